From an optimization exercise on the open Yosys and OpenROAD flow, aimed at small area; shortcuts taken in it are not production practice. RTL that was checked went through simulation tests only; none was proved equivalent to the original. Runs are listed by start time; runs that overlapped did not see each other's results, and the first one shown may already differ from the original design. Some runs may be left out. An edit can pass the tests and still lose a function that they never use. Function not checked in runs 3 to 9: the RTL went through the layout flow alone.

==> flow/run.sh <==
#!/bin/bash
# synth_recipe.tcl (not shown) runs the flow's synth.tcl, then flattens the netlist and writes it again
# the make line also repeats each setting of config.mk as NAME=value (left out here)
make -C /OpenROAD-flow-scripts/flow DESIGN_CONFIG=/design/flow/config.mk WORK_HOME=/design/flow/orfs CLKGATE_MAP_FILE= SYNTH_SCRIPT=/design/flow/synth_recipe.tcl finish
==> flow/config.mk <==
export PLATFORM = sky130hd
export DESIGN_NAME = pianotiles
export DESIGN_NICKNAME = pianotiles
export VERILOG_FILES = /design/flow/design.v
export SDC_FILE = /design/flow/constraint.sdc
export NUM_CORES = 4
export LEC_CHECK = 0
export CAP_MARGIN = 20
export CORE_MARGIN = 2
export CORE_UTILIZATION = 40
export PLACE_DENSITY = 0.6
export SLEW_MARGIN = 20
==> flow/constraint.sdc <==
create_clock -name core_clock -period 10.0 [get_ports {CLOCK_50}]
set_input_delay 2.0000 -clock core_clock [delete_from_list [all_inputs] [get_ports {CLOCK_50}]]
set_output_delay 2.0000 -clock core_clock [all_outputs]
set_load 0.01 [all_outputs]
==> flow/design.v <==
module pianotiles(
		CLOCK_50,
		reset,
		KEY,
		plot,
		vga_x,
		vga_y,
		vga_colour,
		HEX0,
		HEX1,
		LEDR
		);
	input 			CLOCK_50;
	input			reset;
	input 	[3:0] KEY;
	output			plot;
	output	[8:0]	vga_x;
	output	[7:0]	vga_y;
	output	[2:0]	vga_colour;
	output [6:0] HEX0;
	output [6:0] HEX1;
	output [17:0] LEDR;
	reg [1:0] game_state;
	assign LEDR[1:0] = game_state;
	assign LEDR[3:2] = 2'b00;
	assign LEDR[5:4] = game_state;
	assign LEDR[13:6] = 8'd0;
	assign LEDR[17:14] = KEY;
	assign plot = (game_state == 2'd1);
	reg [3:0] rate;
	wire tick = (rate == 4'd7);
	always @(posedge CLOCK_50)
		if (reset) rate <= 4'd0;
		else rate <= rate + 4'd1;
	reg [8:0] n0;
	reg [5:0] n1;
	always @(posedge CLOCK_50)
		if (reset) begin
			n0 <= 9'h100;
			n1 <= 6'h20;
		end else begin
			n0 <= {n0[7:0], n0[3] ^ n0[8]};
			n1 <= {n1[4:0], n1[5] ^ n1[0]};
		end
	wire [1:0] rnd = {n0[0], n1[0]};
	reg [7:0] S;
	reg [5:0] f;
	reg [1:0] q0, q1, q2, q3, q4, q5;
	reg [50:0] B;
	reg [5:0] A;	 
	reg [1:0] ac;
	reg [7:0] score;
	function [2:0] tile_idx;
		input [7:0] r;
		input [5:0] ff;
		reg [8:0] d;
		begin
			d = {1'b0, r} - {3'b0, ff};
			if (d[8] || d == 9'd0) tile_idx = 3'd0;
			else if (d <= 9'd51) tile_idx = 3'd1;
			else if (d <= 9'd102) tile_idx = 3'd2;
			else if (d <= 9'd153) tile_idx = 3'd3;
			else if (d <= 9'd204) tile_idx = 3'd4;
			else tile_idx = 3'd5;
		end
	endfunction
	function [1:0] pick;
		input [2:0] i;
		input [1:0] c0, c1, c2, c3, c4, c5;
		case (i)
			3'd0: pick = c0;
			3'd1: pick = c1;
			3'd2: pick = c2;
			3'd3: pick = c3;
			3'd4: pick = c4;
			default: pick = c5;
		endcase
	endfunction
	wire new_tile = (f == 6'd51);
	wire [5:0] nf = new_tile ? 6'd1 : f + 6'd1;
	wire [1:0] nq0 = new_tile ? rnd : q0;
	wire [1:0] nq1 = new_tile ? q0 : q1;
	wire [1:0] nq2 = new_tile ? q1 : q2;
	wire [1:0] nq3 = new_tile ? q2 : q3;
	wire [1:0] nq4 = new_tile ? q3 : q4;
	wire [1:0] nq5 = new_tile ? q4 : q5;
	wire [7:0] nS = (S == 8'd240) ? S : S + 8'd1;
	wire [50:0] sB = {B[49:0], (S >= 8'd189)};
	wire lit239 = sB[49] & (nS >= 8'd239);
	wire [1:0] c239 = pick(tile_idx(8'd239, nf), nq0, nq1, nq2, nq3, nq4, nq5);
	wire hit = (A != 6'd63) && (A != 6'd0) && (KEY == ~(4'b1000 >> ac));
	wire [49:0] clr;
	genvar gi;
	generate
		for (gi = 0; gi < 50; gi = gi + 1) begin : g_clr
			assign clr[gi] = hit && (A >= 6'd50 - gi) &&
				(pick(tile_idx(8'd190 + gi, nf), nq0, nq1, nq2, nq3, nq4, nq5) == ac);
		end
	endgenerate
	wire start = tick && (game_state != 2'd1) && (KEY != 4'hf);
	wire step = tick && (game_state == 2'd1);
	always @(posedge CLOCK_50) begin
		if (reset) begin
			game_state <= 2'd0;
			S <= 8'd0;
			score <= 8'd0;
		end else if (start) begin
			game_state <= 2'd1;
			S <= 8'd0;
			f <= 6'd1;
			q0 <= rnd;
			A <= 6'd63;
			ac <= 2'd0;
			score <= 8'd0;
		end else if (step) begin
			S <= nS;
			f <= nf;
			q0 <= nq0; q1 <= nq1; q2 <= nq2; q3 <= nq3; q4 <= nq4; q5 <= nq5;
			B <= sB & ~{1'b0, clr};
			if (A == 6'd63) begin
				if (lit239) begin
					A <= 6'd50;
					ac <= c239;
				end
			end else if (A != 6'd0) begin
				if (hit) begin
					score <= score + 8'd1;
					if (lit239 && c239 != ac) begin
						A <= 6'd50;
						ac <= c239;
					end else
						A <= 6'd63;
				end else
					A <= A - 6'd1;
			end else
				game_state <= 2'd2;
		end
	end
	reg [8:0] x;
	reg [7:0] y;
	reg [2:0] colour;
	wire xwrap = (x == 9'd320);
	wire [8:0] nx = xwrap ? 9'd0 : x + 9'd1;
	wire [7:0] ny = xwrap ? ((y == 8'd240) ? 8'd0 : y + 8'd1) : y;
	wire [1:0] cx = (nx < 9'd80) ? 2'd0 : (nx < 9'd160) ? 2'd1 :
		(nx < 9'd240) ? 2'd2 : (nx < 9'd320) ? 2'd3 : 2'd0;
	wire [63:0] Bv = {B[1:0], 13'd0, B[50:2]};
	wire blit = Bv[ny[5:0]];
	wire lit = (ny != 8'd0) && (S >= ny) && ((ny < 8'd190) || blit);
	wire [1:0] rc = pick(tile_idx(ny, f), q0, q1, q2, q3, q4, q5);
	always @(posedge CLOCK_50)
		if (reset) begin
			x <= 9'd0;
			y <= 8'd0;
			colour <= 3'b111;
		end else begin
			x <= nx;
			y <= ny;
			colour <= (lit && rc == cx) ? {1'b0, cx} + 3'd1 : 3'b111;
		end
	assign vga_x = x;
	assign vga_y = y;
	assign vga_colour = colour;
	hex_decoder hd1(score[7:4], HEX1);
	hex_decoder hd0(score[3:0], HEX0);
endmodule
module hex_decoder(hex_digit, segments);
    input [3:0] hex_digit;
    output reg [6:0] segments;
    always @(*)
        case (hex_digit)
            4'h0: segments = 7'b100_0000;
            4'h1: segments = 7'b111_1001;
            4'h2: segments = 7'b010_0100;
            4'h3: segments = 7'b011_0000;
            4'h4: segments = 7'b001_1001;
            4'h5: segments = 7'b001_0010;
            4'h6: segments = 7'b000_0010;
            4'h7: segments = 7'b111_1000;
            4'h8: segments = 7'b000_0000;
            4'h9: segments = 7'b001_1000;
            4'hA: segments = 7'b000_1000;
            4'hB: segments = 7'b000_0011;
            4'hC: segments = 7'b100_0110;
            4'hD: segments = 7'b010_0001;
            4'hE: segments = 7'b000_0110;
            default: segments = 7'b000_1110;
        endcase
endmodule
==> results of run 1 <==
## metal layers
metal,vias to the layer above,routed length [um]
met2,714,24600
met1,7248,22490
li1,6934,-
met5,-,0
met4,0,2375
met3,109,4256
## registers in the layout (all words and copies together), names as in the netlist
register    count
A               6
B              51
HEX0            7
HEX1            7
S               8
ac              2
colour          3
f               6
game_state      2
n0              9
n1              6
q0              2
q1              2
q2              2
q3              2
q4              2
q5              2
rate            4
score           8
x               9
y               8
## how the worst max path moves through the flow
stage                      from     to
after floorplan           reset   B[0]
after global placement     f[0]  ac[0]
after detailed placement   f[0]  ac[0]
after CTS                  f[0]  ac[1]
after global routing       f[0]   B[0]
final                      f[0]  ac[1]
## critical path, stage by stage, from the launching register on
cell      delay, ns
edfxtp_1       0.74
ha_1           0.39
and4_1         0.23
buf_4          0.32
nor2_4         0.15
inv_2          0.29
ha_1           0.97
o21ai_0        0.71
a21boi_0       0.35
o21a_1         0.20
mux2i_1        0.09
mux2i_1        0.42
xor2_1         0.15
a21o_1         0.22
nand3_1        0.14
and2_1         0.19
## area by class of cell
cell class	instances	area (sq um)	area share
clock buffer	17	425.4	0.02567
clock inverter	15	177.7	0.01072
inverter	72	270.3	0.01631
multi-input combinational	1540	10640	0.6418
sequential	148	3734	0.2253
tap	511	639.4	0.03858
timing repair buffer	76	690.7	0.04167
## cell families (layout without fill, tap and decap cells)
kind of cell    Yosys count  in the layout  share of synthesized area
compound gates          594            594                     0.2739
xor+xnor                194            194                     0.1150
fa+ha+maj                84             84                    0.06964
buf+inv                 212            180                    0.05952
flops                   148            148                     0.2456
mux                      42             42                    0.03326
other cells               1             10                  0.0002467
simple gates            616            616                     0.2028
## through the flow
stage               instance area (sq um)  setup WS, ns  utilization  hold WS [ns]  instances
floorplan                           15230         4.536            -        0.3895       1900
global placement                    15970         4.431       0.4250        0.4067       2347
detailed placement                  15970         4.264       0.4250        0.3942       2347
CTS                                 16570         4.270       0.4410        0.4205       2379
global route                        16570         3.746       0.4410        0.4359       2379
finish                              16570         4.131       0.4410        0.4167       2379
## cell usage in the layout (no fill, tap or decap), types with 11 or more instances in the layout
cell             netlist  final
xnor2_1              132    132
xor2_1                57     57
o221ai_1              12     12
o22ai_1               36     36
nand3_1               66     66
nand4_1               18     18
nor2_1               146    144
and3_1                22     22
a22o_1                11     11
and2_1                18     18
a221oi_1              33     33
edfxtp_1              77     77
o31a_1                21     21
mux2i_1               28     28
o211ai_1              25     25
nand2_1              173    173
a21oi_1              130    126
inv_1                 60     60
buf_4                 19     28
nand2b_1              18     18
nor3_1                48     48
o41a_1                22     22
o21ai_0               80     80
or2_2                 11     11
a211oi_1              18     18
a21o_1                24     24
ha_1                  83     83
a31oi_1               56     56
nor2b_1               31     31
clkbuf_16              0     17
clkdlybuf4s50_1        0     48
dfxtp_1               71     71
==> flow_summary.yaml, run 1 <==
layout:
  diodes: 0
  drive_above_1_share: 0.07334
  nFillCells: 3741
  area_growth_pct: 9.039
  fin_nets: 1945
global_route:
  antenna_found_initial: 0
  track_usage: 0.2716
  gr-usage-met1: 0.3557
  grt_pass1_vias: 14016
  grt_use_met2: 0.4385
  grt_use_met3: 0.04663
  grt_max_degree: 62
  grt_remaining_overflow: 0
  busiest_layer: "met2"
  grt_pass1_wl_um: 82530
route:
  antenna_left: 0
  wl_per_cell_um: 22.58
  drt_first_pass_iters: 6
  drt_iter0_drc: 1693
  drcViolationCount: 0
  routed_wl_um: 53720
  viasPerCell: 6.307
  vias: 15005
yosys:
  ys_types: 105
  synth.top_cell.area_share: 0.1521
  ys_ff_latch: 148
  synth-async-reset-ratio: 0
  ys_top_cells_by_count: "173 x nand2_1, 146 x nor2_1, 132 x xnor2_1, 130 x a21oi_1, 88 x clkbuf_1"
  avgSynthCellArea_sq_um: 8.038
  synth-edff-count: 77
  synth.most_common_cell: "nand2_1"
  netlist_instances: 1891
  ys.warnings.count: 2
  yosys.area.top_type: "edfxtp_1"
  synth_area_sq_um: 15200
  synthTopCellsByArea: "edfxtp_1 15%, dfxtp_1 9.4%, xnor2_1 7.6%, ha_1 6.8%, a21oi_1 4.3%"
  ys.flop_type: "edfxtp_1"
  ys_seq_area_frac: 0.2456
timing:
  min_period_ns: 5.869
  max_slew.worst_pin.slew_ns: 1.121
  finalSetupViolations: 0
  max_freq_mhz: 170.4
  fin_tns_setup_ns: 0
  drv_slew: 0
  rsz0062_at_grt: "no"
  hold_viol: 0
  max_slew_margin: 0.2528
  finClkSkew_ns: 0.02197
  period_share: 0.5869
clock_tree:
  cts_tree: "done"
  htreeDepth: 4
  cts_setup_buffers: 0
  clock_sinks: 148
  path_clk_slew_ns: 0.07
  clkLatencyLatePin_ns: 0.46
  ctsRootBufferMaster: "clkbuf_16"
  clk_path_buf_depth: 2
  ctsResizeCount: 0
  cts_made_buffers: 17
  hold_buffers: 0
setup_path:
  reg2reg_depth: 15
  timing.rr.end: "ac[1]"
  reg2reg_from: "f[0]"
  crit_required_ns: 10.16
  critPathArrivalTime_ns: 6.03
  cp_max_fo: 27
  end_kind: "flip-flop"
  start_kind: "flip-flop"
  rrSetupSlack_ns: 4.13
  crit_type: "flip-flop to flip-flop"
floorplan:
  die_area_sq_um: 39580
  die_w_um: 198.9
  fp.dieH_um: 198.9
  io_pins: 59
  start_util: 0.4045
  rows: 71
  core-area_sq_um: 37580
place:
  port_buffers: 48
  gp_congestion: 0.9527
  dp_hpwl_um: 38950
flow_run:
  drv_cap: 0
worst_hold_path:
  hold_path_startpoint: "n1[4]"
  whs_path_depth: 1
  min_to: "n1[5]"
  hold_class: "flip-flop to flip-flop"
run_status:
  status: "timing/DRC/antenna clean"
Power of run 1 is not shown: the default activity estimate is doubtful for this run.
==> run 2: changes to the inputs <==
==> flow/design.v (replaced) <==
module pianotiles(
		CLOCK_50,
		reset,
		KEY,
		plot,
		vga_x,
		vga_y,
		vga_colour,
		HEX0,
		HEX1,
		LEDR
		);
	input 			CLOCK_50;
	input			reset;
	input 	[3:0] KEY;
	output			plot;
	output	[8:0]	vga_x;
	output	[7:0]	vga_y;
	output	[2:0]	vga_colour;
	output [6:0] HEX0;
	output [6:0] HEX1;
	output [17:0] LEDR;
	reg [1:0] game_state;
	assign LEDR[1:0] = game_state;
	assign LEDR[3:2] = 2'b00;
	assign LEDR[5:4] = game_state;
	assign LEDR[13:6] = 8'd0;
	assign LEDR[17:14] = KEY;
	assign plot = (game_state == 2'd1);
	reg [3:0] rate;
	wire tick = (rate == 4'd7);
	always @(posedge CLOCK_50)
		if (reset) rate <= 4'd0;
		else rate <= rate + 4'd1;
	reg [8:0] n0;
	reg [5:0] n1;
	always @(posedge CLOCK_50)
		if (reset) begin
			n0 <= 9'h100;
			n1 <= 6'h20;
		end else begin
			n0 <= {n0[7:0], n0[3] ^ n0[8]};
			n1 <= {n1[4:0], n1[5] ^ n1[0]};
		end
	wire [1:0] rnd = {n0[0], n1[0]};
	reg [5:0] f;
	reg [2:0] T;
	reg [1:0] q0, q1, q2, q3, q4, q5;
	reg [5:0] k3, k4, k5;
	reg P, R240;
	reg [5:0] A;	 
	reg [1:0] ac;
	reg [7:0] score;
	wire new_tile = (f == 6'd51);
	wire [5:0] nf = new_tile ? 6'd1 : f + 6'd1;
	wire [2:0] nT = (new_tile && T != 3'd5) ? T + 3'd1 : T;
	wire [1:0] nq0 = new_tile ? rnd : q0;
	wire [1:0] nq1 = new_tile ? q0 : q1;
	wire [1:0] nq2 = new_tile ? q1 : q2;
	wire [1:0] nq3 = new_tile ? q2 : q3;
	wire [1:0] nq4 = new_tile ? q3 : q4;
	wire [1:0] nq5 = new_tile ? q4 : q5;
	wire [5:0] nk3 = new_tile ? 6'd51 : k3;
	wire [5:0] nk4 = new_tile ? k3 : k4;
	wire [5:0] nk5 = new_tile ? k4 : k5;
	wire t4 = (nf >= 6'd35);
	wire [1:0] c239 = t4 ? nq4 : nq5;
	wire [5:0] o239 = t4 ? 6'd21 - nf : 6'd34 - nf;  
	wire [2:0] i239 = t4 ? 3'd4 : 3'd5;
	wire lit239 = (i239 <= nT) && !(i239 == nT && o239 == 6'd50) &&
		(o239 < (t4 ? nk4 : nk5));
	wire hit = (A != 6'd63) && (A != 6'd0) && (KEY == ~(4'b1000 >> ac));
	wire [6:0] u = A + nf;
	wire [7:0] v3 = 8'd137 - u;
	wire [7:0] v4 = 8'd86 - u;
	wire [7:0] v5 = 8'd35 - u;
	function [5:0] cut;
		input [5:0] k;
		input [7:0] v;
		input m;
		if (m && v[7]) cut = 6'd0;
		else if (m && v < k) cut = v[5:0];
		else cut = k;
	endfunction
	wire [5:0] ck3 = cut(nk3, v3, hit && nq3 == ac);
	wire [5:0] ck4 = cut(nk4, v4, hit && nq4 == ac);
	wire [5:0] ck5 = cut(nk5, v5, hit && nq5 == ac);
	wire start = tick && (game_state != 2'd1) && (KEY != 4'hf);
	wire step = tick && (game_state == 2'd1);
	always @(posedge CLOCK_50) begin
		if (reset) begin
			game_state <= 2'd0;
			f <= 6'd1;
			T <= 3'd0;
			score <= 8'd0;
		end else if (start) begin
			game_state <= 2'd1;
			f <= 6'd1;
			T <= 3'd0;
			q0 <= rnd;
			A <= 6'd63;
			score <= 8'd0;
		end else if (step) begin
			f <= nf;
			T <= nT;
			q0 <= nq0; q1 <= nq1; q2 <= nq2; q3 <= nq3; q4 <= nq4; q5 <= nq5;
			k3 <= ck3; k4 <= ck4; k5 <= ck5;
			R240 <= P;
			P <= lit239 && !(hit && c239 == ac);
			if (A == 6'd63) begin
				if (lit239) begin
					A <= 6'd50;
					ac <= c239;
				end
			end else if (A != 6'd0) begin
				if (hit) begin
					score <= score + 8'd1;
					if (lit239 && c239 != ac) begin
						A <= 6'd50;
						ac <= c239;
					end else
						A <= 6'd63;
				end else
					A <= A - 6'd1;
			end else
				game_state <= 2'd2;
		end
	end
	reg [8:0] x;
	reg [7:0] y;
	reg [2:0] colour;
	wire xwrap = (x == 9'd320);
	wire [8:0] nx = xwrap ? 9'd0 : x + 9'd1;
	wire [7:0] ny = xwrap ? ((y == 8'd240) ? 8'd0 : y + 8'd1) : y;
	wire [1:0] cx = (nx < 9'd80) ? 2'd0 : (nx < 9'd160) ? 2'd1 :
		(nx < 9'd240) ? 2'd2 : (nx < 9'd320) ? 2'd3 : 2'd0;
	wire [8:0] dd = {1'b0, ny} - {3'b0, f};
	wire [2:0] di = (dd[8] || dd == 9'd0) ? 3'd0 : (dd <= 9'd51) ? 3'd1 :
		(dd <= 9'd102) ? 3'd2 : (dd <= 9'd153) ? 3'd3 : (dd <= 9'd204) ? 3'd4 : 3'd5;
	wire [5:0] oo = dd[5:0] + ((di == 3'd0) ? 6'd50 : (di == 3'd1) ? 6'd63 :
		(di == 3'd2) ? 6'd12 : (di == 3'd3) ? 6'd25 : (di == 3'd4) ? 6'd38 : 6'd51);
	wire [5:0] kk = (di == 3'd3) ? k3 : (di == 3'd4) ? k4 : (di == 3'd5) ? k5 : 6'd51;
	wire [1:0] rc = (di == 3'd0) ? q0 : (di == 3'd1) ? q1 : (di == 3'd2) ? q2 :
		(di == 3'd3) ? q3 : (di == 3'd4) ? q4 : q5;
	wire lit = (ny != 8'd0) && (di <= T) && !(di == T && oo == 6'd50) &&
		((ny == 8'd240) ? R240 : (oo < kk));
	always @(posedge CLOCK_50)
		if (reset) begin
			x <= 9'd0;
			y <= 8'd0;
			colour <= 3'b111;
		end else begin
			x <= nx;
			y <= ny;
			colour <= (lit && rc == cx) ? {1'b0, cx} + 3'd1 : 3'b111;
		end
	assign vga_x = x;
	assign vga_y = y;
	assign vga_colour = colour;
	localparam [111:0] SEG = {
		7'b000_1110, 7'b000_0110, 7'b010_0001, 7'b100_0110,
		7'b000_0011, 7'b000_1000, 7'b001_1000, 7'b000_0000,
		7'b111_1000, 7'b000_0010, 7'b001_0010, 7'b001_1001,
		7'b011_0000, 7'b010_0100, 7'b111_1001, 7'b100_0000};
	assign HEX0 = SEG[score[3:0] * 7 +: 7];
	assign HEX1 = SEG[score[7:4] * 7 +: 7];
endmodule
==> run 2 against run 1 <==
Still clean on timing, DRC and antenna. Register-to-register slack worse by 1.7 ns. Via count decreased by 55%. Sequential cell count shrank 50. Critical path depth is 13 higher. Fmax fell by 23%. Final cell count decreased by 48%. Worst setup slack got worse by 1.7 ns. Die area decreased by 46%. First-iteration DRC count is 73% lower. Routed wire length down 64%. Critical path type unchanged. Highest routed layer unchanged.
==> flow_summary.yaml, run 2 <==
clock_tree:
  clk_path_buf_depth: 2
  hold_buffers: 0
  path_clk_slew_ns: 0.08
  cts_tree: "done"
  htreeDepth: 3
  ctsRootBufferMaster: "clkbuf_16"
  clock_sinks: 98
  clkLatencyLatePin_ns: 0.36
  cts_setup_buffers: 0
  ctsResizeCount: 0
  cts_made_buffers: 9
setup_path:
  rrSetupSlack_ns: 2.39
  crit_type: "flip-flop to flip-flop"
  crit_slowest_cell: "o31ai_1"
  critPathArrivalTime_ns: 7.85
  end_kind: "flip-flop"
  path_buf_inv: 1
  crit_path_frequent_cell: "ha_1"
  start_kind: "flip-flop"
  crit_required_ns: 10.24
  cpPeakStageDelay_ns: 0.73
  crit_family: "compound AO/OA/AOI/OAI gates"
  cp_max_fo: 19
timing:
  min_period_ns: 7.609
  finClkSkew_ns: 0.008993
  period_share: 0.7609
  max_slew_margin: 0.3825
  rsz0062_at_grt: "no"
  max_freq_mhz: 131.4
  finalSetupViolations: 0
  fin_tns_setup_ns: 0
  hold_viol: 0
  max_slew.worst_pin.slew_ns: 0.9166
  drv_slew: 0
global_route:
  grt_max_degree: 44
  grt_pass1_wl_um: 31840
  grt_remaining_overflow: 0
  grt_pass1_vias: 6189
  antenna_found_initial: 0
  track_usage: 0.1831
route:
  wl_per_cell_um: 15.50
  vias: 6752
  drt_iter0_drc: 465
  drcViolationCount: 0
  drt_first_pass_iters: 5
  viasPerCell: 5.423
  routed_wl_um: 19300
  antenna_left: 0
yosys:
  netlist_instances: 945
  ys_top_cells_by_count: "90 x nor2_1, 79 x ha_1, 70 x nand2_1, 62 x inv_1, 58 x dfxtp_1"
  avgSynthCellArea_sq_um: 8.555
  synth_area_sq_um: 8084
  synth-async-reset-ratio: 0
  synth.top_cell.area_share: 0.1486
  yosys.area.top_type: "edfxtp_1"
  ys_types: 87
  ys_seq_area_frac: 0.2922
  synthTopCellsByArea: "edfxtp_1 15%, dfxtp_1 14%, ha_1 12%, xnor2_1 4.8%, nor2_1 4.2%"
  synth-edff-count: 40
  synth.most_common_cell: "nor2_1"
  ys_ff_latch: 98
  ys.warnings.count: 1
  ys.flop_type: "dfxtp_1"
run_status:
  status: "timing/DRC/antenna clean"
floorplan:
  die_w_um: 146.2
  fp.dieH_um: 146.2
  die_area_sq_um: 21360
  core-area_sq_um: 20040
  rows: 52
  io_pins: 59
  start_util: 0.4034
layout:
  diodes: 0
  layout_common_cells: "89 x nor2_1, 79 x ha_1, 70 x nand2_1"
  drive_above_1_share: 0.06154
  reg_top3: "n0 x9, x x9"
  layout_commonest_cell: "nor2_1"
  fin_nets: 1058
  area_growth_pct: 11.78
worst_hold_path:
  hold_class: "flip-flop to flip-flop"
place:
  dp_hpwl_um: 14810
  gp_congestion: 0.8924
  port_buffers: 48
flow_run:
  drv_cap: 0
[run 2: cells by family after synthesis]
logic type               after synthesis  share of synthesized area
AND/OR/NAND/NOR                      339                     0.2168
adder cells (fa/ha/maj)               83                     0.1309
multiplexers                          27                    0.03436
other                                  1                  0.0004639
XOR/XNOR                              64                    0.06934
AO/OA/AOI/OAI                        219                     0.1927
buffers and inverters                114                    0.06315
flip-flops                            98                     0.2922
[run 2: through the flow]
stage / instances / worst slack [ns] / utilization / instance area (sq um) / hold WS (ns)
after CTS: 1245 / 2.498 / 0.4509 / 9036 / 0.4152
final: 1245 / 2.391 / 0.4509 / 9036 / 0.4119
after floorplan: 954 / 3.509 / - / 8118 / 0.3895
after global placement: 1229 / 2.825 / 0.4354 / 8726 / 0.3940
after detailed placement: 1229 / 2.526 / 0.4358 / 8732 / 0.3942
after global routing: 1245 / 1.711 / 0.4509 / 9036 / 0.4230
[run 2: final cells by class]
type | instances | area, sq um
Clock buffer | 9 | 225.2
Multi-Input combinational cell | 742 | 5259
Inverter | 64 | 240.2
Sequential cell | 98 | 2362
Clock inverter | 7 | 78.83
Tap cell | 270 | 337.8
Timing Repair Buffer | 55 | 533.0
Fill cell | 2004 | 11000
[run 2: final timing paths]
check	end	from	cells past startpoint
worst max-delay path	colour[2]	x[0]	28
worst max register to register	colour[2]	x[0]	28
worst min register to register	n1[5]	n1[4]	1
worst min-delay path	n1[5]	n1[4]	1
[run 2: worst register-to-register path: cells and delay by family, from the launching register on]
| kind | cells | cell delay (ns) |
|---|---|---|
| and+or+nand+nor | 9 | 1.92 |
| AOI/OAI and AO/OA | 12 | 3.53 |
| buffers and inverters | 1 | 0.08 |
| xor gates and xnor gates | 2 | 0.37 |
| DFF | 1 | 0.37 |
| adders and majority gates | 4 | 1.24 |
[run 2: per-layer routing]
metal  share of wire  routed length (um)  up-vias  track usage
met4           0.020                 380        0      0.05971
li1                -                   -     3436            -
met2            0.46                8875      166       0.2983
met1            0.48                9197     3118       0.2532
met5               0                   0        -            0
met3           0.044                 847       32      0.02219
Power of run 2 is not shown: the default activity estimate is doubtful for this run.
==> run 3: changes to the inputs <==
--- a/flow/design.v
+++ b/flow/design.v
@@ -50,3 +50,5 @@
 	reg P, R240;
-	reg [5:0] A;	 
+	reg al;			 
+	reg [2:0] jc;
+	reg [5:0] oc;
 	reg [1:0] ac;
@@ -71,18 +73,12 @@
 		(o239 < (t4 ? nk4 : nk5));
-	wire hit = (A != 6'd63) && (A != 6'd0) && (KEY == ~(4'b1000 >> ac));
-	wire [6:0] u = A + nf;
-	wire [7:0] v3 = 8'd137 - u;
-	wire [7:0] v4 = 8'd86 - u;
-	wire [7:0] v5 = 8'd35 - u;
-	function [5:0] cut;
-		input [5:0] k;
-		input [7:0] v;
-		input m;
-		if (m && v[7]) cut = 6'd0;
-		else if (m && v < k) cut = v[5:0];
-		else cut = k;
-	endfunction
-	wire [5:0] ck3 = cut(nk3, v3, hit && nq3 == ac);
-	wire [5:0] ck4 = cut(nk4, v4, hit && nq4 == ac);
-	wire [5:0] ck5 = cut(nk5, v5, hit && nq5 == ac);
+	wire g = (nf >= 6'd36);
+	wire [5:0] oq = g ? 6'd22 - nf : 6'd35 - nf;  
+	wire [2:0] njc = new_tile ? jc + 3'd1 : jc;
+	wire over = al && (njc == (g ? 3'd4 : 3'd5)) && (oc == oq);
+	wire hit = al && !over && (KEY == ~(4'b1000 >> ac));
+	wire [5:0] kj = (njc == 3'd3) ? nk3 : (njc == 3'd4) ? nk4 : nk5;
+	wire [5:0] kc = (oc < kj) ? oc : kj;
+	wire [5:0] ck3 = (hit && nq3 == ac && njc == 3'd3) ? kc : nk3;
+	wire [5:0] ck4 = (hit && nq4 == ac) ? ((njc == 3'd4) ? kc : (njc == 3'd3) ? 6'd0 : nk4) : nk4;
+	wire [5:0] ck5 = (hit && nq5 == ac) ? ((njc == 3'd5) ? kc : 6'd0) : nk5;
 	wire start = tick && (game_state != 2'd1) && (KEY != 4'hf);
@@ -100,3 +96,3 @@
 			q0 <= rnd;
-			A <= 6'd63;
+			al <= 1'b0;
 			score <= 8'd0;
@@ -109,19 +105,21 @@
 			P <= lit239 && !(hit && c239 == ac);
-			if (A == 6'd63) begin
+			jc <= njc;
+			if (!al) begin
 				if (lit239) begin
-					A <= 6'd50;
+					al <= 1'b1;
+					jc <= g ? 3'd3 : 3'd4;
+					oc <= oq;
 					ac <= c239;
 				end
-			end else if (A != 6'd0) begin
-				if (hit) begin
-					score <= score + 8'd1;
-					if (lit239 && c239 != ac) begin
-						A <= 6'd50;
-						ac <= c239;
-					end else
-						A <= 6'd63;
+			end else if (over)
+				game_state <= 2'd2;
+			else if (hit) begin
+				score <= score + 8'd1;
+				if (lit239 && c239 != ac) begin
+					jc <= g ? 3'd3 : 3'd4;
+					oc <= oq;
+					ac <= c239;
 				end else
-					A <= A - 6'd1;
-			end else
-				game_state <= 2'd2;
+					al <= 1'b0;
+			end
 		end
--- a/flow/config.mk
+++ b/flow/config.mk
@@ -7,2 +7,3 @@
 export LEC_CHECK = 0
+export ABC_AREA = 1
 export CAP_MARGIN = 20
==> run 3 against run 2 <==
Cell area shrank 4.1%. Synthesized cell count grew 15%. Global-route usage grew 1.2 points. Critical endpoint is now colour[0]. Fmax increased by 22%. Utilization increased by 0.91 points.
==> flow_summary.yaml, run 3 <==
setup_path:
  end_kind: "flip-flop"
  critPathArrivalTime_ns: 6.49
  crit_slowest_cell: "a2111oi_0"
  crit_type: "flip-flop to flip-flop"
  start_kind: "flip-flop"
  crit_path_frequent_cell: "nand2_1"
  cp_max_fo: 12
  cpPeakStageDelay_ns: 0.36
  crit_required_ns: 10.24
yosys:
  ys_seq_area_frac: 0.3213
  ys_top_cells_by_count: "247 x nand2_1, 152 x inv_1, 112 x nor2_1, 78 x o21ai_0"
  synth_area_sq_um: 7725
  synth-simple-area-share: 0.2695
  synth_top_family_by_area: "simple AND/OR/NAND/NOR gates"
  synth_fa_ha_area_frac: 0.09913
  synth.top_cell.area_share: 0.1710
  netlist_instances: 1090
  yosys.area.top_type: "edfxtp_1"
  synth_compound_area_frac: 0.1510
  ys.warnings.count: 1
  synth.most_common_cell: "nand2_1"
  synth-async-reset-ratio: 0
  ys.flop_type: "dfxtp_1"
  synth.area.mux_share: 0.004211
  avgSynthCellArea_sq_um: 7.087
  ys_ff_latch: 102
  ys_types: 61
  synth-edff-count: 44
  synth_xor_area_frac: 0.04276
  synthTopCellsByArea: "edfxtp_1 17%, dfxtp_1 15%, nand2_1 12%, ha_1 9.4%, inv_1 7.4%"
timing:
  setup_ws_ns: 3.748
  max_slew_margin: 0.2898
  drv_slew: 0
  max_slew.worst_pin.slew_ns: 1.039
  period_share: 0.6252
  min_period_ns: 6.252
  rsz0062_at_grt: "no"
  max_freq_mhz: 160.0
  finClkSkew_ns: 0.007452
  finalSetupViolations: 0
  fin_tns_setup_ns: 0
  hold_viol: 0
layout:
  layout_common_cells: "247 x nand2_1, 152 x inv_1, 111 x nor2_1"
  drive_above_1_share: 0.06394
  reg_top3: "n0 x9, x x9"
  diodes: 0
  layout_commonest_cell: "nand2_1"
  fin_nets: 1187
  instances_no_fill: 1386
  area_growth_pct: 12.13
floorplan:
  core-area_sq_um: 18830
  io_pins: 59
  die_w_um: 143.0
  fp.dieH_um: 143.0
  start_util: 0.4102
  rows: 50
  die_area_sq_um: 20440
route:
  antenna_left: 0
  viasPerCell: 4.987
  drt_first_pass_iters: 5
  routed_wl_um: 19170
  drt_iter0_drc: 567
  wl_per_cell_um: 13.83
  drcViolationCount: 0
  vias: 6912
clock_tree:
  clkLatencyLatePin_ns: 0.37
  cts_tree: "done"
  path_clk_slew_ns: 0.07
  clk_path_buf_depth: 2
  cts_setup_buffers: 0
  hold_buffers: 0
  htreeDepth: 3
  clock_sinks: 102
  ctsRootBufferMaster: "clkbuf_16"
  cts_made_buffers: 9
  ctsResizeCount: 0
worst_hold_path:
  hold_class: "flip-flop to flip-flop"
place:
  placedCellCount: 1370
  post-place-ws_ns: 3.787
  gp_congestion: 0.8882
  port_buffers: 48
  dp_hpwl_um: 14750
global_route:
  antenna_found_initial: 0
  grt_pass1_wl_um: 31690
  grt_max_degree: 42
  track_usage: 0.1954
  grt_remaining_overflow: 0
  grt_pass1_vias: 6305
flow_run:
  drv_cap: 0
run_status:
  status: "timing/DRC/antenna clean"
==> run 3: cell count changes in the layout (fill, tap and decap cells not counted), moves of 24 or more <==
cell,delta
inv_1,+90
xnor2_1,-39
nand2_1,+177
nor2b_1,-27
nand3_1,+32
o21ai_1,+24
o21ai_0,+42
==> run 3: through the flow <==
step / utilization / hold slack [ns] / cell area [sq um]
2_1_floorplan: - / 0.3883 / 7759
3_3_place_gp: 0.4439 / 0.3881 / 8358
3_5_place_dp: 0.4439 / 0.3941 / 8358
4_1_cts: 0.4600 / 0.4014 / 8662
5_1_grt: 0.4600 / 0.3986 / 8662
6_report: 0.4600 / 0.3998 / 8662
==> run 3: layout make-up <==
type | count | area, sq um
Clock buffer | 9 | 225.2
Multi-Input combinational cell | 789 | 4417
Fill cell | 1910 | 10170
Tap cell | 260 | 325.3
Inverter | 168 | 630.6
Clock inverter | 7 | 78.83
Timing Repair Buffer | 51 | 503.0
Sequential cell | 102 | 2482
==> run 3: worst paths after layout <==
path | startpoint | end | slack [ns] | depth (start not counted)
max | x[0] | colour[0] | 3.75 | 43
min | n0[2] | n0[3] | 0.40 | 2
max reg2reg | x[0] | colour[0] | 3.75 | 43
min reg2reg | n0[2] | n0[3] | 0.40 | 2
==> run 3: per-layer routing <==
layer,routed length [um],share of wire,global-route usage,up-vias
li1,-,-,-,3601
met1,9330,0.49,0.2697,3136
met2,8663,0.45,0.3135,156
met3,847,0.044,0.02985,19
met4,323,0.017,0.06305,0
met5,0,0,0,-
==> run 3: logic make-up after synthesis <==
kind of cell	Yosys count
AND/OR/NAND/NOR	475
other	1
XOR/XNOR	36
buffers and inverters	208
multiplexers	2
AO/OA/AOI/OAI	206
adder cells (fa/ha/maj)	60
flip-flops	102
==> run 3: worst max-delay path, delay by kind of cell, from the launching register on <==
kind / cells / cell delay [ns]
and+or+nand+nor: 25 / 2.71
buffers and inverters: 6 / 0.55
AOI/OAI and AO/OA: 6 / 1.03
xor gates and xnor gates: 2 / 0.44
adders and majority gates: 4 / 1.08
DFF: 1 / 0.35
Power of run 3 is not shown: the default activity estimate is doubtful for this run.
==> run 4: changes to the inputs <==
==> flow/flow/run.sh (new file) <==
#!/bin/bash
# Own layout flow: the standard layout (standard.sh) with two changes.
#  - Synthesis is the standard script (synth_recipe.tcl), but its abc step
#    uses an area-oriented ABC script (area.abc) and adders are left to ABC
#    (ADDER_MAP_FILE empty) instead of half/full-adder cells. Registers are
#    mapped before the abc step, exactly as in the standard synthesis.
#  - The port buffers are sky130_fd_sc_hd__buf_1 cells.
# Each tool writes its full log under orfs/logs/; make's output goes to
# standard.log in the work folder.
set -euo pipefail
here=$(cd "$(dirname "${BASH_SOURCE[0]}")" && pwd)
bash standard.sh \
	SYNTH_SCRIPT="$here/own_synth.tcl" \
	ADDER_MAP_FILE= \
	"BUFFER_PORTS_ARGS=-buffer_cell sky130_fd_sc_hd__buf_1" \
	finish > standard.log 2>&1
==> flow/flow/area.abc (new file) <==
strash
&get -n
&st
&dch
&nf -a
&put
mfs2 -W 4 -M 5000
strash
&get -n
&st
&dch -f
&nf -a
&put
topo
==> flow/flow/own_synth.tcl (new file) <==
# The standard synthesis (synth_recipe.tcl in the work folder) with its abc
# call pointed at area.abc, next to this file.
set own_dir [file dirname [file normalize [info script]]]
proc abc {args} {
  global own_dir
  set i [lsearch -exact $args -script]
  if { $i >= 0 } {
    lset args [expr { $i + 1 }] [file join $own_dir area.abc]
  }
  puts "own_synth: abc $args"
  yosys abc {*}$args
}
source [file join [file dirname $own_dir] synth_recipe.tcl]
==> flow/standard.sh (new file) <==
#!/bin/bash
# synth_recipe.tcl (not shown) runs the flow's synth.tcl, then flattens the netlist and writes it again
# the make line also repeats each setting of config.mk as NAME=value (left out here)
make -C /OpenROAD-flow-scripts/flow DESIGN_CONFIG=/design/flow/config.mk WORK_HOME=/design/flow/orfs CLKGATE_MAP_FILE= SYNTH_SCRIPT=/design/flow/synth_recipe.tcl "${@:-finish}"
--- a/flow/config.mk
+++ b/flow/config.mk
@@ -7,3 +7,2 @@
 export LEC_CHECK = 0
-export ABC_AREA = 1
 export CAP_MARGIN = 20
removed: flow/run.sh
==> run 4 against run 3 <==
Worst setup slack got worse by 0.31 ns. First-iteration DRC count is 1.4% higher. Clock-buffer cell count rose by 1. Die area down 18%. Global-route usage rose by 0.88 points. Via count is 15% lower. Largest cell class unchanged. Routed wire length fell by 12%. Sequential cell count unchanged. Still clean. Critical path type unchanged.
==> flow_summary.yaml, run 4 <==
yosys:
  synth-edff-count: 44
  synth_area_sq_um: 6332
  yosys.area.top_type: "edfxtp_1"
  netlist_instances: 754
  synth.area.mux_share: 0.04900
  ys_ff_latch: 102
  synth.top_cell.area_share: 0.2087
  synthTopCellsByArea: "edfxtp_1 21%, dfxtp_1 18%, xnor2_1 6.2%, nor2_1 6.1%, nand2_1 5.0%"
  synth_fa_ha_area_frac: 0.01107
  synth-simple-area-share: 0.2403
  synth-async-reset-ratio: 0
  ys.warnings.count: 1
  synth_xor_area_frac: 0.08022
  ys_types: 59
  synth.most_common_cell: "nor2_1"
  synth_top_family_by_area: "simple AND/OR/NAND/NOR gates"
  ys_seq_area_frac: 0.3920
  ys.flop_type: "dfxtp_1"
  avgSynthCellArea_sq_um: 8.398
  ys_top_cells_by_count: "103 x nor2_1, 85 x nand2_1, 58 x dfxtp_1, 48 x a21oi_1, 45 x xnor2_1"
  synth_compound_area_frac: 0.1919
place:
  place_area_sq_um: 6745
  dp_hpwl_um: 12700
  post-place-ws_ns: 3.540
  gp_congestion: 0.9291
  port_buffers: 48
route:
  wl_per_cell_um: 16.49
  drt_first_pass_iters: 5
  vias: 5850
  antenna_left: 0
  routed_wl_um: 16950
  drt_iter0_drc: 575
  drcViolationCount: 0
  viasPerCell: 5.691
clock_tree:
  clock_sinks: 102
  ctsRootBufferMaster: "clkbuf_16"
  cts_setup_buffers: 0
  htreeDepth: 3
  clkLatencyLatePin_ns: 0.35
  ctsResizeCount: 0
  path_clk_slew_ns: 0.08
  hold_buffers: 0
  cts_made_buffers: 9
  cts_tree: "done"
  clk_path_buf_depth: 2
timing:
  rsz0062_at_grt: "no"
  hold_viol: 0
  drv_slew: 0
  max_slew_margin: 0.3050
  max_slew.worst_pin.slew_ns: 1.035
  fin_tns_setup_ns: 0
  setup_ws_ns: 3.434
  period_share: 0.6566
  max_freq_mhz: 152.3
  finClkSkew_ns: 0.006804
  min_period_ns: 6.566
  finalSetupViolations: 0
setup_path:
  critPathArrivalTime_ns: 6.79
  cp_max_fo: 10
  start_kind: "flip-flop"
  end_kind: "flip-flop"
  cpPeakStageDelay_ns: 0.76
  crit_type: "flip-flop to flip-flop"
  path_cells: "or4_1 > nor3_1 > a311oi_1 > maj3_1 > o32ai_1 > xnor2_1 > a21o_1 > o2111ai_1 > o21ai_0 > xnor2_1 > a2111oi_0 > o31ai_1 > nand2_1 > nand2_1 > xor2_1 > a221o_1 > a21oi_1 > o211ai_1"
  crit_slowest_cell: "nor3_1"
  crit_required_ns: 10.23
floorplan:
  core-area_sq_um: 15310
  io_pins: 59
  rows: 45
  die_w_um: 129.8
  die_area_sq_um: 16850
  start_util: 0.4135
  fp.dieH_um: 129.8
global_route:
  grt_use_met3: 0.03485
  gr-usage-met1: 0.2723
  grt_pass1_vias: 5358
  track_usage: 0.2042
  grt_max_degree: 44
  grt_remaining_overflow: 0
  busiest_layer: "met2"
  grt_use_met2: 0.3360
  grt_pass1_wl_um: 27140
  antenna_found_initial: 0
run_status:
  status: "timing/DRC/antenna clean"
layout:
  seqCellArea_sq_um: 2482
  layout_common_cells: "102 x nor2_1, 85 x nand2_1, 58 x dfxtp_1"
  fin_area_sq_um: 7048
  area_growth_pct: 11.30
  fin_nets: 818
  reg_top3: "n0 x9, x x9"
  drive_above_1_share: 0.03182
  multi_input_area_sq_um: 3676
  diodes: 0
  nFillCells: 1547
  layout_commonest_cell: "nor2_1"
worst_hold_path:
  hold_class: "flip-flop to flip-flop"
flow_run:
  drv_cap: 0
## run 4: layout make-up
type | instances | area share
clock inverter | 6 | 0.006746
sequential | 102 | 0.3522
inverter | 27 | 0.01438
multi-input combinational | 618 | 0.5216
timing repair buffer | 54 | 0.03213
clock buffer | 10 | 0.03551
tap | 211 | 0.03746
## run 4: path summary, 6_finish.rpt
| path | end | cells after the start | from | slack [ns] |
|---|---|---|---|---|
| max reg2reg | colour[0] | 18 | x[3] | 3.43 |
| min | n0[8] | 1 | n0[7] | 0.43 |
| max | colour[0] | 18 | x[3] | 3.43 |
| min reg2reg | n0[8] | 1 | n0[7] | 0.43 |
## run 4: kinds of logic (layout without fill, tap and decap cells)
logic type	count (synthesis)	in the layout
AOI/OAI and AO/OA	188	188
xor gates and xnor gates	58	58
adders and majority gates	7	7
buffers and inverters	43	97
DFF	102	102
muxes	31	31
other	1	10
and+or+nand+nor	324	324
## run 4: layer usage
layer / vias up / wire length, um / share of wire
met5: - / 0 / 0
met4: 0 / 349 / 0.021
met3: 26 / 764 / 0.045
met2: 151 / 7908 / 0.47
met1: 2811 / 7932 / 0.47
li1: 2862 / - / -
## run 4: critical path, delay by kind of cell, from the launching register on
family                   cells  cell delay [ns]
adder cells (fa/ha/maj)      1             0.45
AND/OR/NAND/NOR              4             1.52
XOR/XNOR                     3             0.70
AO/OA/AOI/OAI               10             3.41
flip-flops                   1             0.37
## run 4: per-stage QoR
stage,utilization,std cells,hold WS (ns)
after floorplan,-,763,0.3909
after global placement,0.4404,1012,0.3965
after detailed placement,0.4404,1012,0.4216
after CTS,0.4599,1028,0.4445
after global routing,0.4602,1028,0.4615
final,0.4602,1028,0.4349
Power of run 4 is not shown: the default activity estimate is doubtful for this run.
==> run 5: changes to the inputs <==
--- a/flow/config.mk
+++ b/flow/config.mk
@@ -10,2 +10,3 @@
 export CORE_UTILIZATION = 40
+export CTS_BUF_LIST = sky130_fd_sc_hd__clkbuf_8
 export PLACE_DENSITY = 0.6
==> run 5 against run 4 <==
Critical endpoint unchanged. Critical path depth stayed put. Area after synthesis stayed put. First-iteration DRC count is 5.6% lower.
==> flow_summary.yaml, run 5 <==
run_status:
  status: "timing/DRC/antenna clean"
yosys:
  synth_area_sq_um: 6332
  ys_seq_area_frac: 0.3920
  synth.most_common_cell: "nor2_1"
  synth-edff-count: 44
  yosys.area.top_type: "edfxtp_1"
  ys_types: 59
  synthTopCellsByArea: "edfxtp_1 21%, dfxtp_1 18%, xnor2_1 6.2%, nor2_1 6.1%, nand2_1 5.0%"
  ys.flop_type: "dfxtp_1"
  synth.top_cell.area_share: 0.2087
  ys.warnings.count: 1
  ys_top_cells_by_count: "103 x nor2_1, 85 x nand2_1, 58 x dfxtp_1, 48 x a21oi_1, 45 x xnor2_1"
  netlist_instances: 754
  avgSynthCellArea_sq_um: 8.398
  ys_ff_latch: 102
  synth-async-reset-ratio: 0
setup_path:
  critPathArrivalTime_ns: 6.87
  path_buf_inv: 0
  crit_required_ns: 10.27
  end_kind: "flip-flop"
  cp_max_fo: 10
  crit_family: "compound AO/OA/AOI/OAI gates"
  start_kind: "flip-flop"
  path_cells: "or4_1 > nor3_1 > a311oi_1 > maj3_1 > o32ai_1 > xnor2_1 > a21o_1 > o2111ai_1 > o21ai_0 > xnor2_1 > a2111oi_0 > o31ai_1 > nand2_1 > nand2_1 > xor2_1 > a221o_1 > a21oi_1 > o211ai_1"
  crit_slowest_cell: "nor3_1"
  crit_type: "flip-flop to flip-flop"
  cpPeakStageDelay_ns: 0.77
place:
  port_buffers: 48
  gp_congestion: 0.9291
  dp_hpwl_um: 12700
timing:
  hold_viol: 0
  period_share: 0.6608
  min_period_ns: 6.608
  max_slew.worst_pin.slew_ns: 1.013
  whs_ns: 0.4412
  rsz0062_at_grt: "no"
  max_freq_mhz: 151.3
  finalSetupViolations: 0
  fin_tns_setup_ns: 0
  max_slew_margin: 0.3197
  drv_slew: 0
  finClkSkew_ns: 0.008383
route:
  drcViolationCount: 0
  wl_per_cell_um: 16.44
  drt_iter0_drc: 543
  vias: 5845
  antenna_left: 0
  routed_wl_um: 16900
  viasPerCell: 5.686
  drt_first_pass_iters: 5
floorplan:
  fp.dieH_um: 129.8
  io_pins: 59
  die_w_um: 129.8
  start_util: 0.4135
  die_area_sq_um: 16850
  rows: 45
  core-area_sq_um: 15310
layout:
  diodes: 0
  nFillCells: 1560
  reg_top3: "n0 x9, x x9"
  seqCellArea_sq_um: 2482
  drive_above_1_share: 0.03182
  multi_input_area_sq_um: 3676
  area_growth_pct: 9.781
  layout_commonest_cell: "nor2_1"
  fin_nets: 818
  layout_common_cells: "102 x nor2_1, 85 x nand2_1, 58 x dfxtp_1"
clock_tree:
  cts_made_buffers: 9
  clk_path_buf_depth: 2
  hold_buffers: 0
  htreeDepth: 3
  clock_sinks: 102
  path_clk_slew_ns: 0.11
  clkLatencyLatePin_ns: 0.38
  ctsRootBufferMaster: "clkbuf_8"
  cts_setup_buffers: 0
  cts_tree: "done"
  ctsResizeCount: 0
flow_run:
  drv_cap: 0
global_route:
  grt_remaining_overflow: 0
  grt_pass1_vias: 5339
  antenna_found_initial: 0
  grt_max_degree: 44
  grt_pass1_wl_um: 27140
  track_usage: 0.2036
worst_hold_path:
  hold_class: "flip-flop to flip-flop"
[run 5: changes by cell type in the layout (fill, tap and decap cells not counted), sizes merged]
cell / delta
bufinv: +1
clkbuf: -1
[run 5: stage by stage]
step | util | worst slack [ns] | cell area (sq um) | std cells
after floorplan | - | 2.984 | 6366 | 763
after global placement | 0.4404 | 3.666 | 6745 | 1012
after detailed placement | 0.4404 | 3.540 | 6745 | 1012
after CTS | 0.4536 | 3.508 | 6947 | 1028
after global routing | 0.4539 | 2.945 | 6952 | 1028
final | 0.4539 | 3.392 | 6952 | 1028
[run 5: kinds of logic after synthesis]
logic type / Yosys count / synth area share
other: 1 / 0.0005922
multiplexers: 31 / 0.04900
XOR/XNOR: 58 / 0.08022
AND/OR/NAND/NOR: 324 / 0.2403
adder cells (fa/ha/maj): 7 / 0.01107
flip-flops: 102 / 0.3920
buffers and inverters: 43 / 0.03497
AO/OA/AOI/OAI: 188 / 0.1919
[run 5: worst paths after layout]
kind / start / to / slack [ns] / cells past startpoint
hold / removal: n0[7] / n0[8] / 0.44 / 1
hold reg to reg: n0[7] / n0[8] / 0.44 / 1
setup reg to reg: x[3] / colour[0] / 3.39 / 18
setup / recovery: x[3] / colour[0] / 3.39 / 18
[run 5: cell type report]
cell class / count / area share
Clock inverter: 7 / 0.01116
Inverter: 27 / 0.01458
Clock buffer: 9 / 0.01782
Sequential cell: 102 / 0.3571
Tap cell: 211 / 0.03798
Timing Repair Buffer: 54 / 0.03258
Multi-Input combinational cell: 618 / 0.5288
[run 5: layer usage]
layer	share of wire	wire length, um	vias up	GRT usage
met3	0.046	776	28	0.03075
met2	0.47	7911	169	0.3351
met1	0.46	7846	2791	0.2737
li1	-	-	2857	-
met4	0.021	363	0	0.07147
met5	0	0	-	0
Power of run 5 is not shown: the default activity estimate is doubtful for this run.
==> run 6: changes to the inputs <==
--- a/flow/flow/run.sh
+++ b/flow/flow/run.sh
@@ -7,2 +7,3 @@
 #  - The port buffers are sky130_fd_sc_hd__buf_1 cells.
+#  - Clock tree synthesis takes its arguments from cts_args.
 # Each tool writes its full log under orfs/logs/; make's output goes to
@@ -15,2 +16,3 @@
 	"BUFFER_PORTS_ARGS=-buffer_cell sky130_fd_sc_hd__buf_1" \
+	"CTS_ARGS=$(cat "$here/cts_args")" \
 	finish > standard.log 2>&1
==> flow/flow/area.abc (replaced) <==
strash
&get -n
&deepsyn -T 10
&put
&get -n
&st
&dch -f
&nf -a
&put
topo
==> flow/flow/cts_args (new file) <==
-sink_clustering_enable -repair_clock_nets -buf_list sky130_fd_sc_hd__clkbuf_8 -sink_clustering_size 20 -dont_use_dummy_load
--- a/flow/config.mk
+++ b/flow/config.mk
@@ -10,3 +10,2 @@
 export CORE_UTILIZATION = 40
-export CTS_BUF_LIST = sky130_fd_sc_hd__clkbuf_8
 export PLACE_DENSITY = 0.6
==> run 6 against run 5 <==
Clock skew grew 0.039 ns. Non-clock buffer count decreased by 3. Area after synthesis decreased by 2.9%. Global-route usage rose by 0.89 points. Largest cell class unchanged.
==> flow_summary.yaml, run 6 <==
yosys:
  ys.warnings.count: 1
  synth.top_cell.area_share: 0.2150
  ys_seq_area_frac: 0.4039
  synth_area_sq_um: 6146
  synth.most_common_cell: "nor2_1"
  ys.flop_type: "dfxtp_1"
  synth-edff-count: 44
  synth-async-reset-ratio: 0
  avgSynthCellArea_sq_um: 8.373
  synthTopCellsByArea: "edfxtp_1 21%, dfxtp_1 19%, nor2_1 5.9%, a21oi_1 4.6%, o21ai_0 4.5%"
  ys_top_cells_by_count: "97 x nor2_1, 58 x dfxtp_1, 57 x nand2_1, 56 x a21oi_1, 55 x o21ai_0"
  ys_types: 62
  yosys.area.top_type: "edfxtp_1"
  netlist_instances: 734
  ys_ff_latch: 102
route:
  viasPerCell: 5.977
  drcViolationCount: 0
  drt_iter0_drc: 586
  routed_wl_um: 17310
  drt_first_pass_iters: 7
  vias: 5828
  wl_per_cell_um: 17.76
  antenna_left: 0
timing:
  max_slew_margin: 0.4121
  max_slew.worst_pin.slew_ns: 0.8759
  period_share: 0.6109
  rsz0062_at_grt: "no"
  drv_slew: 0
  finClkSkew_ns: 0.04763
  max_freq_mhz: 163.7
  fin_tns_setup_ns: 0
  finalSetupViolations: 0
  hold_viol: 0
  min_period_ns: 6.109
clock_tree:
  cts_setup_buffers: 0
  hold_buffers: 0
  ctsResizeCount: 0
  ctsRootBufferMaster: "clkbuf_8"
  path_clk_slew_ns: 0.12
  clkLatencyLatePin_ns: 0.40
  cts_tree: "done"
  clock_sinks: 102
  clk_path_buf_depth: 2
  cts_made_buffers: 9
  htreeDepth: 3
place:
  dp_hpwl_um: 12830
  gp_congestion: 0.9125
  port_buffers: 48
layout:
  diodes: 0
  reg_top3: "n0 x9, x x9"
  drive_above_1_share: 0.01779
  layout_commonest_cell: "nor2_1"
  fin_nets: 795
  nFillCells: 1520
  layout_common_cells: "96 x nor2_1, 58 x dfxtp_1, 57 x nand2_1"
  seqCellArea_sq_um: 2482
  area_growth_pct: 7.797
  multi_input_area_sq_um: 3471
setup_path:
  end_kind: "flip-flop"
  crit_family: "compound AO/OA/AOI/OAI gates"
  cpPeakStageDelay_ns: 0.55
  start_kind: "flip-flop"
  crit_required_ns: 10.24
  cp_max_fo: 8
  critPathArrivalTime_ns: 6.34
  crit_slowest_cell: "o31ai_1"
  crit_type: "flip-flop to flip-flop"
  path_buf_inv: 0
  path_cells: "nand2b_1 > or3_1 > nor4_1 > and3_1 > nor2_1 > nor3_1 > xor2_1 > o311a_1 > o31ai_1 > o211ai_1 > a22oi_1 > o211ai_1 > maj3_1 > a211oi_1 > o21a_1 > o21a_1 > nor4_1 > nor3_1 > nand4_1"
floorplan:
  rows: 45
  fp.dieH_um: 128.0
  core-area_sq_um: 15090
  die_area_sq_um: 16370
  die_w_um: 128.0
  io_pins: 59
  start_util: 0.4073
global_route:
  grt_pass1_vias: 5153
  antenna_found_initial: 0
  grt_remaining_overflow: 0
  track_usage: 0.2124
  grt_max_degree: 40
  grt_pass1_wl_um: 27190
flow_run:
  drv_cap: 0
run_status:
  status: "timing/DRC/antenna clean"
worst_hold_path:
  hold_class: "flip-flop to flip-flop"
run 6: worst paths after layout:
path	start	end	slack, ns	cells after the start
worst max-delay path	x[7]	colour[2]	3.89	19
worst min-delay path	n0[7]	n0[8]	0.43	1
worst max register to register	x[7]	colour[2]	3.89	19
worst min register to register	n0[7]	n0[8]	0.43	1
run 6: cells by family after synthesis:
family	count (synthesis)	synth area share
muxes	8	0.01344
DFF	102	0.4039
buffers and inverters	45	0.03726
other	1	0.0006102
adders and majority gates	2	0.003257
and+or+nand+nor	305	0.2376
AOI/OAI and AO/OA	229	0.2441
xor gates and xnor gates	42	0.05985
run 6: final cells by class:
cell class,instances,share of cell area
multi-input combinational,596,0.5239
sequential,102,0.3747
tap,188,0.03551
timing repair buffer,51,0.03078
clock buffer,9,0.01870
inverter,29,0.01643
run 6: metrics by stage:
| step | area, sq um | worst slack, ns | cells | hold slack (ns) | utilization |
|---|---|---|---|---|---|
| 4_1_cts | 6625 | 4.036 | 975 | 0.4342 | 0.4391 |
| 3_5_place_dp | 6501 | 4.101 | 966 | 0.4041 | 0.4308 |
| 3_3_place_gp | 6501 | 4.305 | 966 | 0.3951 | 0.4308 |
| 5_1_grt | 6625 | 3.181 | 975 | 0.4452 | 0.4391 |
| 6_report | 6625 | 3.891 | 975 | 0.4296 | 0.4391 |
| 2_1_floorplan | 6180 | 4.772 | 743 | 0.3909 | - |
run 6: metal layers:
layer,up-vias,GRT usage,share of wire
met1,2746,0.2907,0.46
met3,24,0.04508,0.071
li1,2818,-,-
met2,240,0.3350,0.45
met4,0,0.07111,0.019
met5,-,0,0
Power of run 6 is not shown: the default activity estimate is doubtful for this run.
==> run 7: changes to the inputs <==
==> flow/flow/cts_args (replaced) <==
-sink_clustering_enable -repair_clock_nets -buf_list sky130_fd_sc_hd__clkbuf_16 -sink_clustering_size 35 -dont_use_dummy_load
==> run 7 against run 6 <==
Still clean on timing, DRC and antenna. Global-route usage is the same. Utilization rose by 0.67 points. Cell area rose by 1.5%. Worst setup slack gained 0.027 ns. Critical path type unchanged. Largest cell class unchanged. Highest routed layer unchanged.
==> flow_summary.yaml, run 7 <==
worst_hold_path:
  hold_path_startpoint: "n0[7]"
  hold_class: "flip-flop to flip-flop"
floorplan:
  die_w_um: 128.0
  start_util: 0.4073
  core-area_sq_um: 15090
  die_area_sq_um: 16370
  rows: 45
  fp.dieH_um: 128.0
  io_pins: 59
yosys:
  synth-async-reset-ratio: 0
  ys_seq_area_frac: 0.4039
  ys_top_cells_by_count: "97 x nor2_1, 58 x dfxtp_1, 57 x nand2_1, 56 x a21oi_1, 55 x o21ai_0"
  synthTopCellsByArea: "edfxtp_1 21%, dfxtp_1 19%, nor2_1 5.9%, a21oi_1 4.6%, o21ai_0 4.5%"
  ys_types: 62
  synth.most_common_cell: "nor2_1"
  avgSynthCellArea_sq_um: 8.373
  yosys.area.top_type: "edfxtp_1"
  ys.flop_type: "dfxtp_1"
  synth-edff-count: 44
  synth.top_cell.area_share: 0.2150
  ys.warnings.count: 1
  ys_ff_latch: 102
  netlist_instances: 734
  synth_area_sq_um: 6146
clock_tree:
  clkLatencyLatePin_ns: 0.36
  cts_tree: "done"
  ctsRootBufferMaster: "clkbuf_16"
  clock_sinks: 102
  ctsResizeCount: 0
  hold_buffers: 0
  htreeDepth: 3
  path_clk_slew_ns: 0.08
  cts_setup_buffers: 0
  cts_made_buffers: 9
  clk_path_buf_depth: 2
layout:
  fin_nets: 795
  area_growth_pct: 9.446
  nFillCells: 1510
  layout_common_cells: "96 x nor2_1, 58 x dfxtp_1, 57 x nand2_1"
  layout_commonest_cell: "nor2_1"
  diodes: 0
  reg_top3: "n0 x9, x x9"
  multi_input_area_sq_um: 3471
  drive_above_1_share: 0.01779
  seqCellArea_sq_um: 2482
run_status:
  status: "timing/DRC/antenna clean"
route:
  drt_iter0_drc: 684
  viasPerCell: 5.960
  drcViolationCount: 0
  routed_wl_um: 17270
  drt_first_pass_iters: 5
  vias: 5811
  antenna_left: 0
  wl_per_cell_um: 17.71
timing:
  finClkSkew_ns: 0.03085
  fin_tns_setup_ns: 0
  period_share: 0.6082
  finalSetupViolations: 0
  min_period_ns: 6.082
  hold_viol: 0
  drv_slew: 0
  rsz0062_at_grt: "no"
  max_slew.worst_pin.slew_ns: 0.8827
  max_slew_margin: 0.4075
  max_freq_mhz: 164.4
setup_path:
  critPathLaunch: "x[7]"
  critPathArrivalTime_ns: 6.29
  crit_type: "flip-flop to flip-flop"
  cp_max_fo: 8
  end_kind: "flip-flop"
  reg2reg_from: "x[7]"
  start_kind: "flip-flop"
  crit_required_ns: 10.21
global_route:
  grt_remaining_overflow: 0
  grt_pass1_wl_um: 27210
  grt_max_degree: 40
  antenna_found_initial: 0
  grt_pass1_vias: 5145
  track_usage: 0.2124
place:
  gp_congestion: 0.9125
  port_buffers: 48
  dp_hpwl_um: 12830
flow_run:
  drv_cap: 0
## run 7: cell counts after synthesis
Identical to the previous run, type by type.
## run 7: per-layer routing
| metal | routed length, um | global-route usage | vias to the layer above |
|---|---|---|---|
| met5 | 0 | 0 | - |
| met4 | 347 | 0.07886 | 0 |
| met3 | 1125 | 0.03881 | 22 |
| met2 | 7791 | 0.3347 | 233 |
| met1 | 8004 | 0.2917 | 2733 |
| li1 | - | - | 2823 |
## run 7: path summary, 6_finish.rpt
kind                    end  slack [ns]  cells after the start
setup / recovery  colour[2]        3.92                     19
hold / removal        n0[8]        0.42                      1
setup reg to reg  colour[2]        3.92                     19
hold reg to reg       n0[8]        0.42                      1
## run 7: kinds of logic (layout without fill, tap and decap cells)
kind of cell,count (synthesis),count (layout),synth area share
simple gates,305,305,0.2376
compound gates,229,229,0.2441
flops,102,102,0.4039
buf+inv,45,89,0.03726
xor+xnor,42,42,0.05985
mux,8,8,0.01344
fa+ha+maj,2,2,0.003257
other cells,1,10,0.0006102
## run 7: layout make-up
cell class	instances	area share
flip-flops and latches	102	0.3690
inverters	29	0.01618
clock buffers	9	0.03348
multi-input cells	596	0.5160
well taps	188	0.03497
repair buffers	51	0.03032
## run 7: through the flow
step | std cells | instance area (sq um) | hold WS [ns] | setup WS [ns] | utilization
2_1_floorplan | 743 | 6180 | 0.3909 | 4.772 | -
3_3_place_gp | 966 | 6501 | 0.3951 | 4.305 | 0.4308
3_5_place_dp | 966 | 6501 | 0.4041 | 4.101 | 0.4308
4_1_cts | 975 | 6726 | 0.4265 | 4.047 | 0.4458
5_1_grt | 975 | 6726 | 0.4400 | 3.198 | 0.4458
6_report | 975 | 6726 | 0.4229 | 3.918 | 0.4458
## run 7: critical path, cell delays in order (launching register included)
cell      delay, ns
dfxtp_1        0.39
nand2b_1       0.19
or3_1          0.31
nor4_1         0.55
and3_1         0.30
nor2_1         0.07
nor3_1         0.38
xor2_1         0.22
o311a_1        0.39
o31ai_1        0.54
o211ai_1       0.34
a22oi_1        0.43
o211ai_1       0.19
maj3_1         0.45
a211oi_1       0.31
o21a_1         0.18
o21a_1         0.15
nor4_1         0.07
nor3_1         0.33
nand4_1        0.14
Power of run 7 is not shown: the default activity estimate is doubtful for this run.
==> run 8: changes to the inputs <==
--- a/flow/design.v
+++ b/flow/design.v
@@ -51,3 +51,3 @@
 	reg al;			 
-	reg [2:0] jc;
+	reg [1:0] jc;
 	reg [5:0] oc;
@@ -57,3 +57,3 @@
 	wire [5:0] nf = new_tile ? 6'd1 : f + 6'd1;
-	wire [2:0] nT = (new_tile && T != 3'd5) ? T + 3'd1 : T;
+	wire [2:0] nT = (new_tile && T != 3'd6) ? T + 3'd1 : T;
 	wire [1:0] nq0 = new_tile ? rnd : q0;
@@ -71,3 +71,3 @@
 	wire [2:0] i239 = t4 ? 3'd4 : 3'd5;
-	wire lit239 = (i239 <= nT) && !(i239 == nT && o239 == 6'd50) &&
+	wire lit239 = (i239 < nT) && !(i239 + 3'd1 == nT && o239 == 6'd50) &&
 		(o239 < (t4 ? nk4 : nk5));
@@ -75,10 +75,10 @@
 	wire [5:0] oq = g ? 6'd22 - nf : 6'd35 - nf;  
-	wire [2:0] njc = new_tile ? jc + 3'd1 : jc;
-	wire over = al && (njc == (g ? 3'd4 : 3'd5)) && (oc == oq);
+	wire [1:0] njc = new_tile ? jc + 2'd1 : jc;
+	wire over = al && (njc == (g ? 2'd1 : 2'd2)) && (oc == oq);
 	wire hit = al && !over && (KEY == ~(4'b1000 >> ac));
-	wire [5:0] kj = (njc == 3'd3) ? nk3 : (njc == 3'd4) ? nk4 : nk5;
+	wire [5:0] kj = (njc == 2'd0) ? nk3 : (njc == 2'd1) ? nk4 : nk5;
 	wire [5:0] kc = (oc < kj) ? oc : kj;
-	wire [5:0] ck3 = (hit && nq3 == ac && njc == 3'd3) ? kc : nk3;
-	wire [5:0] ck4 = (hit && nq4 == ac) ? ((njc == 3'd4) ? kc : (njc == 3'd3) ? 6'd0 : nk4) : nk4;
-	wire [5:0] ck5 = (hit && nq5 == ac) ? ((njc == 3'd5) ? kc : 6'd0) : nk5;
+	wire [5:0] ck3 = (hit && nq3 == ac && njc == 2'd0) ? kc : nk3;
+	wire [5:0] ck4 = (hit && nq4 == ac) ? ((njc == 2'd1) ? kc : (njc == 2'd0) ? 6'd0 : nk4) : nk4;
+	wire [5:0] ck5 = (hit && nq5 == ac) ? ((njc == 2'd2) ? kc : 6'd0) : nk5;
 	wire start = tick && (game_state != 2'd1) && (KEY != 4'hf);
@@ -88,3 +88,2 @@
 			game_state <= 2'd0;
-			f <= 6'd1;
 			T <= 3'd0;
@@ -94,3 +93,3 @@
 			f <= 6'd1;
-			T <= 3'd0;
+			T <= 3'd1;
 			q0 <= rnd;
@@ -109,3 +108,3 @@
 					al <= 1'b1;
-					jc <= g ? 3'd3 : 3'd4;
+					jc <= g ? 2'd0 : 2'd1;
 					oc <= oq;
@@ -118,3 +117,3 @@
 				if (lit239 && c239 != ac) begin
-					jc <= g ? 3'd3 : 3'd4;
+					jc <= g ? 2'd0 : 2'd1;
 					oc <= oq;
@@ -142,3 +141,3 @@
 		(di == 3'd3) ? q3 : (di == 3'd4) ? q4 : q5;
-	wire lit = (ny != 8'd0) && (di <= T) && !(di == T && oo == 6'd50) &&
+	wire lit = (ny != 8'd0) && (di < T) && !(di + 3'd1 == T && oo == 6'd50) &&
 		((ny == 8'd240) ? R240 : (oo < kk));
==> flow/flow/cts_args (replaced) <==
-sink_clustering_enable -repair_clock_nets -root_buf sky130_fd_sc_hd__clkbuf_16 -buf_list sky130_fd_sc_hd__clkbuf_8 -dont_use_dummy_load
==> run 8 against run 7 <==
First-iteration DRC count decreased by 27%. Final cell count decreased by 4.2%. Sequential share of layout area increased by 0.61 points. Worst setup slack got worse by 0.57 ns. Fmax decreased by 8.6%. Hold slack improved by 0.0020 ns. Largest cell class unchanged. Area after synthesis decreased by 0.92%. Still clean on timing, DRC and antenna.
==> flow_summary.yaml, run 8 <==
flow_run:
  drv_cap: 0
layout:
  instances_no_fill: 934
  fin_nets: 754
  drive_above_1_share: 0.02279
  reg_top3: "n0 x9, x x9"
  layout_commonest_cell: "nor2_1"
  diodes: 0
  area_growth_pct: 9.965
  layout_common_cells: "90 x nor2_1, 61 x nand2_1, 52 x dfxtp_1"
yosys:
  synthTopCellsByArea: "edfxtp_1 24%, dfxtp_1 17%, nor2_1 5.6%, xnor2_1 5.0%, mux2i_1 4.6%"
  ys_seq_area_frac: 0.4126
  ys_types: 55
  synth_fa_ha_area_frac: 0.01808
  synth_compound_area_frac: 0.1759
  synth_xor_area_frac: 0.09040
  ys_ff_latch: 101
  yosys.area.top_type: "edfxtp_1"
  ys.warnings.count: 1
  synth.most_common_cell: "nor2_1"
  synth-edff-count: 49
  netlist_instances: 690
  synth-async-reset-ratio: 0
  synth.top_cell.area_share: 0.2416
  synth-simple-area-share: 0.2207
  synth.area.mux_share: 0.04602
  ys_top_cells_by_count: "91 x nor2_1, 61 x nand2_1, 52 x dfxtp_1, 51 x a21oi_1, 49 x edfxtp_1"
  synth_top_family_by_area: "simple AND/OR/NAND/NOR gates"
  avgSynthCellArea_sq_um: 8.825
  ys.flop_type: "dfxtp_1"
  synth_area_sq_um: 6090
route:
  wl_met3_um: 1024
  routed.top_layer: "met4"
  drt_iter0_drc: 498
  vias: 5370
  drt_first_pass_iters: 5
  viasPerCell: 5.749
  met2_length_um: 6937
  routed_wl_um: 15490
  wl_per_cell_um: 16.59
  drcViolationCount: 0
  antenna_left: 0
  m1WireLength_um: 7125
timing:
  max_freq_mhz: 150.2
  finClkSkew_ns: 0.01300
  max_slew_margin: 0.3083
  period_share: 0.6657
  rsz0062_at_grt: "no"
  fin_tns_setup_ns: 0
  finalSetupViolations: 0
  min_period_ns: 6.657
  max_slew.worst_pin.slew_ns: 1.025
  hold_viol: 0
  drv_slew: 0
global_route:
  grt_pass1_vias: 4935
  grt_pass1_wl_um: 24890
  antenna_found_initial: 0
  grt_remaining_overflow: 0
  grt_max_degree: 41
  track_usage: 0.1947
setup_path:
  crit_path_frequent_cell: "maj3_1"
  crit_required_ns: 10.21
  start_kind: "flip-flop"
  crit_slowest_cell: "o311ai_0"
  cp_max_fo: 6
  crit_type: "flip-flop to flip-flop"
  critPathArrivalTime_ns: 6.87
  path_cells: "nor4_1 > nand3_1 > nor4_1 > o211ai_1 > a311oi_1 > o21a_1 > or2_0 > o211ai_1 > o311ai_0 > nand2_1 > xnor2_1 > a31oi_1 > maj3_1 > maj3_1 > maj3_1 > xor2_1 > a221oi_1 > o221ai_1"
  cpPeakStageDelay_ns: 0.87
  end_kind: "flip-flop"
clock_tree:
  ctsResizeCount: 0
  path_clk_slew_ns: 0.06
  ctsRootBufferMaster: "clkbuf_16"
  clock_sinks: 101
  cts_tree: "done"
  clk_path_buf_depth: 2
  cts_setup_buffers: 0
  clkLatencyLatePin_ns: 0.36
  htreeDepth: 3
  hold_buffers: 0
  cts_made_buffers: 9
floorplan:
  core-area_sq_um: 15030
  die_area_sq_um: 16230
  fp.dieH_um: 127.4
  start_util: 0.4051
  die_w_um: 127.4
  io_pins: 59
  rows: 45
run_status:
  status: "timing/DRC/antenna clean"
place:
  gp_congestion: 0.9307
  dp_hpwl_um: 11450
  port_buffers: 48
  placedCellCount: 925
worst_hold_path:
  hold_class: "flip-flop to flip-flop"
run 8: changes by cell type in the layout (fill, tap and decap cells not counted), sizes merged, moves of 8 or more:
cell,delta
a22oi,-14
maj3,+9
mux2i,+22
o22ai,+12
o21ai,-25
nor3,-14
xnor2,+8
run 8: path summary, 6_finish.rpt:
path,start,end,slack [ns],cells past startpoint
min reg2reg,n0[7],n0[8],0.42,1
max,x[4],colour[2],3.34,18
min,n0[7],n0[8],0.42,1
max reg2reg,x[4],colour[2],3.34,18
run 8: logic make-up (layout without fill, tap and decap cells):
| logic type | after synthesis | after routing |
|---|---|---|
| muxes | 28 | 28 |
| DFF | 101 | 101 |
| AOI/OAI and AO/OA | 169 | 169 |
| other | 1 | 10 |
| xor gates and xnor gates | 58 | 58 |
| buffers and inverters | 42 | 89 |
| and+or+nand+nor | 280 | 280 |
| adders and majority gates | 11 | 11 |
run 8: cell type report:
class	instances	area, sq um
clock buffers	9	225.2
flip-flops and latches	101	2512
inverters	26	97.59
fillers	1449	8337
well taps	188	235.2
multi-input cells	556	3401
repair buffers	54	225.2
run 8: metal layers:
layer	vias up	GRT usage
li1	2627	-
met1	2503	0.2685
met2	208	0.3029
met3	32	0.03392
met4	0	0.08209
met5	-	0
run 8: critical path: cells and delay by family, from the launching register on:
family / cells / cell delay, ns
AOI/OAI and AO/OA: 8 / 2.66
DFF: 1 / 0.35
xor gates and xnor gates: 2 / 0.49
adders and majority gates: 3 / 1.15
and+or+nand+nor: 5 / 1.86
run 8: through the flow:
stage / area, sq um / hold slack, ns / utilization / setup WS (ns)
2_1_floorplan: 6123 / 0.3909 / - / 4.257
3_3_place_gp: 6466 / 0.4071 / 0.4301 / 3.822
6_report: 6696 / 0.4249 / 0.4454 / 3.343
4_1_cts: 6691 / 0.4251 / 0.4451 / 3.445
3_5_place_dp: 6466 / 0.4107 / 0.4301 / 3.443
5_1_grt: 6696 / 0.4399 / 0.4454 / 2.690
Power of run 8 is not shown: the default activity estimate is doubtful for this run.
==> run 9: changes to the inputs <==
==> flow/flow/cts_args (replaced) <==
-sink_clustering_enable -repair_clock_nets -root_buf sky130_fd_sc_hd__clkbuf_16 -buf_list sky130_fd_sc_hd__clkbuf_4 -dont_use_dummy_load
==> run 9 against run 8 <==
Non-clock buffer count unchanged. Die area unchanged. Final cell count unchanged. Sequential cell count unchanged. Cell area unchanged. Synthesized cell count unchanged. Via count unchanged. First-iteration DRC count unchanged. Clock-buffer cell count unchanged. Critical endpoint unchanged. Largest cell class unchanged.
==> flow_summary.yaml, run 9 <==
global_route:
  grt_pass1_wl_um: 24890
  antenna_found_initial: 0
  grt_pass1_vias: 4935
  track_usage: 0.1947
  grt_max_degree: 41
  grt_remaining_overflow: 0
layout:
  final_util: 0.4454
  nFillCells: 1449
  area_growth_pct: 9.965
  reg_top3: "n0 x9, x x9"
  layout_common_cells: "90 x nor2_1, 61 x nand2_1, 52 x dfxtp_1"
  fin_nets: 754
  seqCellArea_sq_um: 2512
  instances_no_fill: 934
  layout_commonest_cell: "nor2_1"
  drive_above_1_share: 0.02279
  multi_input_area_sq_um: 3401
  fin_area_sq_um: 6696
  diodes: 0
setup_path:
  crit_slowest_cell: "o311ai_0"
  reg2reg_depth: 18
  timing.rr.end: "colour[2]"
  crit_type: "flip-flop to flip-flop"
  path_cells: "nor4_1 > nand3_1 > nor4_1 > o211ai_1 > a311oi_1 > o21a_1 > or2_0 > o211ai_1 > o311ai_0 > nand2_1 > xnor2_1 > a31oi_1 > maj3_1 > maj3_1 > maj3_1 > xor2_1 > a221oi_1 > o221ai_1"
  crit_path_frequent_cell: "maj3_1"
  end_kind: "flip-flop"
  start_kind: "flip-flop"
  reg2reg_from: "x[4]"
  crit_required_ns: 10.21
  rrSetupSlack_ns: 3.34
  critPathArrivalTime_ns: 6.87
  cp_max_fo: 6
  cpPeakStageDelay_ns: 0.87
yosys:
  avgSynthCellArea_sq_um: 8.825
  synth-edff-count: 49
  ys_top_cells_by_count: "91 x nor2_1, 61 x nand2_1, 52 x dfxtp_1, 51 x a21oi_1, 49 x edfxtp_1"
  ys_seq_area_frac: 0.4126
  synth_area_sq_um: 6090
  synth.most_common_cell: "nor2_1"
  synthTopCellsByArea: "edfxtp_1 24%, dfxtp_1 17%, nor2_1 5.6%, xnor2_1 5.0%, mux2i_1 4.6%"
  netlist_instances: 690
  ys.flop_type: "dfxtp_1"
  synth-async-reset-ratio: 0
  yosys.area.top_type: "edfxtp_1"
  ys_ff_latch: 101
  synth.top_cell.area_share: 0.2416
  ys.warnings.count: 1
  ys_types: 55
timing:
  max_slew_margin: 0.3083
  max_slew.worst_pin.slew_ns: 1.025
  rsz0062_at_grt: "no"
  finalSetupViolations: 0
  fin_tns_setup_ns: 0
  drv_slew: 0
  min_period_ns: 6.657
  hold_viol: 0
  max_freq_mhz: 150.2
  finClkSkew_ns: 0.01300
  period_share: 0.6657
floorplan:
  rows: 45
  start_util: 0.4051
  die_w_um: 127.4
  fp.dieH_um: 127.4
  core-area_sq_um: 15030
  io_pins: 59
  die_area_sq_um: 16230
clock_tree:
  cts_setup_buffers: 0
  htreeDepth: 3
  cts_tree: "done"
  clock_sinks: 101
  ctsRootBufferMaster: "clkbuf_16"
  ctsResizeCount: 0
  clkLatencyLatePin_ns: 0.36
  cts_made_buffers: 9
  hold_buffers: 0
  clk_path_buf_depth: 2
  path_clk_slew_ns: 0.06
route:
  drcViolationCount: 0
  drt_first_pass_iters: 5
  routed_wl_um: 15490
  viasPerCell: 5.749
  wl_per_cell_um: 16.59
  vias: 5370
  drt_iter0_drc: 498
  antenna_left: 0
worst_hold_path:
  whs_path_depth: 1
  min_to: "n0[8]"
  hold_class: "flip-flop to flip-flop"
  hold_path_startpoint: "n0[7]"
place:
  gp_congestion: 0.9307
  place_area_sq_um: 6466
  port_buffers: 48
  dp_hpwl_um: 11450
  placedCellCount: 925
flow_run:
  drv_cap: 0
run_status:
  status: "timing/DRC/antenna clean"
-- run 9: cell counts after synthesis --
Identical to the previous run, type by type.
-- run 9: logic make-up (layout without fill, tap and decap cells) --
group           after synthesis  after routing  share of synthesized area
flops                       101            101                     0.4126
other cells                   1             10                  0.0006158
xor+xnor                     58             58                    0.09040
compound gates              169            169                     0.1759
fa+ha+maj                    11             11                    0.01808
simple gates                280            280                     0.2207
mux                          28             28                    0.04602
buf+inv                      42             89                    0.03575
-- run 9: final cells by class --
type | instances | share of cell area
multi-input combinational | 556 | 0.5078
inverter | 26 | 0.01457
tap | 188 | 0.03513
sequential | 101 | 0.3752
timing repair buffer | 54 | 0.03363
clock buffer | 9 | 0.03363
-- run 9: per-stage QoR --
step	hold WS [ns]	setup WS, ns
2_1_floorplan	0.3909	4.257
3_3_place_gp	0.4071	3.822
3_5_place_dp	0.4107	3.443
4_1_cts	0.4251	3.445
5_1_grt	0.4399	2.690
6_report	0.4249	3.343
-- run 9: worst max path at each step --
| stage | from | endpoint | slack (ns) |
|---|---|---|---|
| 2_1_floorplan | y[4] | colour[2] | 4.26 |
| 3_3_place_gp | x[4] | colour[2] | 3.82 |
| 3_5_place_dp | x[4] | colour[2] | 3.44 |
| 4_1_cts | x[4] | colour[2] | 3.45 |
| 5_1_grt | x[4] | colour[2] | 2.69 |
| 6_report | x[4] | colour[2] | 3.34 |
-- run 9: routing by layer --
layer | GRT usage | wire, um | up-vias
met3 | 0.03392 | 1024 | 32
met2 | 0.3029 | 6937 | 208
li1 | - | - | 2627
met1 | 0.2685 | 7125 | 2503
met4 | 0.08209 | 405 | 0
met5 | 0 | 0 | -
-- run 9: critical path, delay by kind of cell, from the launching register on --
kind	cells	cell delay, ns
compound gates	8	2.66
flops	1	0.35
xor+xnor	2	0.49
simple gates	5	1.86
fa+ha+maj	3	1.15
Power of run 9 is not shown: the default activity estimate is doubtful for this run.
==> run 10: changes to the inputs <==
--- a/flow/design.v
+++ b/flow/design.v
@@ -78,7 +78,5 @@
 	wire hit = al && !over && (KEY == ~(4'b1000 >> ac));
-	wire [5:0] kj = (njc == 2'd0) ? nk3 : (njc == 2'd1) ? nk4 : nk5;
-	wire [5:0] kc = (oc < kj) ? oc : kj;
-	wire [5:0] ck3 = (hit && nq3 == ac && njc == 2'd0) ? kc : nk3;
-	wire [5:0] ck4 = (hit && nq4 == ac) ? ((njc == 2'd1) ? kc : (njc == 2'd0) ? 6'd0 : nk4) : nk4;
-	wire [5:0] ck5 = (hit && nq5 == ac) ? ((njc == 2'd2) ? kc : 6'd0) : nk5;
+	wire [5:0] ck3 = (hit && nq3 == ac && njc == 2'd0) ? oc : nk3;
+	wire [5:0] ck4 = (hit && nq4 == ac) ? ((njc == 2'd1) ? oc : (njc == 2'd0) ? 6'd0 : nk4) : nk4;
+	wire [5:0] ck5 = (hit && nq5 == ac) ? ((njc == 2'd2) ? oc : 6'd0) : nk5;
 	wire start = tick && (game_state != 2'd1) && (KEY != 4'hf);
==> flow/flow/cts_args (replaced) <==
-sink_clustering_enable -repair_clock_nets -root_buf sky130_fd_sc_hd__clkbuf_16 -tree_buf sky130_fd_sc_hd__clkbuf_8 -buf_list sky130_fd_sc_hd__clkbuf_8 -dont_use_dummy_load
==> run 10 against run 9 <==
Still clean on timing, DRC and antenna. Critical path type unchanged. Critical path depth is the same. Utilization rose by 0.25 points. Non-clock buffer count is 2 lower. Register-to-register slack gained 0.68 ns.
==> flow_summary.yaml, run 10 <==
timing:
  max_freq_mhz: 167.3
  drv_slew: 0
  fin_tns_setup_ns: 0
  period_share: 0.5979
  hold_viol: 0
  finalSetupViolations: 0
  min_period_ns: 5.979
  rsz0062_at_grt: "no"
  finClkSkew_ns: 0.01020
  max_slew_margin: 0.4529
  max_slew.worst_pin.slew_ns: 0.8207
yosys:
  ys_types: 60
  ys.flop_type: "dfxtp_1"
  avgSynthCellArea_sq_um: 8.939
  synth_area_sq_um: 5873
  netlist_instances: 657
  synthTopCellsByArea: "edfxtp_1 25%, dfxtp_1 18%, a21oi_1 4.6%, nor2_1 4.6%, xnor2_1 4.2%"
  ys_ff_latch: 101
  synth-edff-count: 49
  synth.top_cell.area_share: 0.2505
  yosys.area.top_type: "edfxtp_1"
  ys_top_cells_by_count: "72 x nor2_1, 54 x a21oi_1, 53 x nand2_1, 52 x dfxtp_1, 49 x edfxtp_1"
  ys_seq_area_frac: 0.4278
  synth.most_common_cell: "nor2_1"
  ys.warnings.count: 1
  synth-async-reset-ratio: 0
floorplan:
  rows: 44
  start_util: 0.4072
  io_pins: 59
  core-area_sq_um: 14420
  die_w_um: 125.2
  fp.dieH_um: 125.2
  die_area_sq_um: 15670
clock_tree:
  ctsRootBufferMaster: "clkbuf_16"
  path_clk_slew_ns: 0.06
  clock_sinks: 101
  cts_tree: "done"
  cts_setup_buffers: 0
  htreeDepth: 3
  cts_made_buffers: 9
  clk_path_buf_depth: 2
  clkLatencyLatePin_ns: 0.35
  hold_buffers: 0
  ctsResizeCount: 0
layout:
  reg_top3: "n0 x9, x x9"
  area_growth_pct: 10.01
  diodes: 0
  drive_above_1_share: 0.02250
  layout_common_cells: "71 x nor2_1, 54 x a21oi_1, 53 x nand2_1"
  layout_commonest_cell: "nor2_1"
  fin_nets: 719
  nFillCells: 1425
setup_path:
  path_buf_inv: 0
  crit_family: "simple AND/OR/NAND/NOR gates"
  crit_required_ns: 10.22
  cp_max_fo: 7
  crit_slowest_cell: "or3b_1"
  rrSetupSlack_ns: 4.02
  critPathArrivalTime_ns: 6.20
  end_kind: "flip-flop"
  start_kind: "flip-flop"
  cpPeakStageDelay_ns: 0.53
  path_cells: "nor3b_1 > and4_1 > xnor2_1 > maj3_1 > a211oi_1 > o31ai_1 > maj3_1 > xor2_1 > nand3_1 > or3b_1 > and3_1 > a211oi_1 > o31ai_1 > xnor2_1 > o221ai_1 > a21oi_1 > o211ai_1 > or3b_1"
  crit_type: "flip-flop to flip-flop"
route:
  antenna_left: 0
  drcViolationCount: 0
  drt_iter0_drc: 375
  drt_first_pass_iters: 7
  vias: 5161
  viasPerCell: 5.766
  wl_per_cell_um: 16.24
  routed_wl_um: 14540
place:
  dp_hpwl_um: 10890
  gp_congestion: 0.9030
  port_buffers: 48
global_route:
  grt_pass1_vias: 4651
  grt_remaining_overflow: 0
  track_usage: 0.1832
  grt_pass1_wl_um: 23500
  antenna_found_initial: 0
  grt_max_degree: 44
flow_run:
  drv_cap: 0
worst_hold_path:
  hold_class: "flip-flop to flip-flop"
run_status:
  status: "timing/DRC/antenna clean"
[run 10: path summary, 6_finish.rpt]
kind / from / end / cells past startpoint
setup / recovery: x[6] / colour[0] / 18
hold / removal: P / R240 / 0
setup reg to reg: x[6] / colour[0] / 18
hold reg to reg: P / R240 / 0
[run 10: layout make-up]
class                   count  area, sq um  area share
flip-flops and latches    101         2512      0.3888
multi-input cells         516         3158      0.4888
inverters                  33        123.9     0.01917
clock buffers               9        225.2     0.03486
repair buffers             52        211.5     0.03273
well taps                 184        230.2     0.03563
[run 10: logic make-up after synthesis]
kind of cell / Yosys count / synth area share
mux: 13 / 0.02280
xor+xnor: 49 / 0.07797
other cells: 1 / 0.0006385
simple gates: 264 / 0.2235
buf+inv: 49 / 0.04154
fa+ha+maj: 7 / 0.01193
flops: 101 / 0.4278
compound gates: 173 / 0.1939
[run 10: through the flow]
step	util	instance area, sq um	cells	setup slack [ns]	hold WS [ns]
final	0.4480	6461	895	4.021	0.4190
after global routing	0.4480	6461	895	3.388	0.4266
after CTS	0.4476	6456	895	4.054	0.4216
after detailed placement	0.4320	6231	886	4.060	0.4062
after global placement	0.4320	6231	886	4.331	0.3964
after floorplan	-	5907	666	4.661	0.3909
[run 10: layer usage]
metal / up-vias / routed length (um) / GRT usage
li1: 2535 / - / -
met1: 2453 / 6862 / 0.2508
met2: 153 / 6768 / 0.2996
met3: 20 / 682 / 0.03038
met4: 0 / 225 / 0.05425
met5: - / 0 / 0
Power of run 10 is not shown: the default activity estimate is doubtful for this run.
==> run 11: changes to the inputs <==
==> flow/flow/cts_args (replaced) <==
-sink_clustering_enable -repair_clock_nets -buf_list sky130_fd_sc_hd__clkbuf_8 -sink_clustering_max_diameter 50 -dont_use_dummy_load
==> run 11 against run 10 <==
Still clean. Register-to-register slack about the same. Global-route usage increased by 0.17 points. Cell area decreased by 1.6%. Synthesized cell count unchanged. Critical path depth unchanged. Non-clock buffer count unchanged. Critical endpoint unchanged. Largest cell class unchanged. Highest routed layer unchanged.
==> flow_summary.yaml, run 11 <==
run_status:
  status: "timing/DRC/antenna clean"
clock_tree:
  clk_path_buf_depth: 2
  htreeDepth: 3
  hold_buffers: 0
  cts_made_buffers: 9
  cts_tree: "done"
  path_clk_slew_ns: 0.09
  cts_setup_buffers: 0
  ctsResizeCount: 0
  ctsRootBufferMaster: "clkbuf_8"
  clock_sinks: 101
  clkLatencyLatePin_ns: 0.38
yosys:
  yosys.area.top_type: "edfxtp_1"
  avgSynthCellArea_sq_um: 8.939
  synth.top_cell.area_share: 0.2505
  synth_area_sq_um: 5873
  netlist_instances: 657
  ys_top_cells_by_count: "72 x nor2_1, 54 x a21oi_1, 53 x nand2_1, 52 x dfxtp_1, 49 x edfxtp_1"
  ys.warnings.count: 1
  synth-async-reset-ratio: 0
  synthTopCellsByArea: "edfxtp_1 25%, dfxtp_1 18%, a21oi_1 4.6%, nor2_1 4.6%, xnor2_1 4.2%"
  ys_seq_area_frac: 0.4278
  ys_ff_latch: 101
  ys_types: 60
  synth.most_common_cell: "nor2_1"
  ys.flop_type: "dfxtp_1"
  synth-edff-count: 49
route:
  drcViolationCount: 0
  drt_iter0_drc: 354
  antenna_left: 0
  viasPerCell: 5.727
  wl_per_cell_um: 16.26
  vias: 5126
  drt_first_pass_iters: 8
  routed_wl_um: 14550
setup_path:
  reg2reg_from: "x[6]"
  cp_max_fo: 11
  critPathArrivalTime_ns: 6.23
  crit_type: "flip-flop to flip-flop"
  end_kind: "flip-flop"
  start_kind: "flip-flop"
  crit_required_ns: 10.26
  critPathLaunch: "x[6]"
timing:
  max_slew_margin: 0.4485
  setup_ws_ns: 4.032
  fin_tns_setup_ns: 0
  rsz0062_at_grt: "no"
  max_slew.worst_pin.slew_ns: 0.8273
  min_period_ns: 5.968
  finalSetupViolations: 0
  max_freq_mhz: 167.6
  finClkSkew_ns: 0.01262
  drv_slew: 0
  hold_viol: 0
  period_share: 0.5968
layout:
  seqCellArea_sq_um: 2512
  area_growth_pct: 8.287
  layout_commonest_cell: "nor2_1"
  fin_area_sq_um: 6360
  nFillCells: 1442
  layout_common_cells: "71 x nor2_1, 54 x a21oi_1, 53 x nand2_1"
  final_util: 0.4409
  diodes: 0
  fin_nets: 719
  drive_above_1_share: 0.02250
  reg_top3: "n0 x9, x x9"
  multi_input_area_sq_um: 3158
global_route:
  grt_remaining_overflow: 0
  track_usage: 0.1849
  grt_max_degree: 44
  grt_pass1_wl_um: 23610
  grt_pass1_vias: 4658
  antenna_found_initial: 0
place:
  port_buffers: 48
  place_area_sq_um: 6231
  post-place-ws_ns: 4.060
  dp_hpwl_um: 10890
  gp_congestion: 0.9030
floorplan:
  rows: 44
  core-area_sq_um: 14420
  die_w_um: 125.2
  die_area_sq_um: 15670
  fp.dieH_um: 125.2
  start_util: 0.4072
  io_pins: 59
worst_hold_path:
  hold_path_startpoint: "P"
  hold_class: "flip-flop to flip-flop"
flow_run:
  drv_cap: 0
-- run 11: cell counts after synthesis --
Identical to the previous run, type by type.
-- run 11: logic make-up after synthesis --
| family | share of synthesized area |
|---|---|
| AOI/OAI and AO/OA | 0.1939 |
| and+or+nand+nor | 0.2235 |
| other | 0.0006385 |
| adders and majority gates | 0.01193 |
| muxes | 0.02280 |
| DFF | 0.4278 |
| xor gates and xnor gates | 0.07797 |
| buffers and inverters | 0.04154 |
-- run 11: cell type report --
class | instances | area share
inverters | 33 | 0.01948
flip-flops and latches | 101 | 0.3950
repair buffers | 52 | 0.03325
clock buffers | 9 | 0.01948
multi-input cells | 516 | 0.4966
well taps | 184 | 0.03620
-- run 11: worst paths after layout --
kind / cells after the start / slack (ns) / end
worst min-delay path: 0 / 0.42 / R240
worst max register to register: 18 / 4.03 / colour[0]
worst max-delay path: 18 / 4.03 / colour[0]
worst min register to register: 0 / 0.42 / R240
-- run 11: metrics by stage --
step | hold slack [ns] | cells
floorplan | 0.3909 | 666
global placement | 0.3964 | 886
detailed placement | 0.4062 | 886
CTS | 0.4277 | 895
global route | 0.4344 | 895
finish | 0.4246 | 895
-- run 11: worst max-delay path, stage by stage, from the launching register on --
cell	delay, ns
dfxtp_1	0.44
nor3b_1	0.48
and4_1	0.41
xnor2_1	0.15
maj3_1	0.40
a211oi_1	0.33
o31ai_1	0.18
maj3_1	0.48
o221ai_1	0.37
o211a_1	0.34
o21a_1	0.37
o311ai_0	0.21
a211oi_1	0.44
o31ai_1	0.16
xnor2_1	0.27
o221ai_1	0.19
a21oi_1	0.19
o211ai_1	0.11
or3b_1	0.34
-- run 11: per-layer routing --
metal,up-vias,share of wire,GRT usage
li1,2527,-,-
met1,2423,0.46,0.2495
met2,152,0.47,0.2996
met3,24,0.054,0.02781
met4,0,0.020,0.07386
met5,-,0,0
Power of run 11 is not shown: the default activity estimate is doubtful for this run.
==> run 12: changes to the inputs <==
--- a/flow/design.v
+++ b/flow/design.v
@@ -48,3 +48,5 @@
 	reg [1:0] q0, q1, q2, q3, q4, q5;
-	reg [5:0] k3, k4, k5;
+	reg z3, z4, z5;
+	reg [1:0] pj;
+	reg [5:0] pc;
 	reg P, R240;
@@ -64,5 +66,8 @@
 	wire [1:0] nq5 = new_tile ? q4 : q5;
-	wire [5:0] nk3 = new_tile ? 6'd51 : k3;
-	wire [5:0] nk4 = new_tile ? k3 : k4;
-	wire [5:0] nk5 = new_tile ? k4 : k5;
+	wire nz3 = new_tile ? 1'b0 : z3;
+	wire nz4 = new_tile ? z3 : z4;
+	wire nz5 = new_tile ? z4 : z5;
+	wire [1:0] npj = (new_tile && pj != 2'd3) ? pj + 2'd1 : pj;
+	wire [5:0] nk4 = nz4 ? 6'd0 : (npj == 2'd1) ? pc : 6'd51;
+	wire [5:0] nk5 = nz5 ? 6'd0 : (npj == 2'd2) ? pc : 6'd51;
 	wire t4 = (nf >= 6'd35);
@@ -78,5 +83,5 @@
 	wire hit = al && !over && (KEY == ~(4'b1000 >> ac));
-	wire [5:0] ck3 = (hit && nq3 == ac && njc == 2'd0) ? oc : nk3;
-	wire [5:0] ck4 = (hit && nq4 == ac) ? ((njc == 2'd1) ? oc : (njc == 2'd0) ? 6'd0 : nk4) : nk4;
-	wire [5:0] ck5 = (hit && nq5 == ac) ? ((njc == 2'd2) ? oc : 6'd0) : nk5;
+	wire mj = (njc == 2'd0) ? (nq3 == ac) : (njc == 2'd1) ? (nq4 == ac) : (nq5 == ac);
+	wire cz4 = nz4 || (hit && nq4 == ac && njc == 2'd0);
+	wire cz5 = nz5 || (hit && nq5 == ac && njc != 2'd2);
 	wire start = tick && (game_state != 2'd1) && (KEY != 4'hf);
@@ -99,3 +104,8 @@
 			q0 <= nq0; q1 <= nq1; q2 <= nq2; q3 <= nq3; q4 <= nq4; q5 <= nq5;
-			k3 <= ck3; k4 <= ck4; k5 <= ck5;
+			z3 <= nz3; z4 <= cz4; z5 <= cz5;
+			if (hit && mj) begin
+				pj <= njc;
+				pc <= oc;
+			end else
+				pj <= npj;
 			R240 <= P;
@@ -136,3 +146,4 @@
 		(di == 3'd2) ? 6'd12 : (di == 3'd3) ? 6'd25 : (di == 3'd4) ? 6'd38 : 6'd51);
-	wire [5:0] kk = (di == 3'd3) ? k3 : (di == 3'd4) ? k4 : (di == 3'd5) ? k5 : 6'd51;
+	wire zz = (di == 3'd3) ? z3 : (di == 3'd4) ? z4 : (di == 3'd5) ? z5 : 1'b0;
+	wire [5:0] kk = zz ? 6'd0 : (di == {1'b0, pj} + 3'd3) ? pc : 6'd51;
 	wire [1:0] rc = (di == 3'd0) ? q0 : (di == 3'd1) ? q1 : (di == 3'd2) ? q2 :
==> run 12 against run 11 <==
Still clean on timing, DRC and antenna. Critical path type unchanged. Largest cell class unchanged. Fmax is 11% lower. Synthesized cell count decreased by 5.2%. First-iteration DRC count is 29% lower.
==> flow_summary.yaml, run 12 <==
yosys:
  ys.flop_type: "dfxtp_1"
  ys.warnings.count: 1
  ys_seq_area_frac: 0.4164
  avgSynthCellArea_sq_um: 8.758
  ys_top_cells_by_count: "81 x nor2_1, 60 x nand2_1, 52 x dfxtp_1, 41 x a21oi_1, 41 x edfxtp_1"
  netlist_instances: 623
  synth.top_cell.area_share: 0.2256
  synth.most_common_cell: "nor2_1"
  synth-async-reset-ratio: 0
  ys_types: 53
  synth_area_sq_um: 5456
  synth-edff-count: 41
  yosys.area.top_type: "edfxtp_1"
  ys_ff_latch: 93
  synthTopCellsByArea: "edfxtp_1 23%, dfxtp_1 19%, nor2_1 5.6%, xnor2_1 5.1%, nand2_1 4.1%"
global_route:
  grt_pass1_wl_um: 21200
  grt_max_degree: 43
  antenna_found_initial: 0
  track_usage: 0.1838
  grt_remaining_overflow: 0
  grt_pass1_vias: 4406
route:
  drcViolationCount: 0
  routed_wl_um: 12910
  wl_per_cell_um: 15.15
  antenna_left: 0
  drt_iter0_drc: 253
  vias: 4696
  drt_first_pass_iters: 5
  viasPerCell: 5.512
timing:
  max_freq_mhz: 149.8
  finClkSkew_ns: 0.02949
  finalSetupViolations: 0
  rsz0062_at_grt: "no"
  hold_viol: 0
  max_slew_margin: 0.3153
  drv_slew: 0
  fin_tns_setup_ns: 0
  min_period_ns: 6.678
  period_share: 0.6678
  max_slew.worst_pin.slew_ns: 1.022
layout:
  reg_top3: "n0 x9, x x9"
  nFillCells: 1294
  drive_above_1_share: 0.02071
  seqCellArea_sq_um: 2272
  area_growth_pct: 8.507
  fin_nets: 684
  multi_input_area_sq_um: 3033
  layout_common_cells: "80 x nor2_1, 60 x nand2_1, 52 x dfxtp_1"
  layout_commonest_cell: "nor2_1"
  diodes: 0
place:
  port_buffers: 48
  gp_congestion: 0.9092
  dp_hpwl_um: 9893
clock_tree:
  cts_setup_buffers: 0
  path_clk_slew_ns: 0.08
  ctsRootBufferMaster: "clkbuf_8"
  clk_path_buf_depth: 2
  clkLatencyLatePin_ns: 0.39
  ctsResizeCount: 0
  cts_made_buffers: 9
  htreeDepth: 3
  clock_sinks: 93
  hold_buffers: 0
  cts_tree: "done"
floorplan:
  fp.dieH_um: 120.8
  start_util: 0.4104
  rows: 42
  io_pins: 59
  die_area_sq_um: 14590
  core-area_sq_um: 13300
  die_w_um: 120.8
setup_path:
  timing.rr.end: "colour[0]"
  critPathCapture: "colour[0]"
  crit_type: "flip-flop to flip-flop"
  rrSetupSlack_ns: 3.32
  critPathArrivalTime_ns: 6.91
  reg2reg_depth: 19
  critPathLaunch: "x[2]"
  start_kind: "flip-flop"
  reg2reg_from: "x[2]"
  cp_max_fo: 11
  crit_required_ns: 10.23
  end_kind: "flip-flop"
flow_run:
  drv_cap: 0
worst_hold_path:
  hold_class: "flip-flop to flip-flop"
run_status:
  status: "timing/DRC/antenna clean"
run 12: changes by cell type in the layout (fill, tap and decap cells not counted), moves of 8 or more:
cell	before	now
nor2_1	71	80
clkinv_1	33	18
a21oi_1	54	41
edfxtp_1	49	41
nor3_1	36	19
a222oi_1	13	0
run 12: final cells by class:
class                      instances  share of cell area
tap                              176             0.03719
sequential                        93              0.3838
multi-input combinational        505              0.5123
inverter                          18             0.01141
timing repair buffer              51             0.03445
clock buffer                       9             0.02092
run 12: cells by family after synthesis:
logic type      share of synthesized area
simple gates                       0.2564
compound gates                     0.1692
flops                              0.4164
xor+xnor                           0.1046
buf+inv                           0.03440
mux                               0.01835
other cells                     0.0006873
run 12: routing by layer:
layer,GRT usage,routed length [um]
met1,0.2412,5952
met3,0.02783,667
met2,0.2959,5912
met4,0.08939,377
met5,0,0
run 12: worst min-delay path by stage:
stage	start	to	slack [ns]	cells after the start
2_1_floorplan	n0[7]	n0[8]	0.39	1
3_3_place_gp	n1[4]	n1[5]	0.41	1
3_5_place_dp	n1[4]	n1[5]	0.42	1
4_1_cts	P	R240	0.42	0
5_1_grt	P	R240	0.44	0
6_report	P	R240	0.42	0
run 12: per-stage QoR:
stage / hold slack, ns / std cells / utilization / area [sq um] / setup WS, ns
floorplan: 0.3909 / 632 / - / 5490 / 4.392
global placement: 0.4119 / 843 / 0.4358 / 5794 / 3.817
detailed placement: 0.4156 / 843 / 0.4360 / 5797 / 3.453
CTS: 0.4241 / 852 / 0.4453 / 5921 / 3.427
global route: 0.4364 / 852 / 0.4453 / 5921 / 2.441
finish: 0.4230 / 852 / 0.4453 / 5921 / 3.322
run 12: critical path, stage by stage, from the launching register on:
cell,delay [ns]
dfxtp_1,0.34
nor4b_1,0.58
and3_1,0.38
and4_1,0.29
xnor2_1,0.24
nand4_1,0.23
xor3_1,0.28
a21boi_0,0.25
o21ai_0,0.16
a21boi_0,0.62
nor2_1,0.22
a31oi_1,0.78
clkinv_1,0.24
o41ai_1,0.59
o21ai_0,0.19
xnor2_1,0.18
a221oi_1,0.29
o31ai_1,0.12
a311oi_1,0.41
o211ai_1,0.15
Power of run 12 is not shown: the default activity estimate is doubtful for this run.
==> run 13: changes to the inputs <==
--- a/flow/design.v
+++ b/flow/design.v
@@ -48,3 +48,3 @@
 	reg [1:0] q0, q1, q2, q3, q4, q5;
-	reg z3, z4, z5;
+	reg z4, z5;
 	reg [1:0] pj;
@@ -52,3 +52,2 @@
 	reg P, R240;
-	reg al;			 
 	reg [1:0] jc;
@@ -66,8 +65,5 @@
 	wire [1:0] nq5 = new_tile ? q4 : q5;
-	wire nz3 = new_tile ? 1'b0 : z3;
-	wire nz4 = new_tile ? z3 : z4;
+	wire nz4 = new_tile ? 1'b0 : z4;
 	wire nz5 = new_tile ? z4 : z5;
 	wire [1:0] npj = (new_tile && pj != 2'd3) ? pj + 2'd1 : pj;
-	wire [5:0] nk4 = nz4 ? 6'd0 : (npj == 2'd1) ? pc : 6'd51;
-	wire [5:0] nk5 = nz5 ? 6'd0 : (npj == 2'd2) ? pc : 6'd51;
 	wire t4 = (nf >= 6'd35);
@@ -77,6 +73,7 @@
 	wire lit239 = (i239 < nT) && !(i239 + 3'd1 == nT && o239 == 6'd50) &&
-		(o239 < (t4 ? nk4 : nk5));
+		!(t4 ? nz4 : nz5) && !(npj == (t4 ? 2'd1 : 2'd2) && o239 >= pc);
 	wire g = (nf >= 6'd36);
 	wire [5:0] oq = g ? 6'd22 - nf : 6'd35 - nf;  
-	wire [1:0] njc = new_tile ? jc + 2'd1 : jc;
+	wire al = (jc != 2'd3);
+	wire [1:0] njc = (new_tile && al) ? jc + 2'd1 : jc;
 	wire over = al && (njc == (g ? 2'd1 : 2'd2)) && (oc == oq);
@@ -85,3 +82,3 @@
 	wire cz4 = nz4 || (hit && nq4 == ac && njc == 2'd0);
-	wire cz5 = nz5 || (hit && nq5 == ac && njc != 2'd2);
+	wire cz5 = nz5 || (hit && nq5 == ac && njc == 2'd1);
 	wire start = tick && (game_state != 2'd1) && (KEY != 4'hf);
@@ -98,3 +95,3 @@
 			q0 <= rnd;
-			al <= 1'b0;
+			jc <= 2'd3;
 			score <= 8'd0;
@@ -104,3 +101,3 @@
 			q0 <= nq0; q1 <= nq1; q2 <= nq2; q3 <= nq3; q4 <= nq4; q5 <= nq5;
-			z3 <= nz3; z4 <= cz4; z5 <= cz5;
+			z4 <= cz4; z5 <= cz5;
 			if (hit && mj) begin
@@ -115,3 +112,2 @@
 				if (lit239) begin
-					al <= 1'b1;
 					jc <= g ? 2'd0 : 2'd1;
@@ -129,3 +125,3 @@
 				end else
-					al <= 1'b0;
+					jc <= 2'd3;
 			end
@@ -146,4 +142,4 @@
 		(di == 3'd2) ? 6'd12 : (di == 3'd3) ? 6'd25 : (di == 3'd4) ? 6'd38 : 6'd51);
-	wire zz = (di == 3'd3) ? z3 : (di == 3'd4) ? z4 : (di == 3'd5) ? z5 : 1'b0;
-	wire [5:0] kk = zz ? 6'd0 : (di == {1'b0, pj} + 3'd3) ? pc : 6'd51;
+	wire zz = (di == 3'd4) ? z4 : (di == 3'd5) ? z5 : 1'b0;
+	wire cut = zz || ((di == {1'b0, pj} + 3'd3) && oo >= pc);
 	wire [1:0] rc = (di == 3'd0) ? q0 : (di == 3'd1) ? q1 : (di == 3'd2) ? q2 :
@@ -151,3 +147,3 @@
 	wire lit = (ny != 8'd0) && (di < T) && !(di + 3'd1 == T && oo == 6'd50) &&
-		((ny == 8'd240) ? R240 : (oo < kk));
+		((ny == 8'd240) ? R240 : !cut);
 	always @(posedge CLOCK_50)
==> run 13 against run 12 <==
Die area is 3.0% lower. Hold slack better by 0.0095 ns. First-iteration DRC count is 7.1% higher. Sequential share of layout area is 0.59 points higher.
==> flow_summary.yaml, run 13 <==
route:
  vias: 4610
  drt_iter0_drc: 271
  antenna_left: 0
  routed_wl_um: 12980
  drcViolationCount: 0
  wl_per_cell_um: 15.33
  drt_first_pass_iters: 5
  viasPerCell: 5.443
timing:
  drv_slew: 0
  max_slew_margin: 0.3823
  min_period_ns: 6.807
  period_share: 0.6807
  max_slew.worst_pin.slew_ns: 0.9032
  fin_tns_setup_ns: 0
  hold_viol: 0
  max_freq_mhz: 146.9
  finalSetupViolations: 0
  rsz0062_at_grt: "no"
  finClkSkew_ns: 0.03201
yosys:
  synth_xor_area_frac: 0.07621
  yosys.area.top_type: "edfxtp_1"
  netlist_instances: 618
  synth_area_sq_um: 5286
  synth.area.mux_share: 0.01018
  synth-edff-count: 40
  ys.flop_type: "dfxtp_1"
  ys.warnings.count: 1
  synth.most_common_cell: "nor2_1"
  ys_ff_latch: 92
  synth_compound_area_frac: 0.1872
  synth-async-reset-ratio: 0
  synthTopCellsByArea: "edfxtp_1 23%, dfxtp_1 20%, nor2_1 6.7%, xnor2_1 5.5%, a21oi_1 4.5%"
  avgSynthCellArea_sq_um: 8.554
  synth_top_family_by_area: "simple AND/OR/NAND/NOR gates"
  ys_types: 58
  synth.top_cell.area_share: 0.2272
  ys_top_cells_by_count: "94 x nor2_1, 53 x nand2_1, 52 x dfxtp_1, 48 x a21oi_1, 40 x edfxtp_1"
  synth_fa_ha_area_frac: 0.007574
  ys_seq_area_frac: 0.4241
  synth-simple-area-share: 0.2549
clock_tree:
  clk_path_buf_depth: 2
  ctsRootBufferMaster: "clkbuf_8"
  cts_tree: "done"
  path_clk_slew_ns: 0.09
  cts_made_buffers: 9
  ctsResizeCount: 0
  htreeDepth: 3
  cts_setup_buffers: 0
  clkLatencyLatePin_ns: 0.38
  clock_sinks: 92
  hold_buffers: 0
floorplan:
  io_pins: 59
  rows: 42
  die_area_sq_um: 14150
  die_w_um: 119.0
  fp.dieH_um: 119.0
  core-area_sq_um: 13090
  start_util: 0.4040
place:
  placedCellCount: 838
  dp_hpwl_um: 9786
  port_buffers: 48
  gp_congestion: 0.8837
setup_path:
  timing.rr.end: "colour[2]"
  cp_max_fo: 7
  cpPeakStageDelay_ns: 0.64
  crit_slowest_cell: "nor4bb_1"
  rrSetupSlack_ns: 3.19
  crit_path_frequent_cell: "maj3_1"
  reg2reg_depth: 20
  end_kind: "flip-flop"
  crit_type: "flip-flop to flip-flop"
  crit_required_ns: 10.28
  path_cells: "nor4bb_1 > and4_1 > a21oi_1 > o31ai_1 > mux2_1 > a21o_1 > a31o_1 > xnor2_1 > nor3_1 > o311ai_0 > o31a_1 > o211ai_1 > maj3_1 > xor2_1 > maj3_1 > maj3_1 > maj3_1 > a211oi_1 > o21ai_0 > o2111ai_1"
  critPathArrivalTime_ns: 7.08
  start_kind: "flip-flop"
  reg2reg_from: "x[6]"
global_route:
  grt_remaining_overflow: 0
  grt_pass1_vias: 4409
  grt_max_degree: 43
  track_usage: 0.1933
  antenna_found_initial: 0
  grt_pass1_wl_um: 22090
flow_run:
  drv_cap: 0
layout:
  layout_commonest_cell: "nor2_1"
  instances_no_fill: 847
  fin_nets: 679
  area_growth_pct: 8.852
  drive_above_1_share: 0.02086
  layout_common_cells: "94 x nor2_1, 53 x nand2_1, 52 x dfxtp_1"
  reg_top3: "n0 x9, x x9"
  diodes: 0
worst_hold_path:
  whs_path_depth: 1
  min_to: "n0[3]"
  hold_path_startpoint: "n0[2]"
  hold_class: "flip-flop to flip-flop"
run_status:
  status: "timing/DRC/antenna clean"
## run 13: layout make-up
class                           instances  area [sq um]
Fill cell                            1283          7331
Inverter                               23         86.33
Sequential cell                        92          2242
Multi-Input combinational cell        496          2878
Tap cell                              176         220.2
Timing Repair Buffer                   51         203.9
Clock buffer                            9         123.9
## run 13: routing by layer
layer | up-vias | track usage | wire, um | part of all wire
met4 | 0 | 0.05952 | 228 | 0.018
li1 | 2327 | - | - | -
met3 | 17 | 0.04741 | 554 | 0.043
met2 | 117 | 0.3121 | 6050 | 0.47
met1 | 2149 | 0.2558 | 6148 | 0.47
met5 | - | 0 | 0 | 0
## run 13: logic make-up after synthesis
| kind of cell | after synthesis |
|---|---|
| AO/OA/AOI/OAI | 153 |
| adder cells (fa/ha/maj) | 4 |
| other | 1 |
| flip-flops | 92 |
| XOR/XNOR | 46 |
| multiplexers | 5 |
| AND/OR/NAND/NOR | 278 |
| buffers and inverters | 39 |
## run 13: critical path: cells and delay by family (launching register included)
| family | cells | cell delay (ns) |
|---|---|---|
| simple gates | 3 | 1.17 |
| compound gates | 10 | 2.60 |
| fa+ha+maj | 4 | 1.49 |
| mux | 1 | 0.38 |
| flops | 1 | 0.41 |
| xor+xnor | 2 | 0.68 |
## run 13: how the worst max path moves through the flow
stage | slack [ns] | end | from | cells past startpoint
floorplan | 4.08 | colour[2] | x[6] | 20
global placement | 3.47 | colour[2] | x[6] | 20
detailed placement | 3.30 | colour[2] | x[6] | 20
CTS | 3.29 | colour[2] | x[6] | 20
global route | 2.72 | colour[2] | x[6] | 20
finish | 3.19 | colour[2] | x[6] | 20
## run 13: stage by stage
stage,utilization,hold WS (ns),setup WS [ns],cell area (sq um)
final,0.4398,0.4325,3.193,5754
after detailed placement,0.4298,0.3968,3.299,5624
after CTS,0.4393,0.4389,3.287,5748
after global placement,0.4298,0.4056,3.470,5624
after floorplan,-,0.3909,4.080,5320
after global routing,0.4398,0.4536,2.717,5754
Power of run 13 is not shown: the default activity estimate is doubtful for this run.
==> run 14: changes to the inputs <==
==> flow/flow/cts_args (replaced) <==
-sink_clustering_enable -repair_clock_nets -buf_list sky130_fd_sc_hd__clkbuf_16 -sink_clustering_size 40 -sink_clustering_max_diameter 120 -dont_use_dummy_load
==> run 14 against run 13 <==
Hold slack lost 0.018 ns. Highest routed layer unchanged. Critical path depth is the same. Sequential cell count is the same. Non-clock buffer count grew 1. Global-route usage shrank 1.0 points.
==> flow_summary.yaml, run 14 <==
yosys:
  synth.top_cell.area_share: 0.2287
  ys_top_cells_by_count: "94 x nor2_1, 52 x dfxtp_1, 51 x nand2_1, 45 x a21oi_1, 40 x edfxtp_1"
  ys_seq_area_frac: 0.4269
  yosys.area.top_type: "edfxtp_1"
  ys.warnings.count: 1
  synth_top_family_by_area: "simple AND/OR/NAND/NOR gates"
  synth_xor_area_frac: 0.09767
  ys_types: 49
  synth.area.mux_share: 0.01334
  ys_ff_latch: 92
  synth-edff-count: 40
  synthTopCellsByArea: "edfxtp_1 23%, dfxtp_1 20%, nor2_1 6.7%, xnor2_1 6.5%, a21oi_1 4.3%"
  synth_compound_area_frac: 0.1622
  synth.most_common_cell: "nor2_1"
  avgSynthCellArea_sq_um: 8.625
  synth_fa_ha_area_frac: 0.01334
  synth-async-reset-ratio: 0
  ys.flop_type: "dfxtp_1"
  netlist_instances: 609
  synth-simple-area-share: 0.2487
  synth_area_sq_um: 5253
floorplan:
  start_util: 0.4129
  io_pins: 59
  core-area_sq_um: 12720
  die_area_sq_um: 14060
  die_w_um: 118.6
  rows: 41
  fp.dieH_um: 118.6
layout:
  reg_top3: "n0 x9, x x9"
  layout_common_cells: "94 x nor2_1, 52 x dfxtp_1, 51 x nand2_1"
  layout_commonest_cell: "nor2_1"
  fin_nets: 671
  final_util: 0.4573
  diodes: 0
  drive_above_1_share: 0.02112
  area_growth_pct: 10.77
global_route:
  grt_pass1_vias: 4207
  grt_max_degree: 45
  grt_pass1_wl_um: 20610
  antenna_found_initial: 0
  grt_remaining_overflow: 0
  track_usage: 0.1833
route:
  vias: 4527
  drt_iter0_drc: 207
  wl_per_cell_um: 15.08
  drcViolationCount: 0
  antenna_left: 0
  viasPerCell: 5.422
  drt_first_pass_iters: 5
  routed_wl_um: 12590
clock_tree:
  hold_buffers: 0
  cts_tree: "done"
  clock_sinks: 92
  path_clk_slew_ns: 0.07
  htreeDepth: 3
  cts_setup_buffers: 0
  cts_made_buffers: 9
  ctsRootBufferMaster: "clkbuf_16"
  clk_path_buf_depth: 2
  ctsResizeCount: 0
  clkLatencyLatePin_ns: 0.35
setup_path:
  timing.rr.end: "colour[2]"
  crit_required_ns: 10.19
  crit_type: "flip-flop to flip-flop"
  end_kind: "flip-flop"
  crit_slowest_cell: "nor4bb_1"
  crit_path_frequent_cell: "maj3_1"
  reg2reg_from: "x[6]"
  path_cells: "nor4bb_1 > and3_1 > and4_1 > and3_1 > nor2_1 > a211oi_1 > clkinv_1 > maj3_1 > and3_1 > o2bb2ai_1 > and2_0 > xnor2_1 > o31a_1 > maj3_1 > maj3_1 > maj3_1 > xnor2_1 > a221oi_1 > a21oi_1 > o221ai_1"
  cpPeakStageDelay_ns: 0.58
  reg2reg_depth: 20
  critPathArrivalTime_ns: 7.27
  cp_max_fo: 10
  start_kind: "flip-flop"
  rrSetupSlack_ns: 2.93
worst_hold_path:
  min_to: "n1[5]"
  hold_class: "flip-flop to flip-flop"
  whs_path_depth: 1
  hold_path_startpoint: "n1[4]"
timing:
  finClkSkew_ns: 0.01803
  fin_tns_setup_ns: 0
  finalSetupViolations: 0
  setup_ws_ns: 2.926
  drv_slew: 0
  max_slew_margin: 0.3377
  max_freq_mhz: 141.4
  period_share: 0.7074
  min_period_ns: 7.074
  rsz0062_at_grt: "no"
  max_slew.worst_pin.slew_ns: 0.9897
  hold_viol: 0
place:
  post-place-ws_ns: 3.028
  port_buffers: 48
  gp_congestion: 0.9361
  dp_hpwl_um: 9637
run_status:
  status: "timing/DRC/antenna clean"
flow_run:
  drv_cap: 0
-- run 14: kinds of logic after synthesis --
logic type	count (synthesis)
xor gates and xnor gates	57
other	1
and+or+nand+nor	275
muxes	7
DFF	92
buffers and inverters	36
adders and majority gates	7
AOI/OAI and AO/OA	134
-- run 14: per-stage QoR --
step	cells	cell area, sq um	hold WS, ns
6_report	835	5818	0.4142
5_1_grt	835	5818	0.4427
3_3_place_gp	826	5593	0.3974
2_1_floorplan	618	5286	0.3909
3_5_place_dp	826	5593	0.4025
4_1_cts	835	5818	0.4216
-- run 14: worst max path at each step --
| stage | slack, ns | start | endpoint | depth (start not counted) |
|---|---|---|---|---|
| final | 2.93 | x[6] | colour[2] | 20 |
| after CTS | 2.97 | x[6] | colour[2] | 20 |
| after global placement | 3.26 | x[6] | colour[2] | 20 |
| after global routing | 2.39 | x[6] | colour[2] | 20 |
| after floorplan | 3.78 | x[6] | colour[2] | 20 |
| after detailed placement | 3.03 | x[6] | colour[2] | 20 |
-- run 14: cell type report --
cell class | instances | area, sq um
flip-flops and latches | 92 | 2242
clock buffers | 9 | 225.2
well taps | 172 | 215.2
multi-input cells | 490 | 2849
fillers | 1269 | 6904
repair buffers | 52 | 211.5
inverters | 20 | 75.07
-- run 14: worst max-delay path, delay by kind of cell (launching register included) --
kind	cells	cell delay, ns
compound gates	6	1.89
xor+xnor	2	0.46
simple gates	7	2.36
buf+inv	1	0.20
flops	1	0.40
fa+ha+maj	4	1.64
-- run 14: per-layer routing --
layer  track usage  wire, um
met3       0.03089       494
met5             0         0
met4       0.09375       389
met2        0.3082      6103
met1        0.2253      5603
Power of run 14 is not shown: the default activity estimate is doubtful for this run.
==> run 15: changes to the inputs <==
--- a/flow/design.v
+++ b/flow/design.v
@@ -78,3 +78,3 @@
 	wire [1:0] njc = (new_tile && al) ? jc + 2'd1 : jc;
-	wire over = al && (njc == (g ? 2'd1 : 2'd2)) && (oc == oq);
+	wire over = al && (oc == oq);
 	wire hit = al && !over && (KEY == ~(4'b1000 >> ac));
==> flow/flow/cts_args (replaced) <==
-sink_clustering_enable -repair_clock_nets -root_buf sky130_fd_sc_hd__clkbuf_8 -buf_list sky130_fd_sc_hd__clkbuf_4 -sink_clustering_max_diameter 50 -dont_use_dummy_load
==> run 15 against run 14 <==
Utilization fell by 0.98 points. Fmax rose by 2.6%. First-iteration DRC count decreased by 16%. Cell area fell by 2.5%. Global-route usage decreased by 0.86 points. Sequential share of layout area increased by 1.0 points. Register-to-register slack better by 0.18 ns. Critical path type unchanged.
==> flow_summary.yaml, run 15 <==
run_status:
  status: "timing/DRC/antenna clean"
yosys:
  synth_area_sq_um: 5202
  synth-edff-count: 40
  synth.area.mux_share: 0.01563
  synthTopCellsByArea: "edfxtp_1 23%, dfxtp_1 20%, nor2_1 5.8%, a21oi_1 5.3%, xnor2_1 4.9%"
  synth.most_common_cell: "nor2_1"
  ys_types: 59
  ys_seq_area_frac: 0.4310
  avgSynthCellArea_sq_um: 8.863
  ys_ff_latch: 92
  ys.flop_type: "dfxtp_1"
  synth_xor_area_frac: 0.1008
  ys.warnings.count: 1
  ys_top_cells_by_count: "81 x nor2_1, 55 x a21oi_1, 53 x nand2_1, 52 x dfxtp_1, 40 x edfxtp_1"
  yosys.area.top_type: "edfxtp_1"
  synth.top_cell.area_share: 0.2309
  synth_compound_area_frac: 0.1691
  synth-simple-area-share: 0.2275
  synth_top_family_by_area: "simple AND/OR/NAND/NOR gates"
  synth_fa_ha_area_frac: 0.01924
  netlist_instances: 587
  synth-async-reset-ratio: 0
timing:
  finalSetupViolations: 0
  fin_tns_setup_ns: 0
  max_freq_mhz: 145.0
  finClkSkew_ns: 0.02085
  min_period_ns: 6.897
  max_slew_margin: 0.2647
  rsz0062_at_grt: "no"
  max_slew.worst_pin.slew_ns: 1.094
  period_share: 0.6897
  hold_viol: 0
  setup_ws_ns: 3.103
  drv_slew: 0
route:
  wl_per_cell_um: 14.53
  drt_first_pass_iters: 5
  antenna_left: 0
  drt_iter0_drc: 174
  viasPerCell: 5.339
  drcViolationCount: 0
  routed_wl_um: 11820
  vias: 4346
global_route:
  grt_pass1_vias: 3993
  track_usage: 0.1747
  grt_max_degree: 41
  grt_pass1_wl_um: 19780
  grt_remaining_overflow: 0
  antenna_found_initial: 0
layout:
  fin_nets: 650
  drive_above_1_share: 0.02181
  layout_common_cells: "81 x nor2_1, 55 x a21oi_1, 53 x nand2_1"
  instances_no_fill: 814
  reg_top3: "n0 x9, x x9"
  fin_area_sq_um: 5670
  layout_commonest_cell: "nor2_1"
  area_growth_pct: 8.995
  diodes: 0
setup_path:
  cp_max_fo: 8
  end_kind: "flip-flop"
  crit_required_ns: 10.27
  critPathArrivalTime_ns: 7.17
  rrSetupSlack_ns: 3.10
  start_kind: "flip-flop"
  crit_type: "flip-flop to flip-flop"
clock_tree:
  path_clk_slew_ns: 0.09
  cts_tree: "done"
  hold_buffers: 0
  ctsRootBufferMaster: "clkbuf_8"
  clock_sinks: 92
  ctsResizeCount: 0
  cts_setup_buffers: 0
  clk_path_buf_depth: 2
  cts_made_buffers: 9
  clkLatencyLatePin_ns: 0.37
  htreeDepth: 3
place:
  dp_hpwl_um: 8965
  port_buffers: 48
  post-place-ws_ns: 3.266
  placedCellCount: 805
  place_area_sq_um: 5547
  gp_congestion: 0.9136
flow_run:
  drv_cap: 0
floorplan:
  die_area_sq_um: 13930
  fp.dieH_um: 118.0
  io_pins: 59
  start_util: 0.4106
  die_w_um: 118.0
  rows: 41
  core-area_sq_um: 12670
worst_hold_path:
  hold_class: "flip-flop to flip-flop"
run 15: kinds of logic (layout without fill, tap and decap cells):
| logic type | count (synthesis) | after routing |
|---|---|---|
| multiplexers | 8 | 8 |
| adder cells (fa/ha/maj) | 10 | 10 |
| AO/OA/AOI/OAI | 140 | 140 |
| XOR/XNOR | 55 | 55 |
| other | 1 | 10 |
| AND/OR/NAND/NOR | 247 | 247 |
| flip-flops | 92 | 92 |
| buffers and inverters | 34 | 80 |
run 15: metrics by stage:
step / hold slack, ns / utilization
2_1_floorplan: 0.3909 / -
3_3_place_gp: 0.3938 / 0.4373
3_5_place_dp: 0.4040 / 0.4377
5_1_grt: 0.4512 / 0.4475
6_report: 0.4262 / 0.4475
4_1_cts: 0.4312 / 0.4475
run 15: per-layer routing:
layer | track usage | vias to the layer above | routed length [um]
met5 | 0 | - | 0
met4 | 0.06401 | 0 | 211
met3 | 0.02519 | 16 | 502
met2 | 0.2820 | 101 | 5573
met1 | 0.2382 | 2024 | 5536
li1 | - | 2205 | -
run 15: cell type report:
cell class | instances | area [sq um]
Clock buffer | 9 | 123.9
Fill cell | 1252 | 7000
Inverter | 18 | 67.56
Multi-Input combinational cell | 470 | 2806
Sequential cell | 92 | 2242
Tap cell | 172 | 215.2
Timing Repair Buffer | 53 | 215.2
run 15: final timing paths:
check	start	to	cells past startpoint
setup reg to reg	x[3]	colour[1]	21
hold / removal	P	R240	0
hold reg to reg	P	R240	0
setup / recovery	x[3]	colour[1]	21
run 15: worst max-delay path, stage by stage, from the launching register on:
cell      delay (ns)
dfxtp_1         0.34
nor4b_1         0.60
nand3_1         0.23
o211ai_1        0.51
a21oi_1         0.21
o21a_1          0.24
o31ai_1         0.37
maj3_1          0.30
maj3_1          0.24
xnor2_1         0.20
o31ai_1         0.60
o21ai_0         0.37
a211oi_1        0.49
maj3_1          0.32
xnor2_1         0.16
xnor2_1         0.13
maj3_1          0.35
maj3_1          0.37
maj3_1          0.36
o21ai_0         0.09
a21oi_1         0.14
o221ai_1        0.18
Power of run 15 is not shown: the default activity estimate is doubtful for this run.
==> run 16: changes to the inputs <==
==> flow/flow/cts_args (replaced) <==
-sink_clustering_enable -repair_clock_nets -buf_list sky130_fd_sc_hd__clkbuf_8 -sink_clustering_max_diameter 50 -dont_use_dummy_load
==> run 16 against run 15 <==
Sequential cell count stayed put. Critical path depth unchanged. Critical path type unchanged. Final cell count unchanged. Utilization did not move. Fmax unchanged. Worst setup slack did not move. Die area is the same. Cell area unchanged. Non-clock buffer count unchanged. Clock skew did not move. Largest cell class unchanged. First-iteration DRC count unchanged.
==> flow_summary.yaml, run 16 <==
run_status:
  status: "timing/DRC/antenna clean"
route:
  vias: 4346
  drcViolationCount: 0
  wl_per_cell_um: 14.53
  routed_wl_um: 11820
  antenna_left: 0
  drt_first_pass_iters: 5
  drt_iter0_drc: 174
  viasPerCell: 5.339
place:
  dp_hpwl_um: 8965
  gp_congestion: 0.9136
  place_area_sq_um: 5547
  port_buffers: 48
  post-place-ws_ns: 3.266
setup_path:
  start_kind: "flip-flop"
  path_cells: "nor4b_1 > nand3_1 > o211ai_1 > a21oi_1 > o21a_1 > o31ai_1 > maj3_1 > maj3_1 > xnor2_1 > o31ai_1 > o21ai_0 > a211oi_1 > maj3_1 > xnor2_1 > xnor2_1 > maj3_1 > maj3_1 > maj3_1 > o21ai_0 > a21oi_1 > o221ai_1"
  crit_family: "compound AO/OA/AOI/OAI gates"
  path_buf_inv: 0
  crit_required_ns: 10.27
  crit_type: "flip-flop to flip-flop"
  critPathArrivalTime_ns: 7.17
  cp_max_fo: 8
  crit_slowest_cell: "nor4b_1"
  cpPeakStageDelay_ns: 0.60
  reg2reg_depth: 21
  timing.rr.end: "colour[1]"
  rrSetupSlack_ns: 3.10
  reg2reg_from: "x[3]"
  crit_path_frequent_cell: "maj3_1"
  end_kind: "flip-flop"
floorplan:
  start_util: 0.4106
  die_area_sq_um: 13930
  fp.dieH_um: 118.0
  die_w_um: 118.0
  core-area_sq_um: 12670
  rows: 41
  io_pins: 59
layout:
  reg_top3: "n0 x9, x x9"
  layout_common_cells: "81 x nor2_1, 55 x a21oi_1, 53 x nand2_1"
  fin_area_sq_um: 5670
  drive_above_1_share: 0.02181
  diodes: 0
  nFillCells: 1252
  fin_nets: 650
  layout_commonest_cell: "nor2_1"
  area_growth_pct: 8.995
yosys:
  synth.most_common_cell: "nor2_1"
  synth_area_sq_um: 5202
  ys_ff_latch: 92
  ys.flop_type: "dfxtp_1"
  yosys.area.top_type: "edfxtp_1"
  synthTopCellsByArea: "edfxtp_1 23%, dfxtp_1 20%, nor2_1 5.8%, a21oi_1 5.3%, xnor2_1 4.9%"
  ys_top_cells_by_count: "81 x nor2_1, 55 x a21oi_1, 53 x nand2_1, 52 x dfxtp_1, 40 x edfxtp_1"
  synth-edff-count: 40
  synth.top_cell.area_share: 0.2309
  ys.warnings.count: 1
  netlist_instances: 587
  avgSynthCellArea_sq_um: 8.863
  ys_seq_area_frac: 0.4310
  synth-async-reset-ratio: 0
  ys_types: 59
clock_tree:
  clkLatencyLatePin_ns: 0.37
  htreeDepth: 3
  hold_buffers: 0
  ctsResizeCount: 0
  cts_made_buffers: 9
  clk_path_buf_depth: 2
  cts_tree: "done"
  path_clk_slew_ns: 0.09
  ctsRootBufferMaster: "clkbuf_8"
  clock_sinks: 92
  cts_setup_buffers: 0
worst_hold_path:
  min_to: "R240"
  hold_class: "flip-flop to flip-flop"
  whs_path_depth: 0
  hold_path_startpoint: "P"
timing:
  drv_slew: 0
  finalSetupViolations: 0
  rsz0062_at_grt: "no"
  finClkSkew_ns: 0.02085
  max_slew_margin: 0.2647
  period_share: 0.6897
  max_slew.worst_pin.slew_ns: 1.094
  min_period_ns: 6.897
  whs_ns: 0.4262
  hold_viol: 0
  setup_ws_ns: 3.103
  fin_tns_setup_ns: 0
  max_freq_mhz: 145.0
global_route:
  grt_remaining_overflow: 0
  grt_pass1_vias: 3993
  grt_max_degree: 41
  track_usage: 0.1747
  antenna_found_initial: 0
  grt_pass1_wl_um: 19780
flow_run:
  drv_cap: 0
==> run 16: layout make-up <==
| class | count | area, sq um | share of cell area |
|---|---|---|---|
| multi-input combinational | 470 | 2806 | 0.4949 |
| sequential | 92 | 2242 | 0.3954 |
| timing repair buffer | 53 | 215.2 | 0.03795 |
| tap | 172 | 215.2 | 0.03795 |
| clock buffer | 9 | 123.9 | 0.02184 |
| inverter | 18 | 67.56 | 0.01192 |
==> run 16: cell families (layout without fill, tap and decap cells) <==
kind of cell / count (synthesis) / in the layout / share of synthesized area
other: 1 / 10 / 0.0007208
and+or+nand+nor: 247 / 247 / 0.2275
xor gates and xnor gates: 55 / 55 / 0.1008
adders and majority gates: 10 / 10 / 0.01924
DFF: 92 / 92 / 0.4310
AOI/OAI and AO/OA: 140 / 140 / 0.1691
muxes: 8 / 8 / 0.01563
buffers and inverters: 34 / 80 / 0.03608
==> run 16: layer usage <==
layer  up-vias  global-route usage  routed length, um
met2       101              0.2820               5573
met4         0             0.06401                211
li1       2205                   -                  -
met5         -                   0                  0
met1      2024              0.2382               5536
met3        16             0.02519                502
==> run 16: worst max-delay path by stage <==
stage | slack [ns] | startpoint | end | cells after the start
after global routing | 2.63 | x[3] | colour[0] | 21
after floorplan | 3.84 | y[2] | colour[1] | 20
after detailed placement | 3.27 | x[3] | colour[1] | 21
final | 3.10 | x[3] | colour[1] | 21
after global placement | 3.54 | x[3] | colour[1] | 21
after CTS | 3.20 | x[3] | colour[1] | 21
==> run 16: per-stage QoR <==
stage,util,instances
finish,0.4475,814
global route,0.4475,814
CTS,0.4475,814
detailed placement,0.4377,805
global placement,0.4373,804
floorplan,-,596
Power of run 16 is not shown: the default activity estimate is doubtful for this run.
==> run 17: changes to the inputs <==
--- a/flow/flow/run.sh
+++ b/flow/flow/run.sh
@@ -3,3 +3,4 @@
 #  - Synthesis is the standard script (synth_recipe.tcl), but its abc step
-#    uses an area-oriented ABC script (area.abc) and adders are left to ABC
+#    uses an area-oriented ABC script (area.abc), run with eight seeds of its
+#    &deepsyn step keeping the smallest result, and adders are left to ABC
 #    (ADDER_MAP_FILE empty) instead of half/full-adder cells. Registers are
==> flow/flow/area.abc (replaced) <==
strash
&get -n
&deepsyn -T 10 -S @SEED@
&put
&get -n
&st
&dch -f
&nf -R 100 -p -C 32 -F 8 -A 8
&put
topo
==> flow/flow/own_synth.tcl (replaced) <==
# The standard synthesis (synth_recipe.tcl in the work folder) with its abc
# call replaced: the logic is mapped with an area-oriented ABC script
# (area.abc, next to this file) once per random seed of its &deepsyn step,
# and the smallest result is kept. abc maps only the logic between the
# registers, which the standard script has already mapped.
set own_dir [file dirname [file normalize [info script]]]
proc own_area {lib} {
  set fn [file join $::env(OBJECTS_DIR) own_stat.txt]
  tee -q -o $fn stat -liberty $lib
  set f [open $fn r]
  set t [read $f]
  close $f
  if { [regexp {Chip area for module '[^']*': ([0-9.eE+-]+)} $t -> a] } { return $a }
  return 1e30
}
proc abc {args} {
  global own_dir
  set i [lsearch -exact $args -script]
  set lib [lindex $args [expr { [lsearch -exact $args -liberty] + 1 }]]
  set src [open [file join $own_dir area.abc] r]
  set script [read $src]
  close $src
  design -save own_pre
  set best 1e30
  set best_seed -1
  foreach seed {0 1 2 3 4 5 6 7} {
    design -load own_pre
    set fn [file join $::env(OBJECTS_DIR) own_area_$seed.abc]
    set out [open $fn w]
    puts -nonewline $out [string map [list @SEED@ $seed] $script]
    close $out
    set a $args
    lset a [expr { $i + 1 }] $fn
    puts "own_synth: abc seed $seed"
    yosys abc {*}$a
    set area [own_area $lib]
    puts "own_synth: seed $seed area $area"
    if { $area < $best } {
      set best $area
      set best_seed $seed
      design -save own_best
    }
  }
  design -load own_best
  puts "own_synth: kept seed $best_seed, area $best"
}
source [file join [file dirname $own_dir] synth_recipe.tcl]
==> run 17 against run 16 <==
Synthesized cell count down 2.0%. Routed wire length shrank 5.6%. Via count fell by 0.83%. Final cell count decreased by 1.6%. Utilization is 0.29 points lower. Worst setup slack got worse by 1.3 ns. Sequential cell count did not move. Clock skew is 0.0069 ns lower. Non-clock buffer count is 1 lower. Global-route usage down 0.25 points. First-iteration DRC count grew 32%.
==> flow_summary.yaml, run 17 <==
run_status:
  status: "timing/DRC/antenna clean"
worst_hold_path:
  whs_path_depth: 1
  hold_path_startpoint: "n0[7]"
  hold_class: "flip-flop to flip-flop"
  min_to: "n0[8]"
yosys:
  synth-edff-count: 40
  avgSynthCellArea_sq_um: 8.887
  ys_ff_latch: 92
  yosys.area.top_type: "edfxtp_1"
  netlist_instances: 575
  synth.top_cell.area_share: 0.2351
  synth_area_sq_um: 5110
  synth.most_common_cell: "nor2_1"
  synth-async-reset-ratio: 0
  ys_top_cells_by_count: "72 x nor2_1, 53 x a21oi_1, 52 x dfxtp_1, 46 x nand2_1, 40 x edfxtp_1"
  synthTopCellsByArea: "edfxtp_1 24%, dfxtp_1 20%, xnor2_1 6.7%, nor2_1 5.3%, a21oi_1 5.2%"
  ys_types: 51
  ys.flop_type: "dfxtp_1"
  ys_seq_area_frac: 0.4388
  ys.warnings.count: 1
route:
  routed_wl_um: 11160
  wl_per_cell_um: 13.94
  antenna_left: 0
  viasPerCell: 5.381
  routed.top_layer: "met4"
  drt_first_pass_iters: 5
  wl_met3_um: 443
  met2_length_um: 5309
  m1WireLength_um: 5162
  vias: 4310
  drt_iter0_drc: 229
  drcViolationCount: 0
clock_tree:
  clk_path_buf_depth: 2
  ctsResizeCount: 0
  clkLatencyLatePin_ns: 0.37
  hold_buffers: 0
  cts_tree: "done"
  ctsRootBufferMaster: "clkbuf_8"
  cts_made_buffers: 9
  cts_setup_buffers: 0
  path_clk_slew_ns: 0.07
  htreeDepth: 3
  clock_sinks: 92
global_route:
  grt_max_degree: 42
  grt_pass1_wl_um: 18230
  track_usage: 0.1722
  antenna_found_initial: 0
  grt_pass1_vias: 3798
  grt_remaining_overflow: 0
timing:
  hold_viol: 0
  drv_slew: 0
  finalSetupViolations: 0
  period_share: 0.8151
  max_freq_mhz: 122.7
  finClkSkew_ns: 0.01397
  rsz0062_at_grt: "no"
  max_slew.worst_pin.slew_ns: 0.9658
  fin_tns_setup_ns: 0
  max_slew_margin: 0.3537
  min_period_ns: 8.151
setup_path:
  reg2reg_depth: 29
  reg2reg_from: "x[0]"
  crit_required_ns: 10.23
  crit_path_frequent_cell: "o21ai_0"
  start_kind: "flip-flop"
  crit_family: "simple AND/OR/NAND/NOR gates"
  cpPeakStageDelay_ns: 0.55
  end_kind: "flip-flop"
  critPathArrivalTime_ns: 8.38
  crit_type: "flip-flop to flip-flop"
  crit_slowest_cell: "a21oi_1"
  timing.rr.end: "colour[2]"
  worstSetupPathDepth: 29
  cp_max_fo: 12
  path_buf_inv: 0
  rrSetupSlack_ns: 1.85
place:
  port_buffers: 48
  gp_congestion: 0.8583
  dp_hpwl_um: 8571
layout:
  diodes: 0
  fin_nets: 637
  layout_commonest_cell: "nor2_1"
  reg_top3: "n0 x9, x x9"
  layout_common_cells: "72 x nor2_1, 52 x dfxtp_1, 52 x a21oi_1"
  drive_above_1_share: 0.02703
  area_growth_pct: 9.354
floorplan:
  die_w_um: 117.0
  die_area_sq_um: 13690
  rows: 41
  start_util: 0.4066
  io_pins: 59
  fp.dieH_um: 117.0
  core-area_sq_um: 12570
flow_run:
  drv_cap: 0
[run 17: cell count changes after synthesis, moves of 3 or more]
cell,before,now
xor2_1,23,19
and2_0,8,1
clkinv_1,18,21
nand2b_1,8,14
nor3_1,26,22
a21boi_0,4,1
xnor2_1,29,39
a31o_1,4,1
a31oi_1,4,7
nor2b_1,18,22
nor2_1,81,72
a221oi_1,1,4
nand2_1,53,46
o21ai_0,22,28
[run 17: area by class of cell]
class	instances	area, sq um
fill	1239	6980
multi-input combinational	455	2719
sequential	92	2242
tap	172	215.2
timing repair buffer	52	209.0
clock buffer	9	123.9
inverter	21	78.83
[run 17: per-stage QoR]
stage	setup slack, ns	hold slack, ns	instance area (sq um)	utilization	instances
after floorplan	2.624	0.3909	5144	-	584
after global placement	1.918	0.4002	5443	0.4331	791
after detailed placement	1.515	0.4126	5448	0.4334	792
after CTS	1.485	0.4297	5572	0.4433	801
after global routing	1.017	0.4408	5588	0.4446	801
final	1.849	0.4281	5588	0.4446	801
[run 17: kinds of logic (layout without fill, tap and decap cells)]
logic type | after synthesis | after routing | synth area share
and+or+nand+nor | 229 | 229 | 0.2177
AOI/OAI and AO/OA | 138 | 138 | 0.1650
DFF | 92 | 92 | 0.4388
xor gates and xnor gates | 58 | 58 | 0.09941
buffers and inverters | 37 | 82 | 0.03893
adders and majority gates | 12 | 12 | 0.02351
muxes | 8 | 8 | 0.01592
other | 1 | 10 | 0.0007339
[run 17: worst max path at each step]
stage / startpoint / end
floorplan: x[0] / colour[2]
global placement: x[0] / colour[2]
finish: x[0] / colour[2]
detailed placement: x[0] / colour[2]
global route: x[0] / colour[2]
CTS: x[0] / colour[2]
[run 17: worst register-to-register path: cells and delay by family, from the launching register on]
family,cells,cell delay (ns)
simple gates,10,2.54
fa+ha+maj,5,1.98
xor+xnor,3,0.83
compound gates,11,2.32
flops,1,0.36
[run 17: routing by layer]
metal | vias to the layer above | global-route usage
li1 | 2152 | -
met1 | 2039 | 0.2208
met2 | 101 | 0.2748
met3 | 18 | 0.03759
met4 | 0 | 0.08706
met5 | - | 0
Power of run 17 is not shown: the default activity estimate is doubtful for this run.
==> run 18: changes to the inputs <==
--- a/flow/flow/run.sh
+++ b/flow/flow/run.sh
@@ -16,2 +16,3 @@
 	ADDER_MAP_FILE= \
+	SKIP_REPAIR_TIE_FANOUT=1 \
 	"BUFFER_PORTS_ARGS=-buffer_cell sky130_fd_sc_hd__buf_1" \
==> run 18 against run 17 <==
First-iteration DRC count up 13%. Area after synthesis unchanged. Via count down 0.72%. Hold slack worse by 0.011 ns. Fmax down 0.20%. Synthesized cell count unchanged. Critical path depth up 1. Register-to-register slack worse by 0.02 ns. Routed wire length up 1.7%. Global-route usage about the same. Sequential share of layout area up 0.23 points. Final cell count down 1.2%. Critical path type unchanged. Highest routed layer unchanged.
==> flow_summary.yaml, run 18 <==
run_status:
  status: "timing/DRC/antenna clean"
yosys:
  synth-simple-area-share: 0.2177
  ys.flop_type: "dfxtp_1"
  synth_area_sq_um: 5110
  avgSynthCellArea_sq_um: 8.887
  ys_types: 51
  synth_top_family_by_area: "simple AND/OR/NAND/NOR gates"
  synth-async-reset-ratio: 0
  synth_compound_area_frac: 0.1650
  ys_top_cells_by_count: "72 x nor2_1, 53 x a21oi_1, 52 x dfxtp_1, 46 x nand2_1, 40 x edfxtp_1"
  yosys.area.top_type: "edfxtp_1"
  synth.most_common_cell: "nor2_1"
  ys.warnings.count: 1
  synth_fa_ha_area_frac: 0.02351
  synth-edff-count: 40
  synthTopCellsByArea: "edfxtp_1 24%, dfxtp_1 20%, xnor2_1 6.7%, nor2_1 5.3%, a21oi_1 5.2%"
  synth_xor_area_frac: 0.09941
  ys_seq_area_frac: 0.4388
  synth.area.mux_share: 0.01592
  synth.top_cell.area_share: 0.2351
  netlist_instances: 575
  ys_ff_latch: 92
route:
  vias: 4279
  met2_length_um: 5537
  routed_wl_um: 11350
  antenna_left: 0
  drt_iter0_drc: 259
  drcViolationCount: 0
  routed.top_layer: "met4"
  drt_first_pass_iters: 5
  m1WireLength_um: 4995
  viasPerCell: 5.410
  wl_met3_um: 543
  wl_per_cell_um: 14.35
timing:
  rsz0062_at_grt: "no"
  max_slew_margin: 0.3590
  hold_viol: 0
  finalSetupViolations: 0
  max_slew.worst_pin.slew_ns: 0.9580
  min_period_ns: 8.167
  drv_slew: 0
  max_freq_mhz: 122.4
  period_share: 0.8167
  finClkSkew_ns: 0.02280
  fin_tns_setup_ns: 0
setup_path:
  timing.rr.end: "colour[2]"
  end_kind: "flip-flop"
  crit_type: "flip-flop to flip-flop"
  cp_max_fo: 12
  crit_slowest_cell: "o21ai_0"
  reg2reg_from: "x[0]"
  reg2reg_depth: 30
  crit_path_frequent_cell: "o21ai_0"
  crit_required_ns: 10.29
  start_kind: "flip-flop"
  critPathArrivalTime_ns: 8.46
  rrSetupSlack_ns: 1.83
  cpPeakStageDelay_ns: 0.75
clock_tree:
  htreeDepth: 3
  hold_buffers: 0
  clkLatencyLatePin_ns: 0.37
  path_clk_slew_ns: 0.08
  clk_path_buf_depth: 2
  ctsRootBufferMaster: "clkbuf_8"
  clock_sinks: 92
  ctsResizeCount: 0
  cts_setup_buffers: 0
  cts_made_buffers: 9
  cts_tree: "done"
floorplan:
  fp.dieH_um: 117.0
  rows: 41
  die_area_sq_um: 13690
  start_util: 0.4066
  io_pins: 59
  core-area_sq_um: 12570
  die_w_um: 117.0
layout:
  reg_top3: "n0 x9, x x9"
  instances_no_fill: 791
  fin_nets: 627
  area_growth_pct: 8.717
  layout_common_cells: "72 x nor2_1, 52 x dfxtp_1, 52 x a21oi_1"
  nFillCells: 1259
  drive_above_1_share: 0.02746
  final_util: 0.4420
  diodes: 0
  layout_commonest_cell: "nor2_1"
place:
  placedCellCount: 782
  dp_hpwl_um: 8680
  gp_congestion: 0.9302
  port_buffers: 48
worst_hold_path:
  hold_path_startpoint: "n0[7]"
  whs_path_depth: 1
  hold_class: "flip-flop to flip-flop"
  min_to: "n0[8]"
global_route:
  track_usage: 0.1720
  grt_pass1_vias: 3875
  antenna_found_initial: 0
  grt_remaining_overflow: 0
  grt_max_degree: 42
  grt_pass1_wl_um: 18330
flow_run:
  drv_cap: 0
[run 18: cell counts after synthesis]
No cell type changed its count.
[run 18: stage by stage]
step | hold WS, ns | setup WS [ns] | instance area (sq um)
after detailed placement | 0.4052 | 1.513 | 5415
after floorplan | 0.3909 | 2.624 | 5110
after global placement | 0.4013 | 1.953 | 5409
after CTS | 0.4193 | 1.463 | 5539
after global routing | 0.4510 | 1.131 | 5555
final | 0.4171 | 1.833 | 5555
[run 18: cell type report]
| cell class | count | area (sq um) | share of cell area |
|---|---|---|---|
| multi-input cells | 446 | 2691 | 0.4845 |
| repair buffers | 51 | 203.9 | 0.03671 |
| flip-flops and latches | 92 | 2242 | 0.4036 |
| well taps | 172 | 215.2 | 0.03874 |
| inverters | 21 | 78.83 | 0.01419 |
| clock buffers | 9 | 123.9 | 0.02230 |
[run 18: cell families after synthesis]
logic type | Yosys count
AOI/OAI and AO/OA | 138
xor gates and xnor gates | 58
adders and majority gates | 12
buffers and inverters | 37
DFF | 92
muxes | 8
other | 1
and+or+nand+nor | 229
[run 18: routing by layer]
metal,GRT usage,vias up
met2,0.2848,97
met4,0.08627,0
met1,0.2168,2034
li1,-,2128
met3,0.03038,20
met5,0,-
[run 18: how the worst max path moves through the flow]
stage / from / to / slack (ns) / cells past startpoint
after CTS: x[0] / colour[2] / 1.46 / 30
final: x[0] / colour[2] / 1.83 / 30
after detailed placement: x[0] / colour[2] / 1.51 / 30
after global placement: x[0] / colour[2] / 1.95 / 28
after floorplan: x[0] / colour[2] / 2.62 / 28
after global routing: x[0] / colour[2] / 1.13 / 30
[run 18: worst max-delay path, delay by kind of cell, from the launching register on]
kind	cells	cell delay, ns
simple gates	10	2.55
xor+xnor	4	0.74
fa+ha+maj	5	1.89
compound gates	11	2.53
flops	1	0.37
Power of run 18 is not shown: the default activity estimate is doubtful for this run.
==> run 19: changes to the inputs <==
--- a/flow/design.v
+++ b/flow/design.v
@@ -29,7 +29,11 @@
 	assign plot = (game_state == 2'd1);
+	function [3:0] step16;
+		input [3:0] s;
+		step16 = {s[2:0], s[3] ^ s[2] ^ (s[2:0] == 3'b000)};
+	endfunction
 	reg [3:0] rate;
-	wire tick = (rate == 4'd7);
+	wire tick = (rate == 4'd13);	 
 	always @(posedge CLOCK_50)
 		if (reset) rate <= 4'd0;
-		else rate <= rate + 4'd1;
+		else rate <= step16(rate);
 	reg [8:0] n0;
@@ -55,3 +59,3 @@
 	reg [1:0] ac;
-	reg [7:0] score;
+	reg [7:0] score;	 
 	wire new_tile = (f == 6'd51);
@@ -119,3 +123,4 @@
 			else if (hit) begin
-				score <= score + 8'd1;
+				score <= {(score[3:0] == 4'd8) ? step16(score[7:4]) : score[7:4],
+					step16(score[3:0])};
 				if (lit239 && c239 != ac) begin
@@ -162,6 +167,6 @@
 	localparam [111:0] SEG = {
-		7'b000_1110, 7'b000_0110, 7'b010_0001, 7'b100_0110,
-		7'b000_0011, 7'b000_1000, 7'b001_1000, 7'b000_0000,
-		7'b111_1000, 7'b000_0010, 7'b001_0010, 7'b001_1001,
-		7'b011_0000, 7'b010_0100, 7'b111_1001, 7'b100_0000};
+		7'b100_0110, 7'b010_0001, 7'b111_1000, 7'b000_0110,
+		7'b000_1000, 7'b000_0000, 7'b001_1001, 7'b000_1110,
+		7'b000_0011, 7'b000_0010, 7'b001_1000, 7'b011_0000,
+		7'b001_0010, 7'b010_0100, 7'b111_1001, 7'b100_0000};
 	assign HEX0 = SEG[score[3:0] * 7 +: 7];
--- a/flow/flow/run.sh
+++ b/flow/flow/run.sh
@@ -1,3 +1,3 @@
 #!/bin/bash
-# Own layout flow: the standard layout (standard.sh) with two changes.
+# Own layout flow: the standard layout (standard.sh) with these changes.
 #  - Synthesis is the standard script (synth_recipe.tcl), but its abc step
@@ -9,2 +9,3 @@
 #  - Clock tree synthesis takes its arguments from cts_args.
+#  - The constant outputs share one tie cell (SKIP_REPAIR_TIE_FANOUT).
 # Each tool writes its full log under orfs/logs/; make's output goes to
==> run 19 against run 18 <==
Global-route usage grew 0.41 points. Non-clock buffer count shrank 1. Register-to-register slack is essentially flat. Sequential share of layout area grew 0.43 points. Die area shrank 0.55%. Area after synthesis shrank 0.56%. Via count shrank 2.2%. Worst setup slack lost 0.0020 ns. Final cell count shrank 1.5%. Clock-buffer cell count is the same. First-iteration DRC count grew 17%. Synthesized cell count shrank 1.9%. Critical endpoint is now colour[1]. Largest cell class unchanged. Highest routed layer unchanged.
==> flow_summary.yaml, run 19 <==
yosys:
  synth-async-reset-ratio: 0
  synth.top_cell.area_share: 0.2364
  synthTopCellsByArea: "edfxtp_1 24%, dfxtp_1 20%, xnor2_1 5.9%, nor2_1 4.5%, nand2_1 4.1%"
  ys_types: 54
  ys_ff_latch: 92
  ys_top_cells_by_count: "61 x nor2_1, 56 x nand2_1, 52 x dfxtp_1, 40 x edfxtp_1, 34 x xnor2_1"
  ys.warnings.count: 1
  avgSynthCellArea_sq_um: 9.009
  synth-edff-count: 40
  synth.most_common_cell: "nor2_1"
  synth_area_sq_um: 5081
  yosys.area.top_type: "edfxtp_1"
  netlist_instances: 564
  ys_seq_area_frac: 0.4413
  ys.flop_type: "dfxtp_1"
timing:
  max_slew_margin: 0.3833
  hold_viol: 0
  fin_tns_setup_ns: 0
  drv_slew: 0
  finClkSkew_ns: 0.01486
  min_period_ns: 8.169
  max_slew.worst_pin.slew_ns: 0.9250
  rsz0062_at_grt: "no"
  finalSetupViolations: 0
  period_share: 0.8169
  max_freq_mhz: 122.4
global_route:
  grt_remaining_overflow: 0
  grt_max_degree: 44
  grt_pass1_vias: 3882
  antenna_found_initial: 0
  grt_pass1_wl_um: 18760
  track_usage: 0.1761
clock_tree:
  cts_tree: "done"
  clk_path_buf_depth: 2
  ctsRootBufferMaster: "clkbuf_8"
  clkLatencyLatePin_ns: 0.37
  clock_sinks: 92
  path_clk_slew_ns: 0.08
  cts_made_buffers: 9
  cts_setup_buffers: 0
  ctsResizeCount: 0
  htreeDepth: 3
  hold_buffers: 0
route:
  wl_per_cell_um: 14.45
  drt_iter0_drc: 302
  vias: 4184
  routed_wl_um: 11250
  viasPerCell: 5.371
  drcViolationCount: 0
  drt_first_pass_iters: 4
  antenna_left: 0
floorplan:
  die_area_sq_um: 13620
  start_util: 0.4059
  rows: 41
  io_pins: 59
  fp.dieH_um: 116.7
  core-area_sq_um: 12520
  die_w_um: 116.7
layout:
  area_growth_pct: 8.175
  reg_top3: "n0 x9, x x9"
  nFillCells: 1282
  fin_nets: 615
  drive_above_1_share: 0.01977
  diodes: 0
  layout_common_cells: "61 x nor2_1, 56 x nand2_1, 52 x dfxtp_1"
  layout_commonest_cell: "nor2_1"
flow_run:
  drv_cap: 0
setup_path:
  cp_max_fo: 9
  cpPeakStageDelay_ns: 0.66
  start_kind: "flip-flop"
  crit_type: "flip-flop to flip-flop"
  critPathArrivalTime_ns: 8.47
  crit_required_ns: 10.30
  crit_path_frequent_cell: "maj3_1"
  rrSetupSlack_ns: 1.83
  end_kind: "flip-flop"
  crit_slowest_cell: "nor4_1"
place:
  port_buffers: 48
  dp_hpwl_um: 8389
  gp_congestion: 0.8780
run_status:
  status: "timing/DRC/antenna clean"
worst_hold_path:
  hold_class: "flip-flop to flip-flop"
## run 19: cell count changes after synthesis, moves of 6 or more
cell     before  now
nand2_1      46   56
nand3_1      15   21
a21oi_1      53   31
nor2_1       72   61
xor2_1       19   12
a22o_1        0    8
## run 19: cell type report
type	instances	area [sq um]	area share
multi-input cells	436	2644	0.4810
flip-flops and latches	92	2242	0.4079
well taps	172	215.2	0.03915
repair buffers	50	196.4	0.03574
clock buffers	9	123.9	0.02254
inverters	20	75.07	0.01366
## run 19: critical path: cells and delay by family, from the launching register on
family	cells	cell delay, ns
and+or+nand+nor	12	2.48
adders and majority gates	6	2.19
AOI/OAI and AO/OA	9	1.82
xor gates and xnor gates	3	0.97
DFF	1	0.41
muxes	1	0.14
buffers and inverters	1	0.07
## run 19: per-stage QoR
step                      instances  utilization  cell area [sq um]  setup WS, ns  hold WS, ns
after global placement          770       0.4292               5373         2.306       0.4002
after detailed placement        770       0.4292               5373         1.921       0.4116
final                           779       0.4391               5497         1.831       0.4320
after global routing            779       0.4391               5497         1.044       0.4503
after CTS                       779       0.4391               5497         1.866       0.4329
after floorplan                 564            -               5081         2.910       0.3909
## run 19: final timing paths
path              start         to  cells past startpoint
hold reg to reg       P       R240                      0
setup / recovery   x[8]  colour[1]                     32
hold / removal        P       R240                      0
setup reg to reg   x[8]  colour[1]                     32
## run 19: cell families after synthesis
family	count (synthesis)	synth area share
AO/OA/AOI/OAI	126	0.1630
XOR/XNOR	46	0.07929
adder cells (fa/ha/maj)	11	0.02167
buffers and inverters	36	0.03841
flip-flops	92	0.4413
multiplexers	12	0.02389
other	1	0.0007380
AND/OR/NAND/NOR	240	0.2317
## run 19: per-layer routing
metal	part of all wire	vias up	routed length [um]	track usage
li1	-	2123	-	-
met1	0.47	1946	5337	0.2355
met2	0.46	104	5159	0.2825
met3	0.054	11	612	0.04359
met4	0.013	0	145	0.05333
met5	0	-	0	0
Power of run 19 is not shown: the default activity estimate is doubtful for this run.
==> run 20: changes to the inputs <==
--- a/flow/flow/area.abc
+++ b/flow/flow/area.abc
@@ -9,2 +9,16 @@
 &put
+mfs2 -W 4 -M 5000
+strash
+&get -n
+&st
+&dch -f
+&nf -R 100 -p -C 32 -F 8 -A 8
+&put
+mfs2 -W 4 -M 5000
+strash
+&get -n
+&st
+&dch -f
+&nf -R 100 -p -C 32 -F 8 -A 8
+&put
 topo
==> run 20 against run 19 <==
Still clean. Worst setup slack lost 1.0 ns. Sequential cell count is the same. Global-route usage grew 1.0 points. First-iteration DRC count shrank 4.0%. Area after synthesis shrank 1.0%. Utilization grew 1.0 points. Register-to-register slack lost 1.0 ns. Critical path depth grew 4. Via count shrank 0.67%. Clock-buffer cell count is the same. Non-clock buffer count grew 2. Final cell count shrank 2.1%.
==> flow_summary.yaml, run 20 <==
run_status:
  status: "timing/DRC/antenna clean"
yosys:
  synth-async-reset-ratio: 0
  synth_top_family_by_area: "simple AND/OR/NAND/NOR gates"
  yosys.area.top_type: "edfxtp_1"
  ys_top_cells_by_count: "60 x nor2_1, 52 x dfxtp_1, 52 x nand2_1, 40 x edfxtp_1, 38 x xnor2_1"
  synthTopCellsByArea: "edfxtp_1 24%, dfxtp_1 21%, xnor2_1 6.6%, nor2_1 4.5%, nand2_1 3.9%"
  synth.most_common_cell: "nor2_1"
  ys.flop_type: "dfxtp_1"
  ys_seq_area_frac: 0.4458
  synth_compound_area_frac: 0.1540
  avgSynthCellArea_sq_um: 9.145
  ys_types: 53
  synth-simple-area-share: 0.2254
  synth_fa_ha_area_frac: 0.02587
  ys.warnings.count: 1
  synth_xor_area_frac: 0.09055
  ys_ff_latch: 92
  netlist_instances: 550
  synth.area.mux_share: 0.02189
  synth_area_sq_um: 5030
  synth-edff-count: 40
  synth.top_cell.area_share: 0.2388
layout:
  nFillCells: 1192
  area_growth_pct: 8.607
  layout_common_cells: "60 x nor2_1, 52 x dfxtp_1, 52 x nand2_1"
  diodes: 0
  drive_above_1_share: 0.02521
  reg_top3: "n0 x9, x x9"
  layout_commonest_cell: "nor2_1"
  fin_nets: 603
setup_path:
  cp_max_fo: 9
  crit_path_frequent_cell: "maj3_1"
  cpPeakStageDelay_ns: 0.49
  end_kind: "flip-flop"
  start_kind: "flip-flop"
  critPathArrivalTime_ns: 9.42
  crit_type: "flip-flop to flip-flop"
  crit_required_ns: 10.22
  crit_slowest_cell: "dfxtp_1"
timing:
  max_slew_margin: 0.3866
  finalSetupViolations: 0
  period_share: 0.9195
  min_period_ns: 9.195
  max_freq_mhz: 108.8
  fin_tns_setup_ns: 0
  finClkSkew_ns: 0.02747
  max_slew.worst_pin.slew_ns: 0.9201
  hold_viol: 0
  drv_slew: 0
  rsz0062_at_grt: "no"
floorplan:
  io_pins: 59
  die_area_sq_um: 13490
  core-area_sq_um: 12160
  start_util: 0.4136
  fp.dieH_um: 116.1
  rows: 40
  die_w_um: 116.1
clock_tree:
  ctsRootBufferMaster: "clkbuf_8"
  htreeDepth: 3
  path_clk_slew_ns: 0.09
  cts_made_buffers: 9
  cts_setup_buffers: 0
  cts_tree: "done"
  ctsResizeCount: 0
  clock_sinks: 92
  clkLatencyLatePin_ns: 0.37
  clk_path_buf_depth: 2
  hold_buffers: 0
worst_hold_path:
  hold_class: "flip-flop to flip-flop"
place:
  gp_congestion: 0.9747
  port_buffers: 48
  dp_hpwl_um: 8722
global_route:
  track_usage: 0.1861
  grt_pass1_vias: 3945
  grt_max_degree: 46
  grt_remaining_overflow: 0
  grt_pass1_wl_um: 19450
  antenna_found_initial: 0
route:
  vias: 4156
  drcViolationCount: 0
  routed_wl_um: 11890
  viasPerCell: 5.447
  drt_first_pass_iters: 5
  drt_iter0_drc: 290
  antenna_left: 0
  wl_per_cell_um: 15.58
flow_run:
  drv_cap: 0
-- run 20: stage by stage --
step                hold WS [ns]    util  worst slack, ns  std cells  cell area [sq um]
floorplan                 0.3909       -            1.876        550               5030
global placement          0.3974  0.4384            1.141        754               5331
global route              0.4369  0.4492          0.07025        763               5463
finish                    0.4192  0.4492           0.8051        763               5463
CTS                       0.4202  0.4486           0.5693        763               5455
detailed placement        0.4030  0.4384           0.7007        754               5331
-- run 20: cells by family after synthesis --
logic type / count (synthesis)
flops: 92
fa+ha+maj: 13
buf+inv: 32
xor+xnor: 52
simple gates: 227
other cells: 1
mux: 11
compound gates: 122
-- run 20: final timing paths --
path | from | end | slack, ns | cells after the start
max | x[7] | colour[1] | 0.81 | 36
min | n1[4] | n1[5] | 0.42 | 1
max reg2reg | x[7] | colour[1] | 0.81 | 36
min reg2reg | n1[4] | n1[5] | 0.42 | 1
-- run 20: critical path, delay by kind of cell, from the launching register on --
family	cells	cell delay (ns)
xor+xnor	5	1.23
mux	1	0.28
fa+ha+maj	7	2.51
compound gates	11	2.09
simple gates	9	2.00
flops	1	0.49
buf+inv	3	0.43
-- run 20: area by class of cell --
type / instances / area (sq um) / share of cell area
clock buffer: 9 / 123.9 / 0.02268
tap: 168 / 210.2 / 0.03848
timing repair buffer: 52 / 211.5 / 0.03871
multi-input combinational: 426 / 2615 / 0.4787
inverter: 16 / 60.06 / 0.01099
sequential: 92 / 2242 / 0.4104
-- run 20: per-layer routing --
metal,vias up,GRT usage,part of all wire
met1,1969,0.2464,0.45
met4,0,0.07937,0.012
met5,-,0,0
met3,15,0.04152,0.063
met2,105,0.2951,0.47
li1,2067,-,-
Power of run 20 is not shown: the default activity estimate is doubtful for this run.
==> run 21: changes to the inputs <==
==> flow/flow/cts_args (replaced) <==
-sink_clustering_enable -repair_clock_nets -buf_list {sky130_fd_sc_hd__clkbuf_4 sky130_fd_sc_hd__clkbuf_8} -sink_clustering_max_diameter 50 -dont_use_dummy_load
==> run 21 against run 20 <==
Hold slack better by 0.0085 ns. Critical path type unchanged. Clock skew is 0.0073 ns lower. Global-route usage down 1.2 points.
==> flow_summary.yaml, run 21 <==
clock_tree:
  clock_sinks: 92
  path_clk_slew_ns: 0.10
  cts_tree: "done"
  cts_made_buffers: 9
  ctsRootBufferMaster: "clkbuf_8"
  ctsResizeCount: 0
  hold_buffers: 0
  htreeDepth: 3
  cts_setup_buffers: 0
  clk_path_buf_depth: 2
  clkLatencyLatePin_ns: 0.37
timing:
  finClkSkew_ns: 0.02022
  fin_tns_setup_ns: 0
  period_share: 0.8471
  rsz0062_at_grt: "no"
  finalSetupViolations: 0
  max_slew_margin: 0.3541
  hold_viol: 0
  min_period_ns: 8.471
  max_freq_mhz: 118.1
  max_slew.worst_pin.slew_ns: 0.9653
  drv_slew: 0
worst_hold_path:
  hold_class: "flip-flop to flip-flop"
  whs_path_depth: 0
  hold_path_startpoint: "P"
yosys:
  synth-async-reset-ratio: 0
  ys_seq_area_frac: 0.4435
  synthTopCellsByArea: "edfxtp_1 24%, dfxtp_1 21%, xnor2_1 7.1%, nor2_1 5.6%, nand2_1 4.5%"
  synth-edff-count: 40
  ys_types: 47
  synth.top_cell.area_share: 0.2376
  ys_ff_latch: 92
  netlist_instances: 562
  avgSynthCellArea_sq_um: 8.997
  synth.most_common_cell: "nor2_1"
  ys.flop_type: "dfxtp_1"
  yosys.area.top_type: "edfxtp_1"
  ys_top_cells_by_count: "75 x nor2_1, 60 x nand2_1, 52 x dfxtp_1, 41 x xnor2_1, 40 x edfxtp_1"
  synth_area_sq_um: 5056
  ys.warnings.count: 1
route:
  vias: 4069
  drt_first_pass_iters: 4
  drcViolationCount: 0
  antenna_left: 0
  wl_per_cell_um: 14.32
  routed_wl_um: 11150
  viasPerCell: 5.223
  drt_iter0_drc: 208
layout:
  area_growth_pct: 8.513
  diodes: 0
  reg_top3: "n0 x9, x x9"
  drive_above_1_share: 0.02306
  layout_commonest_cell: "nor2_1"
  layout_common_cells: "75 x nor2_1, 60 x nand2_1, 52 x dfxtp_1"
  fin_nets: 615
  nFillCells: 1243
global_route:
  antenna_found_initial: 0
  grt_pass1_vias: 3878
  track_usage: 0.1744
  grt_max_degree: 44
  grt_pass1_wl_um: 18730
  grt_remaining_overflow: 0
setup_path:
  rrSetupSlack_ns: 1.53
  cp_max_fo: 7
  crit_required_ns: 10.30
  critPathLaunch: "x[3]"
  cpPeakStageDelay_ns: 0.54
  crit_type: "flip-flop to flip-flop"
  critPathArrivalTime_ns: 8.78
  end_kind: "flip-flop"
  reg2reg_from: "x[3]"
  reg2reg_depth: 31
  crit_path_frequent_cell: "maj3_1"
  crit_slowest_cell: "or4_1"
  start_kind: "flip-flop"
floorplan:
  die_w_um: 116.4
  io_pins: 59
  die_area_sq_um: 13560
  rows: 41
  start_util: 0.4056
  fp.dieH_um: 116.4
  core-area_sq_um: 12470
place:
  dp_hpwl_um: 8289
  port_buffers: 48
  gp_congestion: 0.8983
run_status:
  status: "timing/DRC/antenna clean"
flow_run:
  drv_cap: 0
-- run 21: routing by layer --
layer,track usage,part of all wire,vias to the layer above
li1,-,-,2067
met1,0.2360,0.49,1928
met2,0.2818,0.46,61
met3,0.02335,0.029,13
met4,0.07381,0.015,0
met5,0,0,-
-- run 21: cell families after synthesis --
group           count (synthesis)  share of synthesized area
mux                            12                    0.02450
flops                          92                     0.4435
compound gates                103                     0.1294
fa+ha+maj                      13                    0.02574
other cells                     1                  0.0007417
xor+xnor                       60                     0.1039
simple gates                  249                     0.2366
buf+inv                        32                    0.03564
-- run 21: worst max-delay path, delay by kind of cell, from the launching register on --
family,cells,cell delay (ns)
xor+xnor,3,0.71
simple gates,10,2.39
fa+ha+maj,9,3.52
buf+inv,1,0.09
compound gates,8,1.35
flops,1,0.34
-- run 21: worst paths after layout --
kind                    end
setup / recovery  colour[0]
hold / removal         R240
setup reg to reg  colour[0]
hold reg to reg        R240
-- run 21: per-stage QoR --
step	instances	area [sq um]	setup WS [ns]	hold slack, ns	utilization
4_1_cts	779	5487	1.658	0.4302	0.4401
3_3_place_gp	770	5363	2.086	0.4026	0.4302
3_5_place_dp	770	5363	1.695	0.4071	0.4302
2_1_floorplan	562	5056	2.561	0.3909	-
6_report	779	5487	1.529	0.4277	0.4401
5_1_grt	779	5487	0.9392	0.4361	0.4401
-- run 21: final cells by class --
cell class	count	area, sq um	share of cell area
multi-input cells	438	2634	0.4800
repair buffers	52	211.5	0.03854
well taps	172	215.2	0.03922
inverters	16	60.06	0.01095
flip-flops and latches	92	2242	0.4087
clock buffers	9	123.9	0.02258
Power of run 21 is not shown: the default activity estimate is doubtful for this run.
==> run 22: changes to the inputs <==
--- a/flow/design.v
+++ b/flow/design.v
@@ -94,2 +94,6 @@
 			score <= 8'd0;
+			f <= 6'd1;
+			pj <= 2'd3;
+			z4 <= 1'b0;
+			z5 <= 1'b0;
 		end else if (start) begin
==> flow/flow/cts_args (replaced) <==
-sink_clustering_enable -repair_clock_nets -buf_list sky130_fd_sc_hd__clkbuf_8 -sink_clustering_max_diameter 50 -dont_use_dummy_load
==> run 22 against run 21 <==
Still clean on timing, DRC and antenna. Sequential cell count unchanged. Non-clock buffer count down 1. Via count up 0.88%. Utilization up 0.67 points. Clock skew up 0.014 ns. Sequential share of layout area down 1.1 points. Largest cell class unchanged. Highest routed layer unchanged.
==> flow_summary.yaml, run 22 <==
run_status:
  status: "timing/DRC/antenna clean"
yosys:
  avgSynthCellArea_sq_um: 8.686
  synth-edff-count: 30
  netlist_instances: 571
  synth-async-reset-ratio: 0
  ys_seq_area_frac: 0.4319
  ys.warnings.count: 1
  synth.top_cell.area_share: 0.2503
  synth_compound_area_frac: 0.1549
  ys.flop_type: "dfxtp_1"
  synthTopCellsByArea: "dfxtp_1 25%, edfxtp_1 18%, xnor2_1 6.5%, nor2_1 5.5%, nand2_1 4.8%"
  synth_xor_area_frac: 0.1060
  synth_area_sq_um: 4960
  yosys.area.top_type: "dfxtp_1"
  synth.most_common_cell: "nor2_1"
  ys_top_cells_by_count: "73 x nor2_1, 64 x nand2_1, 62 x dfxtp_1, 37 x o21ai_0, 37 x xnor2_1"
  ys_types: 49
  synth.area.mux_share: 0.01413
  synth-simple-area-share: 0.2394
  ys_ff_latch: 92
  synth_top_family_by_area: "simple AND/OR/NAND/NOR gates"
  synth_fa_ha_area_frac: 0.01816
place:
  gp_congestion: 0.8254
  dp_hpwl_um: 8408
  port_buffers: 48
timing:
  fin_tns_setup_ns: 0
  max_slew.worst_pin.slew_ns: 1.001
  min_period_ns: 7.900
  max_slew_margin: 0.3265
  period_share: 0.7900
  finClkSkew_ns: 0.03420
  hold_viol: 0
  finalSetupViolations: 0
  rsz0062_at_grt: "no"
  drv_slew: 0
  max_freq_mhz: 126.6
global_route:
  antenna_found_initial: 0
  grt_remaining_overflow: 0
  track_usage: 0.1795
  grt_max_degree: 42
  grt_pass1_wl_um: 18890
  grt_pass1_vias: 3889
setup_path:
  crit_path_frequent_cell: "o21ai_0"
  crit_required_ns: 10.24
  start_kind: "flip-flop"
  cpPeakStageDelay_ns: 0.77
  end_kind: "flip-flop"
  crit_slowest_cell: "nor4_1"
  critPathArrivalTime_ns: 8.14
  cp_max_fo: 7
  crit_type: "flip-flop to flip-flop"
floorplan:
  rows: 40
  fp.dieH_um: 115.4
  start_util: 0.4112
  io_pins: 59
  core-area_sq_um: 12060
  die_area_sq_um: 13310
  die_w_um: 115.4
route:
  viasPerCell: 5.243
  drcViolationCount: 0
  wl_per_cell_um: 14.31
  vias: 4105
  routed_wl_um: 11210
  routed.top_layer: "met4"
  wl_met3_um: 527
  drt_iter0_drc: 290
  met2_length_um: 4929
  antenna_left: 0
  drt_first_pass_iters: 5
  m1WireLength_um: 5571
clock_tree:
  htreeDepth: 3
  ctsRootBufferMaster: "clkbuf_8"
  cts_made_buffers: 9
  cts_setup_buffers: 0
  clock_sinks: 92
  cts_tree: "done"
  hold_buffers: 0
  ctsResizeCount: 0
  path_clk_slew_ns: 0.09
  clkLatencyLatePin_ns: 0.38
  clk_path_buf_depth: 2
layout:
  diodes: 0
  layout_common_cells: "73 x nor2_1, 64 x nand2_1, 62 x dfxtp_1"
  layout_commonest_cell: "nor2_1"
  final_util: 0.4468
  drive_above_1_share: 0.02439
  area_growth_pct: 8.653
  reg_top3: "n0 x9, x x9"
  fin_nets: 623
worst_hold_path:
  hold_class: "flip-flop to flip-flop"
flow_run:
  drv_cap: 0
[run 22: cell types whose count changed after synthesis, sizes merged, moves of 3 or more]
cell and delta:
a21oi +3, dfxtp +10, edfxtp -10, maj3 -4, mux2 -3, nand2 +4
nand2b +3, nor2b +3, nor4 -4, o21ai +14, or3 -3, xnor2 -4
xor2 +4
[run 22: cells by family after synthesis]
logic type	Yosys count
xor gates and xnor gates	60
other	1
adders and majority gates	9
and+or+nand+nor	249
buffers and inverters	30
DFF	92
AOI/OAI and AO/OA	123
muxes	7
[run 22: per-stage QoR]
| stage | instances | cell area [sq um] | hold slack [ns] | setup slack, ns |
|---|---|---|---|---|
| after floorplan | 571 | 4960 | 0.3909 | 3.256 |
| after global placement | 774 | 5260 | 0.4005 | 2.550 |
| after detailed placement | 774 | 5265 | 0.4048 | 2.187 |
| after CTS | 783 | 5389 | 0.4158 | 2.123 |
| after global routing | 783 | 5389 | 0.4240 | 1.183 |
| final | 783 | 5389 | 0.4171 | 2.100 |
[run 22: final cells by class]
cell class,count,area (sq um)
fillers,1203,6673
inverters,14,52.55
multi-input cells,449,2656
well taps,168,210.2
flip-flops and latches,92,2142
repair buffers,51,203.9
clock buffers,9,123.9
[run 22: worst paths after layout]
path / to / slack, ns / depth (start not counted) / start
min reg2reg: R240 / 0.42 / 0 / P
min: R240 / 0.42 / 0 / P
max reg2reg: colour[1] / 2.10 / 30 / x[3]
max: colour[1] / 2.10 / 30 / x[3]
[run 22: per-layer routing]
metal,track usage,vias to the layer above
met5,0,-
met4,0.07550,0
met3,0.03795,17
met2,0.2780,103
met1,0.2433,1898
li1,-,2087
[run 22: critical path: cells and delay by family, from the launching register on]
family	cells	cell delay, ns
adder cells (fa/ha/maj)	4	1.39
XOR/XNOR	2	0.41
AND/OR/NAND/NOR	11	2.89
flip-flops	1	0.34
AO/OA/AOI/OAI	13	2.72
Power of run 22 is not shown: the default activity estimate is doubtful for this run.

-- static timing again, ports no longer ideal --
No port has a modelled driver above. Below, the same layouts with a new extraction and two added sets of constraints.
Step 1 sets driving cells, clkbuf_16 on the clock port and buf_2 on the other inputs (assumed; they add their load-dependent delay and slew).
Step 2, shift: input delay + t, output delay - t, t = (earliest + latest rising clock arrival at the registers) / 2. This alone moves slack from input paths to output paths.
Slacks: no drivers / after step 1 / after step 2; pairs: no drivers / after step 1.
run | t, ns | setup WS [ns] | hold WS [ns] | worst setup path at the end | latest minus earliest clock arrival (ns)
run 1 | 0.500 | 4.131 / 4.131 / 4.131 | 0.417 / 0.417 / 0.417 | register to register | 0.022 / 0.022
run 2 | 0.404 | 2.391 / 2.391 / 2.391 | 0.412 / 0.412 / 0.412 | register to register | 0.009 / 0.009
run 3 | 0.404 | 3.748 / 3.748 / 3.748 | 0.400 / 0.400 / 0.400 | register to register | 0.007 / 0.007
run 4 | 0.387 | 3.434 / 3.434 / 3.434 | 0.435 / 0.435 / 0.435 | register to register | 0.008 / 0.007
run 5 | 0.414 | 3.392 / 3.392 / 3.392 | 0.441 / 0.441 / 0.441 | register to register | 0.008 / 0.008
run 6 | 0.415 | 3.891 / 3.891 / 3.891 | 0.430 / 0.430 / 0.430 | register to register | 0.048 / 0.048
run 7 | 0.391 | 3.918 / 3.918 / 3.918 | 0.423 / 0.423 / 0.423 | register to register | 0.031 / 0.031
run 8 | 0.395 | 3.343 / 3.343 / 3.343 | 0.425 / 0.425 / 0.425 | register to register | 0.014 / 0.013
run 9 | 0.395 | 3.343 / 3.343 / 3.343 | 0.425 / 0.425 / 0.425 | register to register | 0.014 / 0.013
run 10 | 0.380 | 4.021 / 4.021 / 4.021 | 0.419 / 0.419 / 0.419 | register to register | 0.011 / 0.011
run 11 | 0.411 | 4.032 / 4.032 / 4.032 | 0.425 / 0.425 / 0.425 | register to register | 0.013 / 0.013
run 12 | 0.406 | 3.322 / 3.322 / 3.322 | 0.423 / 0.423 / 0.423 | register to register | 0.030 / 0.031
run 13 | 0.403 | 3.193 / 3.193 / 3.193 | 0.433 / 0.433 / 0.433 | register to register | 0.032 / 0.032
run 14 | 0.382 | 2.926 / 2.926 / 2.926 | 0.414 / 0.414 / 0.414 | register to register | 0.018 / 0.018
run 15 | 0.394 | 3.103 / 3.103 / 3.103 | 0.426 / 0.426 / 0.426 | register to register | 0.022 / 0.022
run 16 | 0.394 | 3.103 / 3.103 / 3.103 | 0.426 / 0.426 / 0.426 | register to register | 0.022 / 0.022
run 17 | 0.399 | 1.849 / 1.849 / 1.849 | 0.428 / 0.428 / 0.428 | register to register | 0.015 / 0.015
run 18 | 0.389 | 1.833 / 1.833 / 1.833 | 0.417 / 0.417 / 0.417 | register to register | 0.025 / 0.025
run 19 | 0.398 | 1.831 / 1.831 / 1.831 | 0.432 / 0.432 / 0.432 | register to register | 0.017 / 0.017
run 20 | 0.393 | 0.805 / 0.805 / 0.805 | 0.419 / 0.419 / 0.419 | register to register | 0.029 / 0.028
run 21 | 0.396 | 1.529 / 1.529 / 1.529 | 0.428 / 0.428 / 0.428 | register to register | 0.021 / 0.020
run 22 | 0.396 | 2.100 / 2.100 / 2.100 | 0.417 / 0.417 / 0.417 | register to register | 0.034 / 0.034
After both steps every run listed still meets setup and hold.
